Context: an optimization exercise on an open-source flow, tuned for small area. The choices shown serve that exercise and are no tape-out recipe. Only simulation tests tie the RTL to the original design; equivalence was not proved. Runs are listed by start time; runs that overlapped did not see each other's results, and the first one shown may already differ from the original design. Some runs may be left out. An edit can pass the tests and still lose a function that they never use. No activity file was given, so power comes from the tool's default toggle rates.

==> design.v <==
module crc32_next (
   input  [15:0] x,
   output [31:0] m
   );
   wire t16 = x[9] ^ x[13];
   wire t17 = x[7] ^ x[14];
   wire t18 = x[2] ^ x[6];
   wire t19 = x[3] ^ x[8];
   wire t20 = x[4] ^ x[12];
   wire t21 = x[1] ^ x[5];
   wire t22 = x[15] ^ t19;
   wire t23 = t17 ^ t18;
   wire t24 = x[0] ^ x[1];
   wire t25 = x[6] ^ t16;
   wire t26 = x[0] ^ x[10];
   wire t27 = x[11] ^ t22;
   wire t28 = x[9] ^ t20;
   wire t29 = x[6] ^ t26;
   wire t30 = x[11] ^ t21;
   wire t31 = x[10] ^ t17;
   wire t32 = x[0] ^ t20;
   wire t33 = x[5] ^ x[8];
   wire t34 = t18 ^ t32;
   wire t35 = x[4] ^ t29;
   wire t36 = x[5] ^ t22;
   wire t37 = x[15] ^ t24;
   wire t38 = x[3] ^ x[14];
   wire t39 = x[5] ^ t16;
   wire t40 = x[7] ^ t25;
   wire t41 = x[8] ^ t23;
   wire t42 = x[10] ^ t23;
   wire t43 = x[13] ^ t21;
   wire t44 = x[9] ^ x[12];
   wire t45 = x[4] ^ t30;
   wire t46 = x[7] ^ t36;
   wire t47 = x[1] ^ t31;
   wire t48 = x[2] ^ t47;
   wire t49 = x[11] ^ t24;
   wire t50 = x[3] ^ t43;
   assign m[0] = t29 ^ t44;
   assign m[1] = x[12] ^ t40 ^ t49;
   assign m[2] = t16 ^ t24 ^ t41;
   assign m[3] = x[9] ^ t22 ^ t48;
   assign m[4] = t27 ^ t34;
   assign m[5] = x[7] ^ t35 ^ t50;
   assign m[6] = t41 ^ t45;
   assign m[7] = x[2] ^ t26 ^ t46;
   assign m[8] = x[10] ^ t19 ^ t20 ^ t49;
   assign m[9] = x[2] ^ t16 ^ t20 ^ t30;
   assign m[10] = x[0] ^ x[2] ^ t38 ^ t39;
   assign m[11] = t28 ^ t37 ^ t38;
   assign m[12] = x[15] ^ t16 ^ t21 ^ t34;
   assign m[13] = t42 ^ t50;
   assign m[14] = x[4] ^ t23 ^ t27;
   assign m[15] = t28 ^ t46;
   assign m[16] = x[13] ^ t32 ^ t33;
   assign m[17] = x[14] ^ t21 ^ t25;
   assign m[18] = x[15] ^ t42;
   assign m[19] = x[7] ^ t27;
   assign m[20] = x[8] ^ t28;
   assign m[21] = x[10] ^ t39;
   assign m[22] = x[0] ^ x[11] ^ x[14] ^ t44;
   assign m[23] = t25 ^ t37;
   assign m[24] = t48;
   assign m[25] = x[2] ^ t27;
   assign m[26] = x[3] ^ t35;
   assign m[27] = x[7] ^ t45;
   assign m[28] = x[12] ^ t18 ^ t33;
   assign m[29] = x[3] ^ t40;
   assign m[30] = x[4] ^ x[8] ^ t31;
   assign m[31] = x[9] ^ x[11] ^ x[15] ^ t33;
endmodule
module pkt_proc (
  input      CLK,
  input      RST,
  input      CAR_XTEND,
  input      EOP,
  input      ERR_PROP,
  input      IDLE,
  input      LEN_MAX,
  input      NOK,
  input      PRE,
  input      SOF,
  input      SOP,
  output     RXVALID,
  output     CKDONE,
  output     WFP
);
  localparam
  Wait_for_Pkt  = 3'b000,
  Preamble      = 3'b001,
  Payload       = 3'b011,
  Bad_Pkt       = 3'b010,
  CkCRC         = 3'b110,
  CkDone        = 3'b111,
  Wait_for_Idle = 3'b100;
  reg [2:0] state;
  reg [2:0] nextstate;
  reg       err;
  assign RXVALID = (state == Payload) & !EOP;
  assign CKDONE  = (state == CkDone);
  assign WFP     = (state == Wait_for_Pkt);
  always @* begin
    case (state)
      Wait_for_Pkt : if      (err)         nextstate = Wait_for_Idle;
                     else if (SOF && SOP)  nextstate = Payload;
                     else if (SOP)         nextstate = Preamble;
                     else                  nextstate = Wait_for_Pkt;
      Bad_Pkt      :                       nextstate = Wait_for_Idle;
      CkCRC        :                       nextstate = CkDone;
      Payload      : if      (err)         nextstate = Bad_Pkt;
                     else if (EOP)         nextstate = CkCRC;
                     else                  nextstate = Payload;
      Preamble     : if      (err)         nextstate = Bad_Pkt;
                     else if (SOF)         nextstate = Payload;
                     else                  nextstate = Preamble;
      default      : if      (IDLE)        nextstate = Wait_for_Pkt;
                     else                  nextstate = Wait_for_Idle;
    endcase
  end
  always @(posedge CLK or posedge RST) begin
    if (RST)
      state <= Wait_for_Pkt;
    else
      state <= nextstate;
  end
  always @(posedge CLK or posedge RST) begin
    if (RST)
      err <= 1'b0;
    else
      case (nextstate)
        Wait_for_Pkt : err <= NOK || EOP || CAR_XTEND || ERR_PROP;
        Payload      : err <= LEN_MAX;
        Preamble     : err <= !PRE && !SOF;
        default      : err <= 1'b0;
      endcase
  end
endmodule
module rx_frame_proc
  (
   input             CLK,
   input             RST,
   input [15:0]      RXDATA,
   input [1:0]       RX_IS_K,
   output reg [15:0] FRM_DATA,
   output reg        FRM_DATA_VALID,
   output            GOOD_CRC,
   output            CRC_CHK_VLD
   );
   localparam
     D5_6  = 8'hC5,
     D16_2 = 8'h50,
     K28_5 = 8'hBC,
     K23_7 = 8'hF7,      
     K27_7 = 8'hFB,      
     K29_7 = 8'hFD,      
     K30_7 = 8'hFE,      
     PRMBL = 8'h55,      
     SOF_BYTE = 8'hD5;   
   localparam
     IDLE1 = {D5_6,K28_5},
     IDLE2 = {D16_2,K28_5};
   localparam [9:0] LEN_END = 10'h288;
   reg [15:0] data_d1, data_d2, data_r;
   reg [1:0]  k_d1;
   reg        rxvaldat_d2, rxvaldat_r;
   reg [9:0]  len_lfsr;
   reg        len_ovf;
   reg        bad_crc;
   wire       rxvaldat_d1;
   wire       wfp;
   wire       len_end = (len_lfsr == LEN_END);
   wire idle      = (k_d1 == 2'b01) && ((data_d1 == IDLE1) || (data_d1 == IDLE2));
   wire car_xtend = k_d1[1] && (data_d1[15:8] == K23_7) || k_d1[0] && (data_d1[7:0] == K23_7);
   wire err_prop  = k_d1[1] && (data_d1[15:8] == K30_7) || k_d1[0] && (data_d1[7:0] == K30_7);
   wire sop       = k_d1[0] && (data_d1[7:0] == K27_7);
   wire eop       = k_d1[1] && (data_d1[15:8] == K29_7) || k_d1[0] && (data_d1[7:0] == K29_7);
   wire pre       = !rxvaldat_d2 && ((data_d1[15:8] == PRMBL) || (data_d1[7:0] == PRMBL));
   wire sof       = !rxvaldat_d2 && ((data_d1[15:8] == SOF_BYTE) || (data_d1[7:0] == SOF_BYTE));
   wire nok       = (k_d1 == 2'b00);
   wire crc_calc    = rxvaldat_d1 & rxvaldat_r;
   wire last_crc    = ~rxvaldat_d1 & rxvaldat_d2;
   wire crc_valid_r = ~rxvaldat_d1 & rxvaldat_r;
   wire crc_load    = sop | ~(crc_calc | last_crc);
   wire crc_mtch;
   assign GOOD_CRC = !bad_crc;
   always @ (posedge CLK)
     begin
        data_d1 <= RXDATA;
        k_d1 <= RX_IS_K;
        data_d2 <= data_d1;
        data_r <= data_d2;
        rxvaldat_d2 <= rxvaldat_d1;
        rxvaldat_r <= rxvaldat_d2;
        FRM_DATA_VALID <= rxvaldat_d1 & rxvaldat_r;
        FRM_DATA       <= data_r;
     end
   pkt_proc pkt_proc_i(
              .CLK(CLK),
              .RST(RST),
              .CAR_XTEND(car_xtend),
              .EOP(eop),
              .ERR_PROP(err_prop),
              .IDLE(idle),
              .LEN_MAX(len_end | len_ovf),
              .WFP(wfp),
              .NOK(nok),
              .PRE(pre),
              .SOF(sof),
              .SOP(sop),
              .RXVALID(rxvaldat_d1),
              .CKDONE(CRC_CHK_VLD)
              );
   crc32_bgb crc_gen_i(
                       .clk(CLK),
                       .d(data_r),
                       .calc(crc_calc),
                       .load(crc_load),
                       .mtch(crc_mtch)
                       );
   always @(posedge CLK)
     begin
        if (crc_valid_r)
          bad_crc <= !crc_mtch;
        else if (sop)
          bad_crc <= 1'b0;
     end
   always @(posedge CLK)
     begin: DATA_LEN_REG
        if (!rxvaldat_d1)
          len_lfsr <= 10'h000;
        else
          len_lfsr <= {len_lfsr[8:0], ~(len_lfsr[9] ^ len_lfsr[6])};
     end
   always @(posedge CLK)
     begin
        if (wfp)
          len_ovf <= 1'b0;
        else if (len_end)
          len_ovf <= 1'b1;
     end
endmodule
module crc32_bgb (
   input        clk,
   input [15:0] d,
   input        calc,     
   input        load,     
   output       mtch      
   );
   reg  [31:0] crc_n;
   reg         init;      
   wire [31:0] crc_reg = ~crc_n;
   wire [15:0] x;
   wire [31:0] m;
   genvar j;
   generate
      for (j = 0; j < 16; j = j + 1) begin : gen_x
         assign x[j] = crc_reg[16+j] ^ d[15-j];
      end
   endgenerate
   crc32_next crc32_next_i(.x(x), .m(m));
   assign mtch = init ? (&d) : (&x);
   always @(posedge clk)
     begin
        init <= load;
        if (load)
          crc_n <= 32'h0;
        else if (calc)
          crc_n <= ~{m[31:16] ^ crc_reg[15:0], m[15:0]};
        else
          crc_n <= ~{crc_reg[15:0], m[15:0]};
     end
endmodule
module mgt_cfeb_rx
  #(
    parameter NLINK = 7
  )(
   input                   CLK,
   input                   RST,
   input                   RXREADY,        
   input  [16*NLINK-1:0]   RXDATA,         
   input  [2*NLINK-1:0]    RX_IS_K,
   input  [2*NLINK-1:0]    RXDISPERR,
   input  [2*NLINK-1:0]    RXNOTINTABLE,
   input  [NLINK-1:0]      FIFO_FULL,
   input  [NLINK-1:0]      FIFO_AFULL,
   input  [NLINK-1:0]      KILL_RXOUT,
   output [16*NLINK-1:0]   RXDATA_O,
   output [NLINK-1:0]      RXD_VALID,
   output [NLINK-1:0]      CRC_VALID,
   output [NLINK-1:0]      GOOD_CRC
   );
   wire [NLINK-1:0] rxd_valid_ch;
   wire [NLINK-1:0] crc_valid_ch;
   assign RXD_VALID = RXREADY ? (rxd_valid_ch & ~KILL_RXOUT) : {NLINK{1'b0}};
   assign CRC_VALID = RXREADY ? (crc_valid_ch & ~KILL_RXOUT) : {NLINK{1'b0}};
   genvar i;
   generate
      for (i = 0; i < NLINK; i = i + 1) begin : gen_rx_quality
         wire reset_rxd = RST | KILL_RXOUT[i];
         rx_frame_proc rx_data_check_i
           (
            .CLK(CLK),
            .RST(reset_rxd),
            .RXDATA(RXDATA[16*i +: 16]),
            .RX_IS_K(RX_IS_K[2*i +: 2]),
            .FRM_DATA(RXDATA_O[16*i +: 16]),
            .FRM_DATA_VALID(rxd_valid_ch[i]),
            .GOOD_CRC(GOOD_CRC[i]),
            .CRC_CHK_VLD(crc_valid_ch[i])
            );
      end
   endgenerate
endmodule
==> run.sh <==
#!/bin/bash
# synth_recipe.tcl (not shown) runs the flow's synth.tcl, then flattens the netlist and writes it again
# the make line also repeats each setting of config.mk as NAME=value (left out here)
make -C /OpenROAD-flow-scripts/flow DESIGN_CONFIG=/design/flow/config.mk WORK_HOME=/design/flow/orfs CLKGATE_MAP_FILE= SYNTH_SCRIPT=/design/flow/synth_recipe.tcl finish
==> config.mk <==
export PLATFORM = sky130hd
export DESIGN_NAME = mgt_cfeb_rx
export DESIGN_NICKNAME = mgt_cfeb_rx
export VERILOG_FILES = /design/flow/design.v
export SDC_FILE = /design/flow/constraint.sdc
export NUM_CORES = 4
export LEC_CHECK = 0
export CAP_MARGIN = 20
export CORE_MARGIN = 2
export CORE_UTILIZATION = 40
export PLACE_DENSITY = 0.6
export SLEW_MARGIN = 20
==> constraint.sdc <==
create_clock -name core_clock -period 5.0 [get_ports {CLK}]
set_input_delay 1.0000 -clock core_clock [delete_from_list [all_inputs] [get_ports {CLK}]]
set_output_delay 1.0000 -clock core_clock [all_outputs]
set_load 0.01 [all_outputs]
==> summary.md, run 1 <==
| Metric | Value |
|---|---|
| Startpoint Class | `primary input` |
| Routed WL per cell | `roughly 17 µm` |
| Fmax | `256 MHz` |
| Synth warn | `3` |
| Synth area leader | `dfxtp_1` |
| Critical path class | `in2out` |
| Clock Sinks | `about 830` |
| Routed Antenna Nets | `0` |
| Synth Area in Compound Gates | `3.15%` |
| Clock network fraction of total power | `42.5%` |
| Placement Cell Area | `35100 µm²` |
| Initial Util | `40.4%` |
| CTS H-tree depth | `3` |
| Largest net degree at the start of global routing | `34` |
| Dpl ws | `1.07 ns` |
| Die ar. | `80400 µm²` |
| Unrepaired setup endpoints after global routing | `no` |
| CTS buffer count | `85` |
| Post-CTS Resized | `0` |
| Tmin final | `3.91 ns` |
| Synth cell types | `approximately 80` |
| Slew Limit Headroom | `28.8%` |
| Max IR drop VDD | `0.275 mV` |
| TNS Setup | `0 ns` |
| Hold Path End | `gen_rx_quality[2].rx_data_check_i.data_r[10]` |
| Area of the multi-input gates | `14100 µm²` |
| DR pass1 iterations | `5` |
| Number of synthesized flops with an enable pin | `7` |
| Worst reg2reg path startpoint | `gen_rx_quality[2].rx_data_check_i.data_d1[5]` |
| Final net count | `about 3300` |
| Max FFs per register | `224` |
| Die H | `284 µm` |
| Pwr per Cell Area | `between 400 and 500 nW/µm²` |
| Die X | `284 µm` |
| Initial antenna violation count | `1` |
| CTS hold repair buffers | `0` |
| Synth area leaders | `dfxtp_1, xnor2_1, xor2_1` |
| Vias in the first global route | `20700` |
| Slew Viols, Final | `0` |
| Critical path data required time | `around 4.0 ns` |
| Post-CTS setup buffer count | `0` |
| CP Capture Type | `output port` |
| Synth Flop Type | `dfxtp_1` |
| Core ar. | `77500 µm²` |
| Final hold violations | `0` |
| Clock transition at path regs | `approximately 0.06 ns` |
| RePlAce Congestion | `between 0.9 and 1` |
| Via count | `19600` |
| Setup slack, reg-to-reg | `about 1.7 ns` |
| Post-synthesis cell count | `2784` |
| Setup violators final | `0` |
| Grt ovf | `0` |
| Psw | `0.00386 W` |
| Ports | `311` |
| Number of fillers in the final layout | `6944` |
| Synth top area share | `between 50% and 60%` |
| Hold Path Class | `reg2reg` |
| Beginning of the critical path | `RXREADY` |
| Syn_nets | `2969` |
| Sequential share of power | `44.8%` |
| Post-synthesis adder-cell area fraction | `0.280%` |
| Worst-margin pin slew | `1.07 ns` |
| Syn avg cell area | `11.2 µm²` |
| CTS Root Buffer Type | `clkbuf_16` |
| Worst Skew | `0.0222 ns` |
| Sw frac | `24.5%` |
| Gate power share | `12.7%` |
| Int Power | `0.0119 W` |
| Max cap viols | `0` |
| GRT Resource Usage Total | `17.5%` |
| Register area | `16700 µm²` |
| Fin crit share | `78.1%` |
| Post-layout util | `49.2%` |
| Ys async rst share | `3.39%` |
| Synth Cell Area | `31300 µm²` |
| Arrival time worst endpoint | `2.91 ns` |
| Hold depth | `0` |
| Most flop-heavy register | `gen_rx_quality.rx_data_check_i.crc_gen_i.crc_n` |
| Largest family of logic cells by synthesized area | `XOR/XNOR gates` |
| Critical Path Fanout Max | `13` |
| Xor/xnor share of the synthesized area | `between 20% and 30%` |
| Setup ws final | `about 1.1 ns` |
| Design area | `between 30000 and 40000 µm²` |
| # port buffers | `268` |
| #FFs+latches synth | `around 830` |
| Area Growth Syn to Fin | `22.0%` |
| First-pass GRT wire length | `114000 µm` |
| TritonCTS clock tree | `done` |
| First DRT Iteration DRCs | `829` |
| Beginning of the worst hold path | `gen_rx_quality[2].rx_data_check_i.data_d2[10]` |
| Clock Latency Late Sink | `around 0.63 ns` |
| Status | `timing/DRC/antenna clean` |
| Via density | `4.67` |
| Register area share after synthesis | `53.6%` |
| Hpwl dp | `50900 µm` |
| Top-count cell post-synth | `dfxtp_1` |
| Share of post-route cells with drive strength above 1 | `about 9%` |
| CTS Buffer Depth | `3` |
| Reg2reg path depth | `8` |
| Post-synthesis mux area share | `0.236%` |
| # rows | `102` |
| Post-route DRC | `0` |
| Synth Area in Simple Gates | `13.1%` |
| Synth cell count leaders | `dfxtp_1, xnor2_1, nor2_1, xor2_1, nand2_1` |
| WL final | `70300 µm` |
| Leak | `between 10 and 15 nW` |
[critical path: stages]
cell and delay (ns):
clkdlybuf4s50_1 0.46, buf_4 0.30, nor4bb_1 0.49, clkdlybuf4s50_1 0.64
[layout make-up]
class	instances	area share [%]
Sequential cell	826	43.9
Multi-Input combinational cell	1860	37.0
Timing Repair Buffer	278	7.23
Clock buffer	118	6.54
Tap cell	1040	3.41
Clock inverter	40	1.46
Inverter	40	0.394
Antenna cell	2	0.0131
[metal layers]
layer  vias up  wire length [µm]  global-route usage (%)
met1      9377             32100                    22.5
li1       9714                 -                       -
met3       112              2630                    2.55
met5         -                 0                       0
met2       430             34000                    30.0
met4         0              1590                    5.62
[worst max-delay path by stage]
stage,cells after the start,end
after detailed placement,4,CRC_VALID[3]
final,4,CRC_VALID[3]
after global placement,4,CRC_VALID[3]
after CTS,4,CRC_VALID[3]
after floorplan,2,CRC_VALID[0]
after global routing,4,CRC_VALID[3]
[cell families (layout without fill, tap and decap cells)]
family | Yosys count | after routing
and+or+nand+nor | 816 | 816
adders and majority gates | 7 | 7
xor gates and xnor gates | 881 | 881
DFF | 826 | 826
AOI/OAI and AO/OA | 149 | 149
other | 0 | 2
buffers and inverters | 98 | 476
muxes | 7 | 7
[power by group through the flow]
stage          registers [W]  clock network [W]  logic [W]
4_1_cts              0.00706            0.00690    0.00200
5_1_grt              0.00709            0.00718    0.00217
3_3_place_gp         0.00720                  0    0.00198
6_report             0.00706            0.00670    0.00199
2_1_floorplan        0.00711                  0    0.00153
3_5_place_dp         0.00721                  0    0.00198
[through the flow]
stage	hold WS [ns]	power, W	cells
final	0.318	0.0158	4204
after global routing	0.327	0.0164	4202
after CTS	0.313	0.0160	4202
after detailed placement	0.312	0.00918	4044
after global placement	0.309	0.00918	4044
after floorplan	0.310	0.00864	2784
[layout by cell type (no fill, tap or decap), types with 32 or more instances in the layout]
master             n
dfxtp_1          791
nor4_1            33
nand2_1          120
inv_1             38
and2_1            74
xnor2_2           76
clkbuf_16         88
clkdlybuf4s50_1  268
nand4_1           54
a21oi_1           42
xor2_1           200
xnor2_1          561
nor2_1           341
nand3_1           32
==> run 2: changes to the inputs <==
--- a/config.mk
+++ b/config.mk
@@ -8,5 +8,6 @@
 export CAP_MARGIN = 20
 export CORE_MARGIN = 2
 export CORE_UTILIZATION = 40
+export CTS_BUF_LIST = sky130_fd_sc_hd__clkbuf_4 sky130_fd_sc_hd__clkbuf_8
 export PLACE_DENSITY = 0.6
 export SLEW_MARGIN = 20
==> run 2 against run 1 <==
- critical endpoint unchanged
- clock skew up 0.016 ns
- sequential share of layout area down 0.29 points
- total power up 1.1%
- final area up 0.67%
- still clean
==> summary.md, run 2 <==
| Metric | Value |
|---|---|
| Status | `timing/DRC/antenna clean` |
| Via density | `4.68` |
| Tmin final | `3.86 ns` |
| Initial Util | `40.4%` |
| Setup violators final | `0` |
| Max IR drop VDD | `0.256 mV` |
| Initial antenna violation count | `2` |
| CP Capture Type | `output port` |
| First-pass GRT wire length | `115000 µm` |
| Most frequent cells in the layout | `dfxtp_1, xnor2_1, nor2_1, clkdlybuf4s50_1, xor2_1` |
| CTS Root Buffer Type | `clkbuf_8` |
| Critical path class | `in2out` |
| Top-count cell post-synth | `dfxtp_1` |
| First DRT Iteration DRCs | `between 700 and 800` |
| Beginning of the critical path | `RXREADY` |
| Die ar. | `80400 µm²` |
| CTS hold repair buffers | `0` |
| Grt ovf | `0` |
| Synth Flop Type | `dfxtp_1` |
| Die X | `284 µm` |
| Critical path data required time | `~4.0 ns` |
| Hold_ws | `a little over 0.3 ns` |
| Worst-margin pin slew | `1.11 ns` |
| Clock Latency Late Sink | `just under 0.8 ns` |
| Synth area leader | `dfxtp_1` |
| Largest net degree at the start of global routing | `34` |
| Post-synthesis cell count | `2784` |
| Reg2reg path depth | `8` |
| #FFs+latches synth | `826` |
| Share of post-route cells with drive strength above 1 | `12.0%` |
| Post-CTS setup buffer count | `0` |
| # rows | `~100` |
| Setup ws final | `1.14 ns` |
| Slew Limit Headroom | `25.7%` |
| Post-route DRC | `0` |
| CTS H-tree depth | `4` |
| Dpl ws | `1.07 ns` |
| Synth cell count leaders | `dfxtp_1, xnor2_1, nor2_1, xor2_1, nand2_1` |
| Pwr per Cell Area | `a little over 400 nW/µm²` |
| DR pass1 iterations | `8` |
| Total power | `0.0159 W` |
| Ports | `311` |
| TNS Setup | `0 ns` |
| Most flop-heavy register | `gen_rx_quality.rx_data_check_i.crc_gen_i.crc_n` |
| Slew Viols, Final | `0` |
| Hpwl dp | `50900 µm` |
| Worst reg2reg path startpoint | `gen_rx_quality[2].rx_data_check_i.data_d1[5]` |
| Synth cell types | `82` |
| Synth Cell Area | `31300 µm²` |
| Fin crit share | `77.2%` |
| Met2 Use GR | `between 20% and 30%` |
| Synth warn | `3` |
| Unrepaired setup endpoints after global routing | `no` |
| Clock transition at path regs | `0.06 ns` |
| Die H | `284 µm` |
| Core ar. | `77500 µm²` |
| Register area share after synthesis | `53.6%` |
| Synth area leaders | `dfxtp_1, xnor2_1, xor2_1` |
| RePlAce Congestion | `0.915` |
| Startpoint Class | `primary input` |
| Max FFs per register | `roughly 220` |
| Crit path to | `CRC_VALID[3]` |
| Layer with the highest usage | `met2` |
| Clock Sinks | `826` |
| Routed WL per cell | `approximately 16 µm` |
| Number of synthesized flops with an enable pin | `7` |
| TritonCTS clock tree | `done` |
| Critical Path Fanout Max | `14` |
| # port buffers | `roughly 270` |
| Area Growth Syn to Fin | `22.8%` |
| Hold Path Class | `reg2reg` |
| Met1 global-route usage | `22.2%` |
| Final net count | `3330` |
| Met3 Use GR | `3.77%` |
| Syn_nets | `2969` |
| Most common cell after layout, fill and taps aside | `dfxtp_1` |
| Leak | `14.2 nW` |
| Post-CTS Resized | `0` |
| GRT Resource Usage Total | `17.7%` |
| Routed Antenna Nets | `0` |
| Synth top area share | `50.7%` |
| Via count | `20100` |
| Max cap viols | `0` |
| Ys async rst share | `3.39%` |
| Arrival time worst endpoint | `2.86 ns` |
| Worst Skew | `0.0386 ns` |
| Fmax | `259 MHz` |
| Post-layout util | `49.6%` |
| WL final | `70700 µm` |
| CTS buffer count | `139` |
| Vias in the first global route | `21200` |
| Final hold violations | `0` |
| CTS Buffer Depth | `3` |
| Setup slack, reg-to-reg | `1.60 ns` |
| Syn avg cell area | `~11 µm²` |
==> run 2: cell counts after synthesis <==
Identical to the previous run, type by type.
==> run 2: worst min-delay path by stage <==
stage	start	end	slack, ns	cells after the start
final	gen_rx_quality[3].rx_data_check_i.data_d2[13]	gen_rx_quality[3].rx_data_check_i.data_r[13]	0.31	0
after global routing	gen_rx_quality[6].rx_data_check_i.data_d2[10]	gen_rx_quality[6].rx_data_check_i.data_r[10]	0.31	0
after CTS	gen_rx_quality[3].rx_data_check_i.data_d2[13]	gen_rx_quality[3].rx_data_check_i.data_r[13]	0.31	0
after detailed placement	gen_rx_quality[0].rx_data_check_i.data_d2[10]	gen_rx_quality[0].rx_data_check_i.data_r[10]	0.31	0
after global placement	gen_rx_quality[5].rx_data_check_i.data_d2[11]	gen_rx_quality[5].rx_data_check_i.data_r[11]	0.31	0
after floorplan	gen_rx_quality[0].rx_data_check_i.data_d2[0]	gen_rx_quality[0].rx_data_check_i.data_r[0]	0.31	0
==> run 2: cell type report <==
type	instances	area [µm²]
sequential	826	16700
fill	6959	39100
clock inverter	41	626
multi-input combinational	1860	14100
timing repair buffer	278	2760
tap	1040	1300
clock buffer	210	2680
antenna	4	10.0
inverter	40	150
==> run 2: routing by layer <==
metal,up-vias,part of all wire [%]
met5,-,0
met4,0,2.4
met3,136,4.7
met2,552,48
met1,9570,45
li1,9851,-
==> run 2: cells by family after synthesis <==
logic type | synth area share [%]
buffers and inverters | 1.31
and+or+nand+nor | 13.1
adders and majority gates | 0.280
DFF | 53.6
muxes | 0.236
xor gates and xnor gates | 28.3
AOI/OAI and AO/OA | 3.15
==> run 2: worst max-delay path, stage by stage <==
cell,delay (ns)
clkdlybuf4s50_1,0.46
buf_4,0.27
nor4bb_1,0.47
clkdlybuf4s50_1,0.64
==> run 2: metrics by stage <==
step	cells	instance area, µm²
4_1_cts	4295	38400
2_1_floorplan	2784	31300
3_3_place_gp	4044	35100
3_5_place_dp	4044	35100
6_report	4299	38400
5_1_grt	4296	38400
==> run 2: report_power, final <==
group / switching, W / internal [W] / leakage, nW
combinational: 0.000961 / 0.00103 / 5.54
sequential: 0.000242 / 0.00683 / 6.98
clock: 0.00273 / 0.00414 / 1.73
==> run 3: changes to the inputs <==
==> flow/run.sh (new file) <==
#!/bin/bash
# Own layout flow: the standard ORFS flow (standard.sh, unchanged synthesis,
# floorplan, power grid and tap cells) with two layout choices changed:
#  * port buffers use the smallest buffer (buf_1) instead of the one buffer_ports
#    picks by default (clkdlybuf4s50_1): every input and output still gets a buffer;
#  * clock tree synthesis without dummy loads, with sink clusters sized for clkbuf_8.
# The make output goes to flow_make.log; ORFS writes each tool's log under orfs/logs.
set -euo pipefail
bash standard.sh \
  "BUFFER_PORTS_ARGS=-buffer_cell sky130_fd_sc_hd__buf_1" \
  "CTS_ARGS=-sink_clustering_enable -repair_clock_nets -dont_use_dummy_load -sink_clustering_size 16 -sink_clustering_max_diameter 50 -buf_list sky130_fd_sc_hd__clkbuf_8" \
  finish > flow_make.log 2>&1
==> standard.sh (new file) <==
#!/bin/bash
# synth_recipe.tcl (not shown) runs the flow's synth.tcl, then flattens the netlist and writes it again
# the make line also repeats each setting of config.mk as NAME=value (left out here)
make -C /OpenROAD-flow-scripts/flow DESIGN_CONFIG=/design/flow/config.mk WORK_HOME=/design/flow/orfs CLKGATE_MAP_FILE= SYNTH_SCRIPT=/design/flow/synth_recipe.tcl "${@:-finish}"
--- a/config.mk
+++ b/config.mk
@@ -8,6 +8,5 @@
 export CAP_MARGIN = 20
 export CORE_MARGIN = 2
 export CORE_UTILIZATION = 40
-export CTS_BUF_LIST = sky130_fd_sc_hd__clkbuf_4 sky130_fd_sc_hd__clkbuf_8
 export PLACE_DENSITY = 0.6
 export SLEW_MARGIN = 20
removed: run.sh
==> run 3 against run 2 <==
- global-route usage fell by 1.1 points
- maximum frequency rose by 19%
- critical path depth fell by 1
- clock skew rose by 0.079 ns
- cell count fell by 3.7%
- total power fell by 21%
- clock power fell by 47%
- sequential share of layout area rose by 4.7 points
- register-to-register slack improved by 0.33 ns
- utilization fell by 4.8 points
- critical endpoint unchanged
==> summary.md, run 3 <==
| Metric | Value |
|---|---|
| Dpl ws | `1.71 ns` |
| Clock transition at path regs | `~0.080 ns` |
| Vias in the first global route | `19300` |
| Setup ws final | `1.77 ns` |
| Via density | `4.60` |
| Worst-margin pin slew | `1.05 ns` |
| Hpwl dp | `slightly below 50000 µm` |
| Ports | `311` |
| Die H | `284 µm` |
| #FFs+latches synth | `between 800 and 900` |
| Synth warn | `3` |
| Synth cell types | `82` |
| WL final | `67000 µm` |
| Routed WL per cell | `about 16 µm` |
| First-pass GRT wire length | `107000 µm` |
| Worst Skew | `0.117 ns` |
| Fmax | `309 MHz` |
| Die ar. | `just over 80000 µm²` |
| Hold_ws | `0.269 ns` |
| First DRT Iteration DRCs | `about 770` |
| Clock Latency Late Sink | `between 0.7 and 0.8 ns` |
| Top-count cell post-synth | `dfxtp_1` |
| Startpoint Class | `primary input` |
| Final net count | `about 3300` |
| CTS Root Buffer Type | `clkbuf_8` |
| Number of fillers in the final layout | `7464` |
| TritonCTS clock tree | `done` |
| Number of synthesized flops with an enable pin | `7` |
| # port buffers | `268` |
| Register area | `between 15000 and 20000 µm²` |
| GRT Resource Usage Total | `16.7%` |
| Post-route DRC | `0` |
| Via count | `19100` |
| CTS buffer count | `90` |
| Area of the multi-input gates | `14100 µm²` |
| Core ar. | `77500 µm²` |
| Setup violators final | `0` |
| DR pass1 iterations | `4` |
| # rows | `102` |
| Max cap viols | `0` |
| Synth area leader | `dfxtp_1` |
| Initial antenna violation count | `3` |
| Clock Sinks | `between 800 and 900` |
| Critical path data required time | `about 4.0 ns` |
| Arrival time worst endpoint | `2.23 ns` |
| Initial Util | `40.4%` |
| Grt ovf | `0` |
| CP Capture Type | `output port` |
| Share of post-route cells with drive strength above 1 | `7.55%` |
| Most common cell after layout, fill and taps aside | `dfxtp_1` |
| Synth top area share | `50.7%` |
| Most flop-heavy register | `gen_rx_quality.rx_data_check_i.crc_gen_i.crc_n` |
| Synth cell count leaders | `dfxtp_1, xnor2_1, nor2_1, xor2_1, nand2_1` |
| Largest net degree at the start of global routing | `34` |
| Post-CTS setup buffer count | `0` |
| Ys async rst share | `3.39%` |
| Syn_nets | `2969` |
| Hold Path Class | `in2async` |
| CTS Buffer Depth | `3` |
| CTS hold repair buffers | `0` |
| RePlAce Congestion | `0.854` |
| Status | `timing/DRC/antenna clean` |
| Die X | `between 200 and 300 µm` |
| CTS H-tree depth | `3` |
| Synth area leaders | `dfxtp_1, xnor2_1, xor2_1` |
| Synth Cell Area | `31300 µm²` |
| Fin crit share | `64.6%` |
| Critical Path Fanout Max | `13` |
| Synth Flop Type | `dfxtp_1` |
| Critical path class | `in2out` |
| Leak | `roughly 12 nW` |
| Unrepaired setup endpoints after global routing | `no` |
| Routed Antenna Nets | `0` |
| TNS Setup | `0 ns` |
| Syn avg cell area | `between 10 and 15 µm²` |
| Pwr per Cell Area | `363 nW/µm²` |
| Max FFs per register | `between 200 and 250` |
| Max IR drop VDD | `between 0.2 and 0.25 mV` |
| Register area share after synthesis | `53.6%` |
| Post-CTS Resized | `0` |
| Post-synthesis cell count | `between 2000 and 3000` |
| Final hold violations | `0` |
| Slew Viols, Final | `0` |
| Area Growth Syn to Fin | `11.0%` |
| Tmin final | `3.23 ns` |
| Most frequent cells in the layout | `dfxtp_1, xnor2_1, nor2_1, buf_1, xor2_1` |
| Slew Limit Headroom | `30.0%` |
-- run 3: cell types whose count changed in the layout (fill, tap and decap cells not counted), moves of 3 or more --
cell / before / now
buf_1: 0 / 267
clkinvlp_4: 3 / 0
clkbuf_4: 34 / 0
clkinv_2: 11 / 0
clkdlybuf4s50_1: 268 / 0
inv_8: 3 / 0
clkbuf_8: 176 / 90
bufinv_16: 13 / 0
inv_6: 6 / 0
-- run 3: cell type report --
type | instances | area share (%)
multi-input combinational | 1860 | 40.7
antenna | 2 | 0.0144
timing repair buffer | 282 | 3.23
clock buffer | 90 | 3.57
inverter | 40 | 0.433
tap | 1040 | 3.75
sequential | 826 | 48.3
-- run 3: per-layer routing --
| metal | vias to the layer above | GRT usage [%] | part of all wire, % |
|---|---|---|---|
| met5 | - | 0 | 0 |
| met2 | 339 | 27.4 | 47 |
| met4 | 0 | 5.33 | 2.7 |
| li1 | 9650 | - | - |
| met3 | 104 | 3.07 | 3.7 |
| met1 | 8967 | 22.1 | 47 |
-- run 3: power breakdown --
| group | switching [W] | leakage (nW) | total, W | internal, W |
|---|---|---|---|---|
| Sequential | 0.000238 | 6.98 | 0.00706 | 0.00682 |
| Combinational | 0.000952 | 4.83 | 0.00186 | 0.000906 |
| Clock | 0.00208 | 0.647 | 0.00367 | 0.00159 |
| Total | 0.00327 | 12.5 | 0.0126 | 0.00931 |
-- run 3: worst paths after layout --
kind | cells past startpoint | end | start | slack (ns)
max | 3 | CRC_VALID[3] | RXREADY | 1.77
min | 2 | gen_rx_quality[0].rx_data_check_i.pkt_proc_i.err | KILL_RXOUT[0] | 0.27
max reg2reg | 8 | flop | gen_rx_quality[0].rx_data_check_i.data_d1[1] | 1.93
min reg2reg | 0 | gen_rx_quality[0].rx_data_check_i.data_r[1] | gen_rx_quality[0].rx_data_check_i.data_d2[1] | 0.29
max in group asynchronous | 3 | gen_rx_quality[4].rx_data_check_i.pkt_proc_i.err | RST | 3.98
min in group core_clock | 0 | gen_rx_quality[0].rx_data_check_i.data_r[1] | gen_rx_quality[0].rx_data_check_i.data_d2[1] | 0.29
-- run 3: metrics by stage --
| step | area (µm²) | utilization, % | instances | total power, W |
|---|---|---|---|---|
| floorplan | 31300 | - | 2784 | 0.00864 |
| CTS | 34700 | 44.8 | 4138 | 0.0128 |
| global placement | 33400 | 43.1 | 4046 | 0.00907 |
| global route | 34700 | 44.8 | 4140 | 0.0132 |
| finish | 34700 | 44.8 | 4140 | 0.0126 |
| detailed placement | 33400 | 43.2 | 4048 | 0.00906 |
-- run 3: kinds of logic after synthesis --
| family | after synthesis | synth area share (%) |
|---|---|---|
| xor+xnor | 881 | 28.3 |
| flops | 826 | 53.6 |
| simple gates | 816 | 13.1 |
| compound gates | 149 | 3.15 |
| buf+inv | 98 | 1.31 |
| mux | 7 | 0.236 |
| fa+ha+maj | 7 | 0.280 |
-- run 3: critical path, stage by stage --
cell and delay [ns]:
clkbuf_2 0.50, nor4bb_1 0.51, buf_1 0.21
==> run 4: changes to the inputs <==
==> run.sh (new file) <==
#!/bin/bash
# synth_recipe.tcl (not shown) runs the flow's synth.tcl, then flattens the netlist and writes it again
# the make line also repeats each setting of config.mk as NAME=value (left out here)
make -C /OpenROAD-flow-scripts/flow DESIGN_CONFIG=/design/flow/config.mk WORK_HOME=/design/flow/orfs CLKGATE_MAP_FILE= SYNTH_SCRIPT=/design/flow/synth_recipe.tcl finish
--- a/config.mk
+++ b/config.mk
@@ -7,6 +7,9 @@
 export LEC_CHECK = 0
 export CAP_MARGIN = 20
 export CORE_MARGIN = 2
-export CORE_UTILIZATION = 40
-export PLACE_DENSITY = 0.6
+export CORE_UTILIZATION = 50
+export CTS_BUF_LIST = sky130_fd_sc_hd__clkbuf_8
+export CTS_CLUSTER_DIAMETER = 50
+export CTS_CLUSTER_SIZE = 16
+export PLACE_DENSITY = 0.65
 export SLEW_MARGIN = 20
removed: flow/run.sh
removed: standard.sh
==> run 4 against run 3 <==
- still clean on timing, DRC and antenna
- routed wire length fell by 0.60%
- clock skew is 0.086 ns lower
- area after synthesis did not move
- largest power group unchanged
- flip-flop and latch count is the same
- clock power up 23%
- first-iteration DRC count is 40% higher
- register-to-register slack hardly changed
- cell count decreased by 3.8%
==> summary.md, run 4 <==
| Metric | Value |
|---|---|
| # port buffers | `268` |
| Unrepaired setup endpoints after global routing | `no` |
| Max cap viols | `0` |
| Status | `timing/DRC/antenna clean` |
| Sw frac | `26.8%` |
| Top-count cell post-synth | `dfxtp_1` |
| Die H | `about 250 µm` |
| Hold depth | `0` |
| Synth area leaders | `dfxtp_1, xnor2_1, xor2_1` |
| Clock transition at path regs | `0.09 ns` |
| CTS Buffer Depth | `3` |
| Ports | `311` |
| First-pass GRT wire length | `between 100000 and 150000 µm` |
| Synth area leader | `dfxtp_1` |
| Synth warn | `3` |
| Ys async rst share | `3.39%` |
| CTS buffer count | `80` |
| Crit-path cells | `clkdlybuf4s50_1 > buf_4 > nor4bb_1 > clkdlybuf4s50_1` |
| Hold Path End | `gen_rx_quality[2].rx_data_check_i.data_r[5]` |
| Leak | `13.5 nW` |
| WL final | `around 67000 µm` |
| Initial antenna violation count | `1` |
| Clock Sinks | `826` |
| Sequential share of power | `a little over half` |
| Post-route DRC | `0` |
| Worst-margin pin slew | `0.941 ns` |
| RePlAce Congestion | `0.912` |
| Via count | `just under 20000` |
| Max FFs per register | `224` |
| Routed WL per cell | `16.7 µm` |
| Total power | `0.0136 W` |
| Core ar. | `61700 µm²` |
| Worst reg2reg path startpoint | `gen_rx_quality[0].rx_data_check_i.data_d1[1]` |
| First DRT Iteration DRCs | `1083` |
| Final hold violations | `0` |
| Synth top area share | `50.7%` |
| Most common cell after layout, fill and taps aside | `dfxtp_1` |
| Design area | `36700 µm²` |
| TritonCTS clock tree | `done` |
| Post-CTS Resized | `0` |
| Fmax | `259 MHz` |
| Area Growth Syn to Fin | `17.3%` |
| Psw | `between 0.003 and 0.004 W` |
| CTS Root Buffer Type | `clkbuf_8` |
| Grt ovf | `0` |
| Most frequent cells in the layout | `dfxtp_1, xnor2_1, nor2_1, clkdlybuf4s50_1, xor2_1` |
| Slew Viols, Final | `0` |
| Most used cell, CP | `clkdlybuf4s50_1` |
| Beginning of the worst hold path | `gen_rx_quality[2].rx_data_check_i.data_d2[5]` |
| Critical Path Fanout Max | `13` |
| Syn_nets | `2969` |
| Int Power | `just under 0.01 W` |
| GRT Resource Usage Total | `20.6%` |
| Arrival time worst endpoint | `approximately 2.9 ns` |
| Number of synthesized flops with an enable pin | `7` |
| Synth Cell Area | `31300 µm²` |
| Clock Latency Late Sink | `0.69 ns` |
| Post-CTS setup buffer count | `0` |
| Die ar. | `64500 µm²` |
| Initial Util | `roughly half` |
| Syn avg cell area | `11.2 µm²` |
| Slew Limit Headroom | `36.8%` |
| Hpwl dp | `~49000 µm` |
| Synth cell types | `82` |
| Tmin final | `slightly below 4 ns` |
| Routed Antenna Nets | `0` |
| Clock network fraction of total power | `33.4%` |
| # rows | `91` |
| Synth cell count leaders | `dfxtp_1, xnor2_1, nor2_1, xor2_1, nand2_1` |
| Crit-path slowest cell | `clkdlybuf4s50_1` |
| CTS hold repair buffers | `0` |
| DR pass1 iterations | `5` |
| Hold Path Class | `reg2reg` |
| Most flop-heavy register | `gen_rx_quality.rx_data_check_i.crc_gen_i.crc_n` |
| Synth Flop Type | `dfxtp_1` |
| Gate power share | `14.6%` |
| Setup violators final | `0` |
| Setup slack, reg-to-reg | `1.94 ns` |
| Final net count | `3269` |
| TNS Setup | `0 ns` |
| Register area share after synthesis | `~54%` |
| Die X | `254 µm` |
| #FFs+latches synth | `826` |
| Post-layout util | `roughly three fifths` |
| CTS H-tree depth | `3` |
| Max IR drop VDD | `0.268 mV` |
| Vias in the first global route | `19500` |
| Critical path data required time | `~4 ns` |
| Pwr per Cell Area | `approximately 370 nW/µm²` |
| Startpoint Class | `primary input` |
| CP Capture Type | `output port` |
| Reg2reg path depth | `8` |
| Critical path class | `in2out` |
| CP peak stage delay | `0.64 ns` |
| Share of post-route cells with drive strength above 1 | `under 10%` |
| Largest net degree at the start of global routing | `34` |
| Hold_ws | `between 0.3 and 0.4 ns` |
| Post-synthesis cell count | `2784` |
| Placement Cell Area | `34800 µm²` |
| Fin crit share | `approximately 77%` |
| Worst Skew | `0.0312 ns` |
| Via density | `slightly below 5` |
## run 4: final cells by class
class	count	area [µm²]
Fill cell	5189	25100
Sequential cell	826	16700
Multi-Input combinational cell	1860	14100
Timing Repair Buffer	276	2740
Clock buffer	85	1170
Tap cell	837	1050
Clock inverter	57	659
Inverter	40	150
Antenna cell	2	5.00
## run 4: power groups by stage
stage	registers, W	clock network [W]	logic (W)
6_report	0.00705	0.00453	0.00198
2_1_floorplan	0.00711	0	0.00153
5_1_grt	0.00708	0.00496	0.00215
3_3_place_gp	0.00719	0	0.00197
3_5_place_dp	0.00720	0	0.00197
4_1_cts	0.00705	0.00469	0.00199
## run 4: logic make-up after synthesis
group                      after synthesis  share of synthesized area (%)
buffers and inverters                   98                           1.31
and+or+nand+nor                        816                           13.1
adders and majority gates                7                          0.280
DFF                                    826                           53.6
xor gates and xnor gates               881                           28.3
muxes                                    7                          0.236
AOI/OAI and AO/OA                      149                           3.15
## run 4: worst max path at each step
stage / start / endpoint / slack (ns) / cells past startpoint
floorplan: RXREADY / CRC_VALID[0] / 2.37 / 2
global placement: RXREADY / CRC_VALID[2] / 1.11 / 4
detailed placement: RXREADY / CRC_VALID[3] / 1.12 / 4
CTS: RXREADY / CRC_VALID[3] / 1.12 / 4
global route: RXREADY / CRC_VALID[3] / 1.08 / 4
finish: RXREADY / CRC_VALID[3] / 1.14 / 4
## run 4: worst max-delay path: cells and delay by family
| kind | cells | cell delay [ns] |
|---|---|---|
| buffers and inverters | 3 | 1.39 |
| and+or+nand+nor | 1 | 0.46 |
## run 4: metal layers
metal / vias up / part of all wire (%) / track usage (%)
met3: 116 / 4.4 / 3.46
met4: 0 / 2.2 / 5.66
li1: 9680 / - / -
met1: 9181 / 46 / 27.9
met5: - / 0 / 0
met2: 525 / 47 / 34.1
## run 4: metrics by stage
stage	setup WS, ns	instances
after CTS	1.12	3981
after global routing	1.08	3983
after global placement	1.11	3839
after floorplan	2.37	2784
after detailed placement	1.12	3839
final	1.14	3983
==> run 5: changes to the inputs <==
--- a/design.v
+++ b/design.v
@@ -2,73 +2,115 @@
    input  [15:0] x,
    output [31:0] m
    );
-   wire t16 = x[9] ^ x[13];
-   wire t17 = x[7] ^ x[14];
-   wire t18 = x[2] ^ x[6];
-   wire t19 = x[3] ^ x[8];
-   wire t20 = x[4] ^ x[12];
-   wire t21 = x[1] ^ x[5];
-   wire t22 = x[15] ^ t19;
-   wire t23 = t17 ^ t18;
-   wire t24 = x[0] ^ x[1];
-   wire t25 = x[6] ^ t16;
-   wire t26 = x[0] ^ x[10];
-   wire t27 = x[11] ^ t22;
-   wire t28 = x[9] ^ t20;
-   wire t29 = x[6] ^ t26;
-   wire t30 = x[11] ^ t21;
-   wire t31 = x[10] ^ t17;
-   wire t32 = x[0] ^ t20;
-   wire t33 = x[5] ^ x[8];
-   wire t34 = t18 ^ t32;
-   wire t35 = x[4] ^ t29;
-   wire t36 = x[5] ^ t22;
-   wire t37 = x[15] ^ t24;
-   wire t38 = x[3] ^ x[14];
-   wire t39 = x[5] ^ t16;
-   wire t40 = x[7] ^ t25;
-   wire t41 = x[8] ^ t23;
-   wire t42 = x[10] ^ t23;
-   wire t43 = x[13] ^ t21;
-   wire t44 = x[9] ^ x[12];
-   wire t45 = x[4] ^ t30;
-   wire t46 = x[7] ^ t36;
-   wire t47 = x[1] ^ t31;
-   wire t48 = x[2] ^ t47;
-   wire t49 = x[11] ^ t24;
-   wire t50 = x[3] ^ t43;
-   assign m[0] = t29 ^ t44;
-   assign m[1] = x[12] ^ t40 ^ t49;
-   assign m[2] = t16 ^ t24 ^ t41;
-   assign m[3] = x[9] ^ t22 ^ t48;
-   assign m[4] = t27 ^ t34;
-   assign m[5] = x[7] ^ t35 ^ t50;
-   assign m[6] = t41 ^ t45;
-   assign m[7] = x[2] ^ t26 ^ t46;
-   assign m[8] = x[10] ^ t19 ^ t20 ^ t49;
-   assign m[9] = x[2] ^ t16 ^ t20 ^ t30;
-   assign m[10] = x[0] ^ x[2] ^ t38 ^ t39;
-   assign m[11] = t28 ^ t37 ^ t38;
-   assign m[12] = x[15] ^ t16 ^ t21 ^ t34;
-   assign m[13] = t42 ^ t50;
-   assign m[14] = x[4] ^ t23 ^ t27;
-   assign m[15] = t28 ^ t46;
-   assign m[16] = x[13] ^ t32 ^ t33;
-   assign m[17] = x[14] ^ t21 ^ t25;
-   assign m[18] = x[15] ^ t42;
-   assign m[19] = x[7] ^ t27;
-   assign m[20] = x[8] ^ t28;
-   assign m[21] = x[10] ^ t39;
-   assign m[22] = x[0] ^ x[11] ^ x[14] ^ t44;
-   assign m[23] = t25 ^ t37;
-   assign m[24] = t48;
-   assign m[25] = x[2] ^ t27;
-   assign m[26] = x[3] ^ t35;
-   assign m[27] = x[7] ^ t45;
-   assign m[28] = x[12] ^ t18 ^ t33;
-   assign m[29] = x[3] ^ t40;
-   assign m[30] = x[4] ^ x[8] ^ t31;
-   assign m[31] = x[9] ^ x[11] ^ x[15] ^ t33;
+   wire s16 = x[9] ^ x[13];
+   wire s17 = x[0] ^ x[6];
+   wire s18 = x[4] ^ x[8];
+   wire s19 = x[7] ^ x[14];
+   wire s20 = x[3] ^ x[15];
+   wire s21 = x[2] ^ s19;
+   wire s22 = x[1] ^ x[5];
+   wire s23 = x[9] ^ x[12];
+   wire s24 = s18 ^ s23;
+   wire s25 = x[10] ^ s21;
+   wire s26 = x[1] ^ s25;
+   wire s27 = x[8] ^ s20;
+   wire s28 = x[11] ^ s27;
+   wire s29 = x[7] ^ s28;
+   wire s30 = x[2] ^ s28;
+   wire s31 = x[10] ^ s17;
+   wire s32 = s23 ^ s31;
+   wire s33 = x[0] ^ x[14];
+   wire s34 = s16 ^ s17;
+   wire s35 = x[1] ^ s34;
+   wire s36 = x[15] ^ s35;
+   wire s37 = x[5] ^ s16;
+   wire s38 = x[10] ^ s37;
+   wire s39 = x[3] ^ s37;
+   wire s40 = x[4] ^ x[12];
+   wire s41 = x[2] ^ s40;
+   wire s42 = x[11] ^ s22;
+   wire s43 = x[5] ^ s41;
+   wire s44 = s36 ^ s43;
+   wire s45 = x[5] ^ s33;
+   wire s46 = s35 ^ s45;
+   wire s47 = s27 ^ s45;
+   wire s48 = s25 ^ s47;
+   wire s49 = x[6] ^ s18;
+   wire s50 = s43 ^ s49;
+   wire s51 = s21 ^ s49;
+   wire s52 = s42 ^ s51;
+   wire s53 = x[9] ^ s26;
+   wire s54 = s27 ^ s53;
+   wire s55 = x[6] ^ s39;
+   wire s56 = s53 ^ s55;
+   wire s57 = x[5] ^ x[7];
+   wire s58 = s55 ^ s57;
+   wire s59 = x[2] ^ s33;
+   wire s60 = s39 ^ s59;
+   wire s61 = s29 ^ s46;
+   wire s62 = s20 ^ s51;
+   wire s63 = x[11] ^ s62;
+   wire s64 = x[12] ^ s61;
+   wire s65 = s47 ^ s64;
+   wire s66 = s62 ^ s64;
+   wire s67 = x[10] ^ s19;
+   wire s68 = s18 ^ s67;
+   wire s69 = x[13] ^ s39;
+   wire s70 = s28 ^ s69;
+   wire s71 = x[7] ^ s42;
+   wire s72 = x[4] ^ s71;
+   wire s73 = s26 ^ s44;
+   wire s74 = s61 ^ s73;
+   wire s75 = x[3] ^ s31;
+   wire s76 = x[4] ^ s75;
+   wire s77 = x[15] ^ s25;
+   wire s78 = x[6] ^ s77;
+   wire s79 = s23 ^ s33;
+   wire s80 = x[11] ^ s79;
+   wire s81 = x[0] ^ s37;
+   wire s82 = s24 ^ s81;
+   wire s83 = s24 ^ s47;
+   wire s84 = s22 ^ s83;
+   wire s85 = s56 ^ s59;
+   wire s86 = x[4] ^ s85;
+   wire s87 = s17 ^ s40;
+   wire s88 = s30 ^ s87;
+   wire s89 = s21 ^ s35;
+   wire s90 = x[8] ^ s89;
+   wire s91 = s20 ^ s57;
+   wire s92 = s24 ^ s91;
+   assign m[0] = s32;
+   assign m[1] = s65;
+   assign m[2] = s90;
+   assign m[3] = s54;
+   assign m[4] = s88;
+   assign m[5] = s86;
+   assign m[6] = s52;
+   assign m[7] = s48;
+   assign m[8] = s74;
+   assign m[9] = s66;
+   assign m[10] = s60;
+   assign m[11] = s84;
+   assign m[12] = s44;
+   assign m[13] = s56;
+   assign m[14] = s63;
+   assign m[15] = s92;
+   assign m[16] = s82;
+   assign m[17] = s46;
+   assign m[18] = s78;
+   assign m[19] = s29;
+   assign m[20] = s24;
+   assign m[21] = s38;
+   assign m[22] = s80;
+   assign m[23] = s36;
+   assign m[24] = s26;
+   assign m[25] = s30;
+   assign m[26] = s76;
+   assign m[27] = s72;
+   assign m[28] = s50;
+   assign m[29] = s58;
+   assign m[30] = s68;
+   assign m[31] = s70;
 endmodule
 module pkt_proc (
   input      CLK,
==> flow/run.sh (new file) <==
#!/bin/bash
# Own layout flow: the standard ORFS flow (standard.sh: the standard synthesis,
# floorplan, power grid and tap cells), with these layout choices changed:
#  * after the standard synthesis, flow/shrink.py sets combinational cells to their
#    smallest drive strength and splits 3-input XOR/XNOR cells into 2-input ones
#    (registers untouched); the layout's repair steps size cells up where needed;
#  * port buffers use the smallest buffer (buf_1) instead of buffer_ports' default
#    (clkdlybuf4s50_1): every input and output still gets its own buffer;
#  * clock tree synthesis without dummy loads, with sink clusters sized for clkbuf_8.
# Each step's output goes to a log file in this folder; ORFS also writes each
# tool's log under orfs/logs.
set -euo pipefail
R=orfs/results/sky130hd/mgt_cfeb_rx/base
LIB=$FLOW_HOME/platforms/sky130hd/lib/sky130_fd_sc_hd__tt_025C_1v80.lib
CTS_SIZE=$(cat flow/cts_size)
CTS_DIAM=$(cat flow/cts_diameter)
bash standard.sh synth > flow_synth.log 2>&1
cp $R/1_2_yosys.v flow_standard_synth.v
python3 flow/shrink.py $LIB flow_standard_synth.v $R/1_2_yosys.v > flow_shrink.log 2>&1
rm -f $R/1_synth.odb $R/1_synth.sdc
bash standard.sh \
  "BUFFER_PORTS_ARGS=-buffer_cell sky130_fd_sc_hd__buf_1" \
  "CTS_ARGS=-sink_clustering_enable -repair_clock_nets -dont_use_dummy_load -sink_clustering_size $CTS_SIZE -sink_clustering_max_diameter $CTS_DIAM -buf_list sky130_fd_sc_hd__clkbuf_8" \
  finish > flow_finish.log 2>&1
==> flow/cts_diameter (new file) <==
60
==> flow/cts_size (new file) <==
20
==> flow/shrink.py (new file) <==
#!/usr/bin/env python3
# Rewrites the standard synthesis netlist (yosys write_verilog output) before
# floorplanning, combinational cells only (registers are left exactly as they are):
#  * every combinational cell is set to its smallest drive strength (the layout's
#    repair steps size cells up again where timing, slew or load need it);
#  * each 3-input XOR/XNOR cell becomes two 2-input cells, which are smaller.
# usage: shrink.py LIBERTY NETLIST_IN NETLIST_OUT
import re, sys
lib, fin, fout = sys.argv[1:4]
libtxt = open(lib).read()
cells = set(re.findall(r'^\s*cell\s*\(\s*"?(sky130_fd_sc_hd__\w+?)"?\s*\)', libtxt, re.M))
DONT = re.compile(r'__(probe_p|probec_p|lpflow_|clkdlybuf|dlygate|dlymetal|clkbuf|clkinv|bufbuf|bufinv|conb|tap|fill|decap|diode|df|dl|ed|sd|sr|macro|ebufn|einv)')
src = open(fin).read()
inst_re = re.compile(r'^(\s*)(sky130_fd_sc_hd__(\w+?)_(\d+))\s+(\S+)\s*\((.*?)\);\s*$', re.M | re.S)
n_size = 0; n_x3 = 0; newid = [0]
extra_wires = []
def fresh():
    newid[0] += 1
    w = '_shrink_%d_' % newid[0]
    extra_wires.append(w)
    return w
def repl(m):
    global n_size, n_x3
    ind, cell, base, drive, name, body = m.groups()
    if DONT.search(cell):
        return m.group(0)
    pins = dict(re.findall(r'\.(\w+)\s*\(\s*(.*?)\s*\)\s*(?:,|$)', body.strip(), re.S))
    if base in ('xor3', 'xnor3') and set(pins) == {'A', 'B', 'C', 'X'}:
        n_x3 += 1
        w = fresh()
        a = '%ssky130_fd_sc_hd__xor2_1 %s_a (\n%s  .A(%s),\n%s  .B(%s),\n%s  .X(%s)\n%s);\n' % (
            ind, name, ind, pins['A'], ind, pins['B'], ind, w, ind)
        second = 'xor2' if base == 'xor3' else 'xnor2'
        pout = 'X' if base == 'xor3' else 'Y'
        b = '%ssky130_fd_sc_hd__%s_1 %s_b (\n%s  .A(%s),\n%s  .B(%s),\n%s  .%s(%s)\n%s);' % (
            ind, second, name, ind, w, ind, pins['C'], ind, pout, pins['X'], ind)
        return a + b
    small = 'sky130_fd_sc_hd__%s_1' % base
    if drive != '1' and small in cells:
        n_size += 1
        return m.group(0).replace(cell, small, 1)
    return m.group(0)
out = inst_re.sub(repl, src)
if extra_wires:
    # declare the new wires in the (single) top module
    decl = ''.join('  wire %s;\n' % w for w in extra_wires)
    out = re.sub(r'(\bmodule\s+\w+\s*\(.*?\);\n)', lambda m: m.group(1) + decl, out, count=1, flags=re.S)
open(fout, 'w').write(out)
print('downsized %d cells, split %d xor3/xnor3 cells' % (n_size, n_x3))
==> standard.sh (new file) <==
#!/bin/bash
# synth_recipe.tcl (not shown) runs the flow's synth.tcl, then flattens the netlist and writes it again
# the make line also repeats each setting of config.mk as NAME=value (left out here)
make -C /OpenROAD-flow-scripts/flow DESIGN_CONFIG=/design/flow/config.mk WORK_HOME=/design/flow/orfs CLKGATE_MAP_FILE= SYNTH_SCRIPT=/design/flow/synth_recipe.tcl "${@:-finish}"
==> config.mk (replaced) <==
export PLATFORM = sky130hd
export DESIGN_NAME = mgt_cfeb_rx
export DESIGN_NICKNAME = mgt_cfeb_rx
export VERILOG_FILES = /design/flow/design.v
export SDC_FILE = /design/flow/constraint.sdc
export NUM_CORES = 4
export LEC_CHECK = 0
export CAP_MARGIN = 20
export CORE_MARGIN = 2
export CORE_UTILIZATION = 55
export PLACE_DENSITY = 0.7
export SLEW_MARGIN = 20
removed: run.sh
==> run 5 against run 4 <==
- total power decreased by 12%
- area after synthesis fell by 4.3%
- still clean on timing, DRC and antenna
- flip-flop and latch count did not move
- critical path type is now reg2reg
- worst setup slack improved by 0.46 ns
- sequential share of layout area rose by 5.9 points
- synthesized cell count fell by 0.50%
==> summary.md, run 5 <==
| Metric | Value |
|---|---|
| Initial antenna violation count | `3` |
| Routed Antenna Nets | `0` |
| Post-CTS setup buffer count | `0` |
| Synth warn | `3` |
| Critical path data required time | `5.48 ns` |
| Tmin final | `3.40 ns` |
| Total power | `0.0119 W` |
| Critical path class | `reg2reg` |
| Routed WL per cell | `16.5 µm` |
| Post-CTS Resized | `0` |
| Die X | `237 µm` |
| Unrepaired setup endpoints after global routing | `no` |
| CP Capture Type | `flop` |
| Clock transition at path regs | `about 0.11 ns` |
| Hold Path Class | `in2async` |
| Reg2reg path depth | `8` |
| Die ar. | `~56000 µm²` |
| CTS buffer count | `54` |
| Clock Latency Late Sink | `0.68 ns` |
| Max IR drop VDD | `0.312 mV` |
| Startpoint Class | `flop` |
| Grt ovf | `0` |
| Synth Cell Area | `between 20000 and 30000 µm²` |
| Worst Skew | `0.0907 ns` |
| Largest net degree at the start of global routing | `34` |
| Setup violators final | `0` |
| Hpwl dp | `46000 µm` |
| # rows | `85` |
| CTS Buffer Depth | `3` |
| Post-synthesis cell count | `2770` |
| Fin crit share | `between 60% and 70%` |
| TNS Setup | `0 ns` |
| Setup slack, reg-to-reg | `1.60 ns` |
| Post-route DRC | `0` |
| Design area | `32400 µm²` |
| Clock Sinks | `826` |
| Vias in the first global route | `19200` |
| Number of fillers in the final layout | `between 4000 and 5000` |
| Most common cell after layout, fill and taps aside | `dfxtp_1` |
| Status | `timing/DRC/antenna clean` |
| First-pass GRT wire length | `just under 100000 µm` |
| Slew Viols, Final | `0` |
| Via count | `19200` |
| Worst-margin pin slew | `1.09 ns` |
| Syn_nets | `2948` |
| CTS H-tree depth | `2` |
| WL final | `61700 µm` |
| Most frequent cells in the layout | `dfxtp_1, xnor2_1, nor2_1, xor2_1, buf_1` |
| RePlAce Congestion | `about 0.93` |
| Most flop-heavy register | `gen_rx_quality.rx_data_check_i.crc_gen_i.crc_n` |
| Post-Layout Cell Count | `between 3000 and 4000` |
| Placement Cell Area | `roughly 32000 µm²` |
| Worst reg2reg path startpoint | `gen_rx_quality[0].rx_data_check_i.data_d1[10]` |
| Final hold violations | `0` |
| Core ar. | `53800 µm²` |
| Fmax | `about 290 MHz` |
| Max FFs per register | `224` |
| Critical Path Fanout Max | `33` |
| # port buffers | `between 200 and 300` |
| Final net count | `3227` |
| Share of post-route cells with drive strength above 1 | `about 2.5%` |
| Leak | `11.7 nW` |
| Slew Limit Headroom | `27.5%` |
| Via density | `5.14` |
| CTS Root Buffer Type | `clkbuf_8` |
| Initial Util | `55.6%` |
| Syn avg cell area | `approximately 11 µm²` |
| GRT Resource Usage Total | `approximately 22%` |
| Area Growth Syn to Fin | `8.48%` |
| Placed Cells | `3689` |
| Pwr per Cell Area | `366 nW/µm²` |
| Ports | `approximately 310` |
| Max cap viols | `0` |
| First DRT Iteration DRCs | `972` |
| DR pass1 iterations | `5` |
| Arrival time worst endpoint | `3.88 ns` |
| CTS hold repair buffers | `0` |
| Die H | `237 µm` |
| TritonCTS clock tree | `done` |
-- run 5: layer usage --
metal	global-route usage [%]	vias up	share of wire (%)	wire, µm
li1	-	9590	-	-
met1	29.6	9117	47	28800
met2	35.7	427	46	28300
met3	3.18	102	4.4	2730
met4	7.15	0	2.9	1810
met5	0	-	0	0
-- run 5: report_power, final --
part	switching, W	internal (W)
Sequential	0.000226	0.00682
Clock	0.00187	0.000968
Combinational	0.00108	0.000927
Total	0.00317	0.00871
-- run 5: stage by stage --
stage | worst slack (ns) | utilization (%) | hold slack [ns]
after global placement | 1.53 | 58.9 | 0.310
after floorplan | 2.37 | - | 0.310
final | 1.60 | 60.3 | 0.283
after detailed placement | 1.56 | 58.9 | 0.312
after global routing | 1.31 | 60.3 | 0.260
after CTS | 1.55 | 60.3 | 0.217
-- run 5: how the worst max path moves through the flow --
stage	from	slack, ns	end	cells after the start
detailed placement	RXREADY	1.56	CRC_VALID[2]	4
CTS	RXREADY	1.55	CRC_VALID[2]	4
floorplan	RXREADY	2.37	CRC_VALID[3]	2
global placement	RXREADY	1.53	CRC_VALID[2]	4
finish	gen_rx_quality[0].rx_data_check_i.data_d1[10]	1.60	flop	8
global route	gen_rx_quality[0].rx_data_check_i.data_d1[10]	1.31	flop	8
-- run 5: layout make-up --
cell class              instances  area, µm²  area share [%]
inverters                      47        176           0.544
well taps                     696        871            2.68
flip-flops and latches        826      16700            51.6
diodes                          1       2.50         0.00771
clock buffers                  54        743            2.29
multi-input cells            1837      12800            39.4
repair buffers                283       1120            3.45
-- run 5: critical path, stage by stage (launching register included) --
cell and delay [ns]:
dfxtp_1 0.44, nand4_1 0.13, nor4_1 0.42, nor2_1 0.14
nand2_1 0.18, inv_1 0.16, nand2_1 0.70, a21o_1 0.89
nor2_1 0.12
==> run 6: changes to the inputs <==
==> flow/cts_diameter (replaced) <==
50
==> flow/cts_size (replaced) <==
16
--- a/config.mk
+++ b/config.mk
@@ -7,6 +7,6 @@
 export LEC_CHECK = 0
 export CAP_MARGIN = 20
 export CORE_MARGIN = 2
-export CORE_UTILIZATION = 55
-export PLACE_DENSITY = 0.7
+export CORE_UTILIZATION = 40
+export PLACE_DENSITY = 0.6
 export SLEW_MARGIN = 20
==> run 6 against run 5 <==
- count of clock-buffer cells in the layout is 37 higher
- non-clock buffer count is 8 higher
- area after synthesis stayed put
- cell count is 8.5% higher
- via count is 1.4% lower
- register-to-register slack better by 0.28 ns
- critical path depth is 5 lower
- sequential power hardly changed
- clock skew is 0.019 ns higher
==> summary.md, run 6 <==
| Metric | Value |
|---|---|
| Status | `timing/DRC/antenna clean` |
| Die H | `~280 µm` |
| Number of fillers in the final layout | `7102` |
| Routed Antenna Nets | `0` |
| # rows | `100` |
| Placement Cell Area | `32100 µm²` |
| Hpwl dp | `47600 µm` |
| CTS Root Buffer Type | `clkbuf_8` |
| Hold Path Class | `reg2reg` |
| CTS buffer count | `91` |
| DR pass1 iterations | `5` |
| Startpoint Class | `primary input` |
| Worst Skew | `about 0.11 ns` |
| Die X | `roughly 280 µm` |
| Post-synthesis cell count | `2770` |
| Via count | `19000` |
| Worst-margin pin slew | `0.980 ns` |
| Grt ovf | `0` |
| Core ar. | `74200 µm²` |
| CTS H-tree depth | `3` |
| Die ar. | `77000 µm²` |
| Critical path data required time | `4.00 ns` |
| Syn avg cell area | `10.8 µm²` |
| Critical path class | `in2out` |
| Area Growth Syn to Fin | `11.6%` |
| Vias in the first global route | `between 15000 and 20000` |
| Slew Viols, Final | `0` |
| Post-CTS setup buffer count | `0` |
| Most flop-heavy register | `gen_rx_quality.rx_data_check_i.crc_gen_i.crc_n` |
| Setup violators final | `0` |
| CP Capture Type | `output port` |
| Syn_nets | `2948` |
| Arrival time worst endpoint | `2.39 ns` |
| WL final | `64800 µm` |
| CTS hold repair buffers | `0` |
| Share of post-route cells with drive strength above 1 | `~4%` |
| Clock Sinks | `826` |
| Leak | `12.0 nW` |
| First-pass GRT wire length | `103000 µm` |
| Synth warn | `3` |
| Clock Latency Late Sink | `a little under 0.7 ns` |
| Most common cell after layout, fill and taps aside | `dfxtp_1` |
| Pwr per Cell Area | `between 300 and 400 nW/µm²` |
| TritonCTS clock tree | `done` |
| Fmax | `just under 300 MHz` |
| RePlAce Congestion | `0.889` |
| Final net count | `3272` |
| Post-route DRC | `0` |
| Design area | `33400 µm²` |
| Ports | `a little over 300` |
| Max FFs per register | `224` |
| Max cap viols | `0` |
| TNS Setup | `0 ns` |
| Unrepaired setup endpoints after global routing | `no` |
| CTS Buffer Depth | `3` |
| Register area | `16700 µm²` |
| Most frequent cells in the layout | `dfxtp_1, xnor2_1, nor2_1, xor2_1, buf_1` |
| Final hold violations | `0` |
| Initial Util | `40.3%` |
| Via density | `4.67` |
| # port buffers | `268` |
| Synth Cell Area | `about 30000 µm²` |
| Slew Limit Headroom | `34.2%` |
| Post-CTS Resized | `0` |
| Tmin final | `~3.4 ns` |
| Routed WL per cell | `15.9 µm` |
| Area of the multi-input gates | `12800 µm²` |
| Initial antenna violation count | `1` |
| Largest net degree at the start of global routing | `34` |
| Critical Path Fanout Max | `14` |
| GRT Resource Usage Total | `16.7%` |
| Clock transition at path regs | `0.09 ns` |
| Fin crit share | `between 60% and 70%` |
| Max IR drop VDD | `0.246 mV` |
| First DRT Iteration DRCs | `894` |
[run 6: area by class of cell]
type,count,share of cell area (%)
repair buffers,291,3.54
multi-input cells,1837,38.3
well taps,969,3.63
clock buffers,91,3.75
flip-flops and latches,826,50.2
inverters,47,0.529
diodes,2,0.0150
[run 6: critical path, cell delays in order]
cell and delay [ns]:
clkbuf_2 0.45, nor4b_1 0.68, buf_1 0.23
[run 6: per-layer routing]
layer,vias up,GRT usage [%],share of wire (%)
met2,336,27.7,47
met1,8827,21.8,46
met5,-,0,0
li1,9697,-,-
met4,0,5.23,2.6
met3,116,3.66,4.4
[run 6: worst paths after layout]
path | start | endpoint | slack, ns | depth (start not counted)
min in group asynchronous | KILL_RXOUT[5] | async pin | 0.29 | 2
worst min-delay path | gen_rx_quality[4].rx_data_check_i.data_d2[15] | gen_rx_quality[4].rx_data_check_i.data_r[15] | 0.25 | 0
worst max-delay path | RXREADY | CRC_VALID[3] | 1.61 | 3
max in group asynchronous | RST | gen_rx_quality[3].rx_data_check_i.pkt_proc_i.err | 4.10 | 3
worst min register to register | gen_rx_quality[4].rx_data_check_i.data_d2[15] | gen_rx_quality[4].rx_data_check_i.data_r[15] | 0.25 | 0
worst max register to register | gen_rx_quality[2].rx_data_check_i.data_d1[10] | flop | 1.88 | 10
[run 6: per-stage QoR]
| step | utilization (%) | instances | hold slack [ns] | total power (W) | worst slack (ns) |
|---|---|---|---|---|---|
| floorplan | - | 2770 | 0.310 | 0.00876 | 2.37 |
| global placement | 43.3 | 3970 | 0.310 | 0.00921 | 1.55 |
| detailed placement | 43.3 | 3970 | 0.312 | 0.00920 | 1.51 |
| CTS | 45.0 | 4061 | 0.205 | 0.0129 | 1.52 |
| global route | 45.0 | 4063 | 0.245 | 0.0134 | 1.55 |
| finish | 45.0 | 4063 | 0.253 | 0.0127 | 1.61 |
[run 6: report_power, final]
part / internal (W) / switching, W
logic: 0.000931 / 0.00108
clock network: 0.00161 / 0.00207
registers: 0.00682 / 0.000226
==> run 7: changes to the inputs <==
==> flow/cts_diameter (replaced) <==
60
==> flow/cts_size (replaced) <==
18
--- a/config.mk
+++ b/config.mk
@@ -7,6 +7,6 @@
 export LEC_CHECK = 0
 export CAP_MARGIN = 20
 export CORE_MARGIN = 2
-export CORE_UTILIZATION = 40
-export PLACE_DENSITY = 0.6
+export CORE_UTILIZATION = 55
+export PLACE_DENSITY = 0.7
 export SLEW_MARGIN = 20
==> run 7 against run 6 <==
- routed wire length fell by 4.5%
- cell count fell by 7.7%
- still clean
- flip-flop and latch count did not move
- combinational power barely moved
- first-iteration DRC count rose by 9.3%
- largest power group unchanged
- critical path depth rose by 1
- final area fell by 2.6%
- via count rose by 1.8%
- critical path type unchanged
- worst setup slack got worse by 0.0081 ns
- highest routed layer unchanged
- global-route usage rose by 5.0 points
==> summary.md, run 7 <==
| Metric | Value |
|---|---|
| # rows | `85` |
| Post-Layout Cell Count | `3749` |
| First-pass GRT wire length | `just under 100000 µm` |
| RePlAce Congestion | `0.928` |
| Syn_nets | `2948` |
| DR pass1 iterations | `5` |
| Fmax | `294 MHz` |
| Leak | `11.7 nW` |
| Critical path data required time | `4.00 ns` |
| GRT Resource Usage Total | `21.8%` |
| Clock Sinks | `826` |
| Status | `timing/DRC/antenna clean` |
| Critical path class | `in2out` |
| Max cap viols | `0` |
| Via count | `19300` |
| Startpoint Class | `primary input` |
| CTS Root Buffer Type | `clkbuf_8` |
| Share of post-route cells with drive strength above 1 | `2.59%` |
| Final net count | `~3200` |
| Worst path bufs/invs | `3` |
| Placed Cells | `about 3700` |
| Initial Util | `55.6%` |
| Max IR drop VDD | `0.347 mV` |
| Arrival time worst endpoint | `2.40 ns` |
| Die ar. | `about 56000 µm²` |
| Routed WL per cell | `16.5 µm` |
| Area of the multi-input gates | `12800 µm²` |
| Crit-path slowest cell | `buf_1` |
| Hpwl dp | `between 40000 and 50000 µm` |
| Routed Antenna Nets | `0` |
| Tmin final | `3.40 ns` |
| Final hold violations | `0` |
| CTS H-tree depth | `2` |
| TNS Setup | `0 ns` |
| Post-CTS setup buffer count | `0` |
| Largest net degree at the start of global routing | `34` |
| Slew Limit Headroom | `25.8%` |
| Most common cell after layout, fill and taps aside | `dfxtp_1` |
| Core ar. | `53800 µm²` |
| Worst-margin pin slew | `about 1.1 ns` |
| Max FFs per register | `224` |
| Dpl ws | `1.56 ns` |
| Fin crit share | `between 60% and 70%` |
| Worst Skew | `around 0.05 ns` |
| TritonCTS clock tree | `done` |
| Pwr per Cell Area | `369 nW/µm²` |
| CTS Buffer Depth | `3` |
| Critical Path Fanout Max | `7` |
| Clock Latency Late Sink | `~0.69 ns` |
| Hold Path Class | `in2async` |
| CP Capture Type | `output port` |
| CTS buffer count | `58` |
| Vias in the first global route | `a little under 20000` |
| Post-synthesis cell count | `2770` |
| Number of fillers in the final layout | `4534` |
| Register area | `16700 µm²` |
| # port buffers | `268` |
| Die X | `237 µm` |
| Die H | `237 µm` |
| Grt ovf | `0` |
| First DRT Iteration DRCs | `between 900 and 1000` |
| Initial antenna violation count | `2` |
| Syn avg cell area | `10.8 µm²` |
| Post-CTS Resized | `0` |
| WL final | `approximately 62000 µm` |
| Clock transition at path regs | `0.10 ns` |
| Unrepaired setup endpoints after global routing | `no` |
| CP top delay family | `buffers and inverters` |
| Most used cell, CP | `buf_1` |
| Area Growth Syn to Fin | `8.67%` |
| Post-route DRC | `0` |
| Setup ws final | `~1.6 ns` |
| CTS hold repair buffers | `0` |
| Most frequent cells in the layout | `dfxtp_1, xnor2_1, nor2_1, xor2_1, buf_1` |
| Ports | `311` |
| Setup violators final | `0` |
| Most flop-heavy register | `gen_rx_quality.rx_data_check_i.crc_gen_i.crc_n` |
| Synth Cell Area | `29900 µm²` |
| Synth warn | `3` |
| Crit-path cells | `buf_1 > buf_4 > nor4bb_1 > buf_1` |
| Via density | `5.15` |
| CP peak stage delay | `0.45 ns` |
| Slew Viols, Final | `0` |
==> run 7: final timing paths <==
path	from	endpoint	slack, ns	depth (start not counted)
worst max register to register	gen_rx_quality[0].rx_data_check_i.data_d1[10]	flop	1.65	8
worst min register to register	gen_rx_quality[5].rx_data_check_i.data_d2[6]	gen_rx_quality[5].rx_data_check_i.data_r[6]	0.31	0
max in group asynchronous	RST	async pin	3.88	2
min in group core_clock	gen_rx_quality[5].rx_data_check_i.data_d2[6]	gen_rx_quality[5].rx_data_check_i.data_r[6]	0.31	0
worst max-delay path	RXREADY	CRC_VALID[2]	1.60	4
worst min-delay path	KILL_RXOUT[1]	async pin	0.29	2
==> run 7: final cells by class <==
cell class	count	share of cell area [%]
Sequential cell	826	51.5
Inverter	47	0.543
Antenna cell	2	0.0154
Multi-Input combinational cell	1837	39.3
Clock buffer	58	2.46
Tap cell	696	2.68
Timing Repair Buffer	283	3.44
==> run 7: where the power goes <==
group	internal, W	switching [W]
logic	0.000927	0.00107
clock network	0.00104	0.00190
registers	0.00682	0.000225
total	0.00878	0.00320
==> run 7: stage by stage <==
step / total power, W / hold slack (ns) / util, % / cell area (µm²)
final: 0.0120 / 0.289 / 60.4 / 32500
after global routing: 0.0126 / 0.276 / 60.4 / 32500
after CTS: 0.0121 / 0.225 / 60.4 / 32500
after detailed placement: 0.00918 / 0.312 / 58.9 / 31700
after global placement: 0.00916 / 0.310 / 58.9 / 31700
after floorplan: 0.00876 / 0.310 / - / 29900
==> run 7: per-layer routing <==
| metal | vias to the layer above | global-route usage (%) | wire length [µm] |
|---|---|---|---|
| li1 | 9606 | - | - |
| met1 | 9123 | 29.7 | 28800 |
| met2 | 480 | 35.7 | 28400 |
| met3 | 112 | 2.93 | 2790 |
| met4 | 0 | 7.62 | 1880 |
| met5 | - | 0 | 0 |
==> run 8: changes to the inputs <==
--- a/flow/run.sh
+++ b/flow/run.sh
@@ -6,7 +6,8 @@
 #    (registers untouched); the layout's repair steps size cells up where needed;
 #  * port buffers use the smallest buffer (buf_1) instead of buffer_ports' default
 #    (clkdlybuf4s50_1): every input and output still gets its own buffer;
-#  * clock tree synthesis without dummy loads, with sink clusters sized for clkbuf_8.
+#  * clock tree synthesis without dummy loads, with the sink cluster size, cluster
+#    diameter and clock buffer given in flow/cts_size, flow/cts_diameter, flow/cts_buf.
 # Each step's output goes to a log file in this folder; ORFS also writes each
 # tool's log under orfs/logs.
 set -euo pipefail
@@ -14,11 +15,12 @@
 LIB=$FLOW_HOME/platforms/sky130hd/lib/sky130_fd_sc_hd__tt_025C_1v80.lib
 CTS_SIZE=$(cat flow/cts_size)
 CTS_DIAM=$(cat flow/cts_diameter)
+CTS_BUF=$(cat flow/cts_buf)
 bash standard.sh synth > flow_synth.log 2>&1
 cp $R/1_2_yosys.v flow_standard_synth.v
 python3 flow/shrink.py $LIB flow_standard_synth.v $R/1_2_yosys.v > flow_shrink.log 2>&1
 rm -f $R/1_synth.odb $R/1_synth.sdc
 bash standard.sh \
   "BUFFER_PORTS_ARGS=-buffer_cell sky130_fd_sc_hd__buf_1" \
-  "CTS_ARGS=-sink_clustering_enable -repair_clock_nets -dont_use_dummy_load -sink_clustering_size $CTS_SIZE -sink_clustering_max_diameter $CTS_DIAM -buf_list sky130_fd_sc_hd__clkbuf_8" \
+  "CTS_ARGS=-sink_clustering_enable -repair_clock_nets -dont_use_dummy_load -sink_clustering_size $CTS_SIZE -sink_clustering_max_diameter $CTS_DIAM -buf_list $CTS_BUF" \
   finish > flow_finish.log 2>&1
==> flow/cts_buf (new file) <==
sky130_fd_sc_hd__clkbuf_16
==> flow/cts_size (replaced) <==
30
==> run 8 against run 7 <==
- critical endpoint unchanged
- sequential power hardly changed
- clock skew rose by 0.017 ns
- critical path depth unchanged
- routed wire length grew 0.17%
- still clean on timing, DRC and antenna
==> summary.md, run 8 <==
| Metric | Value |
|---|---|
| Sw frac | `25.7%` |
| Int Power | `around 0.0095 W` |
| Routed Antenna Nets | `0` |
| Beginning of the worst hold path | `gen_rx_quality[6].rx_data_check_i.data_d2[5]` |
| TNS Setup | `0 ns` |
| Hold Path End | `gen_rx_quality[6].rx_data_check_i.data_r[5]` |
| Worst-margin pin slew | `1.13 ns` |
| Most frequent cells in the layout | `dfxtp_1, xnor2_1, nor2_1, xor2_1, buf_1` |
| Grt ovf | `0` |
| Unrepaired setup endpoints after global routing | `no` |
| Pwr per Cell Area | `387 nW/µm²` |
| First DRT Iteration DRCs | `1009` |
| Share of post-route cells with drive strength above 1 | `2.33%` |
| Max FFs per register | `224` |
| Critical path class | `in2out` |
| Clock Sinks | `826` |
| Post-CTS Resized | `0` |
| Post-synthesis cell count | `2770` |
| Sequential share of power | `55.2%` |
| Initial antenna violation count | `1` |
| Max IR drop VDD | `0.379 mV` |
| CTS Buffer Depth | `3` |
| Critical path data required time | `roughly 4 ns` |
| Via density | `between 5 and 6` |
| Tmin final | `3.37 ns` |
| Die ar. | `56300 µm²` |
| Reg2reg path depth | `8` |
| Fin crit share | `67.3%` |
| Diode count | `0` |
| Most flop-heavy register | `gen_rx_quality.rx_data_check_i.crc_gen_i.crc_n` |
| Arrival time worst endpoint | `2.37 ns` |
| GRT Resource Usage Total | `21.8%` |
| CTS hold repair buffers | `0` |
| Max cap viols | `0` |
| Fmax | `297 MHz` |
| Placed Cells | `3689` |
| RePlAce Congestion | `0.928` |
| Ports | `311` |
| Gate power share | `between 10% and 20%` |
| # port buffers | `268` |
| Psw | `0.00327 W` |
| Die H | `237 µm` |
| Slew Limit Headroom | `about a quarter` |
| DR pass1 iterations | `5` |
| Syn avg cell area | `10.8 µm²` |
| Leak | `11.9 nW` |
| CTS Root Buffer Type | `clkbuf_16` |
| Via count | `slightly below 20000` |
| Post-Layout Cell Count | `3739` |
| Startpoint Class | `primary input` |
| Vias in the first global route | `about 19000` |
| CP Capture Type | `output port` |
| WL final | `62000 µm` |
| Clock Latency Late Sink | `~0.6 ns` |
| CTS H-tree depth | `2` |
| Hold Path Class | `reg2reg` |
| Clock network fraction of total power | `around 29%` |
| Final net count | `3223` |
| Final hold violations | `0` |
| Clock transition at path regs | `0.10 ns` |
| Critical Path Fanout Max | `7` |
| Hold depth | `0` |
| Most common cell after layout, fill and taps aside | `dfxtp_1` |
| Area Growth Syn to Fin | `10.2%` |
| Syn_nets | `2948` |
| Worst Skew | `0.0678 ns` |
| TritonCTS clock tree | `done` |
| Status | `timing/DRC/antenna clean` |
| Post-CTS setup buffer count | `0` |
| Worst reg2reg path startpoint | `gen_rx_quality[0].rx_data_check_i.data_d1[10]` |
| Synth Cell Area | `29900 µm²` |
| # rows | `85` |
| First-pass GRT wire length | `99500 µm` |
| Initial Util | `55.6%` |
| Die X | `237 µm` |
| Post-route DRC | `0` |
| Hpwl dp | `46000 µm` |
| Slew Viols, Final | `0` |
| Largest net degree at the start of global routing | `34` |
| Routed WL per cell | `16.6 µm` |
| CTS buffer count | `just under 50` |
| Synth warn | `3` |
| Setup slack, reg-to-reg | `approximately 1.7 ns` |
| Core ar. | `53800 µm²` |
| Setup violators final | `0` |
## run 8: cell type report
cell class / instances / area (µm²)
Multi-Input combinational cell: 1837 / 12800
Sequential cell: 826 / 16700
Tap cell: 696 / 871
Inverter: 47 / 176
Clock buffer: 49 / 1230
Fill cell: 4459 / 20900
Timing Repair Buffer: 284 / 1150
## run 8: stage by stage
stage	instance area, µm²	utilization [%]	power, W	setup slack, ns	hold WS [ns]
finish	32900	61.2	0.0128	1.63	0.283
floorplan	29900	-	0.00876	2.37	0.310
global placement	31700	58.9	0.00916	1.53	0.310
CTS	32900	61.2	0.0129	1.56	0.286
detailed placement	31700	58.9	0.00918	1.56	0.312
global route	32900	61.2	0.0133	1.33	0.291
## run 8: worst max path at each step
stage | from | to | slack, ns | depth (start not counted)
final | RXREADY | CRC_VALID[2] | 1.63 | 4
after global routing | gen_rx_quality[0].rx_data_check_i.data_d1[10] | flop | 1.33 | 8
after CTS | RXREADY | CRC_VALID[2] | 1.56 | 4
after detailed placement | RXREADY | CRC_VALID[2] | 1.56 | 4
after global placement | RXREADY | CRC_VALID[2] | 1.53 | 4
after floorplan | RXREADY | CRC_VALID[3] | 2.37 | 2
## run 8: power groups by stage
stage	Combinational (W)	Sequential, W	Clock (W)
floorplan	0.00166	0.00710	0
global placement	0.00197	0.00718	0
detailed placement	0.00199	0.00719	0
CTS	0.00201	0.00704	0.00382
global route	0.00220	0.00707	0.00406
finish	0.00200	0.00704	0.00371
## run 8: layer usage
metal | track usage [%] | up-vias | part of all wire, %
met5 | 0 | - | 0
met2 | 36.0 | 420 | 46
met3 | 3.05 | 101 | 4.0
li1 | - | 9597 | -
met4 | 6.71 | 0 | 2.8
met1 | 29.8 | 9151 | 47
## run 8: worst max-delay path: stages
cell and delay [ns]:
buf_1 0.44, buf_4 0.29, nor4bb_1 0.43, buf_1 0.20
==> run 9: changes to the inputs <==
--- a/design.v
+++ b/design.v
@@ -267,12 +267,16 @@
         else if (sop)
           bad_crc <= 1'b0;
      end
+   localparam [9:0] LEN_INV = 10'b1010101010;
+   reg  [9:0] len_reg;
+   always @*
+     len_lfsr = len_reg ^ LEN_INV;
    always @(posedge CLK)
      begin: DATA_LEN_REG
         if (!rxvaldat_d1)
-          len_lfsr <= 10'h000;
+          len_reg <= 10'h000 ^ LEN_INV;
         else
-          len_lfsr <= {len_lfsr[8:0], ~(len_lfsr[9] ^ len_lfsr[6])};
+          len_reg <= {len_lfsr[8:0], ~(len_lfsr[9] ^ len_lfsr[6])} ^ LEN_INV;
      end
    always @(posedge CLK)
      begin
==> flow/run.sh (replaced) <==
#!/bin/bash
# Own layout flow: the standard ORFS flow (standard.sh: the standard synthesis,
# floorplan, power grid and tap cells), with these layout choices changed:
#  * after the standard synthesis, flow/shrink.py sets combinational cells to their
#    smallest drive strength and splits 3-input XOR/XNOR cells into 2-input ones
#    (registers untouched); the layout's repair steps size cells up where needed;
#  * port buffers use the smallest buffer (buf_1) instead of buffer_ports' default
#    (clkdlybuf4s50_1): every input and output still gets its own buffer;
#  * clock tree synthesis without dummy loads, with sink clusters sized for clkbuf_8.
# Each step's output goes to a log file in this folder; ORFS also writes each
# tool's log under orfs/logs.
set -euo pipefail
R=orfs/results/sky130hd/mgt_cfeb_rx/base
LIB=$FLOW_HOME/platforms/sky130hd/lib/sky130_fd_sc_hd__tt_025C_1v80.lib
CTS_SIZE=$(cat flow/cts_size)
CTS_DIAM=$(cat flow/cts_diameter)
bash standard.sh synth > flow_synth.log 2>&1
cp $R/1_2_yosys.v flow_standard_synth.v
python3 flow/shrink.py $LIB flow_standard_synth.v $R/1_2_yosys.v > flow_shrink.log 2>&1
rm -f $R/1_synth.odb $R/1_synth.sdc
bash standard.sh \
  "BUFFER_PORTS_ARGS=-buffer_cell sky130_fd_sc_hd__buf_1" \
  "CTS_ARGS=-sink_clustering_enable -repair_clock_nets -dont_use_dummy_load -sink_clustering_size $CTS_SIZE -sink_clustering_max_diameter $CTS_DIAM -buf_list sky130_fd_sc_hd__clkbuf_8" \
  finish > flow_finish.log 2>&1
==> flow/cts_size (replaced) <==
18
removed: flow/cts_buf
==> run 9 against run 8 <==
- largest cell class unchanged
- sequential power barely moved
- maximum frequency fell by 3.6%
- clock power fell by 22%
- critical path depth did not move
- total power fell by 5.8%
- flip-flop and latch count did not move
- combinational power rose by 3%
- area after synthesis fell by 0.87%
- highest routed layer is now met5
==> summary.md, run 9 <==
| Metric | Value |
|---|---|
| Core ar. | `53600 µm²` |
| Max cap viols | `0` |
| Slew Viols, Final | `0` |
| Final hold violations | `0` |
| Largest net degree at the start of global routing | `35` |
| Hpwl dp | `~47000 µm` |
| Crit-path slowest cell | `buf_1` |
| Die X | `around 240 µm` |
| GRT Resource Usage Total | `22.4%` |
| Post-route DRC | `0` |
| Post-CTS setup buffer count | `0` |
| Critical path data required time | `4.00 ns` |
| Most used cell, CP | `buf_1` |
| Arrival time worst endpoint | `2.49 ns` |
| # rows | `85` |
| TritonCTS clock tree | `done` |
| CTS H-tree depth | `2` |
| CP Capture Type | `output port` |
| Routed Antenna Nets | `0` |
| Via count | `roughly 20000` |
| TNS Setup | `0 ns` |
| # port buffers | `268` |
| Hold Path Class | `in2async` |
| Setup slack, reg-to-reg | `1.57 ns` |
| Area Growth Syn to Fin | `8.72%` |
| Unrepaired setup endpoints after global routing | `no` |
| CP peak stage delay | `0.55 ns` |
| First DRT Iteration DRCs | `1056` |
| Ports | `about 310` |
| Post-synthesis cell count | `2767` |
| Setup violators final | `0` |
| Critical Path Fanout Max | `8` |
| Reg2reg path depth | `7` |
| CTS hold repair buffers | `0` |
| Clock Sinks | `826` |
| Max IR drop VDD | `0.399 mV` |
| Die H | `236 µm` |
| Tmin final | `3.49 ns` |
| Startpoint Class | `primary input` |
| Worst Skew | `~0.084 ns` |
| RePlAce Congestion | `0.923` |
| Via density | `5.23` |
| Post-CTS Resized | `0` |
| Worst reg2reg path startpoint | `gen_rx_quality[1].rx_data_check_i.data_d1[13]` |
| Syn_nets | `2945` |
| Pwr per Cell Area | `roughly 370 nW/µm²` |
| Dpl ws | `1.51 ns` |
| Most frequent cells in the layout | `dfxtp_1, xnor2_1, nor2_1, buf_1, xor2_1` |
| Grt ovf | `0` |
| Final net count | `3228` |
| Clock transition at path regs | `roughly 0.10 ns` |
| Synth Cell Area | `29600 µm²` |
| Synth warn | `3` |
| CTS Buffer Depth | `3` |
| Worst-margin pin slew | `roughly 1 ns` |
| Critical path class | `in2out` |
| Fin crit share | `69.8%` |
| Syn avg cell area | `10.7 µm²` |
| Setup ws final | `1.51 ns` |
| Crit-path cells | `buf_1 > buf_4 > nor4bb_1 > buf_1` |
| Most flop-heavy register | `gen_rx_quality.rx_data_check_i.crc_gen_i.crc_n` |
| Vias in the first global route | `a little under 20000` |
| First-pass GRT wire length | `102000 µm` |
| Initial Util | `55.3%` |
| Status | `timing/DRC/antenna clean` |
| Leak | `11.5 nW` |
| CTS buffer count | `57` |
| Max FFs per register | `224` |
| Clock Latency Late Sink | `0.70 ns` |
| Most common cell after layout, fill and taps aside | `dfxtp_1` |
| Die ar. | `55800 µm²` |
| CTS Root Buffer Type | `clkbuf_8` |
| WL final | `63400 µm` |
| Slew Limit Headroom | `32.2%` |
| Initial antenna violation count | `10` |
| Routed WL per cell | `roughly 17 µm` |
| DR pass1 iterations | `6` |
| Share of post-route cells with drive strength above 1 | `2.46%` |
| Fmax | `287 MHz` |
==> run 9: layer usage <==
metal	up-vias	global-route usage (%)	wire length, µm
li1	9724	-	-
met1	9300	30.1	29300
met2	448	37.1	29600
met3	106	4.17	3140
met4	10	6.10	1420
met5	-	0	61
==> run 9: cell type report <==
type                            count  area [µm²]
Fill cell                        4564       21400
Sequential cell                   826       16700
Multi-Input combinational cell   1842       12500
Timing Repair Buffer              282        1130
Tap cell                          696         871
Clock buffer                       57         785
Inverter                           41         154
Antenna cell                        4        10.0
==> run 9: report_power, final <==
| group | internal, W | leakage [nW] | switching (W) | total (W) |
|---|---|---|---|---|
| Sequential | 0.00682 | 6.97 | 0.000230 | 0.00705 |
| Clock | 0.00102 | 0.410 | 0.00189 | 0.00291 |
| Combinational | 0.000952 | 4.11 | 0.00112 | 0.00207 |
==> run 9: worst max-delay path: cells and delay by family <==
family	cells	cell delay, ns
buffers and inverters	3	1.10
and+or+nand+nor	1	0.39
==> run 9: through the flow <==
stage | instance area, µm² | hold WS (ns) | power (W) | util, % | cells
after floorplan | 29600 | 0.310 | 0.00880 | - | 2767
after global placement | 31400 | 0.310 | 0.00922 | 58.6 | 3685
after detailed placement | 31400 | 0.312 | 0.00924 | 58.6 | 3685
after CTS | 32200 | 0.210 | 0.0121 | 60.0 | 3742
after global routing | 32200 | 0.244 | 0.0126 | 60.1 | 3748
final | 32200 | 0.264 | 0.0120 | 60.1 | 3748
==> run 9: worst max path at each step <==
stage | startpoint | endpoint | slack, ns | cells after the start
global route | gen_rx_quality[1].rx_data_check_i.data_d1[11] | flop | 1.33 | 7
detailed placement | gen_rx_quality[0].rx_data_check_i.data_d1[4] | flop | 1.51 | 9
CTS | gen_rx_quality[0].rx_data_check_i.data_d1[7] | flop | 1.44 | 9
global placement | RXREADY | CRC_VALID[0] | 1.52 | 4
floorplan | RXREADY | CRC_VALID[4] | 2.37 | 2
finish | RXREADY | CRC_VALID[0] | 1.51 | 4
==> run 10: changes to the inputs <==
==> flow/run.sh (replaced) <==
#!/bin/bash
# Own layout flow: the standard ORFS flow (standard.sh: the standard synthesis,
# floorplan, power grid and tap cells), with these layout choices changed:
#  * after the standard synthesis, flow/resyn.sh maps its combinational logic again
#    with an area-oriented ABC script (flow/resyn.abc); every register and other
#    sequential cell stays the same instance, with the same name and cell type;
#  * flow/shrink.py then sets combinational cells to their smallest drive strength
#    and splits 3-input XOR/XNOR cells into 2-input ones (registers untouched); the
#    layout's repair steps size cells up again where timing, slew or load need it;
#  * port buffers use the smallest buffer (buf_1) instead of buffer_ports' default
#    (clkdlybuf4s50_1): every input and output still gets its own buffer;
#  * clock tree synthesis without dummy loads, with the sink cluster size, cluster
#    diameter and clock buffer given in flow/cts_size, flow/cts_diameter, flow/cts_buf.
# Each step's output goes to a log file in this folder (flow_*.log); ORFS also
# writes each tool's log under orfs/logs.
set -euo pipefail
R=orfs/results/sky130hd/mgt_cfeb_rx/base
LIB=$FLOW_HOME/platforms/sky130hd/lib/sky130_fd_sc_hd__tt_025C_1v80.lib
CTS_SIZE=$(cat flow/cts_size)
CTS_DIAM=$(cat flow/cts_diameter)
CTS_BUF=$(cat flow/cts_buf)
bash standard.sh synth > flow_synth.log 2>&1
cp $R/1_2_yosys.v flow_standard_synth.v
bash flow/resyn.sh flow_standard_synth.v flow_resyn.v flow_resyn.log
python3 flow/shrink.py $LIB flow_resyn.v $R/1_2_yosys.v > flow_shrink.log 2>&1
rm -f $R/1_synth.odb $R/1_synth.sdc
bash standard.sh \
  "BUFFER_PORTS_ARGS=-buffer_cell sky130_fd_sc_hd__buf_1" \
  "CTS_ARGS=-sink_clustering_enable -repair_clock_nets -dont_use_dummy_load -sink_clustering_size $CTS_SIZE -sink_clustering_max_diameter $CTS_DIAM -buf_list $CTS_BUF" \
  finish > flow_finish.log 2>&1
==> flow/cts_buf (new file) <==
sky130_fd_sc_hd__clkbuf_8
==> flow/resyn.abc (new file) <==
&get -n
&st
&dch
&nf -a
&st
&dch
&nf -a
&put
==> flow/resyn.sh (new file) <==
#!/bin/bash
# resyn.sh IN_NETLIST OUT_NETLIST LOG : re-maps the combinational logic of the
# standard synthesis netlist with an area-oriented ABC script (flow/resyn.abc).
# Registers (and every other sequential cell) are kept as the very same instances.
set -euo pipefail
IN=$1; OUT=$2; LOG=$3
LIB=$FLOW_HOME/platforms/sky130hd/lib/sky130_fd_sc_hd__tt_025C_1v80.lib
YOSYS=$(command -v yosys || echo "$FLOW_HOME/../tools/install/yosys/bin/yosys")
SLOG=orfs/logs/sky130hd/mgt_cfeb_rx/base/1_2_yosys.log
# the don't-use cells the standard synthesis gave ABC
DONT=$(grep -m1 -o "abc -script.*" $SLOG | tr ' ' '\n' | awk 'p{print "-dont_use " $0; p=0} /^-dont_use$/{p=1}' | tr '\n' ' ')
cat > flow_resyn.ys <<EOS
read_liberty -ignore_miss_func $LIB
read_verilog $IN
hierarchy -top $FLOW_TOP
setattr -mod -set keep_hierarchy 1 sky130_fd_sc_hd__df* sky130_fd_sc_hd__edf* sky130_fd_sc_hd__sdf* sky130_fd_sc_hd__dl* sky130_fd_sc_hd__sr*
flatten
opt_clean
select $FLOW_TOP
abc -liberty $LIB $DONT -script $PWD/flow/resyn.abc
setundef -zero
splitnets
opt_clean -purge
hilomap -singleton -hicell sky130_fd_sc_hd__conb_1 HI -locell sky130_fd_sc_hd__conb_1 LO
insbuf -buf sky130_fd_sc_hd__buf_4 A X
rename -enumerate
opt_clean -purge
check
stat
write_verilog -noattr -noexpr -nohex -nodec -selected $OUT
EOS
$YOSYS -s flow_resyn.ys > $LOG 2>&1
==> run 10 against run 9 <==
- utilization up 0.45 points
- global-route usage is 0.85 points higher
- clock skew is 0.026 ns lower
- worst hold slack improved by 0.042 ns
- routed wire length increased by 1.2%
- cell count shrank 0.27%
- critical path type unchanged
==> summary.md, run 10 <==
| Metric | Value |
|---|---|
| Ports | `just over 300` |
| Routed Antenna Nets | `0` |
| Startpoint Class | `primary input` |
| Grt ovf | `0` |
| Slew Limit Headroom | `30.9%` |
| Status | `timing/DRC/antenna clean` |
| # port buffers | `268` |
| CTS hold repair buffers | `0` |
| CP top delay family | `buffers and inverters` |
| Die X | `around 230 µm` |
| Worst Skew | `0.0576 ns` |
| Setup ws final | `between 1 and 1.5 ns` |
| Setup violators final | `0` |
| Post-synthesis cell count | `2715` |
| Total power | `0.0117 W` |
| CP Capture Type | `output port` |
| Most flop-heavy register | `gen_rx_quality.rx_data_check_i.crc_gen_i.crc_n` |
| TNS Setup | `0 ns` |
| First DRT Iteration DRCs | `1565` |
| Setup slack, reg-to-reg | `1.44 ns` |
| Hold Path Class | `in2async` |
| Dpl ws | `1.24 ns` |
| Most common cell after layout, fill and taps aside | `dfxtp_1` |
| Initial Util | `55.3%` |
| Synth warn | `3` |
| Via density | `5.37` |
| Tmin final | `3.74 ns` |
| Worst-margin pin slew | `1.03 ns` |
| RePlAce Congestion | `~0.95` |
| Pwr per Cell Area | `368 nW/µm²` |
| Clock Latency Late Sink | `0.69 ns` |
| Core ar. | `52300 µm²` |
| Synth Cell Area | `29000 µm²` |
| Most frequent cells in the layout | `dfxtp_1, xnor2_1, xor2_1, buf_1, nor2_1` |
| Clock transition at path regs | `0.10 ns` |
| Critical Path Fanout Max | `11` |
| Largest net degree at the start of global routing | `34` |
| Die H | `233 µm` |
| Area Growth Syn to Fin | `9.49%` |
| WL final | `64200 µm` |
| Most used cell, CP | `buf_1` |
| Hpwl dp | `47900 µm` |
| Final net count | `between 3000 and 4000` |
| Max IR drop VDD | `0.311 mV` |
| Post-route DRC | `0` |
| GRT Resource Usage Total | `23.2%` |
| Fmax | `268 MHz` |
| Post-layout util | `60.6%` |
| Critical path class | `in2out` |
| Syn_nets | `2893` |
| Fin crit share | `74.7%` |
| Max FFs per register | `224` |
| Beginning of the critical path | `RXREADY` |
| Share of post-route cells with drive strength above 1 | `about 2.2%` |
| CTS Root Buffer Type | `clkbuf_8` |
| # rows | `84` |
| TritonCTS clock tree | `done` |
| Syn avg cell area | `10.7 µm²` |
| DR pass1 iterations | `5` |
| CTS Buffer Depth | `3` |
| Diode count | `0` |
| Crit path to | `RXD_VALID[0]` |
| Max cap viols | `0` |
| Critical path data required time | `4.00 ns` |
| CP peak stage delay | `about 0.62 ns` |
| Post-CTS setup buffer count | `0` |
| Via count | `roughly 20000` |
| Worst path depth | `5` |
| CTS buffer count | `57` |
| Routed WL per cell | `17.2 µm` |
| Leak | `11.8 nW` |
| CTS H-tree depth | `2` |
| Post-CTS Resized | `0` |
| Final hold violations | `0` |
| Die ar. | `54500 µm²` |
| Worst path bufs/invs | `4` |
| Crit-path slowest cell | `clkinv_1` |
| Placed Cells | `3680` |
| First-pass GRT wire length | `between 100000 and 150000 µm` |
| Unrepaired setup endpoints after global routing | `no` |
| Arrival time worst endpoint | `approximately 2.7 ns` |
| Crit-path cells | `buf_1 > clkinv_1 > buf_4 > nor3b_1 > buf_1` |
| Post-Layout Cell Count | `3738` |
| Clock Sinks | `826` |
| Slew Viols, Final | `0` |
| Vias in the first global route | `19600` |
| Initial antenna violation count | `0` |
| Reg2reg path depth | `9` |
| Worst reg2reg path startpoint | `gen_rx_quality[1].rx_data_check_i.data_d1[1]` |
==> run 10: metrics by stage <==
step,area [µm²],hold slack (ns)
after floorplan,29000,0.310
after global placement,30900,0.311
after detailed placement,30900,0.312
after CTS,31700,0.246
after global routing,31700,0.297
final,31700,0.307
==> run 10: area by class of cell <==
class,instances,area [µm²]
timing repair buffer,278,1090
multi-input combinational,1838,12000
inverter,51,191
clock buffer,57,785
sequential,826,16700
tap,688,861
fill,4459,20600
==> run 10: routing by layer <==
metal | vias to the layer above | global-route usage [%] | wire length [µm]
met1 | 9479 | 32.1 | 29700
met2 | 526 | 37.2 | 29400
met4 | 0 | 8.64 | 1980
li1 | 9937 | - | -
met5 | - | 0 | 0
met3 | 113 | 3.25 | 3150
==> run 10: how the worst min path moves through the flow <==
stage / from / end / slack (ns)
5_1_grt: KILL_RXOUT[6] / async pin / 0.30
3_5_place_dp: gen_rx_quality[3].rx_data_check_i.data_d2[7] / gen_rx_quality[3].rx_data_check_i.data_r[7] / 0.31
3_3_place_gp: gen_rx_quality[1].rx_data_check_i.data_d2[8] / gen_rx_quality[1].rx_data_check_i.data_r[8] / 0.31
2_1_floorplan: gen_rx_quality[0].rx_data_check_i.data_d2[0] / gen_rx_quality[0].rx_data_check_i.data_r[0] / 0.31
6_report: KILL_RXOUT[0] / async pin / 0.31
4_1_cts: KILL_RXOUT[0] / gen_rx_quality[0].rx_data_check_i.pkt_proc_i.err / 0.25
==> run 10: where the power goes <==
| part | internal [W] | switching, W | total [W] |
|---|---|---|---|
| Clock | 0.00102 | 0.00190 | 0.00292 |
| Sequential | 0.00683 | 0.000220 | 0.00705 |
| Combinational | 0.000690 | 0.00101 | 0.00170 |
| Total | 0.00853 | 0.00313 | 0.0117 |
==> run 11: changes to the inputs <==
--- a/design.v
+++ b/design.v
@@ -166,10 +166,7 @@
     else
       state <= nextstate;
   end
-  always @(posedge CLK or posedge RST) begin
-    if (RST)
-      err <= 1'b0;
-    else
+  always @(posedge CLK) begin
       case (nextstate)
         Wait_for_Pkt : err <= NOK || EOP || CAR_XTEND || ERR_PROP;
         Payload      : err <= LEN_MAX;
--- a/flow/run.sh
+++ b/flow/run.sh
@@ -2,7 +2,8 @@
 # Own layout flow: the standard ORFS flow (standard.sh: the standard synthesis,
 # floorplan, power grid and tap cells), with these layout choices changed:
 #  * after the standard synthesis, flow/resyn.sh maps its combinational logic again
-#    with an area-oriented ABC script (flow/resyn.abc); every register and other
+#    with an area-oriented ABC script (flow/resyn.abc, cells from flow/dontuse.py
+#    excluded); every register and other
 #    sequential cell stays the same instance, with the same name and cell type;
 #  * flow/shrink.py then sets combinational cells to their smallest drive strength
 #    and splits 3-input XOR/XNOR cells into 2-input ones (registers untouched); the
==> flow/dontuse.py (new file) <==
#!/usr/bin/env python3
# Prints -dont_use options for resyn.sh: every combinational cell that has a
# smaller-drive (_1) variant of the same function, and the 3-input XOR/XNOR cells,
# so that ABC maps with the cells shrink.py leaves in place.
import re, sys
lib = open(sys.argv[1]).read()
cells = set(re.findall(r'^\s*cell\s*\(\s*"?(sky130_fd_sc_hd__\w+?)"?\s*\)', lib, re.M))
out = []
for c in sorted(cells):
    m = re.match(r'(sky130_fd_sc_hd__\w+?)_(\d+)$', c)
    if not m:
        continue
    base, dr = m.groups()
    if re.search(r'__(df|edf|sdf|dl|sr|clk|lpflow|probe|conb|tap|fill|decap|diode)', c):
        continue
    if base.endswith('xor3') or base.endswith('xnor3') or (dr != '1' and base + '_1' in cells):
        out.append(c)
print(' '.join('-dont_use ' + c for c in out))
==> flow/resyn.abc (replaced) <==
&get -n
&st
&dch -f
&nf -a -F 10 -A 10
&st
&dch -f
&nf -a -F 10 -A 10
&put
--- a/flow/resyn.sh
+++ b/flow/resyn.sh
@@ -1,6 +1,7 @@
 #!/bin/bash
 # resyn.sh IN_NETLIST OUT_NETLIST LOG : re-maps the combinational logic of the
-# standard synthesis netlist with an area-oriented ABC script (flow/resyn.abc).
+# standard synthesis netlist with an area-oriented ABC script (flow/resyn.abc),
+# with only the smallest drive strength of each cell and no 3-input XOR/XNOR.
 # Registers (and every other sequential cell) are kept as the very same instances.
 set -euo pipefail
 IN=$1; OUT=$2; LOG=$3
@@ -9,6 +10,8 @@
 SLOG=orfs/logs/sky130hd/mgt_cfeb_rx/base/1_2_yosys.log
 # the don't-use cells the standard synthesis gave ABC
 DONT=$(grep -m1 -o "abc -script.*" $SLOG | tr ' ' '\n' | awk 'p{print "-dont_use " $0; p=0} /^-dont_use$/{p=1}' | tr '\n' ' ')
+# and the cells shrink.py would replace anyway
+DONT="$DONT $(python3 flow/dontuse.py $LIB)"
 cat > flow_resyn.ys <<EOS
 read_liberty -ignore_miss_func $LIB
 read_verilog $IN
==> run 11 against run 10 <==
- sequential share of layout area rose by 1.1 points
- final area down 2.3%
- still clean
- global-route usage decreased by 0.42 points
- largest power group unchanged
- maximum frequency down 3.0%
- largest cell class unchanged
- clock power hardly changed
- non-clock buffer count unchanged
- combinational power barely moved
- worst hold slack got worse by 0.072 ns
- utilization increased by 0.079 points
- sequential power hardly changed
==> summary.md, run 11 <==
| Metric | Value |
|---|---|
| Status | `timing/DRC/antenna clean` |
| Via count | `19400` |
| Hpwl dp | `45400 µm` |
| CTS Buffer Depth | `3` |
| Post-synthesis cell count | `2629` |
| Most frequent cells in the layout | `dfxtp_1, xnor2_1, buf_1, nor2_1, xor2_1` |
| Syn_nets | `roughly 2800` |
| Pwr per Cell Area | `roughly 370 nW/µm²` |
| Startpoint Class | `flop` |
| Arrival time worst endpoint | `4.36 ns` |
| First-pass GRT wire length | `approximately 100000 µm` |
| Die ar. | `around 53000 µm²` |
| CTS hold repair buffers | `0` |
| DR pass1 iterations | `5` |
| Post-CTS Resized | `0` |
| Initial antenna violation count | `2` |
| Die H | `231 µm` |
| Critical path data required time | `5.50 ns` |
| Number of fillers in the final layout | `~4400` |
| GRT Resource Usage Total | `22.8%` |
| Slew Viols, Final | `0` |
| Synth Cell Area | `approximately 28000 µm²` |
| CTS Root Buffer Type | `clkbuf_8` |
| Worst Skew | `around 0.093 ns` |
| Routed WL per cell | `17.0 µm` |
| Fmax | `260 MHz` |
| Critical path class | `reg2reg` |
| Fin crit share | `77.1%` |
| Final net count | `3143` |
| Unrepaired setup endpoints after global routing | `no` |
| CTS H-tree depth | `2` |
| Max IR drop VDD | `0.272 mV` |
| Via density | `5.33` |
| Grt ovf | `0` |
| Post-CTS setup buffer count | `0` |
| Final hold violations | `0` |
| Setup violators final | `0` |
| Register area | `16700 µm²` |
| Area Growth Syn to Fin | `9.56%` |
| Hold Path Class | `in2async` |
| Clock transition at path regs | `0.10 ns` |
| Leak | `11.3 nW` |
| CP Capture Type | `flop` |
| Max cap viols | `0` |
| Total power | `0.0116 W` |
| Tmin final | `3.85 ns` |
| Clock Sinks | `826` |
| Most common cell after layout, fill and taps aside | `dfxtp_1` |
| Post-route DRC | `0` |
| Share of post-route cells with drive strength above 1 | `2.23%` |
| TNS Setup | `0 ns` |
| TritonCTS clock tree | `done` |
| Most flop-heavy register | `gen_rx_quality.rx_data_check_i.crc_gen_i.crc_n` |
| Clock Latency Late Sink | `0.71 ns` |
| Core ar. | `around 51000 µm²` |
| Initial Util | `55.4%` |
| Synth warn | `3` |
| Routed Antenna Nets | `0` |
| Syn avg cell area | `10.8 µm²` |
| First DRT Iteration DRCs | `1171` |
| # port buffers | `about 270` |
| Slew Limit Headroom | `22.0%` |
| Vias in the first global route | `19000` |
| RePlAce Congestion | `0.933` |
| Critical Path Fanout Max | `19` |
| Max FFs per register | `224` |
| # rows | `a little over 80` |
| Largest net degree at the start of global routing | `28` |
| CTS buffer count | `56` |
| Ports | `311` |
| Worst-margin pin slew | `approximately 1.2 ns` |
| WL final | `61800 µm` |
| Die X | `231 µm` |
| Area of the multi-input gates | `11400 µm²` |
[run 11: changes by cell type in the layout (fill, tap and decap cells not counted), sizes merged, moves of 8 or more]
cell / change
xor2: -45
o21ai: +32
nor3: -27
o21bai: -25
xnor2: +20
nor2b: -18
nor4: -12
nor2: +11
nor3b: -10
a211oi: -8
[run 11: area by class of cell]
type / instances / area share (%)
flip-flops and latches: 826 / 53.9
multi-input cells: 1755 / 36.8
repair buffers: 278 / 3.49
well taps: 680 / 2.75
clock buffers: 56 / 2.49
inverters: 48 / 0.581
diodes: 1 / 0.00807
[run 11: worst max-delay path, cell delays in order, from the launching register on]
cell and delay [ns]:
dfxtp_1 0.40, nand4_1 0.13, or4_1 0.54, o211ai_1 0.15, or3b_1 0.32, clkinv_1 0.29, nand2_1 0.46, clkinv_1 0.46
a21oi_1 0.24, nor2_1 0.07, buf_4 0.22, clkinv_1 0.06, buf_4 0.21, nor3_1 0.08
[run 11: worst paths after layout]
| path | from | endpoint | slack, ns | cells after the start |
|---|---|---|---|---|
| worst max-delay path | gen_rx_quality[6].rx_data_check_i.data_d1[15] | flop | 1.15 | 13 |
| worst min-delay path | KILL_RXOUT[4] | async pin | 0.23 | 2 |
| worst max register to register | gen_rx_quality[6].rx_data_check_i.data_d1[15] | flop | 1.15 | 13 |
| worst min register to register | gen_rx_quality[3].rx_data_check_i.data_d2[3] | gen_rx_quality[3].rx_data_check_i.data_r[3] | 0.27 | 0 |
| max in group asynchronous | RST | async pin | 3.88 | 2 |
| min in group core_clock | gen_rx_quality[3].rx_data_check_i.data_d2[3] | gen_rx_quality[3].rx_data_check_i.data_r[3] | 0.27 | 0 |
[run 11: metal layers]
layer / GRT usage [%] / share of wire, %
met1: 32.0 / 47
met2: 36.8 / 46
met3: 2.82 / 5.1
met4: 7.30 / 2.5
met5: 0 / 0
[run 11: through the flow]
| step | worst slack (ns) | area, µm² | util [%] | cells | hold WS, ns |
|---|---|---|---|---|---|
| 3_3_place_gp | 1.35 | 30200 | 59.1 | 3587 | 0.310 |
| 5_1_grt | 0.854 | 31000 | 60.7 | 3644 | 0.205 |
| 3_5_place_dp | 1.29 | 30200 | 59.1 | 3587 | 0.312 |
| 6_report | 1.15 | 31000 | 60.7 | 3644 | 0.234 |
| 2_1_floorplan | 1.84 | 28300 | - | 2629 | 0.310 |
| 4_1_cts | 1.18 | 31000 | 60.6 | 3643 | 0.178 |
[run 11: power by group]
| group | total [W] | leakage [nW] | internal, W | switching, W |
|---|---|---|---|---|
| clock | 0.00291 | 0.403 | 0.00100 | 0.00190 |
| combinational | 0.00167 | 4.00 | 0.000697 | 0.000975 |
| sequential | 0.00704 | 6.94 | 0.00682 | 0.000216 |
| total | 0.0116 | 11.3 | 0.00852 | 0.00309 |
==> run 12: changes to the inputs <==
==> flow/cts_buf (replaced) <==
sky130_fd_sc_hd__clkbuf_4
==> flow/cts_diameter (replaced) <==
40
==> flow/cts_size (replaced) <==
10
==> run 12 against run 11 <==
- still clean
- non-clock buffer count grew 3
- cell count up 1.5%
- maximum frequency increased by 0.57%
- count of clock-buffer cells in the layout up 51
- synthesized cell count stayed put
- worst hold slack worse by 0.12 ns
- via count increased by 1.7%
- first-iteration DRC count shrank 5.9%
- routed wire length is 0.80% higher
- final area increased by 0.20%
- total power up 0.36%
- largest power group unchanged
==> summary.md, run 12 <==
| Metric | Value |
|---|---|
| Status | `timing/DRC/antenna clean` |
| Synth Cell Area | `28300 µm²` |
| Sw frac | `27.1%` |
| Crit-path slowest cell | `or4_1` |
| CTS buffer count | `roughly 110` |
| Routed Antenna Nets | `0` |
| Slew Viols, Final | `0` |
| Critical path data required time | `roughly 5.7 ns` |
| CP Capture Type | `flop` |
| TritonCTS clock tree | `done` |
| Largest net degree at the start of global routing | `28` |
| CTS H-tree depth | `3` |
| CP top delay family | `simple AND/OR/NAND/NOR gates` |
| Arrival time worst endpoint | `4.49 ns` |
| Vias in the first global route | `19500` |
| Worst path bufs/invs | `5` |
| Most common cell after layout, fill and taps aside | `dfxtp_1` |
| Leak | `11.4 nW` |
| Sequential share of power | `60.4%` |
| CTS hold repair buffers | `3` |
| Psw | `0.00316 W` |
| Via count | `approximately 20000` |
| Critical path class | `reg2reg` |
| Post-CTS setup buffer count | `0` |
| Synth warn | `3` |
| Clock Sinks | `826` |
| Most flop-heavy register | `gen_rx_quality.rx_data_check_i.crc_gen_i.crc_n` |
| Post-route DRC | `0` |
| Final net count | `3197` |
| CTS Root Buffer Type | `clkbuf_4` |
| Clock network fraction of total power | `about a quarter` |
| Worst-margin pin slew | `1.22 ns` |
| Total power | `around 0.012 W` |
| Initial Util | `55.4%` |
| Max FFs per register | `224` |
| Ports | `around 310` |
| Most frequent cells in the layout | `dfxtp_1, xnor2_1, buf_1, nor2_1, xor2_1` |
| Die ar. | `53300 µm²` |
| Die H | `231 µm` |
| Slew Limit Headroom | `18.8%` |
| DR pass1 iterations | `5` |
| Via density | `5.34` |
| Post-synthesis cell count | `between 2000 and 3000` |
| Clock transition at path regs | `0.09 ns` |
| Syn_nets | `2807` |
| Most used cell, CP | `clkinv_1` |
| Routed WL per cell | `16.9 µm` |
| Gate power share | `14.4%` |
| # port buffers | `268` |
| Unrepaired setup endpoints after global routing | `no` |
| Placed Cells | `3587` |
| CP peak stage delay | `0.54 ns` |
| Core ar. | `between 50000 and 60000 µm²` |
| Fin crit share | `76.6%` |
| Fmax | `261 MHz` |
| RePlAce Congestion | `approximately 0.93` |
| # rows | `just over 80` |
| CTS Buffer Depth | `3` |
| Setup violators final | `0` |
| Die X | `between 200 and 250 µm` |
| Clock Latency Late Sink | `0.91 ns` |
| Hold_ws | `between 0.1 and 0.15 ns` |
| WL final | `approximately 62000 µm` |
| Max cap viols | `0` |
| Crit-path cells | `nand4_1 > or4_1 > o211ai_1 > or3b_1 > clkinv_1 > nand2_1 > clkinv_1 > a21oi_1 > nor2_1 > buf_4 > clkinv_1 > buf_4 > nor2_1` |
| Post-CTS Resized | `0` |
| Syn avg cell area | `10.8 µm²` |
| Startpoint Class | `flop` |
| Initial antenna violation count | `2` |
| Hold Path Class | `in2async` |
| Tmin final | `3.83 ns` |
| Number of fillers in the final layout | `~4400` |
| Hpwl dp | `approximately 45000 µm` |
| TNS Setup | `0 ns` |
| Share of post-route cells with drive strength above 1 | `3.88%` |
| GRT Resource Usage Total | `23.2%` |
| Final hold violations | `0` |
| Grt ovf | `0` |
| First-pass GRT wire length | `around 100000 µm` |
| Max IR drop VDD | `around 0.27 mV` |
| First DRT Iteration DRCs | `1102` |
| Int Power | `0.00850 W` |
| Pwr per Cell Area | `375 nW/µm²` |
| Post-Layout Cell Count | `3698` |
| Critical Path Fanout Max | `19` |
| Worst Skew | `0.136 ns` |
| Area Growth Syn to Fin | `9.79%` |
==> run 12: final cells by class <==
class                      count  area (µm²)  share of cell area, %
timing repair buffer         281        1110                   3.58
sequential                   826       16700                   53.8
tap                          680         851                   2.74
multi-input combinational   1755       11400                   36.7
clock buffer                 107         803                   2.59
antenna                        1        2.50                0.00806
inverter                      48         180                  0.580
==> run 12: worst paths after layout <==
kind / depth (start not counted) / to / slack (ns) / startpoint
max: 13 / flop / 1.17 / gen_rx_quality[6].rx_data_check_i.data_d1[10]
min: 2 / async pin / 0.11 / KILL_RXOUT[5]
max reg2reg: 13 / flop / 1.17 / gen_rx_quality[6].rx_data_check_i.data_d1[10]
min reg2reg: 0 / gen_rx_quality[3].rx_data_check_i.data_r[3] / 0.23 / gen_rx_quality[3].rx_data_check_i.data_d2[3]
max in group asynchronous: 2 / async pin / 4.01 / RST
min in group core_clock: 1 / gen_rx_quality[3].rx_data_check_i.data_d1[13] / 0.18 / RXDATA[61]
==> run 12: layer usage <==
metal  vias to the layer above  routed length, µm  track usage, %
met4                         0               1560            8.65
li1                       9782                  -               -
met2                       613              28400            37.2
met3                       104               3580            3.78
met1                      9245              28800            31.6
met5                         -                  0               0
==> run 12: stage by stage <==
step                instance area (µm²)  util, %  setup WS [ns]
floorplan                         28300        -           1.84
global placement                  30200     59.1           1.35
detailed placement                30200     59.1           1.29
CTS                               31000     60.8           1.20
global route                      31100     60.8          0.866
finish                            31100     60.8           1.17
==> run 12: power by group through the flow <==
stage	Combinational (W)	Sequential [W]	Clock (W)
3_5_place_dp	0.00165	0.00719	0
5_1_grt	0.00184	0.00707	0.00333
3_3_place_gp	0.00163	0.00718	0
6_report	0.00167	0.00704	0.00295
4_1_cts	0.00167	0.00704	0.00306
2_1_floorplan	0.00131	0.00713	0
==> run 13: changes to the inputs <==
==> flow/cts_buf (replaced) <==
sky130_fd_sc_hd__clkbuf_8
==> flow/cts_diameter (replaced) <==
50
==> flow/cts_size (replaced) <==
20
--- a/config.mk
+++ b/config.mk
@@ -7,6 +7,6 @@
 export LEC_CHECK = 0
 export CAP_MARGIN = 20
 export CORE_MARGIN = 2
-export CORE_UTILIZATION = 55
-export PLACE_DENSITY = 0.7
+export CORE_UTILIZATION = 70
+export PLACE_DENSITY = 0.8
 export SLEW_MARGIN = 20
==> run 13 against run 12 <==
- final area fell by 0.97%
- routed wire length rose by 0.59%
- non-clock buffer count fell by 3
==> summary.md, run 13 <==
| Metric | Value |
|---|---|
| Fin crit share | `between 70 and 80%` |
| Unrepaired setup endpoints after global routing | `no` |
| Share of post-route cells with drive strength above 1 | `2.13%` |
| Post-CTS Resized | `0` |
| Diode count | `0` |
| CP Capture Type | `flop` |
| Design area | `around 30000 µm²` |
| Status | `timing/DRC/antenna clean` |
| Synth Cell Area | `28300 µm²` |
| Post-CTS setup buffer count | `0` |
| Area Growth Syn to Fin | `8.72%` |
| Critical Path Fanout Max | `12` |
| DR pass1 iterations | `5` |
| CP peak stage delay | `0.53 ns` |
| Slew Limit Headroom | `27.5%` |
| Most common cell after layout, fill and taps aside | `dfxtp_1` |
| First-pass GRT wire length | `99100 µm` |
| CTS H-tree depth | `2` |
| Via density | `about 5.7` |
| CTS Root Buffer Type | `clkbuf_8` |
| WL final | `62700 µm` |
| CTS Buffer Depth | `3` |
| Core ar. | `39800 µm²` |
| Initial Util | `a little under three quarters` |
| Area of the multi-input gates | `between 10000 and 15000 µm²` |
| Synth warn | `3` |
| TritonCTS clock tree | `done` |
| Final hold violations | `0` |
| RePlAce Congestion | `0.956` |
| Routed WL per cell | `18.0 µm` |
| Routed Antenna Nets | `0` |
| Beginning of the critical path | `gen_rx_quality[6].rx_data_check_i.data_d1[10]` |
| Worst path bufs/invs | `4` |
| GRT Resource Usage Total | `29.5%` |
| Worst path depth | `12` |
| Hold Path Class | `in2async` |
| Clock transition at path regs | `approximately 0.10 ns` |
| Max FFs per register | `around 220` |
| Clock Latency Late Sink | `0.68 ns` |
| Most used cell, CP | `clkinv_1` |
| Post-route DRC | `0` |
| Ports | `slightly above 300` |
| Crit-path slowest cell | `or4_1` |
| Pwr per Cell Area | `375 nW/µm²` |
| Die X | `205 µm` |
| Vias in the first global route | `19400` |
| Largest net degree at the start of global routing | `28` |
| Grt ovf | `0` |
| Die ar. | `42000 µm²` |
| Critical path class | `reg2reg` |
| Post-layout util | `approximately 77%` |
| Arrival time worst endpoint | `4.25 ns` |
| Crit-path cells | `nand4_1 > or4_1 > o211ai_1 > or3b_1 > clkinv_1 > nand2_1 > clkinv_1 > a21oi_1 > nor2_1 > clkinv_1 > buf_4 > nor3_1` |
| Syn avg cell area | `about 11 µm²` |
| Reg2reg path depth | `12` |
| Slew Viols, Final | `0` |
| Max IR drop VDD | `approximately 0.38 mV` |
| Max cap viols | `0` |
| Leak | `11.3 nW` |
| Via count | `~20000` |
| Clock Sinks | `826` |
| Placement Cell Area | `30000 µm²` |
| Number of fillers in the final layout | `~2700` |
| Final net count | `3140` |
| # rows | `73` |
| Syn_nets | `2807` |
| Worst Skew | `0.0470 ns` |
| Register area | `16700 µm²` |
| Hpwl dp | `46600 µm` |
| Fmax | `269 MHz` |
| Setup slack, reg-to-reg | `about 1.3 ns` |
| Most flop-heavy register | `gen_rx_quality.rx_data_check_i.crc_gen_i.crc_n` |
| # port buffers | `between 200 and 300` |
| CP top delay family | `simple AND/OR/NAND/NOR gates` |
| First DRT Iteration DRCs | `roughly 1400` |
| Critical path data required time | `5.53 ns` |
| CTS buffer count | `53` |
| Startpoint Class | `flop` |
| CTS hold repair buffers | `0` |
| Most frequent cells in the layout | `dfxtp_1, xnor2_1, buf_1, nor2_1, xor2_1` |
| Die H | `205 µm` |
| Tmin final | `3.72 ns` |
| Worst-margin pin slew | `1.08 ns` |
| TNS Setup | `0 ns` |
| Initial antenna violation count | `2` |
| Post-synthesis cell count | `2629` |
| Setup violators final | `0` |
| Worst reg2reg path startpoint | `gen_rx_quality[6].rx_data_check_i.data_d1[10]` |
==> run 13: worst min-delay path by stage <==
stage                     cells past startpoint                                     endpoint                                          from
final                                         2                                    async pin                                 KILL_RXOUT[6]
after detailed placement                      0  gen_rx_quality[0].rx_data_check_i.data_r[3]  gen_rx_quality[0].rx_data_check_i.data_d2[3]
after floorplan                               0  gen_rx_quality[0].rx_data_check_i.data_r[0]  gen_rx_quality[0].rx_data_check_i.data_d2[0]
after CTS                                     2                                    async pin                                 KILL_RXOUT[6]
after global routing                          2                                    async pin                                 KILL_RXOUT[2]
after global placement                        0  gen_rx_quality[3].rx_data_check_i.data_r[1]  gen_rx_quality[3].rx_data_check_i.data_d2[1]
==> run 13: final cells by class <==
class | instances | area share (%)
Tap cell | 525 | 2.14
Timing Repair Buffer | 278 | 3.52
Inverter | 48 | 0.586
Sequential cell | 826 | 54.3
Clock buffer | 53 | 2.37
Multi-Input combinational cell | 1755 | 37.0
==> run 13: per-stage QoR <==
| step | std cells | total power, W | setup slack (ns) | hold WS [ns] |
|---|---|---|---|---|
| after floorplan | 2629 | 0.00844 | 1.84 | 0.310 |
| after global placement | 3432 | 0.00881 | 1.47 | 0.310 |
| after detailed placement | 3432 | 0.00885 | 1.36 | 0.312 |
| after CTS | 3485 | 0.0116 | 1.32 | 0.199 |
| after global routing | 3485 | 0.0120 | 0.971 | 0.223 |
| final | 3485 | 0.0115 | 1.28 | 0.242 |
==> run 13: layer usage <==
metal | vias to the layer above | track usage [%] | share of wire (%)
li1 | 9616 | - | -
met1 | 9410 | 40.6 | 44
met2 | 658 | 49.1 | 47
met3 | 94 | 3.69 | 6.0
met4 | 0 | 8.38 | 2.2
met5 | - | 0 | 0
==> run 13: where the power goes <==
| part | switching (W) | total [W] | internal, W |
|---|---|---|---|
| clock network | 0.00186 | 0.00281 | 0.000952 |
| logic | 0.000989 | 0.00169 | 0.000697 |
| registers | 0.000224 | 0.00705 | 0.00683 |
==> run 13: worst register-to-register path, stage by stage (launching register included) <==
cell,delay [ns]
dfxtp_1,0.44
nand4_1,0.14
or4_1,0.53
o211ai_1,0.15
or3b_1,0.31
clkinv_1,0.30
nand2_1,0.44
clkinv_1,0.48
a21oi_1,0.24
nor2_1,0.09
clkinv_1,0.18
buf_4,0.21
nor3_1,0.07
==> run 14: changes to the inputs <==
--- a/design.v
+++ b/design.v
@@ -166,7 +166,10 @@
     else
       state <= nextstate;
   end
-  always @(posedge CLK) begin
+  always @(posedge CLK or posedge RST) begin
+    if (RST)
+      err <= 1'b0;
+    else
       case (nextstate)
         Wait_for_Pkt : err <= NOK || EOP || CAR_XTEND || ERR_PROP;
         Payload      : err <= LEN_MAX;
==> flow/cts_diameter (replaced) <==
60
==> flow/cts_size (replaced) <==
18
--- a/config.mk
+++ b/config.mk
@@ -7,6 +7,6 @@
 export LEC_CHECK = 0
 export CAP_MARGIN = 20
 export CORE_MARGIN = 2
-export CORE_UTILIZATION = 70
-export PLACE_DENSITY = 0.8
+export CORE_UTILIZATION = 55
+export PLACE_DENSITY = 0.7
 export SLEW_MARGIN = 20
==> run 14 against run 13 <==
- worst setup slack improved by 0.10 ns
- still clean on timing, DRC and antenna
- clock skew increased by 0.028 ns
- final area up 0.96%
- total power increased by 0.85%
- via count is 1.8% lower
- count of clock-buffer cells in the layout is 3 higher
- flip-flop and latch count unchanged
- area after synthesis up 0.12%
- die area increased by 27%
==> summary.md, run 14 <==
| Metric | Value |
|---|---|
| Max cap viols | `0` |
| Setup slack, reg-to-reg | `1.38 ns` |
| Via count | `just under 20000` |
| Post-route DRC | `0` |
| CTS Buffer Depth | `3` |
| CP Capture Type | `flop` |
| Slew Viols, Final | `0` |
| Synth warn | `3` |
| Initial antenna violation count | `5` |
| Final net count | `3145` |
| Clock transition at path regs | `0.11 ns` |
| Post-Layout Cell Count | `3646` |
| Post-CTS Resized | `0` |
| WL final | `64400 µm` |
| Pwr per Cell Area | `between 300 and 400 nW/µm²` |
| Most flop-heavy register | `gen_rx_quality.rx_data_check_i.crc_gen_i.crc_n` |
| Ports | `311` |
| Unrepaired setup endpoints after global routing | `no` |
| Clock Sinks | `826` |
| Placement Cell Area | `30300 µm²` |
| Syn avg cell area | `10.8 µm²` |
| Grt ovf | `0` |
| Die H | `between 200 and 250 µm` |
| Post-CTS setup buffer count | `0` |
| Reg2reg path depth | `9` |
| Number of fillers in the final layout | `4351` |
| RePlAce Congestion | `~0.9` |
| TNS Setup | `0 ns` |
| GRT Resource Usage Total | `23.6%` |
| Vias in the first global route | `19000` |
| Fin crit share | `between 70 and 80%` |
| Clock Latency Late Sink | `0.71 ns` |
| Routed Antenna Nets | `0` |
| CTS H-tree depth | `2` |
| Worst-margin pin slew | `1.07 ns` |
| Worst Skew | `around 0.075 ns` |
| Slew Limit Headroom | `between 20% and 30%` |
| TritonCTS clock tree | `done` |
| Via density | `5.33` |
| Syn_nets | `2807` |
| CTS hold repair buffers | `0` |
| First-pass GRT wire length | `101000 µm` |
| CTS buffer count | `between 50 and 60` |
| Largest net degree at the start of global routing | `28` |
| Status | `timing/DRC/antenna clean` |
| Post-synthesis cell count | `around 2600` |
| Max IR drop VDD | `0.279 mV` |
| Total power | `0.0116 W` |
| Hpwl dp | `between 40000 and 50000 µm` |
| Critical Path Fanout Max | `16` |
| Critical path data required time | `roughly 5.6 ns` |
| Routed WL per cell | `between 15 and 20 µm` |
| CTS Root Buffer Type | `clkbuf_8` |
| Final hold violations | `0` |
| CP peak stage delay | `approximately 0.77 ns` |
| Arrival time worst endpoint | `about 4.2 ns` |
| Synth Cell Area | `28300 µm²` |
| Beginning of the critical path | `gen_rx_quality[4].rx_data_check_i.data_d1[4]` |
| Startpoint Class | `flop` |
| Setup violators final | `0` |
| Crit-path cells | `and4_1 > nand2_1 > o22a_1 > nand4b_1 > clkinv_1 > nand2_1 > a21oi_1 > clkinv_1 > nor2_1` |
| Max FFs per register | `224` |
| Most common cell after layout, fill and taps aside | `dfxtp_1` |
| Worst reg2reg path startpoint | `gen_rx_quality[4].rx_data_check_i.data_d1[4]` |
| Most frequent cells in the layout | `dfxtp_1, xnor2_1, buf_1, nor2_1, xor2_1` |
| DR pass1 iterations | `5` |
| Setup ws final | `1.38 ns` |
| Design area | `31000 µm²` |
| Hold Path Class | `in2async` |
| First DRT Iteration DRCs | `roughly 1200` |
| Initial Util | `55.4%` |
| Placed Cells | `3589` |
| # rows | `just over 80` |
| # port buffers | `around 270` |
| Tmin final | `3.62 ns` |
| Dpl ws | `1.43 ns` |
| Fmax | `around 280 MHz` |
| Critical path class | `reg2reg` |
| Core ar. | `slightly above 50000 µm²` |
| Die X | `231 µm` |
| Share of post-route cells with drive strength above 1 | `2.36%` |
| Die ar. | `53300 µm²` |
| Crit-path slowest cell | `a21oi_1` |
| Leak | `between 10 and 15 nW` |
| Area Growth Syn to Fin | `9.64%` |
-- run 14: worst max-delay path: cells and delay by family, from the launching register on --
| family | cells | cell delay, ns |
|---|---|---|
| buffers and inverters | 2 | 0.83 |
| AOI/OAI and AO/OA | 2 | 0.98 |
| and+or+nand+nor | 5 | 1.34 |
| DFF | 1 | 0.37 |
-- run 14: worst max path at each step --
| stage | endpoint | slack, ns | cells past startpoint |
|---|---|---|---|
| 6_report | flop | 1.38 | 9 |
| 5_1_grt | flop | 1.00 | 9 |
| 4_1_cts | flop | 1.38 | 12 |
| 3_5_place_dp | flop | 1.43 | 12 |
| 3_3_place_gp | flop | 1.47 | 12 |
| 2_1_floorplan | gen_rx_quality[3].rx_data_check_i.crc_gen_i.init | 1.84 | 9 |
-- run 14: metal layers --
metal / GRT usage [%] / up-vias / routed length (µm)
met2: 39.0 / 531 / 30000
met1: 32.2 / 9156 / 29300
li1: - / 9624 / -
met3: 3.24 / 107 / 3330
met5: 0 / - / 41
met4: 7.54 / 6 / 1760
-- run 14: final cells by class --
cell class / count / area, µm² / share of cell area (%)
flip-flops and latches: 826 / 16700 / 53.9
inverters: 48 / 180 / 0.580
clock buffers: 56 / 771 / 2.48
multi-input cells: 1755 / 11400 / 36.7
well taps: 680 / 851 / 2.74
repair buffers: 280 / 1100 / 3.53
diodes: 1 / 2.50 / 0.00806
-- run 14: metrics by stage --
step | hold WS [ns] | util, %
global placement | 0.310 | 59.2
global route | 0.269 | 60.8
finish | 0.274 | 60.8
CTS | 0.218 | 60.7
detailed placement | 0.312 | 59.2
floorplan | 0.310 | -
-- run 14: report_power, final --
part / internal [W] / switching [W] / total (W) / leakage (nW)
clock network: 0.00100 / 0.00192 / 0.00292 / 0.403
registers: 0.00683 / 0.000222 / 0.00705 / 6.98
logic: 0.000697 / 0.000980 / 0.00168 / 4.01
total: 0.00852 / 0.00312 / 0.0116 / 11.4
==> run 15: changes to the inputs <==
==> flow/cts_buf (replaced) <==
{sky130_fd_sc_hd__clkbuf_2 sky130_fd_sc_hd__clkbuf_4 sky130_fd_sc_hd__clkbuf_8}
==> run 15 against run 14 <==
- total power unchanged
- synthesized cell count did not move
- utilization unchanged
- register-to-register slack about the same
- largest power group unchanged
==> summary.md, run 15 <==
| Metric | Value |
|---|---|
| Clock Latency Late Sink | `0.71 ns` |
| Die ar. | `53300 µm²` |
| CP Capture Type | `flop` |
| Placed Cells | `~3600` |
| Synth warn | `3` |
| WL final | `between 60000 and 70000 µm` |
| Via density | `between 5 and 6` |
| CTS hold repair buffers | `0` |
| TNS Setup | `0 ns` |
| Post-synthesis cell count | `approximately 2600` |
| Beginning of the critical path | `gen_rx_quality[4].rx_data_check_i.data_d1[4]` |
| Post-Layout Cell Count | `3646` |
| Hold Path Class | `in2async` |
| Largest net degree at the start of global routing | `28` |
| Post-layout util | `60.8%` |
| CTS Buffer Depth | `3` |
| Most flop-heavy register | `gen_rx_quality.rx_data_check_i.crc_gen_i.crc_n` |
| Initial Util | `55.4%` |
| Syn avg cell area | `10.8 µm²` |
| Tmin final | `between 3 and 4 ns` |
| Pwr per Cell Area | `375 nW/µm²` |
| Hpwl dp | `about 48000 µm` |
| Critical path class | `reg2reg` |
| Most common cell after layout, fill and taps aside | `dfxtp_1` |
| First-pass GRT wire length | `101000 µm` |
| Synth Cell Area | `28300 µm²` |
| Status | `timing/DRC/antenna clean` |
| # port buffers | `268` |
| CTS H-tree depth | `2` |
| Unrepaired setup endpoints after global routing | `no` |
| Fmax | `276 MHz` |
| Final hold violations | `0` |
| CTS Root Buffer Type | `clkbuf_8` |
| Syn_nets | `roughly 2800` |
| Leak | `11.4 nW` |
| TritonCTS clock tree | `done` |
| Post-CTS Resized | `0` |
| Fin crit share | `72.5%` |
| Routed Antenna Nets | `0` |
| Setup violators final | `0` |
| Grt ovf | `0` |
| GRT Resource Usage Total | `23.6%` |
| Slew Limit Headroom | `28.5%` |
| Area Growth Syn to Fin | `9.64%` |
| Clock transition at path regs | `0.11 ns` |
| Worst reg2reg path startpoint | `gen_rx_quality[4].rx_data_check_i.data_d1[4]` |
| Slew Viols, Final | `0` |
| Critical Path Fanout Max | `16` |
| Final net count | `3145` |
| Routed WL per cell | `17.7 µm` |
| Critical path data required time | `5.59 ns` |
| First DRT Iteration DRCs | `1228` |
| Total power | `0.0116 W` |
| Most frequent cells in the layout | `dfxtp_1, xnor2_1, buf_1, nor2_1, xor2_1` |
| DR pass1 iterations | `5` |
| Clock Sinks | `826` |
| Initial antenna violation count | `5` |
| # rows | `83` |
| Ports | `311` |
| Post-route DRC | `0` |
| Max cap viols | `0` |
| Worst-margin pin slew | `1.07 ns` |
| Max FFs per register | `224` |
| Die H | `~230 µm` |
| Post-CTS setup buffer count | `0` |
| Share of post-route cells with drive strength above 1 | `under 10%` |
| Die X | `231 µm` |
| Startpoint Class | `flop` |
| Max IR drop VDD | `0.279 mV` |
| Worst Skew | `0.0750 ns` |
| CTS buffer count | `56` |
| Via count | `19400` |
| Core ar. | `51100 µm²` |
| Arrival time worst endpoint | `4.22 ns` |
| Vias in the first global route | `19000` |
| RePlAce Congestion | `0.924` |
## run 15: layer usage
layer  track usage [%]  vias to the layer above  wire, µm
met5                 0                        -        41
met4              7.54                        6      1760
met3              3.24                      107      3330
met2              39.0                      531     30000
met1              32.2                     9156     29300
li1                  -                     9624         -
## run 15: layout make-up
class | instances | area (µm²)
timing repair buffer | 280 | 1100
antenna | 1 | 2.50
multi-input combinational | 1755 | 11400
sequential | 826 | 16700
fill | 4351 | 20000
clock buffer | 56 | 771
inverter | 48 | 180
tap | 680 | 851
## run 15: path summary, 6_finish.rpt
| kind | endpoint | slack, ns | cells after the start |
|---|---|---|---|
| worst min register to register | gen_rx_quality[6].rx_data_check_i.data_r[6] | 0.32 | 0 |
| max in group asynchronous | async pin | 3.97 | 2 |
| worst max register to register | flop | 1.38 | 9 |
| worst max-delay path | flop | 1.38 | 9 |
| worst min-delay path | async pin | 0.27 | 2 |
| min in group core_clock | gen_rx_quality[6].rx_data_check_i.data_r[6] | 0.32 | 0 |
## run 15: stage by stage
| step | area [µm²] | hold slack, ns | setup slack, ns |
|---|---|---|---|
| after floorplan | 28300 | 0.310 | 1.84 |
| after detailed placement | 30300 | 0.312 | 1.43 |
| after global placement | 30300 | 0.310 | 1.47 |
| after global routing | 31000 | 0.269 | 1.00 |
| after CTS | 31000 | 0.218 | 1.38 |
| final | 31000 | 0.274 | 1.38 |
## run 15: where the power goes
group	leakage (nW)	internal [W]	switching [W]	total, W
clock network	0.403	0.00100	0.00192	0.00292
logic	4.01	0.000697	0.000980	0.00168
registers	6.98	0.00683	0.000222	0.00705
## run 15: worst max-delay path, cell delays in order, from the launching register on
cell	delay, ns
dfxtp_1	0.37
and4_1	0.22
nand2_1	0.12
o22a_1	0.21
nand4b_1	0.36
clkinv_1	0.29
nand2_1	0.42
a21oi_1	0.77
clkinv_1	0.54
nor2_1	0.22
==> run 16: changes to the inputs <==
==> flow/cts_buf (replaced) <==
sky130_fd_sc_hd__clkbuf_8
--- a/config.mk
+++ b/config.mk
@@ -7,6 +7,6 @@
 export LEC_CHECK = 0
 export CAP_MARGIN = 20
 export CORE_MARGIN = 2
-export CORE_UTILIZATION = 55
-export PLACE_DENSITY = 0.7
+export CORE_UTILIZATION = 70
+export PLACE_DENSITY = 0.8
 export SLEW_MARGIN = 20
==> run 16 against run 15 <==
- still clean
- first-iteration DRC count is 0.57% higher
- combinational power is essentially flat
- critical path type unchanged
- worst hold slack worse by 0.022 ns
- largest power group unchanged
- highest routed layer is now met4
==> summary.md, run 16 <==
| Metric | Value |
|---|---|
| Area Growth Syn to Fin | `8.79%` |
| TritonCTS clock tree | `done` |
| Leak | `11.4 nW` |
| RePlAce Congestion | `0.974` |
| Area of the multi-input gates | `around 11000 µm²` |
| Synth warn | `3` |
| Tmin final | `3.77 ns` |
| TNS Setup | `0 ns` |
| Final net count | `3142` |
| Number of fillers in the final layout | `2804` |
| Worst-margin pin slew | `1.05 ns` |
| Clock transition at path regs | `roughly 0.1 ns` |
| Critical path data required time | `5.55 ns` |
| Slew Limit Headroom | `29.7%` |
| Via count | `19700` |
| Most flop-heavy register | `gen_rx_quality.rx_data_check_i.crc_gen_i.crc_n` |
| Critical path class | `reg2reg` |
| Fin crit share | `75.3%` |
| Beginning of the worst hold path | `gen_rx_quality[6].rx_data_check_i.data_d2[11]` |
| Most frequent cells in the layout | `dfxtp_1, xnor2_1, buf_1, nor2_1, xor2_1` |
| Most common cell after layout, fill and taps aside | `dfxtp_1` |
| Worst Skew | `0.0725 ns` |
| First DRT Iteration DRCs | `1235` |
| Max FFs per register | `about 220` |
| Max IR drop VDD | `between 0.2 and 0.3 mV` |
| Die X | `205 µm` |
| Clock Latency Late Sink | `0.67 ns` |
| Total power | `0.0115 W` |
| CTS hold repair buffers | `0` |
| Status | `timing/DRC/antenna clean` |
| Post-CTS setup buffer count | `0` |
| Vias in the first global route | `19400` |
| Beginning of the critical path | `gen_rx_quality[6].rx_data_check_i.data_d1[10]` |
| Routed Antenna Nets | `0` |
| Core ar. | `39800 µm²` |
| Diode count | `0` |
| CTS H-tree depth | `2` |
| CTS buffer count | `54` |
| Max cap viols | `0` |
| CTS Root Buffer Type | `clkbuf_8` |
| # port buffers | `between 200 and 300` |
| DR pass1 iterations | `5` |
| Slew Viols, Final | `0` |
| Startpoint Class | `flop` |
| Unrepaired setup endpoints after global routing | `no` |
| Die H | `205 µm` |
| Via density | `5.64` |
| Syn_nets | `2807` |
| Post-synthesis cell count | `2629` |
| First-pass GRT wire length | `96400 µm` |
| Syn avg cell area | `10.8 µm²` |
| WL final | `~60000 µm` |
| Initial antenna violation count | `1` |
| Synth Cell Area | `28300 µm²` |
| CP Capture Type | `flop` |
| Pwr per Cell Area | `roughly 370 nW/µm²` |
| Die ar. | `about 42000 µm²` |
| Post-CTS Resized | `0` |
| # rows | `between 70 and 80` |
| Share of post-route cells with drive strength above 1 | `between 2 and 2.5%` |
| Fmax | `266 MHz` |
| Hpwl dp | `44700 µm` |
| Worst reg2reg path startpoint | `gen_rx_quality[6].rx_data_check_i.data_d1[10]` |
| Register area | `16700 µm²` |
| Largest net degree at the start of global routing | `28` |
| Grt ovf | `0` |
| Arrival time worst endpoint | `4.32 ns` |
| CTS Buffer Depth | `3` |
| Clock Sinks | `826` |
| GRT Resource Usage Total | `28.5%` |
| Routed WL per cell | `around 17 µm` |
| Final hold violations | `0` |
| Hold Path Class | `reg2reg` |
| Initial Util | `71.1%` |
| Critical Path Fanout Max | `19` |
| Ports | `311` |
| Setup violators final | `0` |
| Post-route DRC | `0` |
run 16: path summary, 6_finish.rpt:
check	endpoint	slack, ns	cells after the start
min in group asynchronous	async pin	0.27	2
max in group asynchronous	async pin	4.02	3
setup reg to reg	flop	1.23	13
hold / removal	gen_rx_quality[6].rx_data_check_i.data_r[11]	0.25	0
setup / recovery	flop	1.23	13
hold reg to reg	gen_rx_quality[6].rx_data_check_i.data_r[11]	0.25	0
run 16: metrics by stage:
step	worst slack [ns]	area, µm²	hold WS (ns)	utilization [%]	instances
2_1_floorplan	1.84	28300	0.310	-	2629
5_1_grt	0.922	30800	0.249	77.4	3487
4_1_cts	1.31	30800	0.229	77.4	3487
3_5_place_dp	1.33	30100	0.312	75.5	3433
3_3_place_gp	1.41	30100	0.310	75.5	3433
6_report	1.23	30800	0.252	77.4	3487
run 16: per-layer routing:
metal  part of all wire [%]  vias up  track usage [%]
met4                    2.8        0             9.61
met5                      0        -                0
met3                    5.7      115             3.82
li1                       -     9628                -
met2                     48      627             49.3
met1                     43     9291             36.9
run 16: layout make-up:
cell class / count / share of cell area, %
Timing Repair Buffer: 279 / 3.53
Inverter: 48 / 0.585
Sequential cell: 826 / 54.4
Clock buffer: 54 / 2.41
Tap cell: 525 / 2.13
Multi-Input combinational cell: 1755 / 37.0
run 16: worst max-delay path, cell delays in order (launching register included):
cell and delay, ns:
dfxtp_1 0.43, nand4_1 0.13, or4_1 0.57, o211ai_1 0.18, or3b_1 0.31, clkinv_1 0.30, nand2_1 0.43, clkinv_1 0.43
a21oi_1 0.22, nor2_1 0.07, buf_4 0.21, clkinv_1 0.06, buf_4 0.22, nor3_1 0.08
run 16: where the power goes:
group / total, W / switching (W) / internal [W]
registers: 0.00704 / 0.000215 / 0.00682
logic: 0.00168 / 0.000981 / 0.000697
clock network: 0.00283 / 0.00186 / 0.000969
total: 0.0115 / 0.00305 / 0.00849

-- static timing again, ports no longer ideal --
In the flow no input, the clock included, has a driving cell. The finished layouts below were timed again as built, in two steps. Step 1 sets driving cells, clkbuf_16 on the clock port and buf_2 on the other inputs (assumed; they add their load-dependent delay and slew). Step 2 adds t to the input delays and takes it off the output delays; t is the mean of the earliest and latest rising clock arrival at the registers after step 1. Input paths then give back, and output paths get back, about the clock's delay inside the block. a / b / c = ideal / step 1 / step 2; a / b = the first two.
run | t, ns | setup slack, ns | clock arrival spread, ns | cell pins on the clock port's net
run 1 | 0.682 | 1.094 / 1.071 / 1.071 | 0.027 / 0.026 | 1
run 2 | 0.819 | 1.140 / 1.116 / 1.116 | 0.038 / 0.038 | 1
run 3 | 0.722 | 1.768 / 1.745 / 1.745 | 0.124 / 0.124 | 1
run 4 | 0.734 | 1.138 / 1.115 / 1.115 | 0.031 / 0.031 | 1
run 5 | 0.698 | 1.600 / 1.600 / 1.600 | 0.113 / 0.113 | 1
run 6 | 0.694 | 1.610 / 1.585 / 1.585 | 0.113 / 0.112 | 1
run 7 | 0.719 | 1.602 / 1.572 / 1.572 | 0.063 / 0.063 | 1
run 8 | 0.638 | 1.634 / 1.603 / 1.603 | 0.082 / 0.082 | 1
run 9 | 0.720 | 1.510 / 1.483 / 1.483 | 0.086 / 0.086 | 1
run 10 | 0.720 | 1.263 / 1.239 / 1.239 | 0.058 / 0.059 | 1
run 11 | 0.715 | 1.147 / 1.147 / 1.147 | 0.093 / 0.093 | 1
run 12 | 0.895 | 1.169 / 1.169 / 1.169 | 0.140 / 0.140 | 1
run 13 | 0.709 | 1.276 / 1.276 / 1.276 | 0.050 / 0.050 | 1
run 14 | 0.716 | 1.376 / 1.376 / 1.376 | 0.100 / 0.100 | 1
run 15 | 0.716 | 1.376 / 1.376 / 1.376 | 0.100 / 0.100 | 1
run 16 | 0.689 | 1.234 / 1.234 / 1.234 | 0.072 / 0.073 | 1
After both steps setup and hold are still met in every run listed. The setup slack of run 8, which loses most, moves by -0.031 ns with the drivers and by -0.031 ns with both steps.
